Source: an optimization exercise on an open RTL-to-GDS flow (aim: small area, a short achievable clock period and few clock cycles). Production flows keep margins and buffers that such runs may drop.
At most, simulation tests tie the RTL to the original design; equivalence was not proved.
Runs are listed by start time; runs that overlapped did not see each other's results, and the first one shown may already differ from the original design.
The series may have gaps, and a smaller design here may also do less where the tests do not look.
No functional check of the RTL was part of runs 3, 4 and 6 to 13.
Power is estimated from default activity; no workload was simulated.

==> flow/config.mk <==
export PLATFORM = sky130hd
export DESIGN_NAME = RiscvSingleCycle_riscv_core
export DESIGN_NICKNAME = RiscvSingleCycle_riscv_core
export VERILOG_FILES = /design/flow/design.v
export SDC_FILE = /design/flow/constraint.sdc
export NUM_CORES = 4
export LEC_CHECK = 0
export CAP_MARGIN = 20
export CORE_MARGIN = 2
export CORE_UTILIZATION = 30
export PLACE_DENSITY = 0.4
export SLEW_MARGIN = 20
==> flow/constraint.sdc <==
create_clock -name core_clock -period 150.0 [get_ports {clk}]
set_input_delay 30.0000 -clock core_clock [delete_from_list [all_inputs] [get_ports {clk}]]
set_output_delay 30.0000 -clock core_clock [all_outputs]
set_load 0.01 [all_outputs]
==> flow/design.v <==
module RiscvSingleCycle_regfile (
    input var logic clk,
    input var logic rst,
    input  var logic [4-1:0]  rs1_addr,
    input  var logic [4-1:0]  rs2_addr,
    output var logic [32-1:0] rs1_data,
    output var logic [32-1:0] rs2_data,
    input var logic [4-1:0]  rd_addr,
    input var logic [32-1:0] rd_data,
    input var logic          we 
);
    logic [32-1:0] regs [0:16-1];
    always_comb rs1_data = ((rs1_addr == 0) ? ( 32'h0 ) : ( regs[rs1_addr] ));
    always_comb rs2_data = ((rs2_addr == 0) ? ( 32'h0 ) : ( regs[rs2_addr] ));
    always_ff @ (posedge clk, negedge rst) begin
        if (!rst) begin
            for (int unsigned i = 0; i < 16; i++) begin
                regs[i] <= 0;
            end
        end else begin
            if (we && rd_addr != 0) begin
                regs[rd_addr] <= rd_data;
            end
            regs[0] <= 0;
        end
    end
endmodule
module RiscvSingleCycle_mdu #(
    parameter bit ENABLE_MUL = 1,  
    parameter bit ENABLE_DIV = 1  
) (
    input  var logic [3-1:0]  op    ,  
    input  var logic [32-1:0] a     ,  
    input  var logic [32-1:0] b     ,  
    output var logic [32-1:0]  
     result
);
    localparam logic [3-1:0] OP_MUL    = 3'b000;  
    localparam logic [3-1:0] OP_MULH   = 3'b001;  
    localparam logic [3-1:0] OP_MULHSU = 3'b010;  
    localparam logic [3-1:0] OP_MULHU  = 3'b011;  
    localparam logic [3-1:0] OP_DIV    = 3'b100;  
    localparam logic [3-1:0] OP_DIVU   = 3'b101;  
    localparam logic [3-1:0] OP_REM    = 3'b110;  
    localparam logic [3-1:0] OP_REMU   = 3'b111;  
    localparam logic [8-1:0] MASK_MUL    = 1;  
    localparam logic [8-1:0] MASK_MULH   = 2;  
    localparam logic [8-1:0] MASK_MULHSU = 4;  
    localparam logic [8-1:0] MASK_MULHU  = 8;  
    localparam logic [8-1:0] MASK_DIV    = 16;  
    localparam logic [8-1:0] MASK_DIVU   = 32;  
    localparam logic [8-1:0] MASK_REM    = 64;  
    localparam logic [8-1:0] MASK_REMU   = 128;  
    logic [8-1:0] mul_one_hot;
    always_comb begin
        mul_one_hot = '0;
        case (op)
            OP_MUL: begin
                mul_one_hot = MASK_MUL;
            end
            OP_MULH: begin
                mul_one_hot = MASK_MULH;
            end
            OP_MULHSU: begin
                mul_one_hot = MASK_MULHSU;
            end
            OP_MULHU: begin
                mul_one_hot = MASK_MULHU;
            end
            OP_DIV: begin
                mul_one_hot = MASK_DIV;
            end
            OP_DIVU: begin
                mul_one_hot = MASK_DIVU;
            end
            OP_REM: begin
                mul_one_hot = MASK_REM;
            end
            OP_REMU: begin
                mul_one_hot = MASK_REMU;
            end
        endcase
    end
    logic [32-1:0] mdu_result;
    logic [32-1:0] mul_result;
    logic [32-1:0] div_result;
    if (ENABLE_MUL) begin :mul_gen
        logic [64-1:0] mul_full;
        logic [64-1:0] mula    ;
        logic [64-1:0] mulb    ;
        always_comb begin
            case (op)
                OP_MUL, OP_MULHU: begin
                    mula = {32'h0, a};
                    mulb = {32'h0, b};
                end
                OP_MULHSU: begin
                    mula = {{32{a[31]}}, a};
                    mulb = {32'h0, b};
                end
                OP_MULH: begin
                    mula = {{32{a[31]}}, a};
                    mulb = {{32{b[31]}}, b};
                end
                default: begin
                    mula = {32'h0, a};
                    mulb = {32'h0, b};
                end
            endcase
            mul_full = mula * mulb;
            case (op)
                OP_MUL: begin
                    mul_result = mul_full[31:0];
                end
                default: begin
                    mul_result = mul_full[63:32];
                end
            endcase
        end
    end else begin :mul_gen
        always_comb mul_result = 32'h0;
    end
    if (ENABLE_DIV) begin :div_gen
        logic [32-1:0] quotient ;
        logic [32-1:0] remainder;
        logic          a_neg    ;
        logic          b_neg    ;
        logic [32-1:0] a_mag    ;
        logic [32-1:0] b_mag    ;
        always_comb a_neg = ((op == OP_DIV) || (op == OP_REM)) && a[31];
        always_comb b_neg = ((op == OP_DIV) || (op == OP_REM)) && b[31];
        always_comb a_mag = ((a_neg) ? ( -a ) : ( a ));
        always_comb b_mag = ((b_neg) ? ( -b ) : ( b ));
        always_comb begin
            div_result = 32'h0;
            quotient   = 32'h0;
            remainder  = 32'h0;
            case (op)
                OP_DIV, OP_DIVU: begin
                    if (b == 0) begin
                        div_result = 32'hFFFFFFFF;
                    end else begin
                        quotient   = a_mag / b_mag;
                        div_result = (((a_neg ^ b_neg)) ? ( -quotient ) : ( quotient ));
                    end
                end
                OP_REM, OP_REMU: begin
                    if (b == 0) begin
                        div_result = a;
                    end else begin
                        remainder  = a_mag % b_mag;
                        div_result = ((a_neg) ? ( -remainder ) : ( remainder ));
                    end
                end
                default: begin
                    div_result = 32'h0;
                end
            endcase
        end
    end else begin :div_gen
        always_comb div_result = 32'h0;
    end
    always_comb begin
        case (op)
            OP_MUL, OP_MULH, OP_MULHSU, OP_MULHU: begin
                mdu_result = mul_result;
            end
            OP_DIV, OP_DIVU, OP_REM, OP_REMU: begin
                mdu_result = div_result;
            end
            default: begin
                mdu_result = 32'h0;
            end
        endcase
    end
    always_comb result = mdu_result;
endmodule
module RiscvSingleCycle_immgen (
    input  var logic [32-1:0] instruction,
    input  var logic [3-1:0]  imm_sel    ,
    output var logic [32-1:0] imm    
);
    localparam logic [3-1:0] IMM_I = 3'b000;  
    localparam logic [3-1:0] IMM_S = 3'b001;  
    localparam logic [3-1:0] IMM_B = 3'b010;  
    localparam logic [3-1:0] IMM_U = 3'b011;  
    localparam logic [3-1:0] IMM_J = 3'b100;  
    logic [32-1:0] imm_i;
    logic [32-1:0] imm_s;
    logic [32-1:0] imm_b;
    logic [32-1:0] imm_u;
    logic [32-1:0] imm_j;
    always_comb imm_i = {{20{instruction[31]}}, instruction[31:20]};
    always_comb imm_s = {{20{instruction[31]}}, instruction[31:25], instruction[11:7]};
    always_comb imm_b = {{19{instruction[31]}}, instruction[31], instruction[7], instruction[30:25], instruction[11:8], 1'b0};
    always_comb imm_u = {instruction[31:12], 12'h0};
    always_comb imm_j = {{11{instruction[31]}}, instruction[31], instruction[19:12], instruction[20], instruction[30:21], 1'b0};
    always_comb imm = ((imm_sel == IMM_I) ? (
        imm_i
    ) : (imm_sel == IMM_S) ? (
        imm_s
    ) : (imm_sel == IMM_B) ? (
        imm_b
    ) : (imm_sel == IMM_U) ? (
        imm_u
    ) : (imm_sel == IMM_J) ? (
        imm_j
    ) : (
        32'h0
    ));
endmodule
module RiscvSingleCycle_control #(
    parameter bit ENABLE_MUL      = 1,  
    parameter bit ENABLE_DIV      = 1,  
    parameter bit ENABLE_ADDER    = 1,  
    parameter bit ENABLE_SHIFTER  = 1,  
    parameter bit ENABLE_BRANCHES = 1  
) (
    input var logic          rst        ,  
    input var logic [32-1:0] instruction,
    output var logic         branch    ,
    output var logic         jump      ,
    output var logic         mem_read  ,
    output var logic         mem_write ,
    output var logic         mem_to_reg,
    output var logic         alu_src   ,
    output var logic [2-1:0] alu_a_src ,
    output var logic         reg_write ,
    output var logic [4-1:0] alu_op    ,
    output var logic [3-1:0] imm_sel   ,
    output var logic         mdu_en    ,  
    output var logic [3-1:0] funct3,
    output var logic [2-1:0] pc_src
);
    logic [7-1:0] opcode      ;
    logic [3-1:0] funct3_field;
    logic [7-1:0] funct7      ;
    always_comb opcode       = instruction[6:0];
    always_comb funct3_field = instruction[14:12];
    always_comb funct7       = instruction[31:25];
    localparam logic [7-1:0] OP_LUI    = 7'b0110111;
    localparam logic [7-1:0] OP_AUIPC  = 7'b0010111;
    localparam logic [7-1:0] OP_JAL    = 7'b1101111;
    localparam logic [7-1:0] OP_JALR   = 7'b1100111;
    localparam logic [7-1:0] OP_BRANCH = 7'b1100011;
    localparam logic [7-1:0] OP_LOAD   = 7'b0000011;
    localparam logic [7-1:0] OP_STORE  = 7'b0100011;
    localparam logic [7-1:0] OP_IMM    = 7'b0010011;
    localparam logic [7-1:0] OP_REG    = 7'b0110011;  
    localparam logic [4-1:0] ALU_ADD  = 4'b0000;
    localparam logic [4-1:0] ALU_SUB  = 4'b0001;
    localparam logic [4-1:0] ALU_SLL  = 4'b0010;
    localparam logic [4-1:0] ALU_SLT  = 4'b0011;
    localparam logic [4-1:0] ALU_SLTU = 4'b0100;
    localparam logic [4-1:0] ALU_XOR  = 4'b0101;
    localparam logic [4-1:0] ALU_SRL  = 4'b0110;
    localparam logic [4-1:0] ALU_SRA  = 4'b0111;
    localparam logic [4-1:0] ALU_OR   = 4'b1000;
    localparam logic [4-1:0] ALU_AND  = 4'b1001;
    localparam logic [3-1:0] IMM_I = 3'b000;
    localparam logic [3-1:0] IMM_S = 3'b001;
    localparam logic [3-1:0] IMM_B = 3'b010;
    localparam logic [3-1:0] IMM_U = 3'b011;
    localparam logic [3-1:0] IMM_J = 3'b100;
    localparam logic [2-1:0] PC_PLUS4  = 2'b00;
    localparam logic [2-1:0] PC_BRANCH = 2'b01;
    localparam logic [2-1:0] PC_JALR   = 2'b10;
    localparam logic [2-1:0] ALU_A_RS1  = 2'b00;
    localparam logic [2-1:0] ALU_A_PC   = 2'b01;
    localparam logic [2-1:0] ALU_A_ZERO = 2'b10;
    logic         ctrl_branch    ;
    logic         ctrl_jump      ;
    logic         ctrl_mem_read  ;
    logic         ctrl_mem_write ;
    logic         ctrl_mem_to_reg;
    logic         ctrl_alu_src   ;
    logic [2-1:0] ctrl_alu_a_src ;
    logic         ctrl_reg_write ;
    logic [4-1:0] ctrl_alu_op    ;
    logic [3-1:0] ctrl_imm_sel   ;
    logic [2-1:0] ctrl_pc_src    ;
    logic         ctrl_mdu_en    ;
    always_comb begin
        ctrl_branch     = 0;
        ctrl_jump       = 0;
        ctrl_mem_read   = 0;
        ctrl_mem_write  = 0;
        ctrl_mem_to_reg = 0;
        ctrl_alu_src    = 0;
        ctrl_alu_a_src  = ALU_A_RS1;
        ctrl_reg_write  = 0;
        ctrl_alu_op     = ALU_ADD;
        ctrl_imm_sel    = IMM_I;
        ctrl_pc_src     = PC_PLUS4;
        ctrl_mdu_en     = 0;
        case (opcode)
            OP_LUI: begin
                ctrl_reg_write = 1;
                ctrl_imm_sel   = IMM_U;
                ctrl_alu_src   = 1;
                ctrl_alu_a_src = ALU_A_ZERO;  
                ctrl_alu_op    = ALU_ADD;
            end
            OP_AUIPC: begin
                ctrl_reg_write = 1;
                ctrl_imm_sel   = IMM_U;
                ctrl_alu_src   = 1;
                ctrl_alu_a_src = ALU_A_PC;  
                ctrl_alu_op    = ALU_ADD;
            end
            OP_JAL: begin
                ctrl_jump      = 1;
                ctrl_reg_write = 1;
                ctrl_imm_sel   = IMM_J;
                ctrl_pc_src    = PC_BRANCH;
            end
            OP_JALR: begin
                ctrl_jump      = 1;
                ctrl_reg_write = 1;
                ctrl_imm_sel   = IMM_I;
                ctrl_alu_src   = 1;
                ctrl_pc_src    = PC_JALR;
            end
            OP_BRANCH: begin
                ctrl_branch  = 1;
                ctrl_imm_sel = IMM_B;
                ctrl_alu_op  = ALU_SUB;
            end
            OP_LOAD: begin
                ctrl_mem_read   = 1;
                ctrl_mem_to_reg = 1;
                ctrl_reg_write  = 1;
                ctrl_alu_src    = 1;
                ctrl_imm_sel    = IMM_I;
                ctrl_alu_op     = ALU_ADD;
            end
            OP_STORE: begin
                ctrl_mem_write = 1;
                ctrl_alu_src   = 1;
                ctrl_imm_sel   = IMM_S;
                ctrl_alu_op    = ALU_ADD;
            end
            OP_IMM: begin
                ctrl_reg_write = 1;
                ctrl_alu_src   = 1;
                ctrl_imm_sel   = IMM_I;
                case (funct3_field)
                    3'b000: ctrl_alu_op = ALU_ADD;  
                    3'b010: ctrl_alu_op = ALU_SLT;  
                    3'b011: ctrl_alu_op = ALU_SLTU;  
                    3'b100: ctrl_alu_op = ALU_XOR;  
                    3'b110: ctrl_alu_op = ALU_OR;  
                    3'b111: ctrl_alu_op = ALU_AND;  
                    3'b001: ctrl_alu_op = ALU_SLL;  
                    3'b101: begin
                        if (funct7[5]) begin
                            ctrl_alu_op = ALU_SRA;
                        end else begin
                            ctrl_alu_op = ALU_SRL;
                        end
                    end
                    default: ctrl_alu_op = ALU_ADD;
                endcase
            end
            OP_REG: begin
                ctrl_reg_write = 1;
                if (funct7 == 7'b0000001) begin
                    if ((ENABLE_MUL || ENABLE_DIV)) begin
                        ctrl_mdu_en = 1;
                    end else begin
                        ctrl_mdu_en = 0;  
                    end
                end else begin
                    ctrl_mdu_en = 0;
                    case (funct3_field)
                        3'b000: begin
                            if (funct7[5]) begin
                                ctrl_alu_op = ALU_SUB;
                            end else begin
                                ctrl_alu_op = ALU_ADD;
                            end
                        end
                        3'b001: ctrl_alu_op = ALU_SLL;  
                        3'b010: ctrl_alu_op = ALU_SLT;  
                        3'b011: ctrl_alu_op = ALU_SLTU;  
                        3'b100: ctrl_alu_op = ALU_XOR;  
                        3'b101: begin
                            if (funct7[5]) begin
                                ctrl_alu_op = ALU_SRA;
                            end else begin
                                ctrl_alu_op = ALU_SRL;
                            end
                        end
                        3'b110 : ctrl_alu_op = ALU_OR;  
                        3'b111 : ctrl_alu_op = ALU_AND;  
                        default: ctrl_alu_op = ALU_ADD;
                    endcase
                end
            end
            default: begin
            end
        endcase
    end
    always_comb branch     = ctrl_branch;
    always_comb jump       = ctrl_jump;
    always_comb mem_read   = ctrl_mem_read;
    always_comb mem_write  = ctrl_mem_write;
    always_comb mem_to_reg = ctrl_mem_to_reg;
    always_comb alu_src    = ctrl_alu_src;
    always_comb alu_a_src  = ctrl_alu_a_src;
    always_comb reg_write  = ctrl_reg_write;
    always_comb alu_op     = ctrl_alu_op;
    always_comb imm_sel    = ctrl_imm_sel;
    always_comb funct3     = funct3_field;
    always_comb pc_src     = ctrl_pc_src;
    always_comb mdu_en     = ctrl_mdu_en;
endmodule
module RiscvSingleCycle_branch_comp (
    input  var logic [32-1:0] a           ,
    input  var logic [32-1:0] b           ,
    input  var logic [3-1:0]  funct3      ,
    output var logic          branch_taken
);
    localparam logic [3-1:0] BEQ  = 3'b000;  
    localparam logic [3-1:0] BNE  = 3'b001;  
    localparam logic [3-1:0] BLT  = 3'b100;  
    localparam logic [3-1:0] BGE  = 3'b101;  
    localparam logic [3-1:0] BLTU = 3'b110;  
    localparam logic [3-1:0] BGEU = 3'b111;  
    logic                 taken   ;
    logic signed [32-1:0] a_signed;
    logic signed [32-1:0] b_signed;
    always_comb a_signed = a;
    always_comb b_signed = b;
    always_comb begin
        case (funct3)
            BEQ: begin
                taken = a == b;
            end
            BNE: begin
                taken = a != b;
            end
            BLT: begin
                taken = a_signed < b_signed;
            end
            BGE: begin
                taken = a_signed >= b_signed;
            end
            BLTU: begin
                taken = a < b;
            end
            BGEU: begin
                taken = a >= b;
            end
            default: begin
                taken = 0;
            end
        endcase
    end
    always_comb branch_taken = taken;
endmodule
module RiscvSingleCycle_alu #(
    parameter bit ENABLE_ADDER   = 1,  
    parameter bit ENABLE_SHIFTER = 1  
) (
    input  var logic [4-1:0]  op    ,
    input  var logic [32-1:0] a     ,
    input  var logic [32-1:0] b     ,
    output var logic [32-1:0] result,
    output var logic          zero  
);
    localparam logic [4-1:0] OP_ADD  = 4'b0000;
    localparam logic [4-1:0] OP_SUB  = 4'b0001;
    localparam logic [4-1:0] OP_SLL  = 4'b0010;
    localparam logic [4-1:0] OP_SLT  = 4'b0011;
    localparam logic [4-1:0] OP_SLTU = 4'b0100;
    localparam logic [4-1:0] OP_XOR  = 4'b0101;
    localparam logic [4-1:0] OP_SRL  = 4'b0110;
    localparam logic [4-1:0] OP_SRA  = 4'b0111;
    localparam logic [4-1:0] OP_OR   = 4'b1000;
    localparam logic [4-1:0] OP_AND  = 4'b1001;
    logic        [32-1:0] alu_result    ;
    logic        [32-1:0] adder_result  ;
    logic        [32-1:0] shifter_result;
    logic signed [32-1:0] a_signed      ;
    logic signed [32-1:0] b_signed      ;
    always_comb a_signed = a;
    always_comb b_signed = b;
    if (ENABLE_ADDER) begin :adder_gen
        logic signed [33-1:0] sub_result;  
        always_comb begin
            adder_result = 32'h0;
            sub_result   = 33'h0;
            case (op)
                OP_ADD: begin
                    adder_result = a + b;
                end
                OP_SUB: begin
                    adder_result = a - b;
                end
                OP_SLT: begin
                    sub_result   = {a_signed[31], a_signed} - {b_signed[31], b_signed};
                    adder_result = ((sub_result[32]) ? ( 32'h1 ) : ( 32'h0 ));
                end
                OP_SLTU: begin
                    adder_result = (((a < b)) ? ( 32'h1 ) : ( 32'h0 ));
                end
                default: begin
                    adder_result = 32'h0;
                end
            endcase
        end
    end else begin :adder_gen
        always_comb adder_result = 32'h0;
    end
    if (ENABLE_SHIFTER) begin :shifter_gen
        always_comb begin
            shifter_result = 32'h0;
            case (op)
                OP_SLL: begin
                    shifter_result = a << b[4:0];
                end
                OP_SRL: begin
                    shifter_result = a >> b[4:0];
                end
                OP_SRA: begin
                    shifter_result = a_signed >>> b[4:0];
                end
                default: begin
                    shifter_result = 32'h0;
                end
            endcase
        end
    end else begin :shifter_gen
        always_comb shifter_result = 32'h0;
    end
    always_comb begin
        case (op)
            OP_ADD, OP_SUB, OP_SLT, OP_SLTU: begin
                alu_result = adder_result;
            end
            OP_SLL, OP_SRL, OP_SRA: begin
                alu_result = shifter_result;
            end
            OP_XOR: begin
                alu_result = a ^ b;
            end
            OP_OR: begin
                alu_result = a | b;
            end
            OP_AND: begin
                alu_result = a & b;
            end
            default: begin
                alu_result = 32'h0;
            end
        endcase
    end
    always_comb result = alu_result;
    always_comb zero   = alu_result == 0;
endmodule
module RiscvSingleCycle_datapath #(
    parameter bit ENABLE_MUL      = 1,  
    parameter bit ENABLE_DIV      = 1,  
    parameter bit ENABLE_ADDER    = 1,  
    parameter bit ENABLE_SHIFTER  = 1,  
    parameter bit ENABLE_BRANCHES = 1  
) (
    input var logic clk,
    input var logic rst,
    output var logic [32-1:0] imem_addr ,
    input  var logic [32-1:0] imem_rdata,
    output var logic [32-1:0] dmem_addr ,
    output var logic [32-1:0] dmem_wdata,
    input  var logic [32-1:0] dmem_rdata,
    input var logic         branch    ,
    input var logic         jump      ,
    input var logic         mem_to_reg,
    input var logic         alu_src   ,
    input var logic [2-1:0] alu_a_src ,
    input var logic         reg_write ,
    input var logic [4-1:0] alu_op    ,
    input var logic [3-1:0] imm_sel   ,
    input var logic [3-1:0] funct3    ,
    input var logic [2-1:0] pc_src    ,
    input var logic          
     mdu_en
);
    localparam logic [2-1:0] PC_PLUS4  = 2'b00;
    localparam logic [2-1:0] PC_BRANCH = 2'b01;
    localparam logic [2-1:0] PC_JALR   = 2'b10;
    localparam logic [2-1:0] ALU_A_RS1  = 2'b00;
    localparam logic [2-1:0] ALU_A_PC   = 2'b01;
    localparam logic [2-1:0] ALU_A_ZERO = 2'b10;
    logic [32-1:0] pc       ;
    logic [32-1:0] pc_next  ;
    logic [32-1:0] pc_plus4 ;
    logic [32-1:0] pc_target;
    logic [32-1:0] instruction;
    logic [4-1:0]  rs1_addr   ;
    logic [4-1:0]  rs2_addr   ;
    logic [4-1:0]  rd_addr    ;
    logic [32-1:0] rs1_data;
    logic [32-1:0] rs2_data;
    logic [32-1:0] rd_data ;
    logic [32-1:0] imm;
    logic [32-1:0] alu_a     ;
    logic [32-1:0] alu_b     ;
    logic [32-1:0] alu_result;
    logic          alu_zero  ;
    logic [32-1:0] mdu_result;
    logic branch_taken;
    logic take_branch ;
    always_comb instruction = imem_rdata;
    always_comb imem_addr   = pc;
    always_comb rs1_addr = instruction[18:15];
    always_comb rs2_addr = instruction[23:20];
    always_comb rd_addr  = instruction[10:7];
    RiscvSingleCycle_regfile regfile_inst (
        .clk      (clk      ),
        .rst      (rst      ),
        .rs1_addr (rs1_addr ),
        .rs2_addr (rs2_addr ),
        .rs1_data (rs1_data ),
        .rs2_data (rs2_data ),
        .rd_addr  (rd_addr  ),
        .rd_data  (rd_data  ),
        .we       (reg_write)
    );
    RiscvSingleCycle_immgen immgen_inst (
        .instruction (instruction),
        .imm_sel     (imm_sel    ),
        .imm         (imm        )
    );
    always_comb begin
        case (alu_a_src)
            ALU_A_RS1: begin
                alu_a = rs1_data;
            end
            ALU_A_PC: begin
                alu_a = pc;
            end
            ALU_A_ZERO: begin
                alu_a = 32'h0;
            end
            default: begin
                alu_a = rs1_data;
            end
        endcase
    end
    always_comb alu_b = ((alu_src) ? ( imm ) : ( rs2_data ));
    RiscvSingleCycle_alu #(
        .ENABLE_ADDER   (ENABLE_ADDER  ),
        .ENABLE_SHIFTER (ENABLE_SHIFTER)
    ) alu_inst (
        .op     (alu_op    ),
        .a      (alu_a     ),
        .b      (alu_b     ),
        .result (alu_result),
        .zero   (alu_zero  )
    );
    RiscvSingleCycle_mdu #(
        .ENABLE_MUL (ENABLE_MUL),
        .ENABLE_DIV (ENABLE_DIV)
    ) mdu_inst (
        .op     (funct3    ),  
        .a      (rs1_data  ),  
        .b      (rs2_data  ),  
        .result (mdu_result)
    );
    RiscvSingleCycle_branch_comp branch_comp_inst (
        .a            (rs1_data    ),
        .b            (rs2_data    ),
        .funct3       (funct3      ),
        .branch_taken (branch_taken)
    );
    always_comb dmem_addr  = alu_result;
    always_comb dmem_wdata = rs2_data;
    logic [32-1:0] exec_result;
    always_comb exec_result = ((mdu_en) ? ( mdu_result ) : ( alu_result ));
    always_comb rd_data = ((jump) ? ( pc_plus4 ) : (mem_to_reg) ? ( dmem_rdata ) : ( exec_result ));
    always_comb pc_plus4  = pc + 4;
    always_comb pc_target = pc + imm;
    always_comb take_branch = branch & branch_taken;
    always_comb begin
        case (pc_src)
            PC_PLUS4: begin
                pc_next = ((take_branch) ? ( pc_target ) : ( pc_plus4 ));
            end
            PC_BRANCH: begin
                pc_next = pc_target;
            end
            PC_JALR: begin
                pc_next = alu_result & 32'hFFFFFFFE;
            end
            default: begin
                pc_next = pc_plus4;
            end
        endcase
    end
    always_ff @ (posedge clk, negedge rst) begin
        if (!rst) begin
            pc <= 0;
        end else begin
            pc <= pc_next;
        end
    end
endmodule
module RiscvSingleCycle_riscv_core #(
    parameter bit ENABLE_MUL      = 1,  
    parameter bit ENABLE_DIV      = 1,  
    parameter bit ENABLE_ADDER    = 1,  
    parameter bit ENABLE_SHIFTER  = 1,  
    parameter bit ENABLE_BRANCHES = 1  
) (
    input var logic clk,
    input var logic rst,  
    output var logic [32-1:0] imem_addr ,
    input  var logic [32-1:0] imem_rdata,
    output var logic [32-1:0] dmem_addr ,
    output var logic [32-1:0] dmem_wdata,
    input  var logic [32-1:0] dmem_rdata,
    output var logic          dmem_we   ,
    output var logic          dmem_re   
);
    logic         branch    ;
    logic         jump      ;
    logic         mem_read  ;
    logic         mem_write ;
    logic         mem_to_reg;
    logic         alu_src   ;
    logic [2-1:0] alu_a_src ;
    logic         reg_write ;
    logic [4-1:0] alu_op    ;
    logic [3-1:0] imm_sel   ;
    logic [3-1:0] funct3    ;
    logic [2-1:0] pc_src    ;
    logic         mdu_en    ;  
    logic [32-1:0] instruction;
    always_comb instruction = imem_rdata;
    RiscvSingleCycle_control #(
        .ENABLE_MUL      (ENABLE_MUL     ),
        .ENABLE_DIV      (ENABLE_DIV     ),
        .ENABLE_ADDER    (ENABLE_ADDER   ),
        .ENABLE_SHIFTER  (ENABLE_SHIFTER ),
        .ENABLE_BRANCHES (ENABLE_BRANCHES)
    ) control_inst (
        .rst         (rst        ),
        .instruction (instruction),
        .branch      (branch     ),
        .jump        (jump       ),
        .mem_read    (mem_read   ),
        .mem_write   (mem_write  ),
        .mem_to_reg  (mem_to_reg ),
        .alu_src     (alu_src    ),
        .alu_a_src   (alu_a_src  ),
        .reg_write   (reg_write  ),
        .alu_op      (alu_op     ),
        .imm_sel     (imm_sel    ),
        .mdu_en      (mdu_en     ),  
        .funct3      (funct3     ),
        .pc_src      (pc_src     )
    );
    RiscvSingleCycle_datapath #(
        .ENABLE_MUL      (ENABLE_MUL     ),
        .ENABLE_DIV      (ENABLE_DIV     ),
        .ENABLE_ADDER    (ENABLE_ADDER   ),
        .ENABLE_SHIFTER  (ENABLE_SHIFTER ),
        .ENABLE_BRANCHES (ENABLE_BRANCHES)
    ) datapath_inst (
        .clk        (clk       ),
        .rst        (rst       ),
        .imem_addr  (imem_addr ),
        .imem_rdata (imem_rdata),
        .dmem_addr  (dmem_addr ),
        .dmem_wdata (dmem_wdata),
        .dmem_rdata (dmem_rdata),
        .branch     (branch    ),
        .jump       (jump      ),
        .mem_to_reg (mem_to_reg),
        .alu_src    (alu_src   ),
        .alu_a_src  (alu_a_src ),
        .reg_write  (reg_write ),
        .alu_op     (alu_op    ),
        .imm_sel    (imm_sel   ),
        .funct3     (funct3    ),
        .pc_src     (pc_src    ),
        .mdu_en     (mdu_en      
        )    );
    always_comb dmem_we = mem_write;
    always_comb dmem_re = mem_read;
endmodule
==> flow/run.sh <==
#!/bin/bash
# synth_recipe.tcl (not shown) runs the flow's synth.tcl, then flattens the netlist and writes it again
# the make line also repeats each setting of config.mk as NAME=value (left out here)
make -C /OpenROAD-flow-scripts/flow DESIGN_CONFIG=/design/flow/config.mk WORK_HOME=/design/flow/orfs CLKGATE_MAP_FILE= SYNTH_SCRIPT=/design/flow/synth_recipe.tcl finish
==> out/results.tsv, run 1 <==
metric	value	unit
crit_path_frequent_cell	o21ai_0	
slowest_delay	890	ps
outcome	no timing/DRC/antenna violations	
track_usage	34.1	%
syn-num-nets	18085	
drt_pass1_iterations	6	
postRouteAntennaNets	0	
std_cell_rows	234	
cts.sinks	512	
vias	122220	
worstMarginPinSlew	1330	ps
drv_slew	0	
cp-start-kind	input pin	
io_pins	164	
viasPerCell	5.85	
clock-skew-final	53.0	ps
drt-total-wl	723000	um
synth_cells	15520	
synth-seq-area-share	10.5	%
synth_most_common_cell	nand2_1	
clock.fmax	6.98	MHz
antenna_found_initial	61	
cp-end-kind	flop	
setup_tns	0	ps
routedWlPerCell	34.6	um
fp.dieH	643	um
finalCritPeriodShare	95.6	%
synth_edf_count	0	
cts_max_level	2	
r2r-start	datapath_inst.regfile_inst.regs[2][2]$_DFFE_PN0P_	
holdPathStages	2	
setup_viol	0	
maxCapViolCount	0	
hold_violations	0	
holdPathEnd	datapath_inst.regfile_inst.regs[9][23]$_DFFE_PN0P_	
hold_buffers	0	
cts_max_path_buffers	3	
cts_root_buffer	clkbuf_16	
avgSynthCellArea	7.89	sq um
synth_top_cell_area_share	23.6	%
hold_path.startpoint	datapath_inst.regfile_inst.regs[9][23]$_DFFE_PN0P_	
dieWidth	643	um
drive_above_1_share	7.98	%
rsz0062_at_grt	no	
fin_crit	143370	ps
area_growth	9.89	%
yosysUniqueCellTypes	133	
dieArea	413000	sq um
min_path_type	reg -> reg	
regToRegEndpoint	datapath_inst.regfile_inst.regs[7][22]$_DFFE_PN0P_	
first_global_vias	120272	
cp_max_fo	53	
drcViolationCount	0	
fin_nets	17970	
io_buffers	163	
synth-seq-cells	512	
clkTransAtPathRegs	70	ps
synth_area	122000	sq um
routabilityCongestion	1.04	
cpMaxStageDelayCell	o22a_1	
yosys.area.top_type	fa_1	
dp_hpwl	568000	um
arrival	143880	ps
path_class	in -> reg	
yosysWarnings	9	
initial_utilization	30.1	%
reg2reg_slack	37210	ps
grt_overflow	0	
synth_common_cells	2279 x nand2_1, 1686 x inv_1, 1444 x fa_1, 1393 x nor2_1, 1055 x ha_1	
crit_required	150520	ps
async_flop_share	100	%
drt_iter0_drc	13941	
core_area	406000	sq um
grt_pass1_wl	995000	um
synthFlopType	dfrtp_1	
numCtsBuffers	61	
tritoncts	built	
rr_worst_depth	406	
clk_latency	720	ps
grt_max_degree	134	
synth_area_leaders	fa_1 24%, ha_1 11%, dfrtp_1 10%	
fillCellCount	43845	
slew_headroom	10.6	%
per-layer routing:
metal  track usage (%)  vias to the layer above  part of all wire (%)
met5                 0                        -                 0.057
met3              6.58                     1660                   8.1
met4              20.8                       34                   7.6
met2              53.6                     6051                    44
met1              43.2                    61919                    40
li1                  -                    52556                     -
cell usage in the layout, fill, tap and decap left out, types with 70 or more instances in the layout:
master	count
mux2i_1	174
inv_1	1678
nand3_1	289
o21a_1	154
buf_4	509
xor2_1	216
a21o_1	178
xnor2_1	429
nand2b_1	117
and2_1	106
or2_2	70
clkdlybuf4s50_1	152
nand4_1	90
nor3_1	251
dfrtp_1	512
and3_1	86
a221oi_1	79
a22o_1	75
o31ai_1	103
or3_1	94
nand2_1	2262
o211ai_1	107
o21ai_1	141
fa_1	1443
a211oi_1	89
ha_1	1055
nor2_1	1374
a31oi_1	136
a21oi_1	923
nor2b_1	140
mux2_2	155
a22oi_1	97
o21ai_0	791
worst max-delay path by stage:
stage / from / endpoint / slack, ps / cells after the start
6_report: imem_rdata[22] / datapath_inst.regfile_inst.regs[7][22]$_DFFE_PN0P_ / 6630 / 414
2_1_floorplan: imem_rdata[23] / datapath_inst.regfile_inst.regs[10][30]$_DFFE_PN0P_ / 28700 / 432
3_5_place_dp: imem_rdata[21] / datapath_inst.regfile_inst.regs[1][22]$_DFFE_PN0P_ / 6020 / 407
4_1_cts: imem_rdata[21] / datapath_inst.regfile_inst.regs[7][22]$_DFFE_PN0P_ / 6390 / 408
3_3_place_gp: imem_rdata[21] / datapath_inst.regfile_inst.regs[4][22]$_DFFE_PN0P_ / 6950 / 406
5_1_grt: imem_rdata[22] / datapath_inst.regfile_inst.regs[7][31]$_DFFE_PN0P_ / 160 / 420
timing repair:
item,4_1_cts,5_1_grt
gates resized for setup,0,13
setup buffers,0,0
endpoints found under the setup margin,0,465
state kept, by name (all words and copies together) (netlist names):
| signal | flops |
|---|---|
| datapath_inst.regfile_inst.regs | 480 |
| datapath_inst.pc | 32 |
worst max-delay path, delay by kind of cell:
kind	cells	cell delay, ps
AOI/OAI and AO/OA	212	59960
xor gates and xnor gates	1	150
buffers and inverters	34	8820
muxes	4	1680
and+or+nand+nor	130	32740
adders and majority gates	33	9990
cell families after synthesis:
| group | after synthesis | synth area share (%) |
|---|---|---|
| xor+xnor | 666 | 4.76 |
| flops | 512 | 10.5 |
| simple gates | 5210 | 19.0 |
| mux | 341 | 3.00 |
| compound gates | 3717 | 20.1 |
| buf+inv | 2575 | 8.24 |
| fa+ha+maj | 2499 | 34.4 |
area by class of cell:
class	instances	area, sq um	share of cell area (%)
antenna	22	55.1	0.0409
clock buffer	83	1750	1.30
clock inverter	29	280	0.208
inverter	1726	6480	4.81
multi-input combinational	12435	101000	75.0
sequential	512	12800	9.52
tap	5428	6790	5.05
timing repair buffer	669	5440	4.04
stage by stage:
stage	instance area (sq um)	cells	util [%]	hold slack (ps)	setup slack, ps
CTS	134000	20879	33.1	498	6390
global route	135000	20882	33.1	523	161
floorplan	122000	15520	-	456	28700
global placement	132000	20764	32.6	472	6950
detailed placement	132000	20767	32.6	483	6020
finish	135000	20904	33.1	491	6630
Testbench counts, summed over its fixed seeds: cycles 72,971.
Power of run 1 is not shown: the default activity estimate is doubtful for this run.
==> run 2: changes to the inputs <==
==> flow/design.v (replaced) <==
module RiscvSingleCycle_riscv_core (
    input var logic clk,
    input var logic rst,  
    output var logic [32-1:0] imem_addr ,
    input  var logic [32-1:0] imem_rdata,
    output var logic [32-1:0] dmem_addr ,
    output var logic [32-1:0] dmem_wdata,
    input  var logic [32-1:0] dmem_rdata,
    output var logic          dmem_we   ,
    output var logic          dmem_re
);
    logic [31:1]       pc;     
    logic [31:0]       ir;     
    logic [15:1]       valid;  
    logic [15:1][31:0] regs;
    logic [2:0]        cnt;    
    logic [32:0]       hi;
    logic [31:0]       lo;
    logic [6:0] opc;
    logic [2:0] f3;
    logic [3:0] rs1, rs2, rd;
    always_comb opc = ir[6:0];
    always_comb f3  = ir[14:12];
    always_comb rs1 = ir[18:15];
    always_comb rs2 = ir[23:20];
    always_comb rd  = ir[10:7];
    logic is_lui, is_auipc, is_jal, is_jalr, is_br, is_ld, is_st, is_opimm, is_op, is_m, is_alur;
    always_comb begin
        is_lui   = opc == 7'b0110111;
        is_auipc = opc == 7'b0010111;
        is_jal   = opc == 7'b1101111;
        is_jalr  = opc == 7'b1100111;
        is_br    = opc == 7'b1100011;
        is_ld    = opc == 7'b0000011;
        is_st    = opc == 7'b0100011;
        is_opimm = opc == 7'b0010011;
        is_op    = opc == 7'b0110011;
        is_m     = is_op && ir[31:25] == 7'b0000001;
        is_alur  = is_op && !is_m;
    end
    logic [31:0] imm_i, imm_s, imm_b, imm_u, imm_j;
    always_comb begin
        imm_i = {{20{ir[31]}}, ir[31:20]};
        imm_s = {{20{ir[31]}}, ir[31:25], ir[11:7]};
        imm_b = {{19{ir[31]}}, ir[31], ir[7], ir[30:25], ir[11:8], 1'b0};
        imm_u = {ir[31:12], 12'h0};
        imm_j = {{11{ir[31]}}, ir[31], ir[19:12], ir[20], ir[30:21], 1'b0};
    end
    logic [31:0] rs1v, rs2v;
    always_comb begin
        rs1v = '0;
        rs2v = '0;
        for (int i = 1; i < 16; i++) begin
            rs1v = rs1v | (regs[i] & {32{valid[i] && rs1 == 4'(i)}});
            rs2v = rs2v | (regs[i] & {32{valid[i] && rs2 == 4'(i)}});
        end
    end
    logic [31:0] alu_b, bx, sum, alu_res, shr, shl, sh_in;
    logic        sub, cout, ltu, lts, eq, taken;
    logic signed [32:0] sh_sin, sh_full;
    always_comb begin
        alu_b = (is_op || is_br) ? rs2v : (is_st ? imm_s : imm_i);
        sub   = is_br || ((is_op || is_opimm) && f3[2:1] == 2'b01) || (is_alur && f3 == 3'b000 && ir[30]);
        bx    = alu_b ^ {32{sub}};
        {cout, sum} = {1'b0, rs1v} + {1'b0, bx} + {32'h0, sub};
        ltu   = !cout;
        lts   = (rs1v[31] ^ alu_b[31]) ? rs1v[31] : sum[31];
        eq    = rs1v == alu_b;
        case (f3)
            3'b000:  taken = eq;
            3'b001:  taken = !eq;
            3'b100:  taken = lts;
            3'b101:  taken = !lts;
            3'b110:  taken = ltu;
            3'b111:  taken = !ltu;
            default: taken = 1'b0;
        endcase
        for (int i = 0; i < 32; i++) sh_in[i] = f3[2] ? rs1v[i] : rs1v[31-i];
        sh_sin  = {f3[2] && ir[30] && rs1v[31], sh_in};
        sh_full = sh_sin >>> alu_b[4:0];
        shr     = sh_full[31:0];
        for (int i = 0; i < 32; i++) shl[i] = shr[31-i];
        case (f3)
            3'b000:  alu_res = sum;
            3'b001:  alu_res = shl;
            3'b010:  alu_res = {31'h0, lts};
            3'b011:  alu_res = {31'h0, ltu};
            3'b100:  alu_res = rs1v ^ alu_b;
            3'b101:  alu_res = shr;
            3'b110:  alu_res = rs1v | alu_b;
            default: alu_res = rs1v & alu_b;
        endcase
    end
    logic        first, mul_last, div_last, m_last, is_div;
    logic        sa, sb, dsigned, a_neg, b_neg;
    logic [32:0] hi_in, a33, mul_hi;
    logic [31:0] lo_in, mul_lo, a_mag, dv, r, q, res_pre, div_res, mdu_res;
    logic [8:0]  mchunk;
    logic signed [41:0] mstep;
    logic signed [32:0] hi_s, a33_s;
    logic signed [8:0]  mchunk_s;
    logic [32:0] x;
    logic [33:0] t;
    logic        neg;
    always_comb begin
        is_div   = f3[2];
        first    = cnt == 3'd0;
        mul_last = cnt == 3'd3;
        div_last = cnt == 3'd7;
        m_last   = is_div ? div_last : mul_last;
        sa       = f3[1] ^ f3[0];             
        sb       = f3[1:0] == 2'b01;          
        dsigned  = !f3[0];                    
        a_neg    = dsigned && rs1v[31];
        b_neg    = dsigned && rs2v[31];
        a_mag    = a_neg ? 32'h0 - rs1v : rs1v;
        hi_in    = first ? 33'h0 : hi;
        lo_in    = first ? (is_div ? a_mag : rs2v) : lo;
        a33      = {sa && rs1v[31], rs1v};
        mchunk   = {sb && mul_last && lo_in[7], lo_in[7:0]};
        hi_s     = hi_in;
        a33_s    = a33;
        mchunk_s = mchunk;
        mstep    = hi_s + a33_s * mchunk_s;
        mul_hi   = mstep[40:8];
        mul_lo   = {mstep[7:0], lo_in[31:8]};
        dv = rs2v ^ {32{!b_neg}};
        r  = hi_in[31:0];
        q  = lo_in;
        for (int s = 0; s < 4; s++) begin
            x = {r, q[31]};
            t = {1'b0, x} + {1'b0, 1'b1, dv} + {33'h0, !b_neg};
            q = {q[30:0], t[33]};
            r = t[33] ? t[31:0] : x[31:0];
        end
        res_pre = f3[1] ? r : q;
        neg     = f3[1] ? a_neg : (a_neg ^ b_neg) && rs2v != 32'h0;
        div_res = neg ? 32'h0 - res_pre : res_pre;
        mdu_res = is_div ? div_res : (f3[1:0] == 2'b00 ? mul_lo : mul_hi[31:0]);
    end
    logic [31:0] pcf, pc4, pcadd, fa, wd;
    logic        stall, we;
    always_comb begin
        pcf   = {pc, 1'b0};
        pc4   = pcf + 32'd4;
        pcadd = pcf + (is_br ? imm_b : (is_jal ? imm_j : imm_u));
        stall = is_m && !m_last;
        if (stall)                        fa = pcf;
        else if (is_jal || (is_br && taken)) fa = pcadd;
        else if (is_jalr)                 fa = {sum[31:1], 1'b0};
        else                              fa = pc4;
        we = is_lui || is_auipc || is_jal || is_jalr || is_ld || is_opimm || is_alur || (is_m && m_last);
        if (is_ld)                    wd = dmem_rdata;
        else if (is_lui)              wd = imm_u;
        else if (is_auipc)            wd = pcadd;
        else if (is_jal || is_jalr)   wd = pc4;
        else if (is_m)                wd = mdu_res;
        else                          wd = alu_res;
    end
    always_comb imem_addr  = fa;
    always_comb dmem_addr  = sum;
    always_comb dmem_wdata = rs2v;
    always_comb dmem_we    = is_st;
    always_comb dmem_re    = is_ld;
    always_ff @ (posedge clk, negedge rst) begin
        if (!rst) begin
            pc    <= 31'h7FFFFFFE;  
            ir[0] <= 1'b0;          
            cnt   <= 3'd0;
            valid <= '0;
        end else begin
            pc    <= fa[31:1];
            ir[0] <= imem_rdata[0];
            cnt   <= (is_m && !m_last) ? cnt + 3'd1 : 3'd0;
            for (int i = 1; i < 16; i++) begin
                if (we && rd == 4'(i)) valid[i] <= 1'b1;
            end
        end
    end
    always_ff @ (posedge clk) begin
        ir[31:1] <= imem_rdata[31:1];
        hi       <= is_div ? {1'b0, r} : mul_hi;
        lo       <= is_div ? q : mul_lo;
        for (int i = 1; i < 16; i++) begin
            if (we && rd == 4'(i)) regs[i] <= wd;
        end
    end
endmodule
==> out/results.tsv, run 2 <==
metric	value	unit
outcome	no timing/DRC/antenna violations	
io_pins	164	
cts_root_buffer	clkbuf_16	
r2r-start	ir[20]$_DFF_P_	
ff_latch_area	17600	sq um
cts.sinks	626	
setup_tns	0	ps
fin_crit	41550	ps
postRouteAntennaNets	0	
yosysWarnings	1	
io_buffers	162	
grt_max_degree	126	
rsz0062_at_grt	no	
cts_max_level	3	
drive_above_1_share	10.5	%
dp_hpwl	243000	um
first_global_vias	51602	
clock-skew-final	70.7	ps
drt_pass1_iterations	7	
antenna_found_initial	26	
layout_setup_ws	108450	ps
largest_registers	regs x480, hi x33	
grt_overflow	0	
fp.dieH	440	um
track_usage	32.4	%
routedWlPerCell	36.2	um
crit_required	120000	ps
cpMaxStageDelayCell	inv_1	
regToRegEndpoint	regs[120]$_DFFE_PP_	
drcViolationCount	0	
clk_latency	750	ps
place_ws	109500	ps
hold_violations	0	
holdPathStages	1	
grt_pass1_wl	437000	um
numCtsBuffers	79	
synth-seq-cells	626	
viasPerCell	6.10	
tritoncts	built	
synthFlopType	edfxtp_1	
fin_util	34.4	%
cts_setup_buffers	0	
yosysUniqueCellTypes	126	
synth_most_common_cell	nand2_1	
path_class	reg -> out	
dieArea	194000	sq um
synth_cells	6204	
fillCellCount	19527	
avgSynthCellArea	9.21	sq um
slowest_delay	820	ps
synth_common_cells	626 x nand2_1, 480 x edfxtp_1, 472 x nor2_1, 375 x inv_1, 357 x o21ai_0	
min_path_type	reg -> reg	
drv_slew	0	
clock.fmax	24.1	MHz
routabilityCongestion	1.00	
maxCapViolCount	0	
synth_area	57100	sq um
layout_commonest_cell	nand2_1	
cts_max_path_buffers	3	
slew_headroom	17.0	%
top_register	regs	
dieWidth	440	um
hold_buffers	0	
synth_area_leaders	edfxtp_1 25%, fa_1 9.7%, ha_1 7.7%	
std_cell_rows	160	
reg2reg_slack	127120	ps
largest_reg_flops	480	
vias	54415	
multiInputGateArea	36800	sq um
hold_path.startpoint	cnt[0]$_DFF_PN0_	
fin_nets	7033	
drt-total-wl	323000	um
synth-seq-area-share	30.8	%
initial_utilization	30.1	%
cp-start-kind	flop	
cts-resized-gates	0	
drt_iter0_drc	7508	
cp-end-kind	primary output	
rr_worst_depth	71	
core_area	190000	sq um
synth_top_cell_area_share	25.2	%
async_flop_share	7.99	%
holdPathEnd	cnt[0]$_DFF_PN0_	
synth_edf_count	480	
area_growth	14.4	%
clkTransAtPathRegs	60	ps
finalCritPeriodShare	27.7	%
worstMarginPinSlew	1240	ps
cp_max_fo	30	
yosys.area.top_type	edfxtp_1	
arrival	11550	ps
final_cell_mix	625 x nand2_1, 480 x edfxtp_1, 455 x nor2_1	
crit_path_frequent_cell	a21oi_1	
syn-num-nets	6900	
setup_viol	0	
## run 2: changes by cell type after synthesis, moves of 182 or more
cell,before,now
a22oi_1,99,281
inv_1,1686,375
ha_1,1055,353
clkbuf_1,597,249
edfxtp_1,0,480
a21oi_1,928,351
o21ai_0,799,357
xnor2_1,450,215
nand2_1,2279,626
nor2_1,1393,472
fa_1,1444,277
dfrtp_1,512,20
## run 2: cell families (layout without fill, tap and decap cells)
group	Yosys count	count (layout)	share of synthesized area [%]
simple gates	1887	1887	16.2
fa+ha+maj	630	630	17.4
other cells	1	13	0.00656
xor+xnor	332	332	5.09
mux	212	212	3.94
compound gates	1753	1753	21.0
flops	626	626	30.8
buf+inv	763	958	5.53
## run 2: worst max-delay path: cells and delay by family, from the launching register on
| family | cells | cell delay, ps |
|---|---|---|
| fa+ha+maj | 1 | 530 |
| simple gates | 9 | 3040 |
| buf+inv | 3 | 1790 |
| compound gates | 17 | 3990 |
| flops | 1 | 730 |
| mux | 2 | 670 |
## run 2: per-stage QoR
stage	area, sq um	std cells	hold WS (ps)
after floorplan	57100	6204	432
after global placement	62600	8765	449
after detailed placement	62600	8766	465
after CTS	65300	8909	473
after global routing	65300	8912	495
final	65400	8922	463
## run 2: metal layers
layer	vias to the layer above	GRT usage (%)	share of wire (%)
met5	-	0	0.043
met4	20	15.4	5.7
met3	733	5.74	8.2
met2	3050	52.4	46
met1	27560	41.9	40
li1	23052	-	-
## run 2: layout make-up
cell class	instances	share of cell area [%]
Tap cell	2511	4.81
Timing Repair Buffer	416	5.41
Sequential cell	626	27.0
Inverter	399	2.31
Antenna cell	12	0.0459
Multi-Input combinational cell	4815	56.3
Clock inverter	53	0.974
Clock buffer	90	3.17
## run 2: worst max-delay path by stage
stage                   start            end  slack, ps  cells after the start
6_report       ir[17]$_DFF_P_   imem_addr[9]     108450                     32
4_1_cts        ir[20]$_DFF_P_   imem_addr[9]     108700                     36
3_5_place_dp   ir[20]$_DFF_P_   imem_addr[9]     109500                     36
3_3_place_gp   ir[20]$_DFF_P_   imem_addr[9]     109610                     36
5_1_grt        ir[20]$_DFF_P_   imem_addr[9]     107940                     36
2_1_floorplan  ir[22]$_DFF_P_  imem_addr[15]     111580                     37
Testbench counts for the RTL of run 2, summed over its fixed seeds: cycles 89,953.
Power of run 2 is left out: the tool's default activity adds up to more than one toggle a clock period on the data nets, which glitch-free logic cannot reach.
==> run 3: changes to the inputs <==
--- a/flow/design.v
+++ b/flow/design.v
@@ -16,13 +16,13 @@
     logic [2:0]        cnt;    
     logic [32:0]       hi;
     logic [31:0]       lo;
+    logic [31:0]       rs1v;   
+    logic [31:0]       rs2v;
     logic [6:0] opc;
     logic [2:0] f3;
-    logic [3:0] rs1, rs2, rd;
+    logic [3:0] rd;
     always_comb opc = ir[6:0];
     always_comb f3  = ir[14:12];
-    always_comb rs1 = ir[18:15];
-    always_comb rs2 = ir[23:20];
     always_comb rd  = ir[10:7];
     logic is_lui, is_auipc, is_jal, is_jalr, is_br, is_ld, is_st, is_opimm, is_op, is_m, is_alur;
     always_comb begin
@@ -45,15 +45,6 @@
         imm_b = {{19{ir[31]}}, ir[31], ir[7], ir[30:25], ir[11:8], 1'b0};
         imm_u = {ir[31:12], 12'h0};
         imm_j = {{11{ir[31]}}, ir[31], ir[19:12], ir[20], ir[30:21], 1'b0};
-    end
-    logic [31:0] rs1v, rs2v;
-    always_comb begin
-        rs1v = '0;
-        rs2v = '0;
-        for (int i = 1; i < 16; i++) begin
-            rs1v = rs1v | (regs[i] & {32{valid[i] && rs1 == 4'(i)}});
-            rs2v = rs2v | (regs[i] & {32{valid[i] && rs2 == 4'(i)}});
-        end
     end
     logic [31:0] alu_b, bx, sum, alu_res, shr, shl, sh_in;
     logic        sub, cout, ltu, lts, eq, taken;
@@ -157,6 +148,20 @@
         else if (is_m)                wd = mdu_res;
         else                          wd = alu_res;
     end
+    logic [3:0]  nrs1, nrs2;
+    logic [31:0] nrs1v, nrs2v;
+    always_comb begin
+        nrs1  = imem_rdata[18:15];
+        nrs2  = imem_rdata[23:20];
+        nrs1v = '0;
+        nrs2v = '0;
+        for (int i = 1; i < 16; i++) begin
+            nrs1v = nrs1v | (regs[i] & {32{valid[i] && nrs1 == 4'(i)}});
+            nrs2v = nrs2v | (regs[i] & {32{valid[i] && nrs2 == 4'(i)}});
+        end
+        if (we && rd == nrs1 && nrs1 != 4'd0) nrs1v = wd;
+        if (we && rd == nrs2 && nrs2 != 4'd0) nrs2v = wd;
+    end
     always_comb imem_addr  = fa;
     always_comb dmem_addr  = sum;
     always_comb dmem_wdata = rs2v;
@@ -179,6 +184,8 @@
     end
     always_ff @ (posedge clk) begin
         ir[31:1] <= imem_rdata[31:1];
+        rs1v     <= nrs1v;
+        rs2v     <= nrs2v;
         hi       <= is_div ? {1'b0, r} : mul_hi;
         lo       <= is_div ? q : mul_lo;
         for (int i = 1; i < 16; i++) begin
==> out/results.tsv, run 3 <==
metric	value	unit
outcome	no timing/DRC/antenna violations	
top_register	regs	
yosysUniqueCellTypes	120	
fin_util	34.3	%
area_growth	13.8	%
drt_iter0_drc	7994	
largest_reg_flops	480	
drt_pass1_iterations	9	
synth_cells	6555	
avgSynthCellArea	9.19	sq um
yosysWarnings	1	
synth_area	60200	sq um
arrival	9460	ps
synth-seq-area-share	31.4	%
hold_violations	0	
finalCritPeriodShare	26.3	%
crit_required	120000	ps
antenna_found_initial	24	
drive_above_1_share	10.2	%
synth-seq-cells	690	
cts_max_path_buffers	3	
hold_buffers	0	
reg2reg_slack	129920	ps
largest_registers	regs x480, hi x33	
initial_utilization	30.2	%
cts-resized-gates	0	
io_pins	164	
hold_ws	467	ps
place_inst	9197	
drcViolationCount	0	
syn-num-nets	7251	
viasPerCell	6.16	
worstMarginPinSlew	1280	ps
dp_hpwl	250000	um
maxCapViolCount	0	
tritoncts	built	
yosys.area.top_type	edfxtp_1	
final_cell_mix	580 x nand2_1, 497 x nor2_1, 480 x edfxtp_1	
synth_top_cell_area_share	23.9	%
min_path_type	reg -> reg	
fin_crit	39460	ps
cp_max_fo	58	
postRouteAntennaNets	0	
clock.fmax	25.3	MHz
drt-total-wl	347000	um
synth_most_common_cell	nand2_1	
clk_latency	740	ps
grt_overflow	0	
setup_viol	0	
layout_commonest_cell	nand2_1	
clkTransAtPathRegs	60	ps
cp-end-kind	primary output	
slew_headroom	14.3	%
instances_no_fill	9381	
io_buffers	162	
synth_common_cells	581 x nand2_1, 517 x nor2_1, 480 x edfxtp_1, 412 x a21oi_1, 396 x inv_1	
vias	57783	
async_flop_share	7.25	%
cts_setup_buffers	0	
dieArea	204000	sq um
first_global_vias	56465	
grt_pass1_wl	472000	um
fin_nets	7325	
synth_area_leaders	edfxtp_1 24%, fa_1 9.2%, ha_1 7.3%	
dieWidth	452	um
fillCellCount	20555	
cp-start-kind	flop	
track_usage	33.0	%
clock-skew-final	85.5	ps
fp.dieH	452	um
numCtsBuffers	85	
core_area	200000	sq um
cts_max_level	3	
synth_edf_count	480	
std_cell_rows	164	
routedWlPerCell	37.0	um
grt_max_degree	70	
rsz0062_at_grt	no	
path_class	reg -> out	
cts_root_buffer	clkbuf_16	
setup_tns	0	ps
cts.sinks	690	
synthFlopType	edfxtp_1	
drv_slew	0	
routabilityCongestion	1.01	
## run 3: cell type report
class	instances	area [sq um]	share of cell area, %
Antenna cell	28	70.1	0.102
Clock buffer	114	2370	3.46
Clock inverter	41	377	0.549
Inverter	411	1550	2.25
Multi-Input combinational cell	5022	38400	56.0
Sequential cell	690	18900	27.6
Tap cell	2656	3320	4.85
Timing Repair Buffer	419	3540	5.17
## run 3: worst paths after layout
| path | start | endpoint | depth (start not counted) |
|---|---|---|---|
| min reg2reg | cnt[0]$_DFF_PN0_ | cnt[0]$_DFF_PN0_ | 1 |
| min in group asynchronous | rst | valid[12]$_DFFE_PN0P_ | 2 |
| max in group asynchronous | rst | cnt[1]$_DFF_PN0_ | 2 |
| min | cnt[0]$_DFF_PN0_ | cnt[0]$_DFF_PN0_ | 1 |
| max | ir[5]$_DFF_P_ | imem_addr[15] | 23 |
| max reg2reg | ir[12]$_DFF_P_ | regs[381]$_DFFE_PP_ | 52 |
## run 3: critical path: stages, from the launching register on
cell and delay (ps):
dfxtp_1 690, clkinv_1 460, nor4_1 420, a31o_2 690
inv_2 460, xnor2_1 360, ha_1 270, a21boi_0 130
o41ai_1 910, a2111o_1 290, o211ai_1 180, a21oi_1 350
a211oi_1 200, o211a_1 250, or3_1 440, mux2_2 310
a22oi_1 180, mux2i_1 340, a21oi_4 80, buf_4 310
or2_2 430, nor3_1 210, a221o_1 150, clkdlybuf4s50_1 540
## run 3: logic make-up after synthesis
family                     after synthesis  share of synthesized area, %
muxes                                  216                          4.32
xor gates and xnor gates               329                          4.78
other                                    1                       0.00623
AOI/OAI and AO/OA                     1918                          22.4
DFF                                    690                          31.4
buffers and inverters                  843                          5.41
adders and majority gates              630                          16.5
and+or+nand+nor                       1928                          15.2
## run 3: metal layers
metal / wire length, um / vias up / track usage, %
li1: - / 24506 / -
met3: 26400 / 786 / 6.17
met5: 115 / - / 0
met4: 24000 / 16 / 19.4
met2: 157000 / 3062 / 52.5
met1: 140000 / 29413 / 41.7
## run 3: stage by stage
stage                     area (sq um)  worst slack [ps]
after floorplan                  60200            113480
after global placement           65700            111570
after detailed placement         65700            111510
after CTS                        68500            110700
after global routing             68500            109840
final                            68500            110540
Power of run 3 is left out for the same reason.
==> run 4: changes to the inputs <==
--- a/flow/design.v
+++ b/flow/design.v
@@ -25,19 +25,7 @@
     always_comb f3  = ir[14:12];
     always_comb rd  = ir[10:7];
     logic is_lui, is_auipc, is_jal, is_jalr, is_br, is_ld, is_st, is_opimm, is_op, is_m, is_alur;
-    always_comb begin
-        is_lui   = opc == 7'b0110111;
-        is_auipc = opc == 7'b0010111;
-        is_jal   = opc == 7'b1101111;
-        is_jalr  = opc == 7'b1100111;
-        is_br    = opc == 7'b1100011;
-        is_ld    = opc == 7'b0000011;
-        is_st    = opc == 7'b0100011;
-        is_opimm = opc == 7'b0010011;
-        is_op    = opc == 7'b0110011;
-        is_m     = is_op && ir[31:25] == 7'b0000001;
-        is_alur  = is_op && !is_m;
-    end
+    logic use_b, sub;
     logic [31:0] imm_i, imm_s, imm_b, imm_u, imm_j;
     always_comb begin
         imm_i = {{20{ir[31]}}, ir[31:20]};
@@ -47,11 +35,10 @@
         imm_j = {{11{ir[31]}}, ir[31], ir[19:12], ir[20], ir[30:21], 1'b0};
     end
     logic [31:0] alu_b, bx, sum, alu_res, shr, shl, sh_in;
-    logic        sub, cout, ltu, lts, eq, taken;
+    logic        cout, ltu, lts, eq, taken;
     logic signed [32:0] sh_sin, sh_full;
     always_comb begin
-        alu_b = (is_op || is_br) ? rs2v : (is_st ? imm_s : imm_i);
-        sub   = is_br || ((is_op || is_opimm) && f3[2:1] == 2'b01) || (is_alur && f3 == 3'b000 && ir[30]);
+        alu_b = use_b ? rs2v : (is_st ? imm_s : imm_i);
         bx    = alu_b ^ {32{sub}};
         {cout, sum} = {1'b0, rs1v} + {1'b0, bx} + {32'h0, sub};
         ltu   = !cout;
@@ -162,6 +149,26 @@
         if (we && rd == nrs1 && nrs1 != 4'd0) nrs1v = wd;
         if (we && rd == nrs2 && nrs2 != 4'd0) nrs2v = wd;
     end
+    logic [6:0] nopc;
+    logic [2:0] nf3;
+    logic n_lui, n_auipc, n_jal, n_jalr, n_br, n_ld, n_st, n_opimm, n_op, n_m, n_alur, n_use_b, n_sub;
+    always_comb begin
+        nopc     = imem_rdata[6:0];
+        nf3      = imem_rdata[14:12];
+        n_lui    = nopc == 7'b0110111;
+        n_auipc  = nopc == 7'b0010111;
+        n_jal    = nopc == 7'b1101111;
+        n_jalr   = nopc == 7'b1100111;
+        n_br     = nopc == 7'b1100011;
+        n_ld     = nopc == 7'b0000011;
+        n_st     = nopc == 7'b0100011;
+        n_opimm  = nopc == 7'b0010011;
+        n_op     = nopc == 7'b0110011;
+        n_m      = n_op && imem_rdata[31:25] == 7'b0000001;
+        n_alur   = n_op && !n_m;
+        n_use_b  = n_op || n_br;
+        n_sub    = n_br || ((n_op || n_opimm) && nf3[2:1] == 2'b01) || (n_alur && nf3 == 3'b000 && imem_rdata[30]);
+    end
     always_comb imem_addr  = fa;
     always_comb dmem_addr  = sum;
     always_comb dmem_wdata = rs2v;
@@ -170,12 +177,13 @@
     always_ff @ (posedge clk, negedge rst) begin
         if (!rst) begin
             pc    <= 31'h7FFFFFFE;  
-            ir[0] <= 1'b0;          
+            {is_lui, is_auipc, is_jal, is_jalr, is_br, is_ld, is_st, is_opimm, is_op, is_m, is_alur, use_b, sub} <= '0;
             cnt   <= 3'd0;
             valid <= '0;
         end else begin
             pc    <= fa[31:1];
-            ir[0] <= imem_rdata[0];
+            {is_lui, is_auipc, is_jal, is_jalr, is_br, is_ld, is_st, is_opimm, is_op, is_m, is_alur, use_b, sub} <=
+                {n_lui, n_auipc, n_jal, n_jalr, n_br, n_ld, n_st, n_opimm, n_op, n_m, n_alur, n_use_b, n_sub};
             cnt   <= (is_m && !m_last) ? cnt + 3'd1 : 3'd0;
             for (int i = 1; i < 16; i++) begin
                 if (we && rd == 4'(i)) valid[i] <= 1'b1;
@@ -183,7 +191,7 @@
         end
     end
     always_ff @ (posedge clk) begin
-        ir[31:1] <= imem_rdata[31:1];
+        ir       <= imem_rdata;
         rs1v     <= nrs1v;
         rs2v     <= nrs2v;
         hi       <= is_div ? {1'b0, r} : mul_hi;
==> out/results.tsv, run 4 <==
metric	value	unit
synth-seq-cells	695	
cp-end-kind	primary output	
synth_common_cells	577 x nand2_1, 517 x nor2_1, 480 x edfxtp_1, 421 x inv_1, 413 x a21oi_1	
rsz0062_at_grt	no	
cts.sinks	695	
cts_max_path_buffers	3	
grt_max_degree	65	
crit_start	is_st$_DFF_PN0_	
dieWidth	451	um
cts-resized-gates	0	
yosys.area.top_type	edfxtp_1	
largest_registers	regs x480, hi x33	
initial_utilization	30.1	%
min_path_type	reg -> reg	
routedWlPerCell	35.8	um
layout_commonest_cell	nand2_1	
synth_most_common_cell	nand2_1	
holdPathStages	1	
worstMarginPinSlew	1240	ps
drive_above_1_share	9.93	%
drcViolationCount	0	
grt_overflow	0	
drv_slew	0	
arrival	9790	ps
drt_pass1_iterations	9	
crit_required	120000	ps
grt_pass1_wl	454000	um
outcome	no timing/DRC/antenna violations	
synthFlopType	edfxtp_1	
cp_max_fo	41	
io_pins	164	
clk_latency	730	ps
tritoncts	built	
slew_headroom	15.5	%
hold_violations	0	
synth-seq-area-share	31.8	%
final_cell_mix	576 x nand2_1, 500 x nor2_1, 480 x edfxtp_1	
cts_max_level	3	
dp_hpwl	247000	um
path_class	reg -> out	
core_area	199000	sq um
postRouteAntennaNets	0	
synth_area_leaders	edfxtp_1 24%, fa_1 9.2%, ha_1 7.4%	
largest_reg_flops	480	
routabilityCongestion	1.01	
holdPathEnd	cnt[0]$_DFF_PN0_	
viasPerCell	6.08	
regToRegEndpoint	regs[126]$_DFFE_PP_	
fillCellCount	20563	
numCtsBuffers	83	
reg2reg_slack	129390	ps
hold_path.startpoint	cnt[0]$_DFF_PN0_	
fin_nets	7296	
avgSynthCellArea	9.18	sq um
setup_viol	0	
clkTransAtPathRegs	60	ps
fp.dieH	451	um
finalCritPeriodShare	26.5	%
syn-num-nets	7226	
clock.fmax	25.1	MHz
dieArea	203000	sq um
async_flop_share	8.78	%
area_growth	14.0	%
hold_buffers	0	
drt-total-wl	334000	um
fin_crit	39790	ps
synth_edf_count	480	
top_register	regs	
track_usage	31.8	%
rr_worst_depth	60	
stdcell_area	68400	sq um
antenna_found_initial	22	
setup_tns	0	ps
r2r-start	rs1v[3]$_DFF_P_	
drt_iter0_drc	7439	
synth_cells	6530	
clock-skew-final	46.6	ps
yosysWarnings	1	
vias	56700	
maxCapViolCount	0	
yosysUniqueCellTypes	123	
placement.cell_area	65400	sq um
cts_root_buffer	clkbuf_16	
synth_top_cell_area_share	24.0	%
cp-start-kind	flop	
synth_area	60000	sq um
cts_setup_buffers	0	
io_buffers	162	
first_global_vias	54495	
std_cell_rows	164	
-- run 4: stage by stage --
stage	setup WS, ps	hold slack [ps]	cells	util, %
2_1_floorplan	112230	432	6530	-
3_3_place_gp	111030	458	9168	32.8
3_5_place_dp	111030	457	9170	32.8
4_1_cts	110180	466	9322	34.3
5_1_grt	109790	499	9325	34.3
6_report	110220	463	9331	34.3
-- run 4: how the worst max path moves through the flow --
stage	to
final	imem_addr[17]
after global routing	imem_addr[10]
after global placement	imem_addr[10]
after floorplan	imem_addr[2]
after detailed placement	imem_addr[10]
after CTS	imem_addr[10]
-- run 4: layout make-up --
type                    instances  area [sq um]  share of cell area (%)
flip-flops and latches        695         19100                    27.9
multi-input cells            4986         38000                    55.5
clock buffers                  98          2160                    3.16
inverters                     431          1620                    2.37
clock inverters                54           762                    1.11
repair buffers                403          3440                    5.04
diodes                          8          20.0                  0.0293
well taps                    2656          3320                    4.86
-- run 4: cells by family (layout without fill, tap and decap cells) --
logic type,count (synthesis),after routing,synth area share [%]
other,1,9,0.00625
DFF,695,695,31.8
muxes,215,215,4.36
AOI/OAI and AO/OA,1886,1886,21.8
buffers and inverters,849,986,5.39
and+or+nand+nor,1924,1924,15.2
adders and majority gates,630,630,16.6
xor gates and xnor gates,330,330,4.82
-- run 4: layer usage --
metal / part of all wire (%) / up-vias / track usage (%)
met5: 0.037 / - / 0
met4: 6.7 / 18 / 17.9
met3: 7.8 / 704 / 5.68
met2: 45 / 3011 / 51.0
met1: 40 / 28691 / 40.4
li1: - / 24276 / -
-- run 4: critical path, cell delays in order (launching register included) --
cell and delay, ps:
dfrtp_1 520, mux2i_1 560, o21a_2 200, buf_4 500
xnor2_1 220, inv_1 80, fa_1 400, nor2b_1 120
o21ai_0 110, a21boi_0 550, o21a_1 210, o21ai_0 180
a2111oi_0 780, nor3_1 180, or3_1 450, a31oi_1 410
a221oi_1 260, a211oi_1 260, o22ai_1 140, mux2_2 280
a221o_1 340, o311ai_1 300, nand2_2 640, buf_16 360
mux2i_1 120, a21oi_1 240, clkdlybuf4s50_1 580
Power of run 4 is left out for the same reason.
==> run 5: changes to the inputs <==
--- a/flow/design.v
+++ b/flow/design.v
@@ -13,7 +13,7 @@
     logic [31:0]       ir;     
     logic [15:1]       valid;  
     logic [15:1][31:0] regs;
-    logic [2:0]        cnt;    
+    logic [3:0]        cnt;    
     logic [32:0]       hi;
     logic [31:0]       lo;
     logic [31:0]       rs1v;   
@@ -69,52 +69,89 @@
             default: alu_res = rs1v & alu_b;
         endcase
     end
-    logic        first, mul_last, div_last, m_last, is_div;
+    logic        first, m_short, mul_last, d_zero, d_big, div_last, m_last, is_div;
     logic        sa, sb, dsigned, a_neg, b_neg;
     logic [32:0] hi_in, a33, mul_hi;
-    logic [31:0] lo_in, mul_lo, a_mag, dv, r, q, res_pre, div_res, mdu_res;
-    logic [8:0]  mchunk;
-    logic signed [41:0] mstep;
-    logic signed [32:0] hi_s, a33_s;
-    logic signed [8:0]  mchunk_s;
+    logic [31:0] lo_in, mul_lo, mul_res, a_mag, dv, r, q, res_pre, div_res, mdu_res;
+    logic [37:0] mstep, op0, op1, op2, op3, op4, s1, c1, s2, c2, s3, c3;
+    logic        neg3, cc;
     logic [32:0] x;
     logic [33:0] t;
-    logic        neg;
+    logic        neg, orx;
     always_comb begin
         is_div   = f3[2];
-        first    = cnt == 3'd0;
-        mul_last = cnt == 3'd3;
-        div_last = cnt == 3'd7;
-        m_last   = is_div ? div_last : mul_last;
+        first    = cnt == 4'd0;
         sa       = f3[1] ^ f3[0];             
         sb       = f3[1:0] == 2'b01;          
         dsigned  = !f3[0];                    
         a_neg    = dsigned && rs1v[31];
         b_neg    = dsigned && rs2v[31];
-        a_mag    = a_neg ? 32'h0 - rs1v : rs1v;
-        hi_in    = first ? 33'h0 : hi;
-        lo_in    = first ? (is_div ? a_mag : rs2v) : lo;
-        a33      = {sa && rs1v[31], rs1v};
-        mchunk   = {sb && mul_last && lo_in[7], lo_in[7:0]};
-        hi_s     = hi_in;
-        a33_s    = a33;
-        mchunk_s = mchunk;
-        mstep    = hi_s + a33_s * mchunk_s;
-        mul_hi   = mstep[40:8];
-        mul_lo   = {mstep[7:0], lo_in[31:8]};
+        m_short  = rs1v == 32'h0 || (sb ? (rs2v[31:3] == 29'h0 || rs2v[31:3] == 29'h1FFFFFFF) : rs2v[31:4] == 28'h0);
+        mul_last = m_short || cnt == 4'd7;
+        d_zero   = rs2v == 32'h0;
+        d_big    = b_neg ? rs2v[31:28] != 4'hF : rs2v[31:28] != 4'h0;
+        div_last = d_zero || (d_big ? cnt == 4'd1 : cnt == 4'd15);
+        m_last   = is_div ? div_last : mul_last;
+        orx = 1'b0;
+        for (int i = 0; i < 32; i++) begin
+            a_mag[i] = rs1v[i] ^ (a_neg & orx);
+            orx      = orx | rs1v[i];
+        end
+        if (!first) begin
+            hi_in = hi;
+            lo_in = lo;
+        end else if (!is_div) begin
+            hi_in = 33'h0;
+            lo_in = rs2v;
+        end else if (d_big) begin
+            hi_in = {5'h0, a_mag[31:4]};
+            lo_in = {a_mag[3:0], 28'h0};
+        end else begin
+            hi_in = 33'h0;
+            lo_in = a_mag;
+        end
+        a33  = {sa && rs1v[31], rs1v};
+        neg3 = sb && mul_last && lo_in[3];
+        op0  = {{5{hi_in[32]}}, hi_in};
+        op1  = {{5{a33[32]}}, a33} & {38{lo_in[0]}};
+        op2  = {{4{a33[32]}}, a33, 1'b0} & {38{lo_in[1]}};
+        op3  = {{3{a33[32]}}, a33, 2'b0} & {38{lo_in[2]}};
+        op4  = (({{2{a33[32]}}, a33, 3'b0} ^ {38{neg3}}) | {35'h0, {3{neg3}}}) & {38{lo_in[3]}};
+        s1   = op0 ^ op1 ^ op2;
+        c1   = {(op0[36:0] & op1[36:0]) | (op0[36:0] & op2[36:0]) | (op1[36:0] & op2[36:0]), 1'b0};
+        s2   = s1 ^ c1 ^ op3;
+        c2   = {(s1[36:0] & c1[36:0]) | (s1[36:0] & op3[36:0]) | (c1[36:0] & op3[36:0]), 1'b0};
+        s3   = s2 ^ c2 ^ op4;
+        c3   = {(s2[36:0] & c2[36:0]) | (s2[36:0] & op4[36:0]) | (c2[36:0] & op4[36:0]), neg3};
+        cc   = 1'b0;
+        for (int i = 0; i < 38; i++) begin
+            mstep[i] = s3[i] ^ c3[i] ^ cc;
+            cc       = (s3[i] & c3[i]) | (s3[i] & cc) | (c3[i] & cc);
+        end
+        mul_hi   = mstep[36:4];
+        mul_lo   = {mstep[3:0], lo_in[31:4]};
+        if (f3[1:0] == 2'b00) mul_res = m_short ? mstep[31:0] : mul_lo;
+        else                  mul_res = m_short ? {{26{mstep[37]}}, mstep[37:32]} : mul_hi[31:0];
         dv = rs2v ^ {32{!b_neg}};
         r  = hi_in[31:0];
         q  = lo_in;
-        for (int s = 0; s < 4; s++) begin
+        for (int s = 0; s < 2; s++) begin
             x = {r, q[31]};
             t = {1'b0, x} + {1'b0, 1'b1, dv} + {33'h0, !b_neg};
             q = {q[30:0], t[33]};
             r = t[33] ? t[31:0] : x[31:0];
         end
         res_pre = f3[1] ? r : q;
-        neg     = f3[1] ? a_neg : (a_neg ^ b_neg) && rs2v != 32'h0;
-        div_res = neg ? 32'h0 - res_pre : res_pre;
-        mdu_res = is_div ? div_res : (f3[1:0] == 2'b00 ? mul_lo : mul_hi[31:0]);
+        neg     = f3[1] ? a_neg : a_neg ^ b_neg;
+        if (d_zero) div_res = f3[1] ? rs1v : 32'hFFFFFFFF;
+        else begin
+            orx = 1'b0;
+            for (int i = 0; i < 32; i++) begin
+                div_res[i] = res_pre[i] ^ (neg & orx);
+                orx        = orx | res_pre[i];
+            end
+        end
+        mdu_res = is_div ? div_res : mul_res;
     end
     logic [31:0] pcf, pc4, pcadd, fa, wd;
     logic        stall, we;
@@ -178,13 +215,13 @@
         if (!rst) begin
             pc    <= 31'h7FFFFFFE;  
             {is_lui, is_auipc, is_jal, is_jalr, is_br, is_ld, is_st, is_opimm, is_op, is_m, is_alur, use_b, sub} <= '0;
-            cnt   <= 3'd0;
+            cnt   <= 4'd0;
             valid <= '0;
         end else begin
             pc    <= fa[31:1];
             {is_lui, is_auipc, is_jal, is_jalr, is_br, is_ld, is_st, is_opimm, is_op, is_m, is_alur, use_b, sub} <=
                 {n_lui, n_auipc, n_jal, n_jalr, n_br, n_ld, n_st, n_opimm, n_op, n_m, n_alur, n_use_b, n_sub};
-            cnt   <= (is_m && !m_last) ? cnt + 3'd1 : 3'd0;
+            cnt   <= (is_m && !m_last) ? cnt + 4'd1 : 4'd0;
             for (int i = 1; i < 16; i++) begin
                 if (we && rd == 4'(i)) valid[i] <= 1'b1;
             end
==> out/results.tsv, run 5 <==
metric	value	unit
path_class	reg -> out	
slew_headroom	13.2	%
drcViolationCount	0	
hold_buffers	0	
rr_worst_depth	67	
synth_area_leaders	edfxtp_1 28%, dfxtp_1 6.0%, fa_1 5.4%	
wl_met2	127000	um
setup_viol	0	
placement.cell_area	55900	sq um
synth_common_cells	480 x edfxtp_1, 472 x nor2_1, 385 x nand2_1, 374 x a21oi_1, 323 x clkbuf_1	
worstMarginPinSlew	1290	ps
largest_registers	regs x480, hi x33	
yosysWarnings	1	
dieArea	174000	sq um
routabilityCongestion	1.02	
syn-num-nets	5883	
rsz0062_at_grt	no	
io_pins	164	
numCtsBuffers	84	
cts_setup_buffers	0	
avgSynthCellArea	9.36	sq um
async_flop_share	8.91	%
largest_reg_flops	480	
ff_latch_area	19100	sq um
area_growth	14.7	%
grt_pass1_wl	399000	um
cp-start-kind	flop	
fp.dieH	417	um
routed.top_layer	met5	
power.leakage	21.8	nW
reg2reg_slack	125570	ps
maxCapViolCount	0	
ir_drop	17.3	uV
dieWidth	417	um
drt_iter0_drc	7247	
cts-resized-gates	0	
cts.sinks	696	
layout_commonest_cell	edfxtp_1	
synthFlopType	edfxtp_1	
drt-total-wl	295000	um
clock-skew-final	49.2	ps
core_area	169000	sq um
powerDensity	16.2	nW/um^2
synth-seq-area-share	37.2	%
regToRegEndpoint	regs[186]$_DFFE_PP_	
cts_root_buffer	clkbuf_16	
routedWlPerCell	37.6	um
holdPathEnd	valid[14]$_DFFE_PN0P_	
antenna_found_initial	24	
dp_hpwl	206000	um
routed-wl-met3	29000	um
initial_utilization	30.2	%
fin_nets	5941	
holdPathStages	1	
crit_required	120000	ps
grt_overflow	0	
drt_pass1_iterations	9	
drv_slew	0	
synth-seq-cells	696	
cts_max_level	3	
min_path_type	reg -> reg	
drive_above_1_share	10.4	%
arrival	7940	ps
vias	49089	
hold_path.startpoint	valid[14]$_DFFE_PN0P_	
viasPerCell	6.27	
final_cell_mix	480 x edfxtp_1, 456 x nor2_1, 385 x nand2_1	
track_usage	32.8	%
synth_most_common_cell	edfxtp_1	
cp_max_fo	46	
multiInputGateArea	29700	sq um
clkTransAtPathRegs	60	ps
yosysUniqueCellTypes	102	
cp-end-kind	primary output	
grt_max_degree	79	
top_register	regs	
setup_tns	0	ps
stdcell_area	58800	sq um
yosys.area.top_type	edfxtp_1	
fin_util	34.7	%
wl_met1	120000	um
first_global_vias	46660	
io_buffers	162	
r2r-start	rs2v[28]$_DFF_P_	
synth_area	51300	sq um
synth_cells	5479	
finalCritPeriodShare	25.3	%
outcome	no timing/DRC/antenna violations	
tritoncts	built	
clock.fmax	26.4	MHz
hold_violations	0	
fin_crit	37940	ps
cts_max_path_buffers	3	
synth_top_cell_area_share	28.1	%
clk_latency	750	ps
fillCellCount	17394	
postRouteAntennaNets	0	
std_cell_rows	151	
synth_edf_count	480	
==> run 5: cell count changes in the layout (fill, tap and decap cells not counted), moves of 47 or more <==
| cell | before | now |
|---|---|---|
| a21o_1 | 114 | 67 |
| xor2_1 | 130 | 70 |
| inv_1 | 421 | 315 |
| nand2_1 | 576 | 385 |
| ha_1 | 351 | 198 |
| fa_1 | 277 | 139 |
==> run 5: routing by layer <==
metal | vias up | track usage (%)
li1 | 20690 | -
met1 | 24649 | 43.5
met2 | 3068 | 49.8
met3 | 666 | 7.49
met4 | 16 | 17.2
met5 | - | 0
==> run 5: worst max path at each step <==
stage | startpoint | endpoint | depth (start not counted)
after global routing | ir[8]$_DFF_P_ | imem_addr[30] | 21
after global placement | ir[8]$_DFF_P_ | imem_addr[30] | 21
after CTS | ir[8]$_DFF_P_ | imem_addr[14] | 21
final | ir[8]$_DFF_P_ | imem_addr[14] | 21
after detailed placement | ir[8]$_DFF_P_ | imem_addr[14] | 21
after floorplan | is_st$_DFF_PN0_ | imem_addr[12] | 26
==> run 5: final cells by class <==
cell class	count	share of cell area, %
clock inverters	55	1.05
inverters	324	2.07
repair buffers	367	5.37
multi-input cells	4064	50.5
flip-flops and latches	696	32.5
well taps	2218	4.72
diodes	2	0.00851
clock buffers	101	3.79
==> run 5: per-stage QoR <==
step	power, mW	worst slack (ps)	std cells	hold slack [ps]
final	0.952	112060	7827	485
after global routing	0.986	111680	7825	507
after CTS	0.944	112060	7825	485
after detailed placement	0.723	112840	7669	470
after global placement	0.727	112880	7668	464
after floorplan	0.525	113620	5479	446
==> run 5: critical path, cell delays in order, from the launching register on <==
cell             delay [ps]
dfxtp_1                 520
mux2i_1                 510
o21a_2                  860
xnor2_1                 230
inv_1                    90
fa_1                    400
nor2b_1                 120
o21ai_0                 110
a21oi_1                 220
o21a_1                  170
o2111ai_1               190
a41oi_1                 350
o41ai_1                 190
o311a_1                 400
o41a_1                  490
o21a_1                  240
o211a_1                 210
o22ai_1                 290
nor2_4                   30
buf_4                   320
o311ai_0                590
clkdlybuf4s50_1         640
==> run 5: power by group <==
| group | switching (mW) | leakage [nW] | total [mW] | internal (mW) |
|---|---|---|---|---|
| Combinational | 0.332 | 14.1 | 0.494 | 0.162 |
| Clock | 0.0950 | 1.38 | 0.218 | 0.123 |
| Sequential | 0.0155 | 6.30 | 0.240 | 0.225 |
==> run 5: kinds of logic (layout without fill, tap and decap cells) <==
| kind of cell | after synthesis | count (layout) | synth area share [%] |
|---|---|---|---|
| compound gates | 1750 | 1750 | 23.8 |
| flops | 696 | 696 | 37.2 |
| simple gates | 1502 | 1502 | 13.9 |
| fa+ha+maj | 338 | 338 | 10.3 |
| other cells | 1 | 3 | 0.00732 |
| buf+inv | 719 | 847 | 5.34 |
| xor+xnor | 287 | 287 | 4.90 |
| mux | 186 | 186 | 4.58 |
Testbench counts for the RTL of run 5, summed over its fixed seeds: cycles 88,995.
==> run 6: changes to the inputs <==
--- a/flow/design.v
+++ b/flow/design.v
@@ -9,23 +9,27 @@
     output var logic          dmem_we   ,
     output var logic          dmem_re
 );
-    logic [31:1]       pc;     
-    logic [31:0]       ir;     
-    logic [15:1]       valid;  
+    logic [31:1]       fpc;     
+    logic [31:1]       pc;      
+    logic [31:0]       ir;      
+    logic [15:1]       valid;   
     logic [15:1][31:0] regs;
-    logic [3:0]        cnt;    
+    logic [3:0]        cnt;     
     logic [32:0]       hi;
     logic [31:0]       lo;
-    logic [31:0]       rs1v;   
-    logic [31:0]       rs2v;
-    logic [6:0] opc;
+    logic              wb_we, wb_ld;    
+    logic [3:0]        wb_rd;
+    logic [31:0]       wb_val;          
+    logic [31:0]       dm_addr;
+    logic              dm_we, dm_re;
+    logic is_lui, is_auipc, is_jal, is_jalr, is_br, is_ld, is_st, is_opimm, is_op, is_m, is_alur;
+    logic use_b, sub, use1, use2;
     logic [2:0] f3;
-    logic [3:0] rd;
-    always_comb opc = ir[6:0];
+    logic [3:0] rs1, rs2, rd;
     always_comb f3  = ir[14:12];
+    always_comb rs1 = ir[18:15];
+    always_comb rs2 = ir[23:20];
     always_comb rd  = ir[10:7];
-    logic is_lui, is_auipc, is_jal, is_jalr, is_br, is_ld, is_st, is_opimm, is_op, is_m, is_alur;
-    logic use_b, sub;
     logic [31:0] imm_i, imm_s, imm_b, imm_u, imm_j;
     always_comb begin
         imm_i = {{20{ir[31]}}, ir[31:20]};
@@ -34,13 +38,31 @@
         imm_u = {ir[31:12], 12'h0};
         imm_j = {{11{ir[31]}}, ir[31], ir[19:12], ir[20], ir[30:21], 1'b0};
     end
+    logic [31:0] rs1v, rs2v;
+    logic        ld_stall;
+    always_comb begin
+        rs1v = '0;
+        rs2v = '0;
+        for (int i = 1; i < 16; i++) begin
+            rs1v = rs1v | (regs[i] & {32{valid[i] && rs1 == 4'(i)}});
+            rs2v = rs2v | (regs[i] & {32{valid[i] && rs2 == 4'(i)}});
+        end
+        if (wb_we && wb_rd == rs1) rs1v = wb_val;
+        if (wb_we && wb_rd == rs2) rs2v = wb_val;
+        ld_stall = wb_we && wb_ld && ((use1 && wb_rd == rs1) || (use2 && wb_rd == rs2));
+    end
     logic [31:0] alu_b, bx, sum, alu_res, shr, shl, sh_in;
-    logic        cout, ltu, lts, eq, taken;
+    logic        cout, ltu, lts, eq, taken, ca;
     logic signed [32:0] sh_sin, sh_full;
     always_comb begin
         alu_b = use_b ? rs2v : (is_st ? imm_s : imm_i);
         bx    = alu_b ^ {32{sub}};
-        {cout, sum} = {1'b0, rs1v} + {1'b0, bx} + {32'h0, sub};
+        ca    = sub;
+        for (int i = 0; i < 32; i++) begin
+            sum[i] = rs1v[i] ^ bx[i] ^ ca;
+            ca     = (rs1v[i] & bx[i]) | (rs1v[i] & ca) | (bx[i] & ca);
+        end
+        cout  = ca;
         ltu   = !cout;
         lts   = (rs1v[31] ^ alu_b[31]) ? rs1v[31] : sum[31];
         eq    = rs1v == alu_b;
@@ -153,42 +175,35 @@
         end
         mdu_res = is_div ? div_res : mul_res;
     end
-    logic [31:0] pcf, pc4, pcadd, fa, wd;
-    logic        stall, we;
+    logic [31:0] pcf, pcadd, pimm, target, fnext, wd;
+    logic        stall, redirect, we, cp;
     always_comb begin
         pcf   = {pc, 1'b0};
-        pc4   = pcf + 32'd4;
-        pcadd = pcf + (is_br ? imm_b : (is_jal ? imm_j : imm_u));
-        stall = is_m && !m_last;
-        if (stall)                        fa = pcf;
-        else if (is_jal || (is_br && taken)) fa = pcadd;
-        else if (is_jalr)                 fa = {sum[31:1], 1'b0};
-        else                              fa = pc4;
-        we = is_lui || is_auipc || is_jal || is_jalr || is_ld || is_opimm || is_alur || (is_m && m_last);
-        if (is_ld)                    wd = dmem_rdata;
-        else if (is_lui)              wd = imm_u;
+        pimm  = is_br ? imm_b : (is_jal ? imm_j : imm_u);
+        cp    = 1'b0;
+        for (int i = 0; i < 32; i++) begin
+            pcadd[i] = pcf[i] ^ pimm[i] ^ cp;
+            cp       = (pcf[i] & pimm[i]) | (pcf[i] & cp) | (pimm[i] & cp);
+        end
+        stall    = ld_stall || (is_m && !m_last);
+        redirect = is_jal || is_jalr || (is_br && taken);
+        target   = is_jalr ? {sum[31:1], 1'b0} : pcadd;
+        cp = 1'b1;
+        for (int i = 2; i < 32; i++) begin
+            fnext[i] = fpc[i] ^ cp;
+            cp       = fpc[i] & cp;
+        end
+        fnext[1:0] = {fpc[1], 1'b0};
+        we = is_lui || is_auipc || is_jal || is_jalr || is_opimm || is_alur || (is_m && m_last);
+        if (is_lui)                   wd = imm_u;
         else if (is_auipc)            wd = pcadd;
-        else if (is_jal || is_jalr)   wd = pc4;
+        else if (is_jal || is_jalr)   wd = {fpc, 1'b0};
         else if (is_m)                wd = mdu_res;
         else                          wd = alu_res;
     end
-    logic [3:0]  nrs1, nrs2;
-    logic [31:0] nrs1v, nrs2v;
-    always_comb begin
-        nrs1  = imem_rdata[18:15];
-        nrs2  = imem_rdata[23:20];
-        nrs1v = '0;
-        nrs2v = '0;
-        for (int i = 1; i < 16; i++) begin
-            nrs1v = nrs1v | (regs[i] & {32{valid[i] && nrs1 == 4'(i)}});
-            nrs2v = nrs2v | (regs[i] & {32{valid[i] && nrs2 == 4'(i)}});
-        end
-        if (we && rd == nrs1 && nrs1 != 4'd0) nrs1v = wd;
-        if (we && rd == nrs2 && nrs2 != 4'd0) nrs2v = wd;
-    end
     logic [6:0] nopc;
     logic [2:0] nf3;
-    logic n_lui, n_auipc, n_jal, n_jalr, n_br, n_ld, n_st, n_opimm, n_op, n_m, n_alur, n_use_b, n_sub;
+    logic n_lui, n_auipc, n_jal, n_jalr, n_br, n_ld, n_st, n_opimm, n_op, n_m, n_alur, n_use_b, n_sub, n_use1, n_use2;
     always_comb begin
         nopc     = imem_rdata[6:0];
         nf3      = imem_rdata[14:12];
@@ -205,36 +220,49 @@
         n_alur   = n_op && !n_m;
         n_use_b  = n_op || n_br;
         n_sub    = n_br || ((n_op || n_opimm) && nf3[2:1] == 2'b01) || (n_alur && nf3 == 3'b000 && imem_rdata[30]);
-    end
-    always_comb imem_addr  = fa;
-    always_comb dmem_addr  = sum;
-    always_comb dmem_wdata = rs2v;
-    always_comb dmem_we    = is_st;
-    always_comb dmem_re    = is_ld;
+        n_use1   = n_jalr || n_br || n_ld || n_st || n_opimm || n_op;
+        n_use2   = n_br || n_st || n_op;
+    end
+    always_comb imem_addr  = {fpc, 1'b0};
+    always_comb dmem_addr  = dm_addr;
+    always_comb dmem_wdata = wb_val;
+    always_comb dmem_we    = dm_we;
+    always_comb dmem_re    = dm_re;
     always_ff @ (posedge clk, negedge rst) begin
         if (!rst) begin
-            pc    <= 31'h7FFFFFFE;  
-            {is_lui, is_auipc, is_jal, is_jalr, is_br, is_ld, is_st, is_opimm, is_op, is_m, is_alur, use_b, sub} <= '0;
+            fpc   <= '0;
+            {is_lui, is_auipc, is_jal, is_jalr, is_br, is_ld, is_st, is_opimm, is_op, is_m, is_alur, use_b, sub, use1, use2} <= '0;
             cnt   <= 4'd0;
+            wb_we <= 1'b0;
+            wb_ld <= 1'b0;
+            dm_we <= 1'b0;
+            dm_re <= 1'b0;
             valid <= '0;
         end else begin
-            pc    <= fa[31:1];
-            {is_lui, is_auipc, is_jal, is_jalr, is_br, is_ld, is_st, is_opimm, is_op, is_m, is_alur, use_b, sub} <=
-                {n_lui, n_auipc, n_jal, n_jalr, n_br, n_ld, n_st, n_opimm, n_op, n_m, n_alur, n_use_b, n_sub};
-            cnt   <= (is_m && !m_last) ? cnt + 4'd1 : 4'd0;
-            for (int i = 1; i < 16; i++) begin
-                if (we && rd == 4'(i)) valid[i] <= 1'b1;
+            if (!stall) begin
+                fpc <= redirect ? target[31:1] : fnext[31:1];
+                {is_lui, is_auipc, is_jal, is_jalr, is_br, is_ld, is_st, is_opimm, is_op, is_m, is_alur, use_b, sub, use1, use2} <=
+                    redirect ? '0 :
+                    {n_lui, n_auipc, n_jal, n_jalr, n_br, n_ld, n_st, n_opimm, n_op, n_m, n_alur, n_use_b, n_sub, n_use1, n_use2};
             end
+            cnt   <= (is_m && !ld_stall && !m_last) ? cnt + 4'd1 : 4'd0;
+            wb_we <= !stall && rd != 4'd0 && (we || is_ld);
+            wb_ld <= !stall && is_ld;
+            dm_we <= !stall && is_st;
+            dm_re <= !stall && is_ld;
+            if (wb_we) valid[wb_rd] <= 1'b1;
         end
     end
     always_ff @ (posedge clk) begin
-        ir       <= imem_rdata;
-        rs1v     <= nrs1v;
-        rs2v     <= nrs2v;
-        hi       <= is_div ? {1'b0, r} : mul_hi;
-        lo       <= is_div ? q : mul_lo;
-        for (int i = 1; i < 16; i++) begin
-            if (we && rd == 4'(i)) regs[i] <= wd;
-        end
+        if (!stall) begin
+            ir <= imem_rdata;
+            pc <= fpc;
+        end
+        wb_rd   <= rd;
+        wb_val  <= is_st ? rs2v : wd;
+        dm_addr <= sum;
+        hi      <= is_div ? {1'b0, r} : mul_hi;
+        lo      <= is_div ? q : mul_lo;
+        if (wb_we) regs[wb_rd] <= wb_ld ? dmem_rdata : wb_val;
     end
 endmodule
==> out/results.tsv, run 6 <==
metric	value	unit
min_path_type	reg -> reg	
clock-skew-final	48.7	ps
routabilityCongestion	0.996	
cp-end-kind	primary output	
clock.fmax	31.0	MHz
std_cell_rows	159	
top_register	regs	
synth-seq-cells	736	
io_buffers	162	
synth-seq-area-share	36.2	%
yosysUniqueCellTypes	106	
clk_latency	770	ps
fin_util	34.5	%
routed.top_layer	met5	
avgSynthCellArea	8.91	sq um
drv_slew	0	
wl_met1	135000	um
slowest_delay	780	ps
tritoncts	built	
synthFlopType	edfxtp_1	
io_pins	164	
path_class	reg -> out	
maxCapViolCount	0	
grt_max_degree	163	
placement.cell_area	61500	sq um
place_inst	8726	
largest_registers	regs x480, hi x33	
worstMarginPinSlew	1220	ps
drcViolationCount	0	
cp_num_buf_inv	1	
dieArea	192000	sq um
cts_max_path_buffers	3	
core_area	187000	sq um
synth_edf_count	536	
first_global_vias	52491	
hold_buffers	0	
yosys.area.top_type	edfxtp_1	
hold_violations	0	
cts_max_level	3	
async_flop_share	9.10	%
cp_max_fo	4	
antenna_found_initial	30	
postRouteAntennaNets	0	
area_growth	14.5	%
vias	55109	
syn-num-nets	6774	
yosysWarnings	1	
slew_headroom	17.9	%
final_cell_mix	861 x nand2_1, 728 x o21ai_0, 536 x edfxtp_1	
arrival	2210	ps
fin_crit	32210	ps
setup_tns	0	ps
drt-total-wl	332000	um
setup_viol	0	
drt_iter0_drc	7614	
rsz0062_at_grt	no	
cpMaxStageDelayCell	dfxtp_1	
powerDensity	14.4	nW/um^2
synth_area_leaders	edfxtp_1 28%, fa_1 7.0%, o21ai_0 6.4%	
numCtsBuffers	94	
synth_area	56500	sq um
instances_no_fill	8914	
critical-path-top-delay-family	flip-flops	
finalCritPeriodShare	21.5	%
drive_above_1_share	9.60	%
crit_required	120000	ps
synth_top_cell_area_share	28.5	%
initial_utilization	30.1	%
cts-resized-gates	0	
layout_commonest_cell	nand2_1	
outcome	no timing/DRC/antenna violations	
routed-wl-met3	30600	um
dp_hpwl	222000	um
largest_reg_flops	480	
dieWidth	438	um
fin_nets	6765	
ir_drop	14.1	uV
cp-start-kind	flop	
path_cells	clkdlybuf4s50_1	
cts_setup_buffers	0	
track_usage	33.6	%
fp.dieH	438	um
cts_root_buffer	clkbuf_16	
cts.sinks	736	
synth_cells	6337	
viasPerCell	6.18	
clkTransAtPathRegs	60	ps
stdcell_area	64700	sq um
synth_most_common_cell	nand2_1	
grt_pass1_wl	451000	um
drt_pass1_iterations	7	
routedWlPerCell	37.3	um
wl_met2	148000	um
finalPower	0.933	mW
power.leakage	25.1	nW
synth_common_cells	878 x nand2_1, 728 x o21ai_0, 536 x edfxtp_1, 422 x nor2_1, 365 x clkbuf_1	
grt_overflow	0	
run 6: layout make-up:
type | instances | area, sq um
multi-input combinational | 4789 | 33500
tap | 2495 | 3120
inverter | 314 | 1180
timing repair buffer | 393 | 3390
antenna | 16 | 40.0
fill | 19676 | 123000
sequential | 736 | 20400
clock buffer | 131 | 2610
clock inverter | 40 | 430
run 6: power breakdown:
| group | switching, mW | internal [mW] |
|---|---|---|
| logic | 0.293 | 0.142 |
| clock network | 0.105 | 0.131 |
| registers | 0.0226 | 0.239 |
| total | 0.421 | 0.512 |
run 6: metal layers:
metal	up-vias	GRT usage, %
met5	-	0
met4	20	16.6
met3	771	7.08
met2	3216	52.4
met1	27854	44.0
li1	23248	-
run 6: metrics by stage:
stage,hold slack (ps),setup WS (ps)
final,451,117790
after global routing,494,117860
after CTS,461,117820
after detailed placement,437,117900
after global placement,435,117920
after floorplan,392,118830
run 6: cells by family after synthesis:
kind of cell	share of synthesized area, %
AOI/OAI and AO/OA	23.0
and+or+nand+nor	15.6
buffers and inverters	5.62
DFF	36.2
adders and majority gates	10.8
muxes	5.48
xor gates and xnor gates	3.30
other	0.00664
run 6: worst paths after layout:
| kind | start | end | slack, ps | depth (start not counted) |
|---|---|---|---|---|
| max reg2reg | ir[21]$_DFFE_PN_ | wb_val[15]$_DFF_P_ | 124330 | 66 |
| min | ir[8]$_DFFE_PN_ | wb_rd[1]$_DFF_P_ | 450 | 0 |
| max in group asynchronous | rst | wb_we$_DFF_PN0_ | 119690 | 2 |
| max | wb_val[22]$_DFF_P_ | dmem_wdata[22] | 117790 | 1 |
| min in group asynchronous | rst | fpc[2]$_DFFE_PN0N_ | 29180 | 1 |
| min reg2reg | ir[8]$_DFFE_PN_ | wb_rd[1]$_DFF_P_ | 450 | 0 |
==> run 7: changes to the inputs <==
--- a/flow/design.v
+++ b/flow/design.v
@@ -10,13 +10,11 @@
     output var logic          dmem_re
 );
     logic [31:1]       fpc;     
-    logic [31:1]       pc;      
     logic [31:0]       ir;      
     logic [15:1]       valid;   
     logic [15:1][31:0] regs;
     logic [3:0]        cnt;     
-    logic [32:0]       hi;
-    logic [31:0]       lo;
+    logic              hi32;    
     logic              wb_we, wb_ld;    
     logic [3:0]        wb_rd;
     logic [31:0]       wb_val;          
@@ -120,8 +118,8 @@
             orx      = orx | rs1v[i];
         end
         if (!first) begin
-            hi_in = hi;
-            lo_in = lo;
+            hi_in = {hi32, dm_addr};
+            lo_in = wb_val;
         end else if (!is_div) begin
             hi_in = 33'h0;
             lo_in = rs2v;
@@ -175,15 +173,21 @@
         end
         mdu_res = is_div ? div_res : mul_res;
     end
-    logic [31:0] pcf, pcadd, pimm, target, fnext, wd;
+    logic [31:0] pcf, pcadd, pimm, pimm4, target, fnext, wd;
     logic        stall, redirect, we, cp;
     always_comb begin
-        pcf   = {pc, 1'b0};
+        pcf   = {fpc, 1'b0};
         pimm  = is_br ? imm_b : (is_jal ? imm_j : imm_u);
+        pimm4[1:0] = pimm[1:0];
+        cp    = 1'b1;
+        for (int i = 2; i < 32; i++) begin
+            pimm4[i] = pimm[i] ^ cp;
+            cp       = cp & !pimm[i];
+        end
         cp    = 1'b0;
         for (int i = 0; i < 32; i++) begin
-            pcadd[i] = pcf[i] ^ pimm[i] ^ cp;
-            cp       = (pcf[i] & pimm[i]) | (pcf[i] & cp) | (pimm[i] & cp);
+            pcadd[i] = pcf[i] ^ pimm4[i] ^ cp;
+            cp       = (pcf[i] & pimm4[i]) | (pcf[i] & cp) | (pimm4[i] & cp);
         end
         stall    = ld_stall || (is_m && !m_last);
         redirect = is_jal || is_jalr || (is_br && taken);
@@ -254,15 +258,15 @@
         end
     end
     always_ff @ (posedge clk) begin
-        if (!stall) begin
-            ir <= imem_rdata;
-            pc <= fpc;
-        end
+        if (!stall) ir <= imem_rdata;
         wb_rd   <= rd;
-        wb_val  <= is_st ? rs2v : wd;
-        dm_addr <= sum;
-        hi      <= is_div ? {1'b0, r} : mul_hi;
-        lo      <= is_div ? q : mul_lo;
+        if (is_m && !m_last) begin
+            wb_val  <= is_div ? q : mul_lo;
+            {hi32, dm_addr} <= is_div ? {1'b0, r} : mul_hi;
+        end else begin
+            wb_val  <= is_st ? rs2v : wd;
+            dm_addr <= sum;
+        end
         if (wb_we) regs[wb_rd] <= wb_ld ? dmem_rdata : wb_val;
     end
 endmodule
==> out/results.tsv, run 7 <==
metric	value	unit
yosysWarnings	1	
drt-total-wl	326000	um
power.share.combinational	50.9	%
synthFlopType	edfxtp_1	
crit_required	120000	ps
async_flop_share	10.5	%
syn-num-nets	6887	
wl_met1	140000	um
synth_common_cells	931 x nand2_1, 783 x o21ai_0, 506 x edfxtp_1, 445 x nor2_1, 387 x clkbuf_1	
dp_hpwl	221000	um
path_cells	clkdlybuf4s50_1	
slowest_delay	840	ps
initial_utilization	30.2	%
layout_setup_ws	117640	ps
reg2reg_slack	123620	ps
grt_max_degree	159	
cts_max_level	3	
routedWlPerCell	36.5	um
hold_violations	0	
outcome	no timing/DRC/antenna violations	
synth_area_leaders	edfxtp_1 28%, fa_1 7.1%, o21ai_0 7.1%	
postRouteAntennaNets	0	
stdcell_area	63000	sq um
clkPwrFrac	23.4	%
regToRegEndpoint	wb_val[21]$_DFF_P_	
place_ws	117810	ps
clk_latency	770	ps
place_inst	8774	
cp_num_buf_inv	1	
powerDensity	13.7	nW/um^2
min_path_type	reg -> reg	
swShare	46.9	%
fin_util	34.4	%
synth_edf_count	506	
finalCritPeriodShare	21.6	%
wl_met2	132000	um
io_pins	164	
setup_tns	0	ps
synth_area	55300	sq um
cts_max_path_buffers	3	
maxCapViolCount	0	
placement.cell_area	60200	sq um
largest_reg_flops	480	
power_frac_seq	25.8	%
cts_root_buffer	clkbuf_16	
finalPower	0.865	mW
fin_crit	32360	ps
io_buffers	162	
clock-skew-final	50.5	ps
track_usage	33.8	%
cp-start-kind	flop	
drv_slew	0	
path_class	reg -> out	
drcViolationCount	0	
drt_iter0_drc	8913	
antenna_found_initial	18	
cts-resized-gates	0	
routabilityCongestion	1.00	
hold_ws	485	ps
fin_nets	6864	
largest_registers	regs x480, dm_addr x32, wb_val x32	
tritoncts	built	
cp.depth	1	
instances_no_fill	8936	
r2r-start	ir[15]$_DFFE_PN_	
synth_cells	6423	
power.leakage	24.3	nW
drive_above_1_share	9.28	%
slew_headroom	17.1	%
numCtsBuffers	87	
critical-path-top-delay-family	flip-flops	
hold_buffers	0	
clock.fmax	30.9	MHz
cts_setup_buffers	0	
core_area	183000	sq um
cp_max_fo	6	
cpMaxStageDelayCell	dfxtp_1	
cts.sinks	641	
layout_commonest_cell	nand2_1	
dieArea	188000	sq um
yosysUniqueCellTypes	120	
yosys.area.top_type	edfxtp_1	
clkTransAtPathRegs	60	ps
worstMarginPinSlew	1230	ps
avgSynthCellArea	8.60	sq um
viasPerCell	6.25	
ir_drop	14.5	uV
final_cell_mix	910 x nand2_1, 780 x o21ai_0, 506 x edfxtp_1	
synth-seq-cells	641	
routed.top_layer	met5	
p_switching	0.406	mW
grt_pass1_wl	445000	um
rr_worst_depth	70	
synth_most_common_cell	nand2_1	
setup_viol	0	
area_growth	14.0	%
cp-end-kind	primary output	
first_global_vias	52974	
top_register	regs	
grt_overflow	0	
fp.dieH	433	um
dieWidth	433	um
synth-seq-area-share	33.0	%
synth_top_cell_area_share	27.5	%
std_cell_rows	157	
drt_pass1_iterations	8	
crit_start	wb_val[7]$_DFF_P_	
arrival	2360	ps
routed-wl-met3	35800	um
rsz0062_at_grt	no	
internal_power	0.459	mW
vias	55850	
endpoint	dmem_wdata[7]	
[run 7: how the worst min path moves through the flow]
stage | slack (ps) | depth (start not counted) | to | from
finish | 490 | 2 | is_opimm$_DFFE_PN0N_ | is_opimm$_DFFE_PN0N_
global route | 530 | 0 | wb_rd[3]$_DFF_P_ | ir[10]$_DFFE_PN_
CTS | 490 | 2 | is_opimm$_DFFE_PN0N_ | is_opimm$_DFFE_PN0N_
detailed placement | 470 | 2 | is_opimm$_DFFE_PN0N_ | is_opimm$_DFFE_PN0N_
global placement | 480 | 2 | use1$_DFFE_PN0N_ | use1$_DFFE_PN0N_
floorplan | 390 | 0 | wb_rd[3]$_DFF_P_ | ir[10]$_DFFE_PN_
[run 7: cell type report]
class                      instances  area, sq um
multi-input combinational       4969        34400
sequential                       641        18200
tap                             2464         3080
inverter                         299         1120
clock buffer                     112         2300
clock inverter                    43          318
timing repair buffer             402         3480
antenna                            6         15.0
fill                           19220       120000
[run 7: logic make-up after synthesis]
family | after synthesis | share of synthesized area (%)
compound gates | 2113 | 24.8
xor+xnor | 225 | 3.57
fa+ha+maj | 399 | 11.7
buf+inv | 813 | 5.72
flops | 641 | 33.0
mux | 257 | 5.04
other cells | 1 | 0.00679
simple gates | 1974 | 16.1
[run 7: metal layers]
metal,GRT usage (%),up-vias
li1,-,23521
met1,48.7,28081
met2,47.6,3563
met3,7.68,669
met4,15.4,16
met5,0,-
[run 7: power groups by stage]
stage / combinational [mW] / sequential [mW] / clock [mW]
after floorplan: 0.255 / 0.223 / 0
after global placement: 0.423 / 0.226 / 0
after detailed placement: 0.423 / 0.226 / 0
after CTS: 0.426 / 0.223 / 0.205
after global routing: 0.463 / 0.224 / 0.211
final: 0.440 / 0.223 / 0.202
==> run 8: changes to the inputs <==
==> flow/flow/run.sh (new file) <==
#!/bin/bash
# The standard layout (standard.sh: ORFS synthesis to final layout,
# unchanged), except that the buffers ORFS puts on every input and output port
# are plain sky130_fd_sc_hd__buf_2 cells instead of the delay-buffer cells
# buffer_ports picks by default. Each tool's full output goes to flow.log here
# (ORFS also keeps its per-step logs under orfs/logs/).
set -euo pipefail
export BUFFER_PORTS_ARGS="-buffer_cell sky130_fd_sc_hd__buf_2"
bash standard.sh > flow.log 2>&1
==> flow/standard.sh (new file) <==
#!/bin/bash
# synth_recipe.tcl (not shown) runs the flow's synth.tcl, then flattens the netlist and writes it again
# the make line also repeats each setting of config.mk as NAME=value (left out here)
make -C /OpenROAD-flow-scripts/flow DESIGN_CONFIG=/design/flow/config.mk WORK_HOME=/design/flow/orfs CLKGATE_MAP_FILE= SYNTH_SCRIPT=/design/flow/synth_recipe.tcl "${@:-finish}"
removed: flow/run.sh
==> out/results.tsv, run 8 <==
metric	value	unit
outcome	no timing/DRC/antenna violations	
fp.dieH	433	um
grt_pass1_wl	445000	um
drt-total-wl	327000	um
clock.fmax	31.4	MHz
drive_above_1_share	12.0	%
holdPathStages	2	
dieWidth	433	um
largest_reg_flops	480	
finalCritPeriodShare	21.2	%
synth_top_family_by_area	compound AO/OA/AOI/OAI gates	
rsz0062_at_grt	no	
setup_tns	0	ps
fillCellCount	19401	
min_path_type	reg -> reg	
clkPwrFrac	24.7	%
synth_compound_area_share	24.8	%
syn-num-nets	6887	
synth_fa_ha_area_share	11.7	%
ir_drop	12.1	uV
power_frac_seq	25.4	%
synth_area	55300	sq um
antenna_found_initial	14	
first_global_vias	52637	
synth_xor_area_share	3.57	%
grt_overflow	0	
cts_setup_buffers	0	
path_cells	buf_2	
clkTransAtPathRegs	60	ps
drv_slew	0	
rr_worst_depth	70	
muxShareOfSynthArea	5.04	%
area_growth	12.9	%
cts-resized-gates	0	
hold_buffers	0	
power.leakage	24.5	nW
swShare	46.7	%
powerDensity	14.0	nW/um^2
final_cell_mix	910 x nand2_1, 781 x o21ai_0, 506 x edfxtp_1	
vias	55808	
synthFlopType	edfxtp_1	
io_buffers	162	
cp_num_buf_inv	1	
cp-end-kind	primary output	
top_register	regs	
p_switching	0.408	mW
synth_area_leaders	edfxtp_1 28%, fa_1 7.1%, o21ai_0 7.1%	
dp_hpwl	221000	um
drt_iter0_drc	8748	
cts.sinks	641	
maxCapViolCount	0	
r2r-start	ir[16]$_DFFE_PN_	
clk_latency	730	ps
arrival	1870	ps
yosys.area.top_type	edfxtp_1	
std_cell_rows	157	
cp_max_fo	5	
viasPerCell	6.24	
postRouteAntennaNets	0	
cts_root_buffer	clkbuf_16	
slowest_delay	820	ps
worstMarginPinSlew	1320	ps
slew_headroom	11.1	%
initial_utilization	30.2	%
layout_commonest_cell	nand2_1	
cp-start-kind	flop	
drt_pass1_iterations	8	
place_ws	118360	ps
synth-seq-cells	641	
largest_registers	regs x480, dm_addr x32, wb_val x32	
yosysWarnings	1	
tritoncts	built	
synth_cells	6423	
routedWlPerCell	36.6	um
core_area	183000	sq um
synth_edf_count	506	
io_pins	164	
cpMaxStageDelayCell	dfxtp_1	
setup_viol	0	
numCtsBuffers	85	
reg2reg_slack	124090	ps
clock-skew-final	31.0	ps
regToRegEndpoint	wb_val[21]$_DFF_P_	
fin_nets	6868	
cts_max_path_buffers	3	
drcViolationCount	0	
hold_path.startpoint	is_opimm$_DFFE_PN0N_	
crit_start	wb_val[7]$_DFF_P_	
internal_power	0.465	mW
synth_top_cell_area_share	27.5	%
power.share.combinational	49.9	%
track_usage	33.8	%
yosys.area_share.simple	16.1	%
dieArea	188000	sq um
yosysUniqueCellTypes	120	
holdPathEnd	is_opimm$_DFFE_PN0N_	
synth-seq-area-share	33.0	%
crit_required	120000	ps
async_flop_share	10.5	%
grt_max_degree	151	
path_class	reg -> out	
synth_common_cells	931 x nand2_1, 783 x o21ai_0, 506 x edfxtp_1, 445 x nor2_1, 387 x clkbuf_1	
routabilityCongestion	0.985	
avgSynthCellArea	8.60	sq um
layout_setup_ws	118130	ps
hold_violations	0	
fin_crit	31870	ps
synth_most_common_cell	nand2_1	
cts_max_level	3	
critical-path-top-delay-family	flip-flops	
run 8: metrics by stage:
stage / util, % / power [mW] / cell area [sq um] / hold WS (ps) / instances
6_report: 34.1 / 0.873 / 62400 / 487 / 8943
2_1_floorplan: - / 0.477 / 55300 / 392 / 6423
4_1_cts: 34.0 / 0.859 / 62300 / 488 / 8936
3_5_place_dp: 32.5 / 0.643 / 59500 / 471 / 8781
5_1_grt: 34.1 / 0.904 / 62400 / 516 / 8936
3_3_place_gp: 32.5 / 0.643 / 59400 / 470 / 8779
run 8: worst min-delay path, delay by kind of cell, from the launching register on:
kind,cells,cell delay (ps)
AO/OA/AOI/OAI,1,50
flip-flops,1,340
AND/OR/NAND/NOR,1,50
run 8: layer usage:
metal  up-vias  share of wire, %  track usage [%]
li1      23544                 -                -
met1     27952                43             48.5
met2      3642                40             47.3
met3       664                11             8.54
met4         6               5.4             15.4
met5         -             0.010                0
run 8: area by class of cell:
class	count	area, sq um	share of cell area (%)
clock buffer	110	2280	3.66
tap	2464	3080	4.94
antenna	7	17.5	0.0281
timing repair buffer	408	2690	4.30
sequential	641	18200	29.2
inverter	299	1120	1.80
multi-input combinational	4969	34400	55.2
clock inverter	45	519	0.832
run 8: worst max path at each step:
stage | endpoint | slack, ps | cells past startpoint
after floorplan | wb_val[21]$_DFF_P_ | 117330 | 70
after global placement | regs[95]$_DFFE_PP_ | 118430 | 3
after detailed placement | regs[383]$_DFFE_PP_ | 118360 | 3
after CTS | dmem_wdata[7] | 118130 | 1
after global routing | dmem_wdata[7] | 118150 | 1
final | dmem_wdata[7] | 118130 | 1
run 8: power by group through the flow:
stage | clock network [mW] | logic [mW] | registers [mW]
2_1_floorplan | 0 | 0.255 | 0.223
5_1_grt | 0.224 | 0.457 | 0.223
3_3_place_gp | 0 | 0.418 | 0.225
4_1_cts | 0.218 | 0.420 | 0.221
3_5_place_dp | 0 | 0.418 | 0.225
6_report | 0.215 | 0.436 | 0.222
run 8: cells by family after synthesis:
group,Yosys count
xor gates and xnor gates,225
AOI/OAI and AO/OA,2113
and+or+nand+nor,1974
muxes,257
DFF,641
adders and majority gates,399
other,1
buffers and inverters,813
==> run 9: changes to the inputs <==
--- a/flow/config.mk
+++ b/flow/config.mk
@@ -8,5 +8,8 @@
 export CAP_MARGIN = 20
 export CORE_MARGIN = 2
 export CORE_UTILIZATION = 30
+export CTS_BUF_LIST = sky130_fd_sc_hd__clkbuf_4
+export CTS_CLUSTER_DIAMETER = 50
+export CTS_CLUSTER_SIZE = 8
 export PLACE_DENSITY = 0.4
 export SLEW_MARGIN = 20
==> out/results.tsv, run 9 <==
metric	value	unit
powerDensity	13.3	nW/um^2
setup_viol	0	
antenna_found_initial	26	
synth_common_cells	931 x nand2_1, 783 x o21ai_0, 506 x edfxtp_1, 445 x nor2_1, 387 x clkbuf_1	
cp_num_buf_inv	1	
avgSynthCellArea	8.60	sq um
final_cell_mix	910 x nand2_1, 780 x o21ai_0, 506 x edfxtp_1	
cpMaxStageDelayCell	dfxtp_1	
maxCapViolCount	0	
fp.dieH	433	um
slew_headroom	13.8	%
hold_buffers	0	
fin_nets	6903	
first_global_vias	52838	
finalCritPeriodShare	21.6	%
initial_utilization	30.2	%
cp_max_fo	5	
vias	56021	
synth_most_common_cell	nand2_1	
io_pins	164	
ir_drop	12.4	uV
yosys.area.top_type	edfxtp_1	
path_class	reg -> out	
place_ws	118360	ps
crit_required	120000	ps
dieArea	188000	sq um
yosysWarnings	1	
rsz0062_at_grt	no	
arrival	2390	ps
fin_crit	32390	ps
drt-total-wl	327000	um
grt_max_degree	151	
clkTransAtPathRegs	100	ps
drt_pass1_iterations	9	
drt_iter0_drc	8755	
synth-seq-area-share	33.0	%
cts_max_path_buffers	3	
place_inst	8781	
setup_tns	0	ps
tritoncts	built	
grt_overflow	0	
routedWlPerCell	36.3	um
postRouteAntennaNets	0	
layout_commonest_cell	nand2_1	
yosysUniqueCellTypes	120	
syn-num-nets	6887	
cp-end-kind	primary output	
cts-resized-gates	0	
dieWidth	433	um
synth_top_cell_area_share	27.5	%
numCtsBuffers	120	
path_cells	buf_2	
worstMarginPinSlew	1280	ps
routabilityCongestion	0.985	
largest_registers	regs x480, dm_addr x32, wb_val x32	
cts_setup_buffers	0	
cp-start-kind	flop	
grt_pass1_wl	444000	um
synthFlopType	edfxtp_1	
instances_no_fill	8991	
cts_max_level	3	
track_usage	33.8	%
largest_reg_flops	480	
clk_latency	1260	ps
drcViolationCount	0	
async_flop_share	10.5	%
synth_edf_count	506	
cts.sinks	641	
viasPerCell	6.23	
io_buffers	162	
drv_slew	0	
synth-seq-cells	641	
core_area	183000	sq um
outcome	no timing/DRC/antenna violations	
synth_area_leaders	edfxtp_1 28%, fa_1 7.1%, o21ai_0 7.1%	
min_path_type	reg -> reg	
synth_area	55300	sq um
drive_above_1_share	13.0	%
layout_setup_ws	117610	ps
hold_violations	0	
dp_hpwl	221000	um
std_cell_rows	157	
power.leakage	24.1	nW
top_register	regs	
area_growth	11.1	%
clock.fmax	30.9	MHz
cts_root_buffer	clkbuf_4	
slowest_delay	830	ps
critical-path-top-delay-family	flip-flops	
clock-skew-final	123	ps
synth_cells	6423	
[run 9: area by class of cell]
cell class                 count  area (sq um)
antenna                        6          15.0
clock buffer                 141          1060
clock inverter                63           734
fill                       19583        122000
inverter                     299          1120
multi-input combinational   4969         34400
sequential                   641         18200
tap                         2464          3080
timing repair buffer         408          2690
[run 9: cells by family after synthesis]
| group | count (synthesis) | share of synthesized area (%) |
|---|---|---|
| xor gates and xnor gates | 225 | 3.57 |
| other | 1 | 0.00679 |
| buffers and inverters | 813 | 5.72 |
| DFF | 641 | 33.0 |
| and+or+nand+nor | 1974 | 16.1 |
| AOI/OAI and AO/OA | 2113 | 24.8 |
| muxes | 257 | 5.04 |
| adders and majority gates | 399 | 11.7 |
[run 9: where the power goes]
group | internal [mW] | total [mW] | switching [mW]
Sequential | 0.203 | 0.221 | 0.0182
Combinational | 0.139 | 0.436 | 0.298
Clock | 0.0708 | 0.156 | 0.0856
Total | 0.412 | 0.814 | 0.402
[run 9: worst paths after layout]
check	end	startpoint	slack, ps	cells after the start
worst max-delay path	dmem_wdata[7]	wb_val[7]$_DFF_P_	117610	1
worst min-delay path	is_opimm$_DFFE_PN0N_	is_opimm$_DFFE_PN0N_	490	2
worst max register to register	wb_val[21]$_DFF_P_	ir[20]$_DFFE_PN_	124090	69
worst min register to register	is_opimm$_DFFE_PN0N_	is_opimm$_DFFE_PN0N_	490	2
max in group asynchronous	wb_we$_DFF_PN0_	rst	120200	2
min in group asynchronous	fpc[24]$_DFFE_PN0N_	rst	28650	1
[run 9: tightest hold or removal path, delay by kind of cell, from the launching register on]
| kind | cells | cell delay [ps] |
|---|---|---|
| flops | 1 | 360 |
| simple gates | 1 | 50 |
| compound gates | 1 | 50 |
[run 9: layer usage]
metal / part of all wire [%] / GRT usage [%] / vias up
li1: - / - / 23645
met4: 5.5 / 16.1 / 14
met2: 40 / 47.1 / 3771
met1: 43 / 48.2 / 27853
met3: 11 / 8.74 / 738
met5: 0.031 / 0 / -
[run 9: per-stage QoR]
step	util [%]	hold slack [ps]	power, mW	cell area, sq um
after floorplan	-	392	0.477	55300
after global placement	32.5	470	0.643	59400
after detailed placement	32.5	471	0.643	59500
after CTS	33.5	497	0.801	61300
after global routing	33.5	525	0.846	61400
final	33.5	494	0.814	61400
==> run 10: changes to the inputs <==
--- a/flow/config.mk
+++ b/flow/config.mk
@@ -8,8 +8,6 @@
 export CAP_MARGIN = 20
 export CORE_MARGIN = 2
 export CORE_UTILIZATION = 30
-export CTS_BUF_LIST = sky130_fd_sc_hd__clkbuf_4
-export CTS_CLUSTER_DIAMETER = 50
-export CTS_CLUSTER_SIZE = 8
+export CTS_BUF_LIST = sky130_fd_sc_hd__clkbuf_8
 export PLACE_DENSITY = 0.4
 export SLEW_MARGIN = 20
==> out/results.tsv, run 10 <==
metric	value	unit
outcome	no timing/DRC/antenna violations	
std_cell_rows	157	
io_buffers	162	
power.leakage	24.6	nW
slew_headroom	12.5	%
maxCapViolCount	0	
grt_pass1_wl	446000	um
dieArea	188000	sq um
hold_path.startpoint	is_opimm$_DFFE_PN0N_	
slowest_delay	820	ps
synth_compound_area_share	24.8	%
holdPathStages	2	
reg2reg_slack	124250	ps
finalCritPeriodShare	21.4	%
final_cell_mix	910 x nand2_1, 781 x o21ai_0, 506 x edfxtp_1	
fin_nets	6917	
synth_top_family_by_area	compound AO/OA/AOI/OAI gates	
path_cells	buf_2	
r2r-start	ir[16]$_DFFE_PN_	
syn-num-nets	6887	
grt_max_degree	151	
holdPathEnd	is_opimm$_DFFE_PN0N_	
track_usage	34.0	%
clock.fmax	31.2	MHz
fp.dieH	433	um
hold_buffers	0	
tritoncts	built	
clk_latency	940	ps
cp_max_fo	5	
antenna_found_initial	18	
muxShareOfSynthArea	5.04	%
numCtsBuffers	134	
layout_commonest_cell	nand2_1	
fin_util	33.9	%
ir_drop	12.2	uV
synth_xor_area_share	3.57	%
critical-path-top-delay-family	flip-flops	
initial_utilization	30.2	%
cp-start-kind	flop	
synth_common_cells	931 x nand2_1, 783 x o21ai_0, 506 x edfxtp_1, 445 x nor2_1, 387 x clkbuf_1	
cp-end-kind	primary output	
drcViolationCount	0	
area_growth	12.5	%
largest_reg_flops	480	
yosys.area.top_type	edfxtp_1	
synth-seq-area-share	33.0	%
cts-resized-gates	0	
viasPerCell	6.22	
synth_cells	6423	
dp_hpwl	221000	um
hold_violations	0	
rr_worst_depth	70	
cpMaxStageDelayCell	dfxtp_1	
powerDensity	13.7	nW/um^2
drt-total-wl	328000	um
rsz0062_at_grt	no	
grt_overflow	0	
synth_area_leaders	edfxtp_1 28%, fa_1 7.1%, o21ai_0 7.1%	
arrival	2040	ps
clock-skew-final	83.0	ps
regToRegEndpoint	wb_val[21]$_DFF_P_	
core_area	183000	sq um
place_inst	8781	
instances_no_fill	9030	
async_flop_share	10.5	%
first_global_vias	53142	
cts_max_path_buffers	3	
cp_num_buf_inv	1	
drv_slew	0	
cts_max_level	4	
min_path_type	reg -> reg	
synth-seq-cells	641	
setup_tns	0	ps
routabilityCongestion	0.985	
setup_viol	0	
fin_crit	32040	ps
stdcell_area	62100	sq um
path_class	reg -> out	
synth_most_common_cell	nand2_1	
hold_ws	488	ps
layout_setup_ws	117960	ps
io_pins	164	
crit_required	120000	ps
synth_top_cell_area_share	27.5	%
fillCellCount	19516	
drt_pass1_iterations	6	
cts.sinks	641	
cts_root_buffer	clkbuf_8	
yosysUniqueCellTypes	120	
worstMarginPinSlew	1300	ps
place_ws	118360	ps
drt_iter0_drc	8698	
finalPower	0.848	mW
yosys.area_share.simple	16.1	%
dieWidth	433	um
synthFlopType	edfxtp_1	
cts_setup_buffers	0	
drive_above_1_share	12.6	%
clkTransAtPathRegs	60	ps
top_register	regs	
yosysWarnings	1	
vias	56176	
synth_fa_ha_area_share	11.7	%
avgSynthCellArea	8.60	sq um
routedWlPerCell	36.3	um
synth_area	55300	sq um
postRouteAntennaNets	0	
placement.cell_area	59500	sq um
largest_registers	regs x480, dm_addr x32, wb_val x32	
synth_edf_count	506	
## run 10: worst max path at each step
| stage | startpoint | end | depth (start not counted) |
|---|---|---|---|
| 2_1_floorplan | wb_we$_DFF_PN0_ | wb_val[21]$_DFF_P_ | 70 |
| 3_3_place_gp | dmem_rdata[31] | regs[95]$_DFFE_PP_ | 3 |
| 3_5_place_dp | dmem_rdata[31] | regs[383]$_DFFE_PP_ | 3 |
| 4_1_cts | wb_val[7]$_DFF_P_ | dmem_wdata[7] | 1 |
| 5_1_grt | wb_val[7]$_DFF_P_ | dmem_wdata[7] | 1 |
| 6_report | wb_val[7]$_DFF_P_ | dmem_wdata[7] | 1 |
## run 10: kinds of logic after synthesis
family                   Yosys count
adder cells (fa/ha/maj)          399
XOR/XNOR                         225
flip-flops                       641
multiplexers                     257
AO/OA/AOI/OAI                   2113
AND/OR/NAND/NOR                 1974
other                              1
buffers and inverters            813
## run 10: layout make-up
type	instances	area (sq um)	share of cell area, %
clock inverters	100	653	1.05
flip-flops and latches	641	18200	29.4
multi-input cells	4969	34400	55.4
diodes	11	27.5	0.0443
clock buffers	138	1900	3.06
repair buffers	408	2690	4.32
well taps	2464	3080	4.96
inverters	299	1120	1.81
## run 10: per-layer routing
metal	track usage (%)	up-vias	wire, um
met1	48.4	28118	142000
li1	-	23666	-
met5	0	-	97
met4	16.6	12	18400
met2	47.1	3678	131000
met3	8.74	702	36200
## run 10: where the power goes
part	internal, mW	switching [mW]	total [mW]
Clock	0.0943	0.0965	0.191
Combinational	0.139	0.297	0.436
Sequential	0.204	0.0182	0.222
Total	0.436	0.412	0.848
==> run 11: changes to the inputs <==
--- a/flow/config.mk
+++ b/flow/config.mk
@@ -7,7 +7,6 @@
 export LEC_CHECK = 0
 export CAP_MARGIN = 20
 export CORE_MARGIN = 2
-export CORE_UTILIZATION = 30
-export CTS_BUF_LIST = sky130_fd_sc_hd__clkbuf_8
-export PLACE_DENSITY = 0.4
+export CORE_UTILIZATION = 45
+export PLACE_DENSITY = 0.55
 export SLEW_MARGIN = 20
==> out/results.tsv, run 11 <==
metric	value	unit
drcViolationCount	0	
synth_compound_area_share	24.8	%
fin_nets	6855	
synth_area	55300	sq um
ff_latch_area	18200	sq um
critical-path-top-delay-family	flip-flops	
power.leakage	24.3	nW
maxCapViolCount	0	
cts_setup_buffers	0	
multiInputGateArea	34300	sq um
yosysWarnings	1	
area_growth	10.5	%
drt_pass1_iterations	10	
core_area	122000	sq um
place_inst	7931	
clock.fmax	31.5	MHz
path_class	reg -> out	
slew_headroom	7.92	%
path_cells	buf_2	
cts_max_path_buffers	3	
postRouteAntennaNets	0	
yosys.area_share.simple	16.1	%
final_cell_mix	910 x nand2_1, 779 x o21ai_0, 506 x edfxtp_1	
cp_num_buf_inv	1	
synth-seq-area-share	33.0	%
setup_viol	0	
ir_drop	16.2	uV
viasPerCell	7.00	
synthFlopType	edfxtp_1	
synth_top_family_by_area	compound AO/OA/AOI/OAI gates	
clk_latency	710	ps
drt-total-wl	295000	um
crit_required	120000	ps
yosysUniqueCellTypes	120	
dp_hpwl	199000	um
routedWlPerCell	36.5	um
layout_setup_ws	118240	ps
synth_area_leaders	edfxtp_1 28%, fa_1 7.1%, o21ai_0 7.1%	
std_cell_rows	128	
rsz0062_at_grt	no	
clock-skew-final	49.4	ps
io_buffers	162	
worstMarginPinSlew	1370	ps
cpMaxStageDelayCell	dfxtp_1	
fp.dieH	354	um
arrival	1760	ps
io_pins	164	
clkTransAtPathRegs	60	ps
grt_max_degree	168	
finalCritPeriodShare	21.2	%
cp-end-kind	primary output	
cp_max_fo	5	
place_ws	118420	ps
min_path_type	reg -> reg	
synth-seq-cells	641	
top_register	regs	
routabilityCongestion	1.03	
initial_utilization	45.3	%
synth_cells	6423	
muxShareOfSynthArea	5.04	%
synth_edf_count	506	
first_global_vias	52659	
hold_buffers	0	
hold_violations	0	
grt_overflow	0	
antenna_found_initial	24	
layout_commonest_cell	nand2_1	
synth_common_cells	931 x nand2_1, 783 x o21ai_0, 506 x edfxtp_1, 445 x nor2_1, 387 x clkbuf_1	
track_usage	45.7	%
dieWidth	354	um
cp-start-kind	flop	
cts-resized-gates	0	
drt_iter0_drc	11001	
avgSynthCellArea	8.60	sq um
grt_pass1_wl	410000	um
fillCellCount	11778	
cts_max_level	3	
dieArea	126000	sq um
cts_root_buffer	clkbuf_16	
tritoncts	built	
largest_reg_flops	480	
drv_slew	0	
async_flop_share	10.5	%
cts.sinks	641	
stdcell_area	61100	sq um
yosys.area.top_type	edfxtp_1	
synth_most_common_cell	nand2_1	
setup_tns	0	ps
vias	56672	
fin_crit	31760	ps
powerDensity	14.2	nW/um^2
syn-num-nets	6887	
drive_above_1_share	11.5	%
synth_fa_ha_area_share	11.7	%
largest_registers	regs x480, dm_addr x32, wb_val x32	
slowest_delay	810	ps
instances_no_fill	8091	
finalPower	0.865	mW
synth_xor_area_share	3.57	%
placement.cell_area	58200	sq um
numCtsBuffers	79	
synth_top_cell_area_share	27.5	%
outcome	no timing/DRC/antenna violations	
run 11: cell types whose count changed in the layout (fill, tap and decap cells not counted), sizes merged:
cell,before,now
inv,349,297
buf,408,400
bufinv,4,11
diode,11,10
clkinv,43,38
clkinvlp,3,2
clkbuf,138,98
run 11: path summary, 6_finish.rpt:
kind	start	end	slack, ps	depth (start not counted)
worst max register to register	ir[22]$_DFFE_PN_	wb_val[31]$_DFF_P_	123620	66
worst max-delay path	wb_val[0]$_DFF_P_	dmem_wdata[0]	118240	1
worst min-delay path	ir[8]$_DFFE_PN_	wb_rd[1]$_DFF_P_	470	0
min in group asynchronous	rst	fpc[16]$_DFFE_PN0N_	29410	1
worst min register to register	ir[8]$_DFFE_PN_	wb_rd[1]$_DFF_P_	470	0
max in group asynchronous	rst	wb_we$_DFF_PN0_	119830	1
run 11: cells by family after synthesis:
group,count (synthesis)
AOI/OAI and AO/OA,2113
and+or+nand+nor,1974
buffers and inverters,813
DFF,641
adders and majority gates,399
muxes,257
xor gates and xnor gates,225
other,1
run 11: power breakdown:
group	switching [mW]	total [mW]	internal, mW
registers	0.0167	0.220	0.203
logic	0.298	0.438	0.139
clock network	0.0871	0.207	0.120
total	0.402	0.865	0.463
run 11: metrics by stage:
stage | hold slack (ps) | util, %
2_1_floorplan | 392 | -
3_3_place_gp | 467 | 47.8
3_5_place_dp | 455 | 47.8
4_1_cts | 474 | 50.0
5_1_grt | 485 | 50.1
6_report | 470 | 50.1
run 11: layout make-up:
cell class	count	share of cell area (%)
repair buffers	401	4.36
flip-flops and latches	641	29.9
inverters	299	1.84
clock inverters	49	0.959
well taps	1625	3.33
diodes	10	0.0410
multi-input cells	4969	56.1
clock buffers	97	3.45
run 11: layer usage:
layer  vias to the layer above  share of wire, %  GRT usage [%]
li1                      23517                 -              -
met1                     27296                39           63.3
met2                      4871                38           60.2
met3                       968                17           18.7
met4                        20               6.3           23.3
met5                         -             0.094          0.566
==> run 12: changes to the inputs <==
==> flow/config.mk (replaced) <==
export PLATFORM = sky130hd
export DESIGN_NAME = RiscvSingleCycle_riscv_core
export DESIGN_NICKNAME = RiscvSingleCycle_riscv_core
export VERILOG_FILES = /design/flow/design.v
export SDC_FILE = /design/flow/constraint.sdc
export NUM_CORES = 4
export LEC_CHECK = 0
export CAP_MARGIN = 0
export CORE_MARGIN = 2
export CORE_UTILIZATION = 30
export PLACE_DENSITY = 0.4
export SLEW_MARGIN = 0
==> out/results.tsv, run 12 <==
metric	value	unit
outcome	finished with violations	
so.violations	max-capacitance violations, max-slew violations	
cp_max_fo	5	
dieWidth	433	um
drv_slew	2	
largest_reg_flops	480	
cts-resized-gates	0	
clk_latency	750	ps
hold_violations	0	
vias	55780	
synth_cells	6423	
p_switching	0.407	mW
finalCritPeriodShare	21.2	%
crit_required	120000	ps
numCtsBuffers	85	
viasPerCell	6.24	
power.leakage	24.3	nW
clock.fmax	31.4	MHz
setup_tns	0	ps
area_growth	12.4	%
grt_max_degree	151	
postRouteAntennaNets	0	
yosysUniqueCellTypes	120	
fin_util	33.9	%
yosys.area.top_type	edfxtp_1	
cts_max_level	3	
slew_headroom	-5.74	%
worstMarginPinSlew	1550	ps
min_path_type	reg -> reg	
path_cells	buf_2	
routedWlPerCell	36.5	um
clock-skew-final	35.6	ps
slowest_delay	800	ps
clkPwrFrac	23.6	%
synth-seq-area-share	33.0	%
grt_overflow	0	
synth_most_common_cell	nand2_1	
rr_worst_depth	69	
arrival	1840	ps
routabilityCongestion	0.985	
synth_area	55300	sq um
critical-path-top-delay-family	flip-flops	
synth_area_leaders	edfxtp_1 28%, fa_1 7.1%, o21ai_0 7.1%	
dieArea	188000	sq um
avgSynthCellArea	8.60	sq um
rsz0062_at_grt	no	
synth-seq-cells	641	
async_flop_share	10.5	%
yosysWarnings	1	
std_cell_rows	157	
synth_top_cell_area_share	27.5	%
holdPathStages	2	
drcViolationCount	0	
cp.depth	1	
first_global_vias	52563	
drt_iter0_drc	9197	
cp_num_buf_inv	1	
maxCapViolCount	1	
cts_max_path_buffers	3	
layout_commonest_cell	nand2_1	
final_cell_mix	910 x nand2_1, 781 x o21ai_0, 506 x edfxtp_1	
synth_edf_count	506	
syn-num-nets	6887	
synth_common_cells	931 x nand2_1, 783 x o21ai_0, 506 x edfxtp_1, 445 x nor2_1, 387 x clkbuf_1	
track_usage	33.9	%
cpMaxStageDelayCell	dfxtp_1	
power.share.combinational	50.6	%
tritoncts	built	
largest_registers	regs x480, dm_addr x32, wb_val x32	
dp_hpwl	221000	um
setup_viol	0	
drive_above_1_share	11.5	%
antenna_found_initial	22	
grt_pass1_wl	445000	um
powerDensity	13.8	nW/um^2
fin_nets	6866	
power_frac_seq	25.8	%
internal_power	0.453	mW
initial_utilization	30.2	%
cts.sinks	641	
cp-start-kind	flop	
hold_buffers	0	
swShare	47.4	%
cts_root_buffer	clkbuf_16	
core_area	183000	sq um
cts_setup_buffers	0	
fp.dieH	433	um
top_register	regs	
io_pins	164	
cp-end-kind	primary output	
fillCellCount	19416	
synthFlopType	edfxtp_1	
clkTransAtPathRegs	60	ps
path_class	reg -> out	
drt_pass1_iterations	9	
drt-total-wl	327000	um
fin_crit	31840	ps
ir_drop	14.7	uV
io_buffers	162	
run 12: cell types whose count changed in the layout (fill, tap and decap cells not counted), moves of 7 or more:
cell	previous run	this run
mux2i_1	192	209
mux2i_2	17	0
clkbuf_1	14	25
nand2_2	22	12
nand2_4	0	10
buf_4	234	243
bufinv_16	11	3
clkinvlp_4	2	9
run 12: metal layers:
metal  track usage (%)  part of all wire (%)
met5                 0                 0.014
met1              48.5                    43
met3              8.71                    11
met2              46.8                    40
met4              16.3                   5.7
run 12: layout make-up:
class	instances	area (sq um)	area share, %
Tap cell	2464	3080	4.97
Multi-Input combinational cell	4969	34300	55.3
Clock inverter	43	369	0.594
Inverter	299	1120	1.81
Clock buffer	112	2250	3.62
Timing Repair Buffer	406	2670	4.30
Antenna cell	11	27.5	0.0443
Sequential cell	641	18200	29.4
run 12: cells by family (layout without fill, tap and decap cells):
| kind of cell | count (synthesis) | after routing | share of synthesized area (%) |
|---|---|---|---|
| AOI/OAI and AO/OA | 2113 | 2113 | 24.8 |
| other | 1 | 12 | 0.00679 |
| muxes | 257 | 257 | 5.04 |
| DFF | 641 | 641 | 33.0 |
| buffers and inverters | 813 | 860 | 5.72 |
| adders and majority gates | 399 | 399 | 11.7 |
| xor gates and xnor gates | 225 | 225 | 3.57 |
| and+or+nand+nor | 1974 | 1974 | 16.1 |
run 12: power by group through the flow:
| stage | Combinational [mW] | Sequential, mW | Clock, mW |
|---|---|---|---|
| 3_3_place_gp | 0.418 | 0.225 | 0 |
| 2_1_floorplan | 0.255 | 0.223 | 0 |
| 6_report | 0.435 | 0.222 | 0.203 |
| 4_1_cts | 0.420 | 0.221 | 0.206 |
| 3_5_place_dp | 0.418 | 0.225 | 0 |
| 5_1_grt | 0.458 | 0.223 | 0.212 |
run 12: tightest hold or removal path: stages, from the launching register on:
cell     delay [ps]
dfrtp_1         340
nand2_1          60
o31ai_1          60
run 12: path summary, 6_finish.rpt:
| kind | to | start | slack, ps |
|---|---|---|---|
| min in group asynchronous | fpc[19]$_DFFE_PN0N_ | rst | 29080 |
| min reg2reg | is_opimm$_DFFE_PN0N_ | is_opimm$_DFFE_PN0N_ | 490 |
| max | dmem_wdata[7] | wb_val[7]$_DFF_P_ | 118160 |
| max reg2reg | wb_val[21]$_DFF_P_ | ir[22]$_DFFE_PN_ | 124180 |
| min | is_opimm$_DFFE_PN0N_ | is_opimm$_DFFE_PN0N_ | 490 |
| max in group asynchronous | wb_we$_DFF_PN0_ | rst | 119780 |
run 12: per-stage QoR:
| step | std cells | hold WS [ps] | area [sq um] | setup WS (ps) | total power [mW] |
|---|---|---|---|---|---|
| after floorplan | 6423 | 392 | 55300 | 117330 | 0.477 |
| after global placement | 8779 | 470 | 59400 | 118430 | 0.643 |
| after detailed placement | 8779 | 481 | 59400 | 118360 | 0.643 |
| after CTS | 8934 | 496 | 62100 | 118090 | 0.847 |
| after global routing | 8934 | 515 | 62100 | 118120 | 0.892 |
| final | 8945 | 493 | 62100 | 118160 | 0.860 |
==> run 13: changes to the inputs <==
==> flow/flow/run.sh (replaced) <==
#!/bin/bash
# The standard layout (standard.sh: ORFS synthesis to final layout,
# unchanged), with two changes to how the ports' paths are built:
#  - the buffers ORFS puts on every input and output port are plain
#    sky130_fd_sc_hd__buf_2 cells instead of the delay-buffer cells buffer_ports
#    picks by default;
#  - after placement, each flip-flop that drives an output port's buffer is
#    resized to its 4x drive strength (same cell function), then the placement
#    is legalized again (flow/upsize.tcl).
# Each tool's full output goes to a log file here (ORFS also keeps its per-step
# logs under orfs/logs/).
set -euo pipefail
export BUFFER_PORTS_ARGS="-buffer_cell sky130_fd_sc_hd__buf_2"
bash standard.sh place > flow_place.log 2>&1
R=orfs/results/$FLOW_PLATFORM/RiscvSingleCycle_riscv_core/base
UPSIZE_DB=$R/3_place.odb openroad -no_init -exit flow/upsize.tcl > upsize.log 2>&1
bash standard.sh > flow.log 2>&1
==> flow/flow/upsize.tcl (new file) <==
# Resize every flip-flop that drives an output port's buffer to 4x drive, then
# legalize the placement. Reads and rewrites $::env(UPSIZE_DB).
read_liberty $::env(FLOW_HOME)/platforms/sky130hd/lib/sky130_fd_sc_hd__tt_025C_1v80.lib
read_db $::env(UPSIZE_DB)
set n 0
foreach port [get_ports -filter "direction == output"] {
  set net [get_nets [get_name $port]]
  foreach drv [get_pins -of_objects $net -filter "direction == output"] {
    set buf [get_cells -of_objects $drv]
    foreach ip [get_pins -of_objects $buf -filter "direction == input"] {
      set n2 [get_nets -of_objects $ip]
      foreach p2 [get_pins -of_objects $n2 -filter "direction == output"] {
        set ff [get_cells -of_objects $p2]
        set m [get_property $ff ref_name]
        if {[regexp {^(sky130_fd_sc_hd__(dfxtp|dfrtp|dfstp|edfxtp))_[12]$} $m -> base]} {
          set to ${base}_4
          if {[llength [get_lib_cells */$to]] == 0} { set to ${base}_2 }
          if {[llength [get_lib_cells */$to]] == 0} { continue }
          puts "upsize [get_full_name $ff] $m -> $to"
          replace_cell $ff $to
          incr n
        }
      }
    }
  }
}
puts "upsized $n flip-flops"
detailed_placement
check_placement -verbose
write_db $::env(UPSIZE_DB)
--- a/flow/config.mk
+++ b/flow/config.mk
@@ -5,8 +5,8 @@
 export SDC_FILE = /design/flow/constraint.sdc
 export NUM_CORES = 4
 export LEC_CHECK = 0
-export CAP_MARGIN = 0
+export CAP_MARGIN = 20
 export CORE_MARGIN = 2
 export CORE_UTILIZATION = 30
 export PLACE_DENSITY = 0.4
-export SLEW_MARGIN = 0
+export SLEW_MARGIN = 20
==> out/results.tsv, run 13 <==
metric	value	unit
core_area	183000	sq um
fin_crit	31570	ps
p_switching	0.410	mW
cp-end-kind	primary output	
grt_pass1_wl	445000	um
yosysUniqueCellTypes	120	
multiInputGateArea	34400	sq um
synth_top_cell_area_share	27.5	%
routedWlPerCell	36.6	um
power.leakage	24.4	nW
std_cell_rows	157	
hold_buffers	0	
synth_area_leaders	edfxtp_1 28%, fa_1 7.1%, o21ai_0 7.1%	
power_frac_seq	26.0	%
viasPerCell	6.24	
largest_registers	regs x480, dm_addr x32, wb_val x32	
slowest_delay	310	ps
hold_violations	0	
layout_commonest_cell	nand2_1	
dieWidth	433	um
synth_edf_count	506	
grt_max_degree	151	
cp_num_buf_inv	2	
clock-skew-final	89.6	ps
hold_ws	485	ps
dieArea	188000	sq um
cts_setup_buffers	0	
critical-path-top-delay-family	buffers and inverters	
fillCellCount	19420	
vias	55851	
synth_most_common_cell	nand2_1	
track_usage	33.9	%
synth_common_cells	931 x nand2_1, 783 x o21ai_0, 506 x edfxtp_1, 445 x nor2_1, 387 x clkbuf_1	
ir_drop	12.5	uV
avgSynthCellArea	8.60	sq um
synth_cells	6423	
setup_viol	0	
cpMaxStageDelayCell	dfxtp_1	
async_flop_share	10.5	%
routabilityCongestion	0.985	
outcome	no timing/DRC/antenna violations	
synth_area	55300	sq um
cp_max_fo	7	
synthFlopType	edfxtp_1	
cts_root_buffer	clkbuf_16	
placement.cell_area	59500	sq um
drt_iter0_drc	8705	
finalCritPeriodShare	21.0	%
cp-start-kind	flop	
drive_above_1_share	13.1	%
yosysWarnings	1	
place_ws	118360	ps
drcViolationCount	0	
cts.sinks	641	
arrival	1570	ps
drv_slew	0	
synth-seq-cells	641	
tritoncts	built	
initial_utilization	30.2	%
numCtsBuffers	85	
power.share.combinational	50.2	%
top_register	regs	
setup_tns	0	ps
final_cell_mix	910 x nand2_1, 781 x o21ai_0, 506 x edfxtp_1	
fin_util	34.2	%
reg2reg_slack	124190	ps
cts_max_path_buffers	3	
synth-seq-area-share	33.0	%
crit_required	120000	ps
maxCapViolCount	0	
io_buffers	162	
area_growth	13.2	%
io_pins	164	
drt-total-wl	327000	um
swShare	47.3	%
cts-resized-gates	0	
postRouteAntennaNets	0	
clkTransAtPathRegs	60	ps
min_path_type	reg -> reg	
layout_setup_ws	118430	ps
yosys.area.top_type	edfxtp_1	
grt_overflow	0	
clock.fmax	31.7	MHz
syn-num-nets	6887	
cts_max_level	3	
clk_latency	770	ps
rsz0062_at_grt	no	
fin_nets	6868	
drt_pass1_iterations	8	
internal_power	0.457	mW
path_class	reg -> out	
ff_latch_area	18500	sq um
worstMarginPinSlew	1260	ps
stdcell_area	62600	sq um
fp.dieH	433	um
antenna_found_initial	14	
largest_reg_flops	480	
dp_hpwl	221000	um
powerDensity	13.9	nW/um^2
slew_headroom	15.1	%
clkPwrFrac	23.8	%
path_cells	buf_4 > buf_2	
first_global_vias	52623	
## run 13: cell counts after synthesis
No cell type changed its count.
## run 13: layout make-up
class	instances	area share (%)
multi-input combinational	4969	55.0
sequential	641	29.6
tap	2464	4.93
timing repair buffer	408	4.29
clock buffer	106	3.61
inverter	299	1.80
clock inverter	53	0.708
antenna	7	0.0280
## run 13: stage by stage
step | power (mW) | std cells
3_5_place_dp | 0.643 | 8781
2_1_floorplan | 0.477 | 6423
3_3_place_gp | 0.643 | 8779
4_1_cts | 0.854 | 8940
6_report | 0.867 | 8947
5_1_grt | 0.899 | 8940
## run 13: layer usage
metal	share of wire, %	global-route usage, %
met1	43	48.5
met3	11	8.32
met5	0.020	0
met4	5.6	16.5
met2	40	47.0
## run 13: kinds of logic (layout without fill, tap and decap cells)
kind of cell               count (synthesis)  count (layout)  share of synthesized area [%]
and+or+nand+nor                         1974            1974                           16.1
xor gates and xnor gates                 225             225                           3.57
muxes                                    257             257                           5.04
DFF                                      641             641                           33.0
other                                      1               8                        0.00679
adders and majority gates                399             399                           11.7
buffers and inverters                    813             866                           5.72
AOI/OAI and AO/OA                       2113            2113                           24.8
## run 13: power by group through the flow
stage / Sequential [mW] / Clock [mW] / Combinational [mW]
after CTS: 0.225 / 0.209 / 0.420
after detailed placement: 0.225 / 0 / 0.418
after global routing: 0.227 / 0.215 / 0.458
after floorplan: 0.223 / 0 / 0.255
final: 0.225 / 0.206 / 0.436
after global placement: 0.225 / 0 / 0.418
## run 13: worst reg2reg max path, delay by kind of cell, from the launching register on
family | cells | cell delay (ps)
AO/OA/AOI/OAI | 8 | 1810
AND/OR/NAND/NOR | 12 | 3580
flip-flops | 1 | 1030
multiplexers | 1 | 250
adder cells (fa/ha/maj) | 37 | 16280
buffers and inverters | 12 | 2760
## run 13: final timing paths
kind / endpoint / from / cells past startpoint
worst min register to register: is_opimm$_DFFE_PN0N_ / is_opimm$_DFFE_PN0N_ / 2
worst min-delay path: is_opimm$_DFFE_PN0N_ / is_opimm$_DFFE_PN0N_ / 2
worst max register to register: wb_val[21]$_DFF_P_ / ir[16]$_DFFE_PN_ / 70
min in group asynchronous: fpc[27]$_DFFE_PN0N_ / rst / 1
max in group asynchronous: wb_we$_DFF_PN0_ / rst / 2
worst max-delay path: dmem_wdata[31] / wb_val[31]$_DFF_P_ / 2
==> run 14: changes to the inputs <==
--- a/flow/design.v
+++ b/flow/design.v
@@ -89,7 +89,7 @@
             default: alu_res = rs1v & alu_b;
         endcase
     end
-    logic        first, m_short, mul_last, d_zero, d_big, div_last, m_last, is_div;
+    logic        first, m_short, mul_last, d_zero, d_big, a8, a16, div_last, m_last, is_div;
     logic        sa, sb, dsigned, a_neg, b_neg;
     logic [32:0] hi_in, a33, mul_hi;
     logic [31:0] lo_in, mul_lo, mul_res, a_mag, dv, r, q, res_pre, div_res, mdu_res;
@@ -110,13 +110,15 @@
         mul_last = m_short || cnt == 4'd7;
         d_zero   = rs2v == 32'h0;
         d_big    = b_neg ? rs2v[31:28] != 4'hF : rs2v[31:28] != 4'h0;
-        div_last = d_zero || (d_big ? cnt == 4'd1 : cnt == 4'd15);
-        m_last   = is_div ? div_last : mul_last;
         orx = 1'b0;
         for (int i = 0; i < 32; i++) begin
             a_mag[i] = rs1v[i] ^ (a_neg & orx);
             orx      = orx | rs1v[i];
         end
+        a8       = a_mag[31:8] == 24'h0;
+        a16      = a_mag[31:16] == 16'h0;
+        div_last = d_zero || (d_big ? cnt == 4'd1 : (a8 ? cnt == 4'd3 : (a16 ? cnt == 4'd7 : cnt == 4'd15)));
+        m_last   = is_div ? div_last : mul_last;
         if (!first) begin
             hi_in = {hi32, dm_addr};
             lo_in = wb_val;
@@ -126,6 +128,12 @@
         end else if (d_big) begin
             hi_in = {5'h0, a_mag[31:4]};
             lo_in = {a_mag[3:0], 28'h0};
+        end else if (a8) begin
+            hi_in = 33'h0;
+            lo_in = {a_mag[7:0], 24'h0};
+        end else if (a16) begin
+            hi_in = 33'h0;
+            lo_in = {a_mag[15:0], 16'h0};
         end else begin
             hi_in = 33'h0;
             lo_in = a_mag;
==> out/results.tsv, run 14 <==
metric	value	unit
postRouteAntennaNets	0	
vias	57044	
synth_xor_area_share	3.15	%
setup_viol	0	
maxCapViolCount	0	
outcome	no timing/DRC/antenna violations	
path_class	reg -> out	
power.leakage	24.6	nW
antenna_found_initial	22	
synth_top_cell_area_share	27.2	%
dieWidth	436	um
io_buffers	162	
yosys.area_share.simple	15.7	%
cp-end-kind	primary output	
synth-seq-cells	641	
cp-start-kind	flop	
synth_top_family_by_area	compound AO/OA/AOI/OAI gates	
powerDensity	14.3	nW/um^2
synth_most_common_cell	nand2_1	
clkTransAtPathRegs	50	ps
drt_pass1_iterations	7	
synth_area_leaders	edfxtp_1 27%, fa_1 7.1%, o21ai_0 6.9%	
fillCellCount	19557	
largest_reg_flops	480	
rsz0062_at_grt	no	
std_cell_rows	158	
drt-total-wl	337000	um
cts_max_level	3	
dp_hpwl	233000	um
dieArea	190000	sq um
fp.dieH	436	um
hold_violations	0	
synth_compound_area_share	25.3	%
cts_max_path_buffers	3	
top_register	regs	
clock.fmax	31.6	MHz
path_cells	buf_2	
viasPerCell	6.33	
synth-seq-area-share	32.6	%
drv_slew	0	
worstMarginPinSlew	1240	ps
cts-resized-gates	0	
cts.sinks	641	
min_path_type	reg -> reg	
routabilityCongestion	0.988	
avgSynthCellArea	8.65	sq um
layout_commonest_cell	nand2_1	
critical-path-top-delay-family	flip-flops	
multiInputGateArea	34600	sq um
ir_drop	15.9	uV
drt_iter0_drc	8966	
synth_edf_count	506	
grt_overflow	0	
numCtsBuffers	85	
area_growth	12.9	%
track_usage	34.2	%
yosysWarnings	1	
ff_latch_area	18500	sq um
cp_max_fo	8	
setup_tns	0	ps
synth_cells	6464	
finalCritPeriodShare	21.1	%
fin_crit	31640	ps
slew_headroom	16.6	%
fin_nets	6906	
initial_utilization	30.2	%
yosys.area.top_type	edfxtp_1	
cp_num_buf_inv	1	
cpMaxStageDelayCell	dfrtp_4	
cts_root_buffer	clkbuf_16	
synth_area	55900	sq um
core_area	185000	sq um
cts_setup_buffers	0	
hold_ws	462	ps
clock-skew-final	72.3	ps
drive_above_1_share	13.1	%
final_cell_mix	905 x nand2_1, 766 x o21ai_0, 506 x edfxtp_1	
drcViolationCount	0	
tritoncts	built	
hold_buffers	0	
synth_fa_ha_area_share	11.6	%
largest_registers	regs x480, dm_addr x32, wb_val x32	
muxShareOfSynthArea	5.24	%
clk_latency	750	ps
slowest_delay	570	ps
synthFlopType	edfxtp_1	
grt_pass1_wl	456000	um
arrival	1640	ps
io_pins	164	
async_flop_share	10.5	%
yosysUniqueCellTypes	112	
crit_required	120000	ps
grt_max_degree	171	
syn-num-nets	6931	
synth_common_cells	923 x nand2_1, 766 x o21ai_0, 506 x edfxtp_1, 454 x nor2_1, 369 x clkbuf_1	
routedWlPerCell	37.4	um
first_global_vias	53492	
-- run 14: logic make-up after synthesis --
family	after synthesis
AOI/OAI and AO/OA	2124
xor gates and xnor gates	201
adders and majority gates	401
buffers and inverters	867
DFF	641
muxes	278
other	1
and+or+nand+nor	1951
-- run 14: through the flow --
stage          instance area, sq um  power (mW)  setup WS (ps)  util (%)  std cells
5_1_grt                       63100       0.935         118360      34.1       8992
4_1_cts                       63000       0.887         118340      34.0       8990
2_1_floorplan                 55900       0.483         118150         -       6464
3_5_place_dp                  59900       0.662         118400      32.3       8831
3_3_place_gp                  59900       0.662         118420      32.3       8830
6_report                      63100       0.906         118360      34.1       9007
-- run 14: worst paths after layout --
path | from | slack (ps) | endpoint | cells after the start
hold / removal | ir[9]$_DFFE_PN_ | 460 | wb_rd[2]$_DFF_P_ | 0
min in group asynchronous | rst | 29140 | fpc[19]$_DFFE_PN0N_ | 1
setup / recovery | dm_re$_DFF_PN0_ | 118360 | dmem_re | 1
setup reg to reg | ir[18]$_DFFE_PN_ | 123390 | wb_val[13]$_DFF_P_ | 74
max in group asynchronous | rst | 119690 | dm_re$_DFF_PN0_ | 2
hold reg to reg | ir[9]$_DFFE_PN_ | 460 | wb_rd[2]$_DFF_P_ | 0
-- run 14: final cells by class --
cell class	instances	area share, %
clock inverter	53	1.02
timing repair buffer	413	4.31
tap	2480	4.92
multi-input combinational	4956	54.8
inverter	342	2.06
clock buffer	106	3.54
antenna	16	0.0634
sequential	641	29.3
-- run 14: power breakdown --
group,total (mW),internal (mW),switching (mW),leakage (nW)
clock network,0.219,0.126,0.0929,1.39
logic,0.461,0.143,0.317,17.2
registers,0.226,0.207,0.0190,6.02
-- run 14: routing by layer --
layer / vias up / global-route usage [%] / share of wire, %
li1: 23765 / - / -
met1: 28506 / 48.1 / 43
met2: 3978 / 47.5 / 40
met3: 789 / 9.12 / 11
met4: 6 / 17.8 / 6.1
met5: - / 0 / 0.012
Testbench counts for the RTL of run 14, summed over its fixed seeds: cycles 94,172.
==> run 15: changes to the inputs <==
==> flow/flow/run.sh (replaced) <==
#!/bin/bash
# The standard layout (standard.sh: ORFS synthesis to final layout,
# unchanged), with two changes to how the ports' paths are built:
#  - the buffers ORFS puts on every input and output port are plain
#    sky130_fd_sc_hd__buf_2 cells instead of the delay-buffer cells buffer_ports
#    picks by default;
#  - after global placement (where the port buffers are added), each flip-flop
#    that drives an output port's buffer is resized to its 4x drive strength
#    (same cell function) and the placement legalized (flow/upsize.tcl); the
#    standard flow then continues with its repair, detailed placement, CTS and
#    routing.
# Each tool's full output goes to a log file here (ORFS also keeps its per-step
# logs under orfs/logs/).
set -euo pipefail
export BUFFER_PORTS_ARGS="-buffer_cell sky130_fd_sc_hd__buf_2"
R=$PWD/orfs/results/$FLOW_PLATFORM/RiscvSingleCycle_riscv_core/base
bash standard.sh $R/3_3_place_gp.odb > flow_gp.log 2>&1
UPSIZE_DB=$R/3_3_place_gp.odb openroad -no_init -exit flow/upsize.tcl > upsize.log 2>&1
bash standard.sh > flow.log 2>&1
--- a/flow/flow/upsize.tcl
+++ b/flow/flow/upsize.tcl
@@ -1,5 +1,6 @@
-# Resize every flip-flop that drives an output port's buffer to 4x drive, then
-# legalize the placement. Reads and rewrites $::env(UPSIZE_DB).
+# Resize every flip-flop that drives an output port's buffer to 4x drive.
+# Reads and rewrites $::env(UPSIZE_DB), a global placement: the standard flow's
+# detailed placement legalizes it afterwards.
 read_liberty $::env(FLOW_HOME)/platforms/sky130hd/lib/sky130_fd_sc_hd__tt_025C_1v80.lib
 read_db $::env(UPSIZE_DB)
 set n 0
@@ -25,6 +26,4 @@
   }
 }
 puts "upsized $n flip-flops"
-detailed_placement
-check_placement -verbose
 write_db $::env(UPSIZE_DB)
--- a/flow/config.mk
+++ b/flow/config.mk
@@ -7,6 +7,6 @@
 export LEC_CHECK = 0
 export CAP_MARGIN = 20
 export CORE_MARGIN = 2
-export CORE_UTILIZATION = 30
-export PLACE_DENSITY = 0.4
+export CORE_UTILIZATION = 45
+export PLACE_DENSITY = 0.55
 export SLEW_MARGIN = 20
==> out/results.tsv, run 15 <==
metric	value	unit
tritoncts	built	
slowest_delay	300	ps
power_frac_seq	25.5	%
async_flop_share	10.5	%
synth-seq-cells	641	
finalCritPeriodShare	21.0	%
grt_overflow	0	
grt_pass1_wl	427000	um
largest_reg_flops	480	
area_growth	10.5	%
drt_iter0_drc	11461	
outcome	no timing/DRC/antenna violations	
synth_compound_area_share	25.3	%
yosysUniqueCellTypes	112	
cts_max_path_buffers	3	
hold_violations	0	
io_buffers	162	
drt_pass1_iterations	10	
drv_slew	0	
vias	58329	
numCtsBuffers	80	
synth_cells	6464	
std_cell_rows	129	
internal_power	0.464	mW
powerDensity	14.3	nW/um^2
drt-total-wl	313000	um
drcViolationCount	0	
viasPerCell	7.16	
rsz0062_at_grt	no	
layout_setup_ws	118460	ps
clkPwrFrac	23.0	%
cp-start-kind	flop	
muxShareOfSynthArea	5.24	%
cts.sinks	641	
track_usage	47.8	%
synth_fa_ha_area_share	11.6	%
hold_ws	453	ps
cp-end-kind	primary output	
synth_common_cells	923 x nand2_1, 766 x o21ai_0, 506 x edfxtp_1, 454 x nor2_1, 369 x clkbuf_1	
yosys.area_share.simple	15.7	%
path_cells	buf_4 > buf_2	
fin_crit	31540	ps
clk_latency	730	ps
clock.fmax	31.7	MHz
maxCapViolCount	0	
synth_area	55900	sq um
syn-num-nets	6931	
place_inst	7979	
instances_no_fill	8144	
power.share.combinational	51.5	%
fin_nets	6895	
routedWlPerCell	38.4	um
layout_commonest_cell	nand2_1	
place_ws	118410	ps
cp_max_fo	6	
top_register	regs	
p_switching	0.421	mW
synthFlopType	edfxtp_1	
first_global_vias	53166	
synth_area_leaders	edfxtp_1 27%, fa_1 7.1%, o21ai_0 6.9%	
cts_max_level	3	
power.leakage	24.4	nW
yosysWarnings	1	
fp.dieH	357	um
swShare	47.6	%
dieWidth	357	um
synth_edf_count	506	
avgSynthCellArea	8.65	sq um
synth_most_common_cell	nand2_1	
cpMaxStageDelayCell	dfxtp_1	
path_class	reg -> out	
crit_required	120000	ps
antenna_found_initial	25	
synth_top_cell_area_share	27.2	%
cts_setup_buffers	0	
cts-resized-gates	0	
core_area	123000	sq um
largest_registers	regs x480, dm_addr x32, wb_val x32	
synth_top_family_by_area	compound AO/OA/AOI/OAI gates	
drive_above_1_share	12.8	%
finalPower	0.885	mW
worstMarginPinSlew	1190	ps
setup_viol	0	
dieArea	127000	sq um
clock-skew-final	59.1	ps
clkTransAtPathRegs	60	ps
routabilityCongestion	1.08	
hold_buffers	0	
initial_utilization	45.3	%
slew_headroom	19.9	%
final_cell_mix	905 x nand2_1, 764 x o21ai_0, 506 x edfxtp_1	
min_path_type	reg -> reg	
setup_tns	0	ps
synth-seq-area-share	32.6	%
grt_max_degree	184	
arrival	1540	ps
io_pins	164	
postRouteAntennaNets	0	
ir_drop	22.0	uV
cts_root_buffer	clkbuf_16	
synth_xor_area_share	3.15	%
dp_hpwl	214000	um
yosys.area.top_type	edfxtp_1	
[run 15: cell types whose count changed in the layout (fill, tap and decap cells not counted), sizes merged]
cell,change
diode,-4
bufinv,-3
clkinvlp,-4
buf,-5
inv,-1
clkbuf,-11
clkinv,+8
[run 15: worst paths after layout]
path / from / end / slack, ps / depth (start not counted)
min in group asynchronous: rst / fpc[15]$_DFFE_PN0N_ / 29210 / 1
worst max register to register: ir[16]$_DFFE_PN_ / wb_val[14]$_DFF_P_ / 122800 / 73
worst max-delay path: wb_val[4]$_DFF_P_ / dmem_wdata[4] / 118460 / 2
worst min-delay path: ir[9]$_DFFE_PN_ / wb_rd[2]$_DFF_P_ / 450 / 0
max in group asynchronous: rst / wb_we$_DFF_PN0_ / 119740 / 2
worst min register to register: ir[9]$_DFFE_PN_ / wb_rd[2]$_DFF_P_ / 450 / 0
[run 15: per-layer routing]
metal	up-vias	global-route usage, %	share of wire, %
met5	-	0.556	0.064
li1	23741	-	-
met4	20	27.0	7.1
met2	5122	62.5	38
met3	1059	19.2	16
met1	28387	66.0	39
[run 15: critical path, delay by kind of cell, from the launching register on]
kind | cells | cell delay [ps]
buffers and inverters | 2 | 490
DFF | 1 | 300
[run 15: power groups by stage]
stage          Sequential, mW  Clock, mW  Combinational (mW)
2_1_floorplan           0.223          0               0.260
3_3_place_gp            0.224          0               0.424
3_5_place_dp            0.228          0               0.426
4_1_cts                 0.224      0.204               0.429
5_1_grt                 0.226      0.210               0.474
6_report                0.225      0.204               0.456
[run 15: logic make-up after synthesis]
logic type | count (synthesis)
buffers and inverters | 867
adders and majority gates | 401
xor gates and xnor gates | 201
DFF | 641
and+or+nand+nor | 1951
muxes | 278
AOI/OAI and AO/OA | 2124
other | 1
[run 15: layout make-up]
cell class / instances / area, sq um
Clock inverter: 53 / 576
Inverter: 342 / 1300
Fill cell: 12011 / 61700
Tap cell: 1637 / 2050
Sequential cell: 641 / 18500
Antenna cell: 12 / 30.0
Timing Repair Buffer: 407 / 2700
Multi-Input combinational cell: 4956 / 34500
Clock buffer: 96 / 2080
[run 15: per-stage QoR]
stage	area, sq um	utilization (%)
2_1_floorplan	55900	-
3_3_place_gp	58700	47.5
3_5_place_dp	59000	47.8
4_1_cts	61700	49.9
5_1_grt	61800	50.0
6_report	61800	50.1
==> run 16: changes to the inputs <==
--- a/flow/config.mk
+++ b/flow/config.mk
@@ -8,5 +8,7 @@
 export CAP_MARGIN = 20
 export CORE_MARGIN = 2
 export CORE_UTILIZATION = 45
+export CTS_CLUSTER_DIAMETER = 60
+export CTS_CLUSTER_SIZE = 20
 export PLACE_DENSITY = 0.55
 export SLEW_MARGIN = 20
==> out/results.tsv, run 16 <==
metric	value	unit
dieArea	127000	sq um
power_frac_seq	24.9	%
cp_max_fo	5	
hold_violations	0	
antenna_found_initial	29	
clock.fmax	31.7	MHz
fin_crit	31510	ps
final_cell_mix	905 x nand2_1, 764 x o21ai_0, 506 x edfxtp_1	
synth_common_cells	923 x nand2_1, 766 x o21ai_0, 506 x edfxtp_1, 454 x nor2_1, 369 x clkbuf_1	
clock-skew-final	57.0	ps
drive_above_1_share	13.3	%
finalCritPeriodShare	21.0	%
cp-start-kind	flop	
synth-seq-cells	641	
synthFlopType	edfxtp_1	
clkPwrFrac	24.8	%
synth_edf_count	506	
powerDensity	14.5	nW/um^2
std_cell_rows	129	
largest_reg_flops	480	
finalPower	0.906	mW
ir_drop	21.9	uV
crit_required	120000	ps
hold_buffers	0	
outcome	no timing/DRC/antenna violations	
setup_viol	0	
drt_pass1_iterations	9	
synth_cells	6464	
synth_area	55900	sq um
area_growth	11.4	%
dieWidth	357	um
clkTransAtPathRegs	80	ps
core_area	123000	sq um
synth_top_cell_area_share	27.2	%
path_cells	buf_4 > buf_2	
drcViolationCount	0	
grt_max_degree	184	
routedWlPerCell	38.4	um
top_register	regs	
yosysWarnings	1	
first_global_vias	53081	
io_pins	164	
critical-path-top-delay-family	buffers and inverters	
routabilityCongestion	1.08	
cts_setup_buffers	0	
power.share.combinational	50.3	%
track_usage	47.8	%
synth-seq-area-share	32.6	%
vias	58746	
syn-num-nets	6931	
yosys.area.top_type	edfxtp_1	
io_buffers	162	
min_path_type	reg -> reg	
drv_slew	0	
cts_root_buffer	clkbuf_16	
rsz0062_at_grt	no	
grt_overflow	0	
clk_latency	740	ps
slowest_delay	320	ps
initial_utilization	45.3	%
synth_most_common_cell	nand2_1	
postRouteAntennaNets	0	
cts-resized-gates	0	
hold_ws	479	ps
yosysUniqueCellTypes	112	
p_switching	0.430	mW
async_flop_share	10.5	%
cpMaxStageDelayCell	dfxtp_1	
grt_pass1_wl	427000	um
arrival	1510	ps
fp.dieH	357	um
numCtsBuffers	85	
fillCellCount	11949	
setup_tns	0	ps
internal_power	0.476	mW
power.leakage	24.7	nW
cts_max_level	3	
dp_hpwl	214000	um
fin_nets	6900	
viasPerCell	7.19	
maxCapViolCount	0	
worstMarginPinSlew	1210	ps
largest_registers	regs x480, dm_addr x32, wb_val x32	
swShare	47.5	%
drt_iter0_drc	11092	
cts.sinks	641	
cts_max_path_buffers	3	
drt-total-wl	313000	um
cp-end-kind	primary output	
cp_num_buf_inv	2	
path_class	reg -> out	
layout_commonest_cell	nand2_1	
synth_area_leaders	edfxtp_1 27%, fa_1 7.1%, o21ai_0 6.9%	
avgSynthCellArea	8.65	sq um
slew_headroom	18.9	%
tritoncts	built	
==> run 16: tightest hold or removal path, delay by kind of cell, from the launching register on <==
kind	cells	cell delay, ps
AND/OR/NAND/NOR	2	100
flip-flops	1	350
==> run 16: layout make-up <==
class                      instances  area (sq um)  share of cell area, %
clock buffer                     100          2400                   3.86
clock inverter                    58           703                   1.13
tap                             1637          2050                   3.29
multi-input combinational       4956         34500                   55.5
inverter                         342          1300                   2.09
antenna                           28          70.1                  0.112
sequential                       641         18500                   29.7
timing repair buffer             407          2690                   4.32
==> run 16: through the flow <==
stage	utilization, %	instances	instance area, sq um	setup WS, ps
2_1_floorplan	-	6464	55900	118150
3_3_place_gp	47.5	7978	58700	118460
3_5_place_dp	47.8	7979	59000	118410
4_1_cts	50.3	8137	62100	118490
5_1_grt	50.4	8143	62200	118500
6_report	50.4	8169	62300	118490
==> run 16: logic make-up after synthesis <==
kind of cell    count (synthesis)  share of synthesized area, %
compound gates               2124                          25.3
fa+ha+maj                     401                          11.6
xor+xnor                      201                          3.15
flops                         641                          32.6
other cells                     1                       0.00671
buf+inv                       867                          6.31
simple gates                 1951                          15.7
mux                           278                          5.24
==> run 16: power by group through the flow <==
| stage | Sequential [mW] | Combinational, mW | Clock, mW |
|---|---|---|---|
| final | 0.225 | 0.456 | 0.225 |
| after global routing | 0.226 | 0.473 | 0.231 |
| after CTS | 0.224 | 0.429 | 0.225 |
| after detailed placement | 0.228 | 0.426 | 0 |
| after floorplan | 0.223 | 0.260 | 0 |
| after global placement | 0.224 | 0.424 | 0 |
==> run 16: path summary, 6_finish.rpt <==
kind,end,slack (ps),depth (start not counted),start
worst min register to register,use1$_DFFE_PN0N_,480,2,use1$_DFFE_PN0N_
max in group asynchronous,wb_we$_DFF_PN0_,119760,2,rst
worst min-delay path,use1$_DFFE_PN0N_,480,2,use1$_DFFE_PN0N_
min in group asynchronous,fpc[8]$_DFFE_PN0N_,29190,1,rst
worst max-delay path,dmem_wdata[27],118490,2,wb_val[27]$_DFF_P_
worst max register to register,wb_val[14]$_DFF_P_,122910,73,ir[16]$_DFFE_PN_
==> run 16: routing by layer <==
metal	GRT usage [%]	vias to the layer above	share of wire (%)
met5	1.26	-	0.11
met4	27.3	24	7.0
met3	18.6	1058	16
met2	62.6	5142	38
met1	66.1	28708	39
li1	-	23814	-
==> run 17: changes to the inputs <==
--- a/flow/config.mk
+++ b/flow/config.mk
@@ -8,7 +8,7 @@
 export CAP_MARGIN = 20
 export CORE_MARGIN = 2
 export CORE_UTILIZATION = 45
-export CTS_CLUSTER_DIAMETER = 60
-export CTS_CLUSTER_SIZE = 20
+export CTS_CLUSTER_DIAMETER = 80
+export CTS_CLUSTER_SIZE = 24
 export PLACE_DENSITY = 0.55
 export SLEW_MARGIN = 20
==> out/results.tsv, run 17 <==
metric	value	unit
outcome	no timing/DRC/antenna violations	
hold_violations	0	
synth_top_family_by_area	compound AO/OA/AOI/OAI gates	
fin_nets	6868	
antenna_found_initial	27	
setup_viol	0	
synth_area_leaders	edfxtp_1 27%, fa_1 7.1%, o21ai_0 6.9%	
clk_latency	750	ps
stdcell_area	61100	sq um
synthFlopType	edfxtp_1	
routedWlPerCell	38.6	um
cp-end-kind	primary output	
synth_cells	6464	
std_cell_rows	129	
min_path_type	reg -> reg	
fillCellCount	12056	
postRouteAntennaNets	0	
cts.sinks	641	
largest_registers	regs x480, dm_addr x32, wb_val x32	
synth_top_cell_area_share	27.2	%
instances_no_fill	8102	
yosysUniqueCellTypes	112	
slew_headroom	18.8	%
synth_xor_area_share	3.15	%
clock.fmax	31.7	MHz
final_cell_mix	905 x nand2_1, 764 x o21ai_0, 506 x edfxtp_1	
fin_crit	31520	ps
drive_above_1_share	12.5	%
setup_tns	0	ps
yosysWarnings	1	
multiInputGateArea	34500	sq um
path_class	reg -> out	
tritoncts	built	
drt_iter0_drc	10593	
rsz0062_at_grt	no	
power.leakage	24.1	nW
cts_setup_buffers	0	
vias	58178	
numCtsBuffers	52	
drt-total-wl	312000	um
powerDensity	13.8	nW/um^2
muxShareOfSynthArea	5.24	%
ir_drop	21.8	uV
synth-seq-cells	641	
finalPower	0.842	mW
first_global_vias	52768	
core_area	123000	sq um
top_register	regs	
synth-seq-area-share	32.6	%
grt_pass1_wl	425000	um
syn-num-nets	6931	
placement.cell_area	59000	sq um
yosys.area.top_type	edfxtp_1	
largest_reg_flops	480	
fp.dieH	357	um
yosys.area_share.simple	15.7	%
drv_slew	0	
grt_max_degree	184	
synth_compound_area_share	25.3	%
dieWidth	357	um
drcViolationCount	0	
ff_latch_area	18500	sq um
routabilityCongestion	1.08	
io_pins	164	
async_flop_share	10.5	%
worstMarginPinSlew	1210	ps
arrival	1520	ps
cp-start-kind	flop	
place_inst	7979	
clock-skew-final	86.9	ps
cts-resized-gates	0	
slowest_delay	320	ps
track_usage	47.6	%
cp_max_fo	5	
clkTransAtPathRegs	100	ps
dieArea	127000	sq um
initial_utilization	45.3	%
synth_most_common_cell	nand2_1	
dp_hpwl	214000	um
maxCapViolCount	0	
cts_max_level	2	
synth_area	55900	sq um
viasPerCell	7.18	
synth_fa_ha_area_share	11.6	%
hold_buffers	0	
cpMaxStageDelayCell	dfxtp_1	
finalCritPeriodShare	21.0	%
io_buffers	162	
grt_overflow	0	
synth_common_cells	923 x nand2_1, 766 x o21ai_0, 506 x edfxtp_1, 454 x nor2_1, 369 x clkbuf_1	
synth_edf_count	506	
layout_commonest_cell	nand2_1	
crit_required	120000	ps
cts_max_path_buffers	3	
hold_ws	470	ps
avgSynthCellArea	8.65	sq um
path_cells	buf_4 > buf_2	
cts_root_buffer	clkbuf_16	
area_growth	9.26	%
drt_pass1_iterations	13	
[run 17: changes by cell type in the layout (fill, tap and decap cells not counted), moves of 3 or more]
cell,change
clkbuf_8,-3
inv_6,-4
inv_8,-4
clkinvlp_4,-6
clkinv_4,+4
inv_16,+3
clkbuf_16,-41
clkinv_2,-3
clkinv_1,-3
inv_12,+3
diode_2,-6
clkinv_8,-3
[run 17: power breakdown]
group	leakage (nW)	internal, mW	total (mW)	switching [mW]
Clock	0.921	0.0740	0.161	0.0868
Sequential	6.03	0.207	0.225	0.0177
Combinational	17.1	0.142	0.457	0.315
Total	24.1	0.423	0.842	0.419
[run 17: logic make-up (layout without fill, tap and decap cells)]
| logic type | Yosys count | in the layout |
|---|---|---|
| flops | 641 | 641 |
| mux | 278 | 278 |
| buf+inv | 867 | 846 |
| xor+xnor | 201 | 201 |
| fa+ha+maj | 401 | 401 |
| other cells | 1 | 23 |
| simple gates | 1951 | 1951 |
| compound gates | 2124 | 2124 |
[run 17: area by class of cell]
cell class | instances | area share (%)
Multi-Input combinational cell | 4956 | 56.5
Sequential cell | 641 | 30.3
Timing Repair Buffer | 408 | 4.45
Tap cell | 1637 | 3.35
Clock buffer | 54 | 2.18
Inverter | 342 | 2.13
Clock inverter | 42 | 0.950
Antenna cell | 22 | 0.0901
[run 17: final timing paths]
check / cells after the start / slack, ps / from / endpoint
max: 2 / 118480 / wb_val[27]$_DFF_P_ / dmem_wdata[27]
min: 0 / 470 / ir[9]$_DFFE_PN_ / wb_rd[2]$_DFF_P_
max reg2reg: 73 / 122790 / ir[15]$_DFFE_PN_ / wb_val[14]$_DFF_P_
min reg2reg: 0 / 470 / ir[9]$_DFFE_PN_ / wb_rd[2]$_DFF_P_
max in group asynchronous: 2 / 119760 / rst / cnt[1]$_DFF_PN0_
min in group asynchronous: 1 / 29190 / rst / fpc[11]$_DFFE_PN0N_
[run 17: layer usage]
layer | vias up | track usage, % | wire length [um]
met4 | 24 | 27.0 | 21400
met3 | 992 | 19.6 | 51300
li1 | 23671 | - | -
met1 | 28331 | 65.1 | 120000
met2 | 5160 | 62.3 | 119000
met5 | - | 1.67 | 412
[run 17: per-stage QoR]
step	util [%]	setup WS (ps)
global route	49.4	118510
global placement	47.5	118460
finish	49.5	118480
detailed placement	47.8	118410
CTS	49.3	118490
floorplan	-	118150
[run 17: worst max-delay path, delay by kind of cell (launching register included)]
family	cells	cell delay (ps)
flops	1	320
buf+inv	2	470
==> run 18: changes to the inputs <==
--- a/flow/config.mk
+++ b/flow/config.mk
@@ -7,8 +7,8 @@
 export LEC_CHECK = 0
 export CAP_MARGIN = 20
 export CORE_MARGIN = 2
-export CORE_UTILIZATION = 45
+export CORE_UTILIZATION = 55
 export CTS_CLUSTER_DIAMETER = 80
 export CTS_CLUSTER_SIZE = 24
-export PLACE_DENSITY = 0.55
+export PLACE_DENSITY = 0.65
 export SLEW_MARGIN = 20
==> out/results.tsv, run 18 <==
metric	value	unit
slew_headroom	10.6	%
synth-seq-area-share	32.6	%
setup_viol	0	
drt_pass1_iterations	17	
fp.dieH	323	um
cts-resized-gates	0	
path_class	reg -> out	
grt_overflow	0	
yosysWarnings	1	
io_buffers	162	
stdcell_area	60300	sq um
initial_utilization	55.7	%
syn-num-nets	6931	
crit_start	wb_val[18]$_DFF_P_	
fin_crit	31490	ps
drcViolationCount	0	
synth_most_common_cell	nand2_1	
place_ws	118450	ps
synth_cells	6464	
routabilityCongestion	1.11	
dp_hpwl	202000	um
synth-seq-cells	641	
cts.sinks	641	
worstMarginPinSlew	1340	ps
setup_tns	0	ps
yosys.area_share.simple	15.7	%
clk_latency	730	ps
synth_area_leaders	edfxtp_1 27%, fa_1 7.1%, o21ai_0 6.9%	
cpMaxStageDelayCell	dfxtp_1	
dieWidth	323	um
vias	59791	
synth_top_cell_area_share	27.2	%
clkTransAtPathRegs	90	ps
powerDensity	13.7	nW/um^2
postRouteAntennaNets	0	
clock-skew-final	86.8	ps
crit_required	120000	ps
final_cell_mix	910 x nand2_1, 763 x o21ai_0, 506 x edfxtp_1	
antenna_found_initial	32	
core_area	100000	sq um
rsz0062_at_grt	no	
tritoncts	built	
io_pins	164	
viasPerCell	7.66	
multiInputGateArea	34500	sq um
drt-total-wl	294000	um
track_usage	55.1	%
hold_buffers	0	
synth_top_family_by_area	compound AO/OA/AOI/OAI gates	
hold_ws	489	ps
cp-start-kind	flop	
grt_pass1_wl	407000	um
hold_violations	0	
clock.fmax	31.8	MHz
grt_max_degree	183	
outcome	no timing/DRC/antenna violations	
drv_slew	0	
async_flop_share	10.5	%
top_register	regs	
synth_xor_area_share	3.15	%
synth_area	55900	sq um
finalPower	0.824	mW
synth_compound_area_share	25.3	%
muxShareOfSynthArea	5.24	%
cts_max_level	2	
layout_setup_ws	118520	ps
r2r-start	ir[15]$_DFFE_PN_	
cp-end-kind	primary output	
first_global_vias	54148	
cts_setup_buffers	0	
largest_registers	regs x480, dm_addr x32, wb_val x32	
ir_drop	15.6	uV
min_path_type	reg -> reg	
yosys.area.top_type	edfxtp_1	
synth_edf_count	506	
cp_max_fo	5	
layout_commonest_cell	nand2_1	
path_cells	buf_4 > buf_2	
cts_max_path_buffers	3	
synth_fa_ha_area_share	11.6	%
fillCellCount	8844	
drt_iter0_drc	13206	
arrival	1490	ps
drive_above_1_share	11.9	%
placement.cell_area	58600	sq um
routedWlPerCell	37.7	um
power.leakage	23.9	nW
largest_reg_flops	480	
cts_root_buffer	clkbuf_16	
avgSynthCellArea	8.65	sq um
synth_common_cells	923 x nand2_1, 766 x o21ai_0, 506 x edfxtp_1, 454 x nor2_1, 369 x clkbuf_1	
area_growth	7.88	%
slowest_delay	320	ps
finalCritPeriodShare	21.0	%
dieArea	104000	sq um
synthFlopType	edfxtp_1	
std_cell_rows	116	
ff_latch_area	18500	sq um
maxCapViolCount	0	
hold_path.startpoint	ir[9]$_DFFE_PN_	
numCtsBuffers	48	
yosysUniqueCellTypes	112	
fin_nets	6849	
[run 18: cells by family after synthesis]
logic type	Yosys count
compound gates	2124
xor+xnor	201
fa+ha+maj	401
buf+inv	867
flops	641
mux	278
other cells	1
simple gates	1951
[run 18: critical path: cells and delay by family, from the launching register on]
kind	cells	cell delay [ps]
buffers and inverters	2	460
flip-flops	1	320
[run 18: cell type report]
class | instances | share of cell area (%)
clock buffer | 57 | 2.10
inverter | 342 | 2.15
multi-input combinational | 4956 | 57.2
clock inverter | 25 | 0.566
tap | 1357 | 2.81
timing repair buffer | 393 | 4.27
antenna | 37 | 0.153
sequential | 641 | 30.7
[run 18: per-stage QoR]
step | util (%) | cells
2_1_floorplan | - | 6464
3_3_place_gp | 58.0 | 7689
3_5_place_dp | 58.3 | 7689
4_1_cts | 59.9 | 7771
5_1_grt | 60.0 | 7774
6_report | 60.1 | 7808
[run 18: metal layers]
layer	part of all wire [%]	track usage, %
met1	35	71.2
met2	36	70.1
met3	20	30.4
met4	8.6	34.4
met5	0.15	1.44
[run 18: path summary, 6_finish.rpt]
kind                            slack [ps]                   to  cells after the start
min in group asynchronous            29440  fpc[16]$_DFFE_PN0N_                      1
worst min-delay path                   490     wb_rd[2]$_DFF_P_                      0
worst max register to register      121890   wb_val[14]$_DFF_P_                     70
worst min register to register         490     wb_rd[2]$_DFF_P_                      0
worst max-delay path                118520       dmem_wdata[18]                      2
max in group asynchronous           119780   fpc[1]$_DFFE_PN0P_                      1
[run 18: power breakdown]
group | switching (mW) | internal (mW)
clock network | 0.0807 | 0.0647
logic | 0.313 | 0.142
registers | 0.0167 | 0.207

## separate check: timing with driven ports
The flow's constraints put no driver on any port. The routed layouts listed below were extracted and timed again, unchanged, in two steps. Step 1 (the two cells are an assumption about what drives the block):
set clk [get_ports {clk}]
set_driving_cell -lib_cell sky130_fd_sc_hd__clkbuf_16 $clk
set_driving_cell -lib_cell sky130_fd_sc_hd__buf_2 [delete_from_list [all_inputs] $clk]
Step 2 times the ports against the registers' clock, not the clock port: input delays grow and output delays shrink by t, the midpoint of the rising clock arrivals with the driver on. a / b / c = ideal / step 1 / step 2; a / b = the first two.
| run | shift t [ns] | setup slack, ns | hold slack, ns | worst register clock-pin slew, ns | worst data-port slew with drivers (ns) |
|---|---|---|---|---|---|
| run 1 | 0.762 | 6.633 / 6.663 / 5.902 | 0.491 / 0.491 / 0.491 | 0.07 / 0.07 | 0.13 |
| run 2 | 0.797 | 108.452 / 108.369 / 109.167 | 0.463 / 0.463 / 0.463 | 0.07 / 0.07 | 0.12 |
| run 3 | 0.778 | 110.540 / 110.457 / 111.235 | 0.467 / 0.467 / 0.467 | 0.08 / 0.08 | 0.09 |
| run 4 | 0.788 | 110.215 / 110.131 / 110.919 | 0.463 / 0.463 / 0.463 | 0.07 / 0.07 | 0.13 |
| run 5 | 0.801 | 112.057 / 111.977 / 112.779 | 0.485 / 0.485 / 0.485 | 0.08 / 0.08 | 0.07 |
| run 6 | 0.837 | 117.791 / 117.701 / 118.086 | 0.451 / 0.451 / 0.451 | 0.09 / 0.09 | 0.08 |
| run 7 | 0.826 | 117.644 / 117.562 / 118.055 | 0.485 / 0.485 / 0.485 | 0.09 / 0.09 | 0.05 |
| run 8 | 0.800 | 118.130 / 118.047 / 118.555 | 0.487 / 0.487 / 0.487 | 0.07 / 0.07 | 0.06 |
| run 9 | 1.281 | 117.614 / 117.535 / 118.444 | 0.494 / 0.494 / 0.494 | 0.12 / 0.12 | 0.06 |
| run 10 | 0.982 | 117.964 / 117.882 / 118.523 | 0.488 / 0.488 / 0.488 | 0.07 / 0.07 | 0.05 |
| run 11 | 0.764 | 118.241 / 118.162 / 118.447 | 0.470 / 0.470 / 0.470 | 0.07 / 0.07 | 0.04 |
| run 12 | 0.812 | 118.164 / 118.081 / 118.332 | 0.493 / 0.493 / 0.493 | 0.07 / 0.07 | 0.06 |
| run 13 | 0.810 | 118.427 / 118.346 / 118.512 | 0.485 / 0.485 / 0.485 | 0.07 / 0.07 | 0.06 |
| run 14 | 0.794 | 118.360 / 118.278 / 118.337 | 0.462 / 0.462 / 0.462 | 0.07 / 0.07 | 0.05 |
| run 15 | 0.784 | 118.464 / 118.383 / 118.402 | 0.453 / 0.453 / 0.453 | 0.07 / 0.07 | 0.07 |
| run 16 | 0.794 | 118.489 / 118.403 / 118.419 | 0.479 / 0.479 / 0.479 | 0.08 / 0.08 | 0.06 |
| run 17 | 0.783 | 118.484 / 118.404 / 118.440 | 0.470 / 0.470 / 0.470 | 0.11 / 0.11 | 0.07 |
| run 18 | 0.766 | 118.515 / 118.439 / 118.405 | 0.489 / 0.489 / 0.489 | 0.11 / 0.11 | 0.05 |
For run 1, which loses most, drivers alone change the setup slack by +0.030 ns; drivers and shift together by -0.731 ns.
